This is an optimization exercise on Yosys and OpenROAD, whose aim is small area, not a production implementation. Only simulation tests tie the RTL to the original design; equivalence was not proved. The runs stand in the order in which they began. Some may have run side by side, so a run need not build on the results above it, and the first need not be the original design. Not every run is shown, and edits may drop behaviour that the tests do not exercise.

===== run.sh =====
#!/bin/bash
# synth_recipe.tcl (not shown) runs the flow's synth.tcl, then flattens the netlist and writes it again
# the make line also repeats each setting of config.mk as NAME=value (left out here)
make -C /OpenROAD-flow-scripts/flow DESIGN_CONFIG=/design/flow/config.mk WORK_HOME=/design/flow/orfs CLKGATE_MAP_FILE= SYNTH_SCRIPT=/design/flow/synth_recipe.tcl finish

===== design.v =====
`timescale 1ns / 1ps
module clock_divider(
    clk, rst,
    clk_1ms, clk_1s
    );
    parameter MS_LAST = 3;    
    parameter S_LAST  = 199;  
    reg [27:0] i;
    reg [27:0] j;
    reg tgl_1ms;
    reg tgl_1s;
    input wire clk;
    input wire rst;
    output wire clk_1ms;
    output wire clk_1s;
    assign clk_1ms = (i == MS_LAST) && !tgl_1ms;
    assign clk_1s  = (j == S_LAST) && !tgl_1s;
    always @ (posedge clk)
    begin
        if (rst)
        begin
            i <= 0;
            tgl_1ms <= 1'b0;
        end
        else if (i == MS_LAST) 
        begin
            i <= 0;
            tgl_1ms <= ~tgl_1ms;
        end
        else i <= i+1;
    end
    always @ (posedge clk)
    begin
        if (rst)
        begin
            j <= 0;
            tgl_1s <= 1'b0;
        end
        else if (j == S_LAST) 
        begin
            j <= 0;
            tgl_1s <= ~tgl_1s;
        end
        else j <= j+1;
    end
endmodule
`timescale 1ns / 1ps
module Keypad(clk, rst, clk_1ms, row, col, LED, clk_1s);
    input wire clk;
    input wire rst;
    input wire clk_1ms;
    input wire clk_1s;
    input wire [3:0] row; 
    output reg [3:0] col;
    output reg [3:0] LED;
     always @ (posedge clk)
        if (rst)
            LED <= 4'd0;
        else if (clk_1s)
        begin
            case(col)
                4'b0111:
                begin
                    if(row == 4'b0111) 
                    LED <= 13;
                    else if(row == 4'b1011) 
                    LED <= 12;
                    else if(row == 4'b1101) 
                    LED <= 11;
                    else if(row == 4'b1110) 
                    LED <= 10;
                    else LED <= 0;
                end
                4'b1011:
                begin
                    if(row == 4'b0111) 
                    LED <= 14;
                    else if(row == 4'b1011) 
                    LED <= 9;
                    else if(row == 4'b1101) 
                    LED <= 6;
                    else if(row == 4'b1110) 
                    LED <= 3;
                    else LED <= 0;
                end
                4'b1101:
                begin
                    if(row == 4'b0111) 
                    LED <= 15;
                    else if(row == 4'b1011) 
                    LED <= 8;
                    else if(row == 4'b1101) 
                    LED <= 5;
                    else if(row == 4'b1110) 
                    LED <= 2;
                    else LED <= 0;
                end
                4'b1110:
                begin
                    if(row == 4'b0111) 
                    LED <= 0;
                    else if(row == 4'b1011) 
                    LED <= 7;
                    else if(row == 4'b1101) 
                    LED <= 4;
                    else if(row == 4'b1110) 
                    LED <= 1;
                    else LED <= 0;
                    end
                    default: LED <= 0; 
        endcase
       end
       always @ (posedge clk)
       if (rst)
           col <= 4'b0000;
       else if (clk_1s)
       begin
       case (col)
       4'b0111: col <= 4'b1011;
       4'b1011: col <= 4'b1101;
       4'b1101: col <= 4'b1110;
       4'b1110: col <= 4'b0111;
       default: col <= 4'b0111;   
       endcase
       end
endmodule
`timescale 1ns / 1ps
module NSL(
clk, rst, clk_1ms, LED, dispense, change, led_reset, ps, CurrProd, CurrPrice, money, btn, clk_1s, refnd, E_quantity
    );
 input wire clk;
 input wire rst;
 input wire clk_1ms;    
 input wire clk_1s;
 input wire [3:0] LED;
 output reg dispense;
 output reg [3:0] change;
 output reg led_reset;
 input wire btn;
 input wire refnd;
 reg flag;
 reg flag2;
 output reg [2:0] ps;
 reg [2:0] ns;
 parameter Reset   =  0;
 parameter ProdSel =  1;
 parameter AmtSel  =  2;
 parameter Disp    =  3;
 parameter Chng    =  4;
 parameter Refund  =  5;
 parameter Stock =  6;
 parameter A_price = 06;
 parameter B_price = 05;
 parameter C_price = 09;
 parameter D_price = 04;
 parameter E_price = 11;
 reg [3:0] A_quantity;
 reg [3:0] B_quantity;
 reg [3:0] C_quantity;
 reg [3:0] D_quantity;
 output reg [3:0] E_quantity;
 output reg [3:0] CurrProd;
 output reg [3:0] CurrPrice;
 output reg [3:0] money;  
 wire prod_key = (LED == 4'hA || LED == 4'hB || LED == 4'hC || LED == 4'hD || LED == 4'hE);
 wire [3:0] SelProd = prod_key ? LED : CurrProd;
 always @ (posedge clk)
 if (rst)
    ps <= Reset;
 else if (clk_1ms)
    ps <= ns;
 always @ (posedge clk)
    if (rst)
    begin
        ns <= Reset;
        flag <= 1'b0;
        flag2 <= 1'b0;
        money <= 0;
        change <= 0;
        dispense <= 1'b0;
        led_reset <= 1'b0;
        CurrProd <= 0;
        CurrPrice <= 0;
        A_quantity <= 10;
        B_quantity <= 4;
        C_quantity <= 1;
        D_quantity <= 3;
        E_quantity <= 2;
    end
    else if (clk_1ms)
    begin
    case(ps)
        Reset:  
        begin
            led_reset <= 1'b1;
            if (prod_key)  
            begin
                ns <= ProdSel;
                CurrProd <= LED;
            end
            else 
                begin
                    flag <= 1'b0;
                    flag2 <= 1'b0;
                    money <= 0;
                    change <= 0;
                    dispense <= 1'b0;
                    CurrPrice <= 4'd0; 
                end
        end 
        ProdSel:
        begin
            if (prod_key)  
            begin
                CurrProd <= LED;
                ns <= ProdSel;
            end
            else if (LED == 4'h1 || LED == 4'h2 || LED == 4'h5)  
            begin
                ns <= AmtSel;
                money <= money + LED;
            end
            case (SelProd)
                4'hA:CurrPrice <= A_price;
                4'hB:CurrPrice <= B_price;
                4'hC:CurrPrice <= C_price;
                4'hD:CurrPrice <= D_price;
                4'hE:CurrPrice <= E_price;
                default: CurrPrice <= 0;
            endcase
            case (SelProd)    
                4'hA: if (A_quantity == 4'h0) ns <= Stock;
                4'hB: if (B_quantity == 4'h0) ns <= Stock;
                4'hC: if (C_quantity == 4'h0) ns <= Stock;
                4'hD: if (D_quantity == 4'h0) ns <= Stock;
                4'hE: if (E_quantity == 4'h0) ns <= Stock;
                default : ns <= ProdSel;
            endcase 
        end
        AmtSel: 
        begin
            led_reset <= ~led_reset;
            if (refnd)
                ns <= Refund;
            case (LED)
            4'h1: 
            begin
                money <= money + 1;
            end
            4'h2: 
            begin
                money <= money + 2;
            end
            4'h5: 
            begin
                money <= money + 5;
            end
            default: money <= money;
            endcase
            if (money >= CurrPrice)
            begin
                ns <= Disp;
            end
        end 
        Disp:   
        begin 
            dispense <= 1'b1;  
            if (flag2 == 1'b0)
            begin 
                case(CurrProd)
                4'hA: A_quantity <= A_quantity -1;
                4'hB: B_quantity <= B_quantity -1;
                4'hC: C_quantity <= C_quantity -1;
                4'hD: D_quantity <= D_quantity -1;
                4'hE: E_quantity <= E_quantity -1;
                default: A_quantity <= A_quantity;
                endcase
            end
            flag2 <= 1'b1;
            if (btn)
                ns <= Reset;
            else if (money > CurrPrice)
                ns <= Chng;
            else if (money == CurrPrice)
            begin
                ns <= Disp;
            end
        end 
        Chng:   
        begin
            if (flag == 1'b0)
                change <= (money-CurrPrice); 
            if (btn)
                ns <= Reset;
            else 
            begin
                ns <= Chng;
                flag <= 1'b1;
            end
        end
        Refund: 
        begin
            change <= money;             
            if (btn)
                ns <= Reset;
            else ns <= Refund;
        end
        Stock:
        begin
            if (btn)
                ns <= Reset;
            else ns <= Stock;
        end
        default: 
        begin 
            ns <= Reset;
            led_reset <= 1'b0;
        end
    endcase
    end
endmodule
`timescale 1ns / 1ps
module sevenseg(clk, rst, clk_1ms, ps, anode, dout, LED, led_check, CurrPrice, CurrProd, money);
    input wire clk;
    input wire rst;
    input wire clk_1ms;    
    input wire [2:0] ps;
    input wire [3:0] LED;
    input wire [3:0] CurrProd;
    input wire [3:0] CurrPrice;
    input wire [3:0] money;
    output reg [3:0] anode;
    output reg [6:0] dout;
    output reg led_check;
    parameter Reset   =  0;
    parameter ProdSel =  1;
    parameter AmtSel  =  2;
    parameter Disp    =  3;
    parameter Chng    =  4;
    parameter Refund  =  5;
    parameter Stock =  6;
    function [6:0] prod_disp; 
    input [3:0] CurrProd;
    input [3:0] CurrPrice;
    input [3:0] anode;
    begin
    prod_disp = 7'b1111111;
    if (anode == 4'b1110)
    begin 
    case (CurrProd)
        4'hA : prod_disp = 7'b0001000;   
        4'hB : prod_disp = 7'b0000011;   
        4'hC : prod_disp = 7'b1000110;   
        4'hD : prod_disp = 7'b0100001;   
        4'hE : prod_disp = 7'b0000110;   
      default: prod_disp = 7'b1111111;
     endcase
     end  
   else if (anode == 4'b1101)
    case(CurrPrice)
        4'h0 : prod_disp = 7'b1000000;   
        4'h1 : prod_disp = 7'b1111001;   
        4'h2 : prod_disp = 7'b0100100;   
        4'h3 : prod_disp = 7'b0110000;   
        4'h4 : prod_disp = 7'b0011001;   
        4'h5 : prod_disp = 7'b0010010;   
        4'h6 : prod_disp = 7'b0000010;   
        4'h7 : prod_disp = 7'b1111000;   
        4'h8 : prod_disp = 7'b0000000;   
        4'h9 : prod_disp = 7'b0010000;   
        4'hA : prod_disp = 7'b1000000;   
        4'hB : prod_disp = 7'b1111001;   
        4'hC : prod_disp = 7'b0100100;   
        4'hD : prod_disp = 7'b0110000;   
        4'hE : prod_disp = 7'b0011001;   
        4'hF : prod_disp = 7'b0010010;   
     default : prod_disp = 7'b1111111;
    endcase
    end
    endfunction
    always @ (posedge clk)
    if (rst)
    begin
        led_check <= 1'b0;
        anode <= 4'b1111;
    end
    else if (clk_1ms)
    begin
        led_check <= ~led_check;
        case (anode)
        4'b0111: anode <= 4'b1011;
        4'b1011: anode <= 4'b1101;
        4'b1101: anode <= 4'b1110;
        4'b1110: anode <= 4'b0111;
        default: anode <= 4'b0111;
        endcase
    end
    always @ (posedge clk)
    if (rst)
        dout <= 7'b1111111;
    else if (clk_1ms)
    begin
    case (ps)
        Reset: 
            begin
                if (anode == 4'b1110) 
                    dout  <= 7'b0000011; 
                else if (anode == 4'b0111)
                    dout  <= 7'b1000001; 
                else if (anode == 4'b1011)
                    dout  <= 7'b0010001; 
                else dout <= 7'b1111111; 
            end
        ProdSel:
        begin
            if (anode == 4'b1110) 
            begin   
                 dout <= prod_disp(CurrProd, CurrPrice, anode);
            end
            if (anode ==4'b0111)
            begin
                dout <= 7'b1111111;
            end
            if (anode == 4'b1011)
            begin
                if (CurrPrice < 4'hA)
                    dout <= 7'b1000000;   
                else dout <= 7'b1111001;   
            end
            if (anode == 4'b1101)
            begin
                dout <= prod_disp(CurrProd, CurrPrice, anode);
            end
        end
        AmtSel:
        begin
            if (anode == 4'b1110) 
            begin   
                 dout <= prod_disp(CurrProd, CurrPrice, anode);
            end
            if (anode ==4'b0111)
            begin
                 dout <= 7'b0111111;
            end
            if (anode == 4'b1011)
            begin
                if ((CurrPrice-money) < 4'hA)  
                    dout <= 7'b1000000;   
                else dout <= 7'b1111001;   
            end
            if (anode == 4'b1101)
            begin
                dout <= prod_disp(CurrProd, (CurrPrice-money), anode);  
            end
        end
        Disp:
        begin 
            if (anode == 4'b1110) 
                dout  <= 7'b0100001; 
            else if (anode == 4'b0111)
                dout  <= 7'b1111001; 
            else if (anode == 4'b1011)
                dout  <= 7'b0010010; 
            else dout <= 7'b0001100; 
        end
        Chng:
        begin 
            if (anode == 4'b1110) 
                dout  <= 7'b1000110; 
            else if (anode == 4'b0111)
                dout  <= 7'b0001001; 
            else if (anode == 4'b1011) 
                if ((money-CurrPrice) < 4'hA)  
                    dout <= 7'b1000000;   
                else dout <= 7'b1111001;   
            else dout <= prod_disp(CurrProd, (money-CurrPrice), anode);  
        end
        Refund:
        begin
            if (anode == 4'b1110) 
                dout  <= 7'b0101111; 
            else if (anode == 4'b0111)
                dout  <= 7'b0001110; 
            else if (anode == 4'b1011) 
                if ((money) < 4'hA)  
                    dout <= 7'b1000000;   
                else dout <= 7'b1111001;   
            else dout <= prod_disp(CurrProd, (money), anode);  
        end
        Stock:
        begin
            if (anode == 4'b1110) 
                dout  <= 7'b0101011; 
            else if (anode == 4'b0111)
                dout  <= 7'b0100011; 
            else if (anode == 4'b1011)
                dout  <= 7'b1111111; 
            else  
                begin
                    case (CurrProd)
                        4'hA : dout <= 7'b0001000;   
                        4'hB : dout <= 7'b0000011;   
                        4'hC : dout <= 7'b1000110;   
                        4'hD : dout <= 7'b0100001;   
                        4'hE : dout <= 7'b0000110;   
                      default: dout <= 7'b1111111;
                    endcase
                end
        end
        default: 
        begin
            dout <= 7'b1111111;
        end
    endcase
    end
endmodule
`timescale 1ns / 1ps
module top(
    clk, rst, row, col,
    an, seg, led_reset, led_check, ps, dispense, money, btn, refnd, dp, E_quantity
    );
    input wire clk;
    input wire rst;
    input wire [3:0] row;
    input wire btn;
    input wire refnd;
    output [3:0] an;
    output wire dp;
    output [6:0] seg;
    output led_reset;
    output wire [3:0] col;
    output wire dispense; 
    output wire [2:0] ps;
    output wire led_check;
    output wire [3:0] money; 
    output wire [3:0] E_quantity;
    wire clk_1ms, clk_1s;
    wire [3:0] LED;
    wire [3:0] change;
    wire [2:0] ns;
    wire [6:0] dout;
    wire [3:0] CurrProd;
    wire [3:0] CurrPrice;
    assign dp = 1'b1;
    clock_divider c1 (.clk(clk), .rst(rst), .clk_1ms(clk_1ms), .clk_1s(clk_1s));   
    Keypad k1(.clk(clk), .rst(rst), .clk_1ms(clk_1ms), .row(row), .col(col), .LED(LED), .clk_1s(clk_1s));
    NSL n1(.clk(clk), .rst(rst), .clk_1ms(clk_1s), .LED(LED), .dispense(dispense), .change(change), .led_reset(led_reset), .ps(ps), .CurrProd(CurrProd), .CurrPrice(CurrPrice), .money(money), .btn(btn), .refnd(refnd), .E_quantity(E_quantity)); 
    sevenseg s1(.clk(clk), .rst(rst), .clk_1ms(clk_1ms), .ps(ps), .anode(an), .dout(seg), .LED(LED), .led_check(led_check), .CurrProd(CurrProd), .CurrPrice(CurrPrice), .money(money));
endmodule

===== constraint.sdc =====
create_clock -name core_clock -period 10.0 [get_ports {clk}]
set_input_delay 2.0000 -clock core_clock [delete_from_list [all_inputs] [get_ports {clk}]]
set_output_delay 2.0000 -clock core_clock [all_outputs]
set_load 0.01 [all_outputs]

===== config.mk =====
export PLATFORM = sky130hd
export DESIGN_NAME = top
export DESIGN_NICKNAME = top
export VERILOG_FILES = /design/flow/design.v
export SDC_FILE = /design/flow/constraint.sdc
export NUM_CORES = 4
export LEC_CHECK = 0
export CAP_MARGIN = 20
export CORE_MARGIN = 2
export CORE_UTILIZATION = 40
export SLEW_MARGIN = 20

==> flow_metrics.py, run 1 <==
metrics = {
    "status": {
        "outcome": "complete, no violations",
    },
    "clock_network": {
        "cts_buffers": 17,
        "cts_root_buffer": "clkbuf_16",
        "cts_hold_buffers": 0,
        "clock_path_buffers": 2,
        "cts_resized": 0,
        "cts_tree": "built",
        "cts.sinks": 132,
        "clock_latency_ns": 0.43,
        "postCtsSetupBuffers": 0,
        "cts.clk_slew.worst_paths_ns": 0.06,
        "cts.htree.levels": 4,
    },
    "synth": {
        "yosysSeqAreaShare_pct": 30.91,
        "syn_inst": 1101,
        "synthMuxAreaShare_pct": 2.766,
        "synth_warnings": 4,
        "ys_types": 78,
        "synthSimpleGateAreaFrac_pct": 27.02,
        "synth_ff_type": "dfxtp_1",
        "synth_top_family_by_area": "simple AND/OR/NAND/NOR gates",
        "synthAdderAreaFrac_pct": 7.142,
        "yosys.cell_count.top_type": "nor2_1",
        "synthArstFlopShare_pct": 0,
        "synth_compound_area_share_pct": 18.94,
        "synth_area_um2": 8549,
        "synth.avg_cell_area_um2": 7.765,
        "syn_nets": 1156,
        "synth-xor-area-share_pct": 8.400,
        "synthTopCellsByArea": "dfxtp_1 (31%), nor2_1 (6.8%), ha_1 (6.4%)",
        "yosysTopAreaCellShare_pct": 30.91,
        "yosys.area.top_type": "dfxtp_1",
        "synth_enable_flop_cells": 0,
        "synthTopCellsByCount": "nor2_1 (154), dfxtp_1 (132), nand2_1 (100), o21ai_0 (55), clkbuf_1 (50)",
        "synth_seq_cells": 132,
    },
    "cells_and_area": {
        "finalNonFillerCells": 1390,
        "layout-drive-gt1-share_pct": 5.291,
        "nets": 1157,
        "area_growth_pct": 12.92,
        "antennaDiodeCount": 0,
    },
    "sta": {
        "setup-violations-final": 0,
        "rsz0062_at_grt": "no",
        "post-route-period-util_pct": 39.69,
        "hold_viol_final": 0,
        "totalNegativeSetupSlack_ns": 0,
        "finalCriticalPeriod_ns": 3.969,
        "fin_skew_ns": 0.01067,
        "max_freq_mhz": 251.9,
        "tightest_slew_ns": 1.024,
        "relSlewSlack_pct": 31.73,
        "finalMaxSlewViolations": 0,
    },
    "drt": {
        "vias": 7908,
        "totalWireLength_um": 22910,
        "routed_via_density": 5.689,
        "drt-pass1-iter-count": 6,
        "ant_nets": 0,
        "routedWlPerCell_um": 16.48,
        "drt_iter0_markers": 464,
        "post-route-drc-count": 0,
    },
    "global_routing": {
        "grt_first_pass_wirelength_um": 37590,
        "grt_overflow_total": 0,
        "antenna_found_initial": 0,
        "grt_usage_pct": 20.86,
        "grt_max_degree": 54,
        "grt_pass1_vias": 7347,
    },
    "setup_path": {
        "worst-path-max-fanout": 21,
        "arrival_ns": 1.97,
        "cp-end-kind": "output port",
        "crit_path_cell_trace": "clkdlybuf4s50_1",
        "cp_num_buf_inv": 1,
        "cpLargestDelayFamily": "flip-flops",
        "rrSetupSlack_ns": 6.24,
        "crit_type": "reg2out",
        "cpPeakStageDelay_ns": 0.84,
        "startpoint_type": "flip-flop",
        "critPathSlowestCell": "dfxtp_1",
        "required_ns": 8.00,
    },
    "placement": {
        "gp_congestion": 0.9522,
        "placed_cells": 1358,
        "place_hpwl_um": 16350,
        "numPortBuffers": 36,
    },
    "floorplanning": {
        "fp-row-count": 53,
        "die_w_um": 150.2,
        "core_area_um2": 21020,
        "pin_count": 38,
        "initial_utilization_pct": 40.67,
        "die_h_um": 150.2,
        "die-area_um2": 22560,
    },
    "job": {
        "maxCapViolCount": 0,
    },
    "worst_hold_path": {
        "hold_path.class": "reg2reg",
    },
}
==> cells by family after synthesis <==
kind of cell | Yosys count
buffers and inverters | 107
adder cells (fa/ha/maj) | 47
AO/OA/AOI/OAI | 242
multiplexers | 22
XOR/XNOR | 82
other | 1
flip-flops | 132
AND/OR/NAND/NOR | 468
==> area by class of cell <==
type | count | area, µm²
Fill cell | 2091 | 11370
Multi-Input combinational cell | 862 | 5520
Sequential cell | 132 | 2643
Clock buffer | 18 | 439.2
Timing Repair Buffer | 42 | 400.4
Tap cell | 275 | 344.1
Inverter | 47 | 176.4
Clock inverter | 14 | 131.4
==> through the flow <==
| step | hold WS [ns] | util, % | setup WS, ns | instance area (µm²) |
|---|---|---|---|---|
| floorplan | 0.4179 | - | 6.269 | 8549 |
| detailed placement | 0.4380 | 43.14 | 5.799 | 9069 |
| global route | 0.4710 | 45.93 | 5.943 | 9654 |
| finish | 0.4498 | 45.93 | 6.031 | 9654 |
| global placement | 0.4291 | 43.14 | 5.855 | 9069 |
| CTS | 0.4523 | 45.85 | 6.039 | 9639 |
==> layer usage <==
metal	global-route usage [%]	share of wire, %	vias up
met5	0	0	-
met4	7.642	2.8	0
met3	4.303	6.8	52
met2	32.97	45	245
met1	28.12	46	3670
li1	-	-	3941
==> path summary, 6_finish.rpt <==
kind,startpoint,end,cells after the start
max,n1.ps[1],ps[1],1
min,c1.j[0],c1.j[0],1
max reg2reg,c1.j[8],flip-flop,12
min reg2reg,c1.j[0],c1.j[0],1
==> placed cells by master (no fill, tap or decap), types with 18 or more instances in the layout <==
master,n
nand3_1,44
xnor2_1,37
mux2i_1,18
nor2_1,154
a21oi_1,49
nand2_1,100
o21ai_0,55
dfxtp_1,132
ha_1,44
inv_1,47
nor3_1,37
clkdlybuf4s50_1,35
xor2_1,45
Power of run 1 is not shown: the default activity estimate is doubtful for this run.
==> inputs of run 2 (changes only) <==
==> design.v (replaced) <==
`timescale 1ns / 1ps
module top(
    clk, rst, row, col,
    an, seg, led_reset, led_check, ps, dispense, money, btn, refnd, dp, E_quantity
    );
    input wire clk;
    input wire rst;
    input wire [3:0] row;
    input wire btn;
    input wire refnd;
    output wire [3:0] an;
    output wire dp;
    output reg [6:0] seg;
    output reg led_reset;
    output wire [3:0] col;
    output reg dispense;
    output reg [2:0] ps;
    output wire led_check;
    output reg [3:0] money;
    output reg [3:0] E_quantity;
    assign dp = 1'b1;
    reg [2:0] c8;
    reg [5:0] c50;
    reg       w;     
    reg       vf;    
    reg [1:0] ci;    
    reg       vs;    
    wire fast = (c8 == 3'd7);
    wire slow = (c8 == 3'd3) && (c50 == 6'd25);
    wire wrap = (c50 == 6'd49);
    always @(posedge clk) begin
        if (rst) begin
            c8 <= 3'd4;
            c50 <= 6'd0;
            w <= 1'b0;
            vf <= 1'b0;
            ci <= 2'd3;
            vs <= 1'b0;
        end else begin
            c8 <= c8 + 3'd1;
            if (fast) begin
                c50 <= wrap ? 6'd0 : c50 + 6'd1;
                if (wrap) w <= ~w;
                vf <= 1'b1;
            end
            if (slow) begin
                ci <= ci + 2'd1;
                vs <= 1'b1;
            end
        end
    end
    wire [1:0] m  = {c50[1] ^ w, c50[0]};
    wire [1:0] ai = m - 2'd1;
    assign led_check = c50[0];
    assign an  = vf ? ~(4'b1000 >> ai) : 4'b1111;
    assign col = vs ? ~(4'b1000 >> ci) : 4'b0000;
    reg [3:0] LED;
    reg [3:0] key;
    always @* begin
        key = 4'd0;
        if (vs)
            case (ci)
                2'd0: case (row)
                        4'b0111: key = 4'hD;
                        4'b1011: key = 4'hC;
                        4'b1101: key = 4'hB;
                        4'b1110: key = 4'hA;
                        default: key = 4'd0;
                      endcase
                2'd1: key = (row == 4'b0111) ? 4'hE : 4'd0;
                2'd2: key = (row == 4'b1101) ? 4'd5 : (row == 4'b1110) ? 4'd2 : 4'd0;
                2'd3: key = (row == 4'b1110) ? 4'd1 : 4'd0;
            endcase
    end
    always @(posedge clk)
        if (rst) LED <= 4'd0;
        else if (slow) LED <= key;
    localparam R = 3'd0, PS = 3'd1, AS = 3'd2, DS = 3'd3, CH = 3'd4, RF = 3'd5, ST = 3'd6;
    reg [2:0] ns;
    reg       flag2;
    reg [2:0] cp;     
    reg [2:0] cpr;    
    reg [3:0] qA, qB, qC, qD;
    function [3:0] price(input [2:0] c);
        case (c)
            3'd2: price = 4'd6;
            3'd3: price = 4'd5;
            3'd4: price = 4'd9;
            3'd5: price = 4'd4;
            3'd6: price = 4'd11;
            default: price = 4'd0;
        endcase
    endfunction
    wire       pkey = LED[3];
    wire       coin = ~LED[3] & (LED[2:0] != 3'd0);
    wire [2:0] sel  = pkey ? LED[2:0] : cp;
    wire [3:0] CurrPrice = price(cpr);
    wire [4:0] diff = {1'b0, money} - {1'b0, CurrPrice};
    wire       ge = ~diff[4];
    wire       eq = (diff[3:0] == 4'd0);
    reg        empty;
    always @*
        case (sel)
            3'd2: empty = (qA == 4'd0);
            3'd3: empty = (qB == 4'd0);
            3'd4: empty = (qC == 4'd0);
            3'd5: empty = (qD == 4'd0);
            3'd6: empty = (E_quantity == 4'd0);
            default: empty = 1'b0;
        endcase
    always @(posedge clk)
        if (rst) begin
            ps <= R;
            ns <= R;
            flag2 <= 1'b0;
            money <= 4'd0;
            dispense <= 1'b0;
            led_reset <= 1'b0;
            cp <= 3'd0;
            cpr <= 3'd0;
            qA <= 4'd10;
            qB <= 4'd4;
            qC <= 4'd1;
            qD <= 4'd3;
            E_quantity <= 4'd2;
        end else if (slow) begin
            ps <= ns;
            case (ps)
                R: begin
                    led_reset <= 1'b1;
                    if (pkey) begin
                        ns <= PS;
                        cp <= LED[2:0];
                    end else begin
                        flag2 <= 1'b0;
                        money <= 4'd0;
                        dispense <= 1'b0;
                        cpr <= 3'd0;
                    end
                end
                PS: begin
                    if (pkey) begin
                        cp <= LED[2:0];
                        ns <= PS;
                    end else if (coin) begin
                        ns <= AS;
                        money <= money + {1'b0, LED[2:0]};
                    end
                    cpr <= sel;
                    if (sel == 3'd0) ns <= PS;
                    else if (empty) ns <= ST;
                end
                AS: begin
                    led_reset <= ~led_reset;
                    if (refnd) ns <= RF;
                    if (coin) money <= money + {1'b0, LED[2:0]};
                    if (ge) ns <= DS;
                end
                DS: begin
                    dispense <= 1'b1;
                    if (!flag2)
                        case (cp)
                            3'd2: qA <= qA - 4'd1;
                            3'd3: qB <= qB - 4'd1;
                            3'd4: qC <= qC - 4'd1;
                            3'd5: qD <= qD - 4'd1;
                            3'd6: E_quantity <= E_quantity - 4'd1;
                            default: ;
                        endcase
                    flag2 <= 1'b1;
                    if (btn) ns <= R;
                    else if (ge && !eq) ns <= CH;
                    else if (eq) ns <= DS;
                end
                CH, RF, ST: begin
                    if (btn) ns <= R;
                    else ns <= ps;
                end
                default: begin
                    ns <= R;
                    led_reset <= 1'b0;
                end
            endcase
        end
    function [6:0] letter(input [2:0] c);
        case (c)
            3'd2: letter = 7'b0001000;   
            3'd3: letter = 7'b0000011;   
            3'd4: letter = 7'b1000110;   
            3'd5: letter = 7'b0100001;   
            3'd6: letter = 7'b0000110;   
            default: letter = 7'b1111111;
        endcase
    endfunction
    function [6:0] digit(input [3:0] v);    
        case (v)
            4'h0, 4'hA: digit = 7'b1000000;
            4'h1, 4'hB: digit = 7'b1111001;
            4'h2, 4'hC: digit = 7'b0100100;
            4'h3, 4'hD: digit = 7'b0110000;
            4'h4, 4'hE: digit = 7'b0011001;
            4'h5, 4'hF: digit = 7'b0010010;
            4'h6: digit = 7'b0000010;
            4'h7: digit = 7'b1111000;
            4'h8: digit = 7'b0000000;
            default: digit = 7'b0010000;
        endcase
    endfunction
    reg [3:0] val;
    always @*
        case (ps)
            PS: val = CurrPrice;
            AS: val = -diff[3:0];
            CH: val = diff[3:0];
            default: val = money;
        endcase
    wire [6:0] tens = (val >= 4'd10) ? 7'b1111001 : 7'b1000000;
    reg [6:0] dnext;
    always @*
        case (ps)
            R:  case (ai)
                    2'd3: dnext = vf ? 7'b0000011 : 7'b1111111;
                    2'd0: dnext = 7'b1000001;
                    2'd1: dnext = 7'b0010001;
                    default: dnext = 7'b1111111;
                endcase
            PS: case (ai)
                    2'd3: dnext = letter(cp);
                    2'd0: dnext = 7'b1111111;
                    2'd1: dnext = tens;
                    default: dnext = digit(val);
                endcase
            AS: case (ai)
                    2'd3: dnext = letter(cp);
                    2'd0: dnext = 7'b0111111;
                    2'd1: dnext = tens;
                    default: dnext = digit(val);
                endcase
            DS: case (ai)
                    2'd3: dnext = 7'b0100001;
                    2'd0: dnext = 7'b1111001;
                    2'd1: dnext = 7'b0010010;
                    default: dnext = 7'b0001100;
                endcase
            CH: case (ai)
                    2'd3: dnext = 7'b1000110;
                    2'd0: dnext = 7'b0001001;
                    2'd1: dnext = tens;
                    default: dnext = digit(val);
                endcase
            RF: case (ai)
                    2'd3: dnext = 7'b0101111;
                    2'd0: dnext = 7'b0001110;
                    2'd1: dnext = tens;
                    default: dnext = digit(val);
                endcase
            ST: case (ai)
                    2'd3: dnext = 7'b0101011;
                    2'd0: dnext = 7'b0100011;
                    2'd1: dnext = 7'b1111111;
                    default: dnext = letter(cp);
                endcase
            default: dnext = 7'b1111111;
        endcase
    always @(posedge clk)
        if (rst) seg <= 7'b1111111;
        else if (fast) seg <= dnext;
endmodule
--- a/config.mk
+++ b/config.mk
@@ -5,6 +5,7 @@
 export SDC_FILE = /design/flow/constraint.sdc
 export NUM_CORES = 4
 export LEC_CHECK = 0
+export ABC_AREA = 1
 export CAP_MARGIN = 20
 export CORE_MARGIN = 2
 export CORE_UTILIZATION = 40
==> run 2 against run 1 <==
  * Routed wire length is 48% lower
  * Via count down 43%
  * Final area is 45% lower
  * Critical path depth is 3 higher
  * Non-clock buffer count down 5
  * Global-route usage is 0.56 points lower
  * Synthesized cell count down 38%
  * Highest routed layer unchanged
==> flow_metrics.py, run 2 <==
metrics = {
    "floorplanning": {
        "pin_count": 38,
        "initial_utilization_pct": 41.27,
        "die_h_um": 110.2,
        "fp-row-count": 38,
        "die-area_um2": 12150,
        "core_area_um2": 10940,
        "die_w_um": 110.2,
    },
    "sta": {
        "finalCriticalPeriod_ns": 3.978,
        "fin_skew_ns": 0.006009,
        "max_freq_mhz": 251.4,
        "totalNegativeSetupSlack_ns": 0,
        "hold_viol_final": 0,
        "tightest_slew_ns": 0.6942,
        "rsz0062_at_grt": "no",
        "relSlewSlack_pct": 53.37,
        "post-route-period-util_pct": 39.78,
        "setup-violations-final": 0,
        "finalMaxSlewViolations": 0,
    },
    "synth": {
        "synth_compound_area_share_pct": 19.74,
        "synthSimpleGateAreaFrac_pct": 30.25,
        "yosys.cell_count.top_type": "nand2_1",
        "synthArstFlopShare_pct": 0,
        "synth_warnings": 1,
        "synthTopCellsByCount": "nand2_1 (144), inv_1 (97), a21oi_1 (75), dfxtp_1 (63)",
        "synthMuxAreaShare_pct": 0,
        "ys_types": 47,
        "synthTopCellsByArea": "dfxtp_1 (28%), nand2_1 (12%), ha_1 (9.4%)",
        "synth_top_family_by_area": "simple AND/OR/NAND/NOR gates",
        "synth_enable_flop_cells": 0,
        "yosys.area.top_type": "dfxtp_1",
        "synth_ff_type": "dfxtp_1",
        "synth_seq_cells": 63,
        "synth-xor-area-share_pct": 1.164,
        "synth_area_um2": 4513,
        "synth.avg_cell_area_um2": 6.608,
        "synthAdderAreaFrac_pct": 10.31,
        "syn_nets": 727,
        "syn_inst": 683,
        "yosysTopAreaCellShare_pct": 27.95,
        "yosysSeqAreaShare_pct": 27.95,
    },
    "drt": {
        "ant_nets": 0,
        "totalWireLength_um": 11810,
        "vias": 4489,
        "post-route-drc-count": 0,
        "routedWlPerCell_um": 13.72,
        "routed_via_density": 5.214,
        "drt-pass1-iter-count": 4,
        "drt_iter0_markers": 258,
    },
    "worst_hold_path": {
        "hold_path.class": "reg2reg",
    },
    "global_routing": {
        "antenna_found_initial": 0,
        "grt_pass1_vias": 4116,
        "grt_max_degree": 41,
        "grt_usage_pct": 20.30,
        "grt_first_pass_wirelength_um": 19290,
        "grt_overflow_total": 0,
    },
    "clock_network": {
        "cts_root_buffer": "clkbuf_16",
        "clock_path_buffers": 2,
        "cts.htree.levels": 3,
        "cts_resized": 0,
        "cts_hold_buffers": 0,
        "cts.clk_slew.worst_paths_ns": 0.05,
        "clock_latency_ns": 0.33,
        "cts.sinks": 63,
        "postCtsSetupBuffers": 0,
        "cts_tree": "built",
        "cts_buffers": 9,
    },
    "cells_and_area": {
        "layout_commonest_cell": "nand2_1",
        "antennaDiodeCount": 0,
        "layout-drive-gt1-share_pct": 6.935,
        "nets": 760,
        "largest_register_ffs": 7,
        "area_growth_pct": 17.33,
        "fillCellCount": 1127,
        "top_register": "seg",
        "multi_input_area_um2": 2778,
        "layout_common_cells": "nand2_1 (144), inv_1 (97), a21oi_1 (75)",
        "biggestRegsByFlops": "seg (7), c50 (6)",
        "seqCellArea_um2": 1261,
        "fin_util_pct": 48.42,
    },
    "job": {
        "maxCapViolCount": 0,
    },
    "setup_path": {
        "worst-path-max-fanout": 11,
        "cp-end-kind": "output port",
        "crit_path_cell_trace": "inv_1, ha_1, nand2_1, clkdlybuf4s50_1",
        "required_ns": 8.00,
        "cpPeakStageDelay_ns": 0.56,
        "arrival_ns": 1.98,
        "startpoint_type": "flip-flop",
        "critPathSlowestCell": "dfxtp_1",
        "crit_type": "reg2out",
    },
    "placement": {
        "gp_congestion": 0.9621,
        "place_hpwl_um": 9044,
        "numPortBuffers": 36,
    },
    "status": {
        "outcome": "complete, no violations",
    },
}
run 2: cell count changes after synthesis, moves of 14 or more:
cell,previous run,this run
xor2_1,45,3
dfxtp_1,132,63
xnor2_1,37,3
or3_1,16,0
inv_1,47,97
nor2b_1,14,0
nand2_1,100,144
nor3_1,37,18
mux2i_1,18,0
o21ai_0,55,41
a21oi_1,49,75
clkbuf_1,50,8
nor2_1,154,51
run 2: cell families after synthesis:
family / count (synthesis)
other cells: 1
xor+xnor: 6
fa+ha+maj: 36
compound gates: 155
buf+inv: 119
flops: 63
simple gates: 303
run 2: final cells by class:
type	instances	area share [%]
clock buffers	10	4.513
clock inverters	6	1.583
inverters	104	7.372
multi-input cells	501	52.46
flip-flops and latches	63	23.82
well taps	140	3.308
repair buffers	37	6.947
run 2: path summary, 6_finish.rpt:
kind	startpoint	slack, ns	end	depth (start not counted)
hold reg to reg	c8[0]	0.42	c8[0]	1
setup / recovery	c50[0]	6.02	an[0]	4
setup reg to reg	cpr[1]	6.48	seg[3]	22
hold / removal	c8[0]	0.42	c8[0]	1
run 2: layer usage:
metal / track usage [%] / share of wire [%]
met3: 3.469 / 3.7
met1: 26.41 / 49
met5: 0 / 0
met4: 7.768 / 1.8
met2: 33.57 / 46
run 2: worst max-delay path: cells and delay by family (launching register included):
family | cells | cell delay, ns
and+or+nand+nor | 1 | 0.08
adders and majority gates | 1 | 0.28
buffers and inverters | 2 | 0.73
DFF | 1 | 0.56
run 2: metrics by stage:
stage / cells / hold WS [ns] / instance area [µm²] / setup slack, ns
global route: 861 / 0.4377 / 5295 / 5.885
finish: 861 / 0.4208 / 5295 / 6.022
floorplan: 683 / 0.3992 / 4513 / 6.943
global placement: 845 / 0.4078 / 4972 / 6.260
detailed placement: 845 / 0.4175 / 4972 / 6.211
CTS: 861 / 0.4252 / 5295 / 5.999
Power of run 2 is not shown: the default activity estimate is doubtful for this run.
==> inputs of run 3 (changes only) <==
--- a/config.mk
+++ b/config.mk
@@ -9,4 +9,7 @@
 export CAP_MARGIN = 20
 export CORE_MARGIN = 2
 export CORE_UTILIZATION = 40
+export CTS_BUF_LIST = sky130_fd_sc_hd__clkbuf_4
+export CTS_CLUSTER_DIAMETER = 100
+export CTS_CLUSTER_SIZE = 20
 export SLEW_MARGIN = 20
==> run 3 against run 2 <==
  * Non-clock buffer count unchanged
  * Flip-flop and latch count unchanged
  * Register-to-register slack barely moved
  * Cell count unchanged
  * Largest cell class unchanged
  * Fmax fell by 2.2%
  * Global-route usage shrank 0.23 points
  * Highest routed layer unchanged
==> flow_metrics.py, run 3 <==
metrics = {
    "status": {
        "outcome": "complete, no violations",
    },
    "clock_network": {
        "cts.htree.levels": 3,
        "cts_hold_buffers": 0,
        "clock_latency_ns": 0.40,
        "cts.clk_slew.worst_paths_ns": 0.11,
        "cts_resized": 0,
        "cts_root_buffer": "clkbuf_4",
        "postCtsSetupBuffers": 0,
        "cts_buffers": 9,
        "cts.sinks": 63,
        "clock_path_buffers": 2,
        "cts_tree": "built",
    },
    "drt": {
        "drt-pass1-iter-count": 5,
        "drt_iter0_markers": 283,
        "routed_via_density": 5.229,
        "totalWireLength_um": 11650,
        "vias": 4502,
        "ant_nets": 0,
        "routedWlPerCell_um": 13.53,
        "post-route-drc-count": 0,
    },
    "global_routing": {
        "grt_first_pass_wirelength_um": 19140,
        "grt_max_degree": 41,
        "grt_overflow_total": 0,
        "grt_usage_pct": 20.07,
        "antenna_found_initial": 0,
        "grt_pass1_vias": 4083,
    },
    "synth": {
        "yosys.area.top_type": "dfxtp_1",
        "synthTopCellsByCount": "nand2_1 (144), inv_1 (97), a21oi_1 (75), dfxtp_1 (63)",
        "synth_enable_flop_cells": 0,
        "synthArstFlopShare_pct": 0,
        "synth_seq_cells": 63,
        "syn_nets": 727,
        "synth_area_um2": 4513,
        "synth.avg_cell_area_um2": 6.608,
        "synthTopCellsByArea": "dfxtp_1 (28%), nand2_1 (12%), ha_1 (9.4%)",
        "yosys.cell_count.top_type": "nand2_1",
        "yosysTopAreaCellShare_pct": 27.95,
        "yosysSeqAreaShare_pct": 27.95,
        "synth_warnings": 1,
        "ys_types": 47,
        "synth_ff_type": "dfxtp_1",
        "syn_inst": 683,
    },
    "sta": {
        "relSlewSlack_pct": 52.83,
        "rsz0062_at_grt": "no",
        "fin_skew_ns": 0.01387,
        "tightest_slew_ns": 0.7023,
        "setup-violations-final": 0,
        "totalNegativeSetupSlack_ns": 0,
        "hold_viol_final": 0,
        "max_freq_mhz": 245.9,
        "finalCriticalPeriod_ns": 4.067,
        "post-route-period-util_pct": 40.67,
        "finalMaxSlewViolations": 0,
        "whs_ns": 0.4288,
    },
    "cells_and_area": {
        "nets": 760,
        "layout-drive-gt1-share_pct": 6.796,
        "layout_common_cells": "nand2_1 (144), inv_1 (97), a21oi_1 (75)",
        "largest_register_ffs": 7,
        "biggestRegsByFlops": "seg (7), c50 (6)",
        "top_register": "seg",
        "area_growth_pct": 13.61,
        "antennaDiodeCount": 0,
        "finalNonFillerCells": 861,
        "layout_commonest_cell": "nand2_1",
    },
    "worst_hold_path": {
        "hold_path.class": "reg2reg",
    },
    "floorplanning": {
        "pin_count": 38,
        "initial_utilization_pct": 41.27,
        "fp-row-count": 38,
        "core_area_um2": 10940,
        "die_h_um": 110.2,
        "die_w_um": 110.2,
        "die-area_um2": 12150,
    },
    "setup_path": {
        "worstReg2RegEnd": "seg[0]",
        "crit_type": "reg2out",
        "r2r_start": "cpr[1]",
        "arrival_ns": 2.07,
        "cp-startpoint": "c50[0]",
        "required_ns": 8.00,
        "reg2reg_depth": 22,
        "cp-end-kind": "output port",
        "worst-path-max-fanout": 11,
        "rrSetupSlack_ns": 6.48,
        "startpoint_type": "flip-flop",
        "crit_end": "an[0]",
    },
    "placement": {
        "place_hpwl_um": 9044,
        "gp_congestion": 0.9621,
        "placed_cells": 845,
        "numPortBuffers": 36,
    },
    "job": {
        "maxCapViolCount": 0,
    },
}
## run 3: cell types whose count changed in the layout (fill, tap and decap cells not counted)
cell       change
clkbuf_8       -1
clkinv_1       +1
clkbuf_4       +9
clkbuf_16      -9
## run 3: worst max-delay path, cell delays in order (launching register included)
cell	delay [ns]
dfxtp_1	0.58
inv_1	0.20
ha_1	0.29
nand2_1	0.08
clkdlybuf4s50_1	0.53
## run 3: how the worst min path moves through the flow
| stage | from | endpoint | slack [ns] | depth (start not counted) |
|---|---|---|---|---|
| floorplan | c8[0] | c8[0] | 0.40 | 1 |
| global placement | c8[0] | c8[0] | 0.41 | 1 |
| detailed placement | c8[0] | c8[0] | 0.42 | 1 |
| CTS | c8[0] | c8[0] | 0.43 | 1 |
| global route | c8[0] | c8[0] | 0.45 | 1 |
| finish | c8[0] | c8[0] | 0.43 | 1 |
## run 3: cell families after synthesis
| kind of cell | count (synthesis) | synth area share, % |
|---|---|---|
| AND/OR/NAND/NOR | 303 | 30.25 |
| AO/OA/AOI/OAI | 155 | 19.74 |
| buffers and inverters | 119 | 10.51 |
| flip-flops | 63 | 27.95 |
| adder cells (fa/ha/maj) | 36 | 10.31 |
| XOR/XNOR | 6 | 1.165 |
| other | 1 | 0.08309 |
## run 3: per-stage QoR
step | cell area, µm² | worst slack (ns) | util (%)
2_1_floorplan | 4513 | 6.943 | -
3_3_place_gp | 4972 | 6.260 | 45.47
3_5_place_dp | 4972 | 6.211 | 45.47
4_1_cts | 5127 | 5.894 | 46.89
5_1_grt | 5127 | 5.756 | 46.89
6_report | 5127 | 5.933 | 46.89
## run 3: area by class of cell
cell class | count | area (µm²)
clock buffer | 9 | 67.56
clock inverter | 7 | 87.58
fill | 1156 | 5808
inverter | 104 | 390.4
multi-input combinational | 501 | 2778
sequential | 63 | 1261
tap | 140 | 175.2
timing repair buffer | 37 | 367.9
## run 3: metal layers
metal  GRT usage (%)  routed length, µm
met1           26.63               5710
met2           32.87               5302
met3           3.645                450
met4           6.696                185
met5               0                  0
Power of run 3 is not shown: the default activity estimate is doubtful for this run.
==> inputs of run 4 (changes only) <==
==> flow/run.sh (new file) <==
#!/bin/bash
# Own layout flow: the standard ORFS flow (standard.sh) with
#  - synthesis through flow/synth.tcl (standard synthesis, area-oriented ABC
#    mapping, no half/full adder cell extraction),
#  - port buffers of the smallest buffer cell,
#  - a clock tree of small clock buffers without dummy loads.
# Each tool's full output goes to the ORFS logs under orfs/logs/; make's own
# output goes to flow_make.log in this folder.
set -euo pipefail
W=$(pwd)
bash standard.sh \
  SYNTH_SCRIPT="$W/flow/synth.tcl" \
  ADDER_MAP_FILE= \
  "BUFFER_PORTS_ARGS=-buffer_cell sky130_fd_sc_hd__buf_1" \
  "CTS_ARGS=-sink_clustering_enable -repair_clock_nets -dont_use_dummy_load -buf_list sky130_fd_sc_hd__clkbuf_4 -sink_clustering_size 20 -sink_clustering_max_diameter 100" \
  finish > "$W/flow_make.log" 2>&1
==> flow/abc_1.script (new file) <==
strash
&get -n
&deepsyn -T 30
&dch -f
&nf -R 1000
&put
==> flow/abc_2.script (new file) <==
strash
&get -n
&deepsyn -T 60
&put
dch -f
map -a
strash
&get -n
&deepsyn -T 30
&put
dch -f
map -a
==> flow/abc_3.script (new file) <==
strash
dc2
&get -n
&dch -f
&nf -R 1000
&put
strash
dc2
&get -n
&dch -f
&nf -R 1000
&put
==> flow/abc_4.script (new file) <==
strash
dch
map -B 0.9
topo
==> flow/synth.tcl (new file) <==
set own_dir [file dirname [file normalize [info script]]]
set own_scripts [lsort [glob -directory $own_dir abc_*.script]]

proc own_area {} {
  set libargs {}
  foreach lib $::env(LIB_FILES) { lappend libargs -liberty $lib }
  set s [tee -q -s result.string stat {*}$libargs]
  if {[regexp {Chip area for module [^:]*: ([0-9.eE+-]+)} $s -> a]} { return $a }
  return 1e18
}

proc abc {args} {
  set i [lsearch -exact $args -script]
  if {$i < 0} { return [yosys abc {*}$args] }
  yosys design -save own_pre_abc
  set best_area 1e18
  set best {}
  set n 0
  foreach s $::own_scripts {
    yosys design -load own_pre_abc
    set a [lreplace $args [expr {$i + 1}] [expr {$i + 1}] $s]
    if {[catch {yosys abc {*}$a} err]} { puts "own abc: $s failed: $err"; continue }
    yosys opt_clean
    set area [own_area]
    puts "own abc: $s area $area"
    if {$area < $best_area} {
      set best_area $area
      set best $s
      yosys design -save own_best
    }
    incr n
  }
  if {$best eq {}} {
    yosys design -load own_pre_abc
    return [yosys abc {*}$args]
  }
  puts "own abc: using $best (area $best_area)"
  yosys design -load own_best
}

source [file join $own_dir .. synth_recipe.tcl]
==> standard.sh (new file) <==
#!/bin/bash
# synth_recipe.tcl (not shown) runs the flow's synth.tcl, then flattens the netlist and writes it again
# the make line also repeats each setting of config.mk as NAME=value (left out here)
make -C /OpenROAD-flow-scripts/flow DESIGN_CONFIG=/design/flow/config.mk WORK_HOME=/design/flow/orfs CLKGATE_MAP_FILE= SYNTH_SCRIPT=/design/flow/synth_recipe.tcl "${@:-finish}"
==> config.mk (replaced) <==
export PLATFORM = sky130hd
export DESIGN_NAME = top
export DESIGN_NICKNAME = top
export VERILOG_FILES = /design/flow/design.v
export SDC_FILE = /design/flow/constraint.sdc
export NUM_CORES = 4
export LEC_CHECK = 0
export CAP_MARGIN = 20
export CORE_MARGIN = 2
export CORE_UTILIZATION = 40
export SLEW_MARGIN = 20
removed: run.sh
==> run 4 against run 3 <==
  * Synthesized cell count down 33%
  * Global-route usage down 0.27 points
  * Fmax about the same
  * Register-to-register slack about the same
  * Non-clock buffer count unchanged
  * Cell count down 30%
  * Final area down 26%
  * Core utilization down 1.2 points
  * Count of clock-buffer cells in the layout unchanged
==> flow_metrics.py, run 4 <==
metrics = {
    "global_routing": {
        "grt_max_degree": 42,
        "grt_usage_pct": 19.80,
        "antenna_found_initial": 0,
        "grt_overflow_total": 0,
        "grt_pass1_vias": 3172,
        "grt_first_pass_wirelength_um": 15440,
    },
    "sta": {
        "rsz0062_at_grt": "no",
        "max_freq_mhz": 245.7,
        "totalNegativeSetupSlack_ns": 0,
        "post-route-period-util_pct": 40.70,
        "finalCriticalPeriod_ns": 4.070,
        "setup-violations-final": 0,
        "fin_skew_ns": 0.03765,
        "tightest_slew_ns": 0.8623,
        "relSlewSlack_pct": 41.90,
        "whs_ns": 0.4766,
        "finalMaxSlewViolations": 0,
        "hold_viol_final": 0,
    },
    "floorplanning": {
        "core_area_um2": 8299,
        "die-area_um2": 9405,
        "pin_count": 38,
        "fp-row-count": 33,
        "die_h_um": 96.98,
        "die_w_um": 96.98,
        "initial_utilization_pct": 41.67,
    },
    "setup_path": {
        "cp-startpoint": "c50[0]",
        "cp.depth": 4,
        "startpoint_type": "flip-flop",
        "crit_end": "an[3]",
        "critPathSlowestCell": "dfxtp_1",
        "cpPeakStageDelay_ns": 0.72,
        "cpLargestDelayFamily": "flip-flops",
        "arrival_ns": 2.07,
        "worstReg2RegEnd": "seg[1]",
        "rrSetupSlack_ns": 6.49,
        "reg2reg_depth": 16,
        "cp-end-kind": "output port",
        "r2r_start": "cpr[1]",
        "crit_path_cell_trace": "clkinv_1, nor2_1, nand2_1, buf_1",
        "required_ns": 8.00,
        "worst-path-max-fanout": 20,
        "cp_num_buf_inv": 2,
        "crit_type": "reg2out",
    },
    "worst_hold_path": {
        "min_from": "qA[2]",
        "hold_path.class": "reg2reg",
        "holdPathStages": 2,
    },
    "drt": {
        "drt-pass1-iter-count": 5,
        "vias": 3504,
        "routedWlPerCell_um": 15.09,
        "totalWireLength_um": 9162,
        "drt_iter0_markers": 184,
        "routed_via_density": 5.773,
        "ant_nets": 0,
        "post-route-drc-count": 0,
    },
    "clock_network": {
        "postCtsSetupBuffers": 0,
        "cts_resized": 0,
        "clock_path_buffers": 2,
        "cts.clk_slew.worst_paths_ns": 0.10,
        "cts.htree.levels": 3,
        "cts_tree": "built",
        "cts_root_buffer": "clkbuf_4",
        "cts.sinks": 63,
        "clock_latency_ns": 0.41,
        "cts_buffers": 9,
        "cts_hold_buffers": 0,
    },
    "synth": {
        "synthAdderAreaFrac_pct": 0.5789,
        "syn_nets": 465,
        "yosys.area.top_type": "dfxtp_1",
        "synth_ff_type": "dfxtp_1",
        "synth_top_family_by_area": "compound AO/OA/AOI/OAI gates",
        "yosysTopAreaCellShare_pct": 36.47,
        "synthSimpleGateAreaFrac_pct": 27.39,
        "synth_area_um2": 3458,
        "synthArstFlopShare_pct": 0,
        "ys_types": 49,
        "synth_compound_area_share_pct": 27.57,
        "synth.avg_cell_area_um2": 7.567,
        "synth_enable_flop_cells": 0,
        "synthTopCellsByCount": "nor2_1 (64), dfxtp_1 (63), nand2_1 (55), a21oi_1 (49), o21ai_0 (38)",
        "synth_seq_cells": 63,
        "synth_warnings": 1,
        "yosysSeqAreaShare_pct": 36.47,
        "synthTopCellsByArea": "dfxtp_1 (36%), a21oi_1 (7.1%), nor2_1 (6.9%)",
        "yosys.cell_count.top_type": "nor2_1",
        "syn_inst": 457,
        "synthMuxAreaShare_pct": 1.773,
        "synth-xor-area-share_pct": 4.812,
    },
    "placement": {
        "numPortBuffers": 36,
        "place_area_um2": 3726,
        "gp_congestion": 0.9247,
        "place_hpwl_um": 6810,
    },
    "cells_and_area": {
        "largest_register_ffs": 7,
        "top_register": "seg",
        "fin_util_pct": 45.71,
        "antennaDiodeCount": 0,
        "layout_common_cells": "nor2_1 (64), dfxtp_1 (63), nand2_1 (55)",
        "layout-drive-gt1-share_pct": 2.191,
        "biggestRegsByFlops": "seg (7), c50 (6)",
        "area_growth_pct": 9.696,
        "layout_commonest_cell": "nor2_1",
        "design_area_um2": 3794,
        "nets": 512,
    },
    "status": {
        "outcome": "complete, no violations",
    },
    "job": {
        "maxCapViolCount": 0,
    },
}
==> run 4: cell count changes after synthesis, moves of 8 or more <==
cell      previous run  this run
nor2_1              51        64
nand2b_1             0         8
nor2b_1              0        13
inv_1               97         0
nand2_1            144        55
clkbuf_1             8         0
or3_1                0         9
clkinv_1             1        10
nand3_1             51        11
nor2_2              11         0
ha_1                34         0
a21oi_1             75        49
==> run 4: worst register-to-register path: stages, from the launching register on <==
cell	delay [ns]
dfxtp_1	0.39
nor2b_1	0.27
o21bai_1	0.20
nor2_1	0.10
nor3_1	0.23
a21oi_1	0.13
a21oi_1	0.21
nor2_1	0.10
xnor2_1	0.24
xor2_1	0.16
o21ai_0	0.19
nor2_1	0.27
o21ai_0	0.18
nand2_1	0.12
o21ai_0	0.09
and3_1	0.21
o32a_1	0.32
==> run 4: worst min path at each step <==
stage | endpoint
global placement | c8[0]
global route | led_reset
CTS | led_reset
detailed placement | c8[0]
floorplan | c8[0]
finish | qA[2]
==> run 4: stage by stage <==
stage | std cells | setup WS (ns)
finish | 607 | 5.930
global route | 607 | 5.655
CTS | 607 | 5.927
detailed placement | 598 | 6.335
global placement | 598 | 6.399
floorplan | 457 | 6.659
==> run 4: layout make-up <==
class	instances	area (µm²)
timing repair buffer	37	143.9
fill	869	4506
tap	105	131.4
sequential	63	1261
multi-input combinational	383	2152
inverter	10	37.54
clock buffer	9	67.56
==> run 4: routing by layer <==
metal  GRT usage, %  routed length [µm]
met2          31.94                4159
met5              0                   0
met1          26.33                4261
met4          6.284                 170
met3          4.408                 571
==> run 4: kinds of logic (layout without fill, tap and decap cells) <==
logic type | count (synthesis) | count (layout)
flip-flops | 63 | 63
XOR/XNOR | 19 | 19
AO/OA/AOI/OAI | 153 | 153
multiplexers | 6 | 6
AND/OR/NAND/NOR | 202 | 202
adder cells (fa/ha/maj) | 2 | 2
buffers and inverters | 11 | 56
other | 1 | 1
Power of run 4 is not shown: the default activity estimate is doubtful for this run.
==> inputs of run 5 (changes only) <==
--- a/design.v
+++ b/design.v
@@ -91,7 +91,7 @@
             default: price = 4'd0;
         endcase
     endfunction
-    wire       pkey = LED[3];
+    wire       pkey = LED[3] & vs;
     wire       coin = ~LED[3] & (LED[2:0] != 3'd0);
     wire [2:0] sel  = pkey ? LED[2:0] : cp;
     wire [3:0] CurrPrice = price(cpr);
@@ -105,83 +105,88 @@
             3'd3: empty = (qB == 4'd0);
             3'd4: empty = (qC == 4'd0);
             3'd5: empty = (qD == 4'd0);
-            3'd6: empty = (E_quantity == 4'd0);
-            default: empty = 1'b0;
+            default: empty = (E_quantity == 4'd0);
         endcase
     always @(posedge clk)
         if (rst) begin
             ps <= R;
             ns <= R;
-            flag2 <= 1'b0;
             money <= 4'd0;
             dispense <= 1'b0;
             led_reset <= 1'b0;
-            cp <= 3'd0;
-            cpr <= 3'd0;
+        end else if (slow) begin
+            ps <= ns;
+            case (ps)
+                R: begin
+                    led_reset <= 1'b1;
+                    if (pkey) ns <= PS;
+                    else begin
+                        money <= 4'd0;
+                        dispense <= 1'b0;
+                    end
+                end
+                PS: begin
+                    if (pkey) ns <= PS;
+                    else if (coin) begin
+                        ns <= AS;
+                        money <= money + {1'b0, LED[2:0]};
+                    end
+                    if (empty) ns <= ST;
+                end
+                AS: begin
+                    led_reset <= ~led_reset;
+                    if (refnd) ns <= RF;
+                    if (coin) money <= money + {1'b0, LED[2:0]};
+                    if (ge) ns <= DS;
+                end
+                DS: begin
+                    dispense <= 1'b1;
+                    if (btn) ns <= R;
+                    else if (ge && !eq) ns <= CH;
+                    else if (eq) ns <= DS;
+                end
+                default: begin  
+                    if (btn) ns <= R;
+                    else ns <= ps;
+                end
+            endcase
+        end
+    wire dec = slow & (ps == DS) & ~flag2;
+    always @(posedge clk)
+        if (rst) begin
             qA <= 4'd10;
             qB <= 4'd4;
             qC <= 4'd1;
             qD <= 4'd3;
             E_quantity <= 4'd2;
-        end else if (slow) begin
-            ps <= ns;
+        end else begin
+            qA <= qA - {3'd0, dec & (cp == 3'd2)};
+            qB <= qB - {3'd0, dec & (cp == 3'd3)};
+            qC <= qC - {3'd0, dec & (cp == 3'd4)};
+            qD <= qD - {3'd0, dec & (cp == 3'd5)};
+            E_quantity <= E_quantity - {3'd0, dec & (cp == 3'd6)};
+        end
+    always @(posedge clk)
+        if (rst) begin
+            cp <= 3'd0;
+            cpr <= 3'd0;
+            flag2 <= 1'b0;
+        end else if (slow)
             case (ps)
                 R: begin
-                    led_reset <= 1'b1;
-                    if (pkey) begin
-                        ns <= PS;
-                        cp <= LED[2:0];
-                    end else begin
+                    if (pkey) cp <= LED[2:0];
+                    else begin
                         flag2 <= 1'b0;
-                        money <= 4'd0;
-                        dispense <= 1'b0;
                         cpr <= 3'd0;
                     end
                 end
                 PS: begin
-                    if (pkey) begin
-                        cp <= LED[2:0];
-                        ns <= PS;
-                    end else if (coin) begin
-                        ns <= AS;
-                        money <= money + {1'b0, LED[2:0]};
-                    end
+                    if (pkey) cp <= LED[2:0];
                     cpr <= sel;
-                    if (sel == 3'd0) ns <= PS;
-                    else if (empty) ns <= ST;
-                end
-                AS: begin
-                    led_reset <= ~led_reset;
-                    if (refnd) ns <= RF;
-                    if (coin) money <= money + {1'b0, LED[2:0]};
-                    if (ge) ns <= DS;
-                end
-                DS: begin
-                    dispense <= 1'b1;
-                    if (!flag2)
-                        case (cp)
-                            3'd2: qA <= qA - 4'd1;
-                            3'd3: qB <= qB - 4'd1;
-                            3'd4: qC <= qC - 4'd1;
-                            3'd5: qD <= qD - 4'd1;
-                            3'd6: E_quantity <= E_quantity - 4'd1;
-                            default: ;
-                        endcase
-                    flag2 <= 1'b1;
-                    if (btn) ns <= R;
-                    else if (ge && !eq) ns <= CH;
-                    else if (eq) ns <= DS;
-                end
-                CH, RF, ST: begin
-                    if (btn) ns <= R;
-                    else ns <= ps;
-                end
-                default: begin
-                    ns <= R;
-                    led_reset <= 1'b0;
-                end
+                end
+                DS: flag2 <= 1'b1;
+                default: ;
             endcase
-        end
     function [6:0] letter(input [2:0] c);
         case (c)
             3'd2: letter = 7'b0001000;   
==> run 5 against run 4 <==
  * Still clean
  * Worst setup slack gained 0.22 ns
  * Non-clock buffer count grew 1
  * Cell count shrank 1.3%
  * Count of clock-buffer cells in the layout is the same
  * Global-route usage grew 1.4 points
  * Final area shrank 2.3%
  * Synthesized cell count shrank 2.0%
  * Fmax grew 5.6%
  * Critical path type unchanged
  * Highest routed layer unchanged
==> flow_metrics.py, run 5 <==
metrics = {
    "sta": {
        "layout_setup_ws_ns": 6.146,
        "tightest_slew_ns": 0.8719,
        "post-route-period-util_pct": 38.54,
        "finalCriticalPeriod_ns": 3.854,
        "rsz0062_at_grt": "no",
        "relSlewSlack_pct": 41.34,
        "hold_viol_final": 0,
        "setup-violations-final": 0,
        "finalMaxSlewViolations": 0,
        "fin_skew_ns": 0.03597,
        "totalNegativeSetupSlack_ns": 0,
        "max_freq_mhz": 259.5,
    },
    "global_routing": {
        "antenna_found_initial": 0,
        "grt_max_degree": 41,
        "grt_pass1_vias": 3182,
        "grt_first_pass_wirelength_um": 15080,
        "grt_usage_pct": 21.15,
        "grt_overflow_total": 0,
    },
    "synth": {
        "synthSimpleGateAreaFrac_pct": 28.60,
        "synth_top_family_by_area": "simple AND/OR/NAND/NOR gates",
        "synth_ff_type": "dfxtp_1",
        "synthTopCellsByArea": "dfxtp_1 (37%), a21oi_1 (6.8%), nor2_1 (6.7%)",
        "yosys.area.top_type": "dfxtp_1",
        "ys_types": 49,
        "yosysTopAreaCellShare_pct": 37.49,
        "syn_inst": 448,
        "yosys.cell_count.top_type": "dfxtp_1",
        "synth_compound_area_share_pct": 26.70,
        "synth-xor-area-share_pct": 3.384,
        "synth_enable_flop_cells": 0,
        "synthTopCellsByCount": "dfxtp_1 (63), nor2_1 (60), nand2_1 (55), a21oi_1 (46), o21ai_0 (40)",
        "synthArstFlopShare_pct": 0,
        "synth_warnings": 1,
        "yosysSeqAreaShare_pct": 37.49,
        "synth_area_um2": 3364,
        "synth.avg_cell_area_um2": 7.510,
        "synthAdderAreaFrac_pct": 0,
        "synth_seq_cells": 63,
        "synthMuxAreaShare_pct": 1.488,
        "syn_nets": 456,
    },
    "cells_and_area": {
        "area_growth_pct": 10.15,
        "layout_common_cells": "dfxtp_1 (63), nor2_1 (60), nand2_1 (55)",
        "antennaDiodeCount": 0,
        "nets": 504,
        "top_register": "seg",
        "largest_register_ffs": 7,
        "layout_commonest_cell": "dfxtp_1",
        "layout-drive-gt1-share_pct": 2.227,
        "biggestRegsByFlops": "seg (7), c50 (6)",
    },
    "placement": {
        "gp_congestion": 0.8936,
        "dpl_worst_slack_ns": 6.250,
        "numPortBuffers": 36,
        "place_hpwl_um": 6614,
    },
    "drt": {
        "vias": 3448,
        "routedWlPerCell_um": 15.17,
        "post-route-drc-count": 0,
        "drt_iter0_markers": 175,
        "routed_via_density": 5.756,
        "drt-pass1-iter-count": 5,
        "totalWireLength_um": 9087,
        "ant_nets": 0,
    },
    "setup_path": {
        "startpoint_type": "flip-flop",
        "required_ns": 8.00,
        "r2r_start": "money[0]",
        "arrival_ns": 1.85,
        "cp-startpoint": "c50[1]",
        "rrSetupSlack_ns": 6.18,
        "worst-path-max-fanout": 7,
        "crit_type": "reg2out",
        "cp-end-kind": "output port",
    },
    "clock_network": {
        "cts_root_buffer": "clkbuf_4",
        "cts_hold_buffers": 0,
        "cts.sinks": 63,
        "cts.htree.levels": 3,
        "clock_latency_ns": 0.42,
        "cts_buffers": 9,
        "cts_tree": "built",
        "clock_path_buffers": 2,
        "cts.clk_slew.worst_paths_ns": 0.12,
        "cts_resized": 0,
        "postCtsSetupBuffers": 0,
    },
    "floorplanning": {
        "fp-row-count": 33,
        "die_w_um": 95.71,
        "core_area_um2": 8175,
        "die-area_um2": 9160,
        "die_h_um": 95.71,
        "initial_utilization_pct": 41.15,
        "pin_count": 38,
    },
    "worst_hold_path": {
        "min_from": "c8[2]",
        "hold_path.class": "reg2reg",
    },
    "status": {
        "outcome": "complete, no violations",
    },
    "job": {
        "maxCapViolCount": 0,
    },
}
run 5: changes by cell type in the layout (fill, tap and decap cells not counted), sizes merged, moves of 4 or more:
cell / change
xnor2: -5
clkinv: +8
o31ai: +6
nor2: -4
a21boi: -6
run 5: stage by stage:
| step | cell area, µm² | instances | hold slack, ns | util, % |
|---|---|---|---|---|
| final | 3706 | 599 | 0.4699 | 45.33 |
| after floorplan | 3364 | 448 | 0.4302 | - |
| after global routing | 3706 | 599 | 0.4997 | 45.33 |
| after global placement | 3638 | 590 | 0.4477 | 44.51 |
| after CTS | 3706 | 599 | 0.4714 | 45.33 |
| after detailed placement | 3638 | 590 | 0.4555 | 44.51 |
run 5: kinds of logic after synthesis:
group / Yosys count
other: 1
DFF: 63
AOI/OAI and AO/OA: 144
buffers and inverters: 19
and+or+nand+nor: 203
muxes: 5
xor gates and xnor gates: 13
run 5: final timing paths:
path            end  cells past startpoint
max reg2reg  seg[3]                     16
max           an[0]                      4
min           c8[2]                      2
min reg2reg   c8[2]                      2
run 5: metal layers:
layer | part of all wire, % | GRT usage (%) | wire length (µm)
met1 | 49 | 28.20 | 4441
met2 | 44 | 33.22 | 4010
met3 | 4.7 | 4.150 | 425
met4 | 2.3 | 9.286 | 210
met5 | 0 | 0 | 0
run 5: cell type report:
type                    instances  area, µm²
well taps                     105      131.4
multi-input cells             366       2028
inverters                      18      67.56
fillers                       884       4469
clock buffers                   9      67.56
repair buffers                 38      150.1
flip-flops and latches         63       1261
run 5: critical path, stage by stage, from the launching register on:
cell and delay, ns:
dfxtp_1 0.45, xor2_1 0.53, nor2_1 0.18, nand2_1 0.12, buf_1 0.15
Power of run 5 is not shown: the default activity estimate is doubtful for this run.
==> inputs of run 6 (changes only) <==
==> design.v (replaced) <==
`timescale 1ns / 1ps
module top(
    clk, rst, row, col,
    an, seg, led_reset, led_check, ps, dispense, money, btn, refnd, dp, E_quantity
    );
    input wire clk;
    input wire rst;
    input wire [3:0] row;
    input wire btn;
    input wire refnd;
    output wire [3:0] an;
    output wire dp;
    output reg [6:0] seg;
    output reg led_reset;
    output wire [3:0] col;
    output reg dispense;
    output reg [2:0] ps;
    output wire led_check;
    output reg [3:0] money;
    output reg [3:0] E_quantity;
    assign dp = 1'b1;
    reg [2:0] c8;
    reg [5:0] c50;
    reg       w;     
    reg [1:0] cs;    
    reg       vs;    
    wire fast = (c8 == 3'd7);
    wire slow = (c8 == 3'd3) && (c50 == 6'd24);
    wire wrap = c50[5] & c50[4] & ~c50[3] & c50[0];    
    wire vf   = ~(c50[5] & c50[4] & c50[3]);           
    always @(posedge clk) begin
        if (rst) begin
            c8 <= 3'd4;
            c50 <= 6'd63;
            w <= 1'b0;
            cs <= 2'd2;
            vs <= 1'b0;
        end else begin
            c8 <= c8 + 3'd1;
            if (fast) begin
                c50 <= wrap ? 6'd0 : c50 + 6'd1;
                if (wrap) w <= ~w;
            end
            if (slow) begin
                cs <= cs + 2'd1;
                vs <= 1'b1;
            end
        end
    end
    wire [1:0] ai = {c50[1] ^ w, c50[0]};
    wire [1:0] cc = cs + 2'd1;   
    assign led_check = ~c50[0];
    assign an  = vf ? ~(4'b1000 >> ai) : 4'b1111;
    assign col = vs ? ~(4'b1000 >> cc) : 4'b0000;
    reg        kv;
    reg  [1:0] kr;
    reg        nv;
    reg  [1:0] nr;
    always @* begin
        nr = 2'd0;
        nv = 1'b0;
        case (row)
            4'b0111: begin nr = 2'd0; nv = (cc == 2'd0) | (cc == 2'd1); end
            4'b1011: begin nr = 2'd1; nv = (cc == 2'd0); end
            4'b1101: begin nr = 2'd2; nv = (cc == 2'd0) | (cc == 2'd2); end
            4'b1110: begin nr = 2'd3; nv = (cc != 2'd1); end
            default: begin nr = 2'bxx; nv = 1'b0; end
        endcase
        nv = nv & vs;
    end
    always @(posedge clk)
        if (rst) begin
            kv <= 1'b0;
            kr <= 2'd0;
        end else if (slow) begin
            kv <= nv;
            kr <= nr;
        end
    localparam R = 3'd0, PS = 3'd1, AS = 3'd2, DS = 3'd3, CH = 3'd4, RF = 3'd5, ST = 3'd6;
    reg [2:0] ns;
    reg       flag2;
    reg [2:0] cp;     
    reg [2:0] cpr;    
    reg [3:0] qA, qB, qC, qD;
    function [3:0] price(input [2:0] c);
        case (c)
            3'b000: price = 4'd4;
            3'b001: price = 4'd9;
            3'b010: price = 4'd5;
            3'b011: price = 4'd6;
            3'b100: price = 4'd11;
            3'b111: price = 4'd0;
            default: price = 4'bxxxx;
        endcase
    endfunction
    wire       pkey = kv & ~cs[1];
    wire       coin = kv & cs[1];
    wire [2:0] kprod = {cs[0], kr};                        
    wire [2:0] kcoin = cs[0] ? 3'b001 : {~kr[0], kr[0], ~kr[0]};   
    wire [2:0] sel  = pkey ? kprod : cp;
    wire [3:0] CurrPrice = price(cpr);
    wire       p_is_money = (ps == CH) | (ps == RF);
    wire [3:0] sub_p = p_is_money ? money : CurrPrice;
    wire [3:0] sub_q = (ps == AS || ps == DS) ? money : (ps == CH) ? CurrPrice : 4'd0;
    wire [4:0] diff = {1'b0, sub_p} - {1'b0, sub_q};
    wire       eq = (diff[3:0] == 4'd0);      
    wire       gt = diff[4];                  
    wire       ge = gt | eq;
    function [4:0] pdec(input [2:0] c);    
        pdec = {c[2], c[1] & c[0], c[1] & ~c[0], ~c[1] & c[0], ~c[2] & ~c[1] & ~c[0]};
    endfunction
    wire [4:0] sd = pdec(sel);
    wire empty = (sd[4] & (E_quantity == 4'd0)) | (sd[3] & (qA == 4'd0)) |
                 (sd[2] & (qB == 4'd0)) | (sd[1] & (qC == 4'd0)) | (sd[0] & (qD == 4'd0));
    always @(posedge clk)
        if (rst) begin
            ps <= R;
            ns <= R;
            money <= 4'd0;
            dispense <= 1'b0;
            led_reset <= 1'b0;
        end else if (slow) begin
            ps <= ns;
            case (ps)
                R: begin
                    led_reset <= 1'b1;
                    if (pkey) ns <= PS;
                    else begin
                        money <= 4'd0;
                        dispense <= 1'b0;
                    end
                end
                PS: begin
                    if (pkey) ns <= PS;
                    else if (coin) begin
                        ns <= AS;
                        money <= money + {1'b0, kcoin};
                    end
                    if (empty) ns <= ST;
                end
                AS: begin
                    led_reset <= ~led_reset;
                    if (refnd) ns <= RF;
                    if (coin) money <= money + {1'b0, kcoin};
                    if (ge) ns <= DS;
                end
                DS: begin
                    dispense <= 1'b1;
                    if (btn) ns <= R;
                    else if (gt) ns <= CH;
                    else if (eq) ns <= DS;
                end
                default: begin  
                    if (btn) ns <= R;
                    else ns <= ps;
                end
            endcase
        end
    wire       dec = slow & (ps == DS) & ~flag2;
    wire [4:0] cd  = pdec(cp);
    always @(posedge clk)
        if (rst) begin
            qA <= 4'd10;
            qB <= 4'd4;
            qC <= 4'd1;
            qD <= 4'd3;
            E_quantity <= 4'd2;
        end else begin
            qA <= qA - {3'd0, dec & cd[3]};
            qB <= qB - {3'd0, dec & cd[2]};
            qC <= qC - {3'd0, dec & cd[1]};
            qD <= qD - {3'd0, dec & cd[0]};
            E_quantity <= E_quantity - {3'd0, dec & cd[4]};
        end
    always @(posedge clk)
        if (rst) begin
            cp <= 3'd0;
            cpr <= 3'b111;
            flag2 <= 1'b0;
        end else if (slow)
            case (ps)
                R: begin
                    if (pkey) cp <= kprod;
                    else begin
                        flag2 <= 1'b0;
                        cpr <= 3'b111;
                    end
                end
                PS: begin
                    if (pkey) cp <= kprod;
                    cpr <= sel;
                end
                DS: flag2 <= 1'b1;
                default: ;
            endcase
    function [6:0] glyph(input [4:0] y);
        case (y)
            5'd0:  glyph = 7'b1000000;   
            5'd1:  glyph = 7'b1111001;   
            5'd2:  glyph = 7'b0100100;   
            5'd3:  glyph = 7'b0110000;   
            5'd4:  glyph = 7'b0011001;   
            5'd5:  glyph = 7'b0010010;   
            5'd6:  glyph = 7'b0000010;   
            5'd7:  glyph = 7'b1111000;   
            5'd8:  glyph = 7'b0000000;   
            5'd9:  glyph = 7'b0010000;   
            5'd10: glyph = 7'b1111111;   
            5'd11: glyph = 7'b1000001;   
            5'd12: glyph = 7'b0010001;   
            5'd13: glyph = 7'b0001100;   
            5'd14: glyph = 7'b0001001;   
            5'd15: glyph = 7'b0101111;   
            5'd16: glyph = 7'b0100001;   
            5'd17: glyph = 7'b1000110;   
            5'd18: glyph = 7'b0000011;   
            5'd19: glyph = 7'b0001000;   
            5'd20: glyph = 7'b0000110;   
            5'd21: glyph = 7'b0001110;   
            5'd22: glyph = 7'b0101011;   
            5'd23: glyph = 7'b0100011;   
            5'd24: glyph = 7'b0111111;   
            default: glyph = 7'bxxxxxxx;
        endcase
    endfunction
    wire [3:0] val = diff[3:0];
    wire       ten = val[3] & (val[2] | val[1]);
    wire [3:0] lo  = ten ? val - 4'd10 : val;
    wire [4:0] num = ai[0] ? {4'd0, ten} : {1'b0, lo};
    wire [4:0] ltr = {2'b10, cp};       
    reg [4:0] sym;
    always @*
        case (ps)
            R:  case (ai)
                    2'd3: sym = vf ? 5'd18 : 5'd10;
                    2'd0: sym = 5'd11;
                    2'd1: sym = 5'd12;
                    default: sym = 5'd10;
                endcase
            PS: case (ai)
                    2'd3: sym = ltr;
                    2'd0: sym = 5'd10;
                    default: sym = num;
                endcase
            AS: case (ai)
                    2'd3: sym = ltr;
                    2'd0: sym = 5'd24;
                    default: sym = num;
                endcase
            DS: case (ai)
                    2'd3: sym = 5'd16;
                    2'd0: sym = 5'd1;
                    2'd1: sym = 5'd5;
                    default: sym = 5'd13;
                endcase
            CH: case (ai)
                    2'd3: sym = 5'd17;
                    2'd0: sym = 5'd14;
                    default: sym = num;
                endcase
            RF: case (ai)
                    2'd3: sym = 5'd15;
                    2'd0: sym = 5'd21;
                    default: sym = num;
                endcase
            ST: case (ai)
                    2'd3: sym = 5'd22;
                    2'd0: sym = 5'd23;
                    2'd1: sym = 5'd10;
                    default: sym = ltr;
                endcase
            default: sym = 5'bxxxxx;
        endcase
    always @(posedge clk)
        if (rst) seg <= 7'b1111111;
        else if (fast) seg <= glyph(sym);
endmodule
==> run 6 against run 5 <==
  * First-iteration DRC count fell by 8.0%
  * Worst hold slack got worse by 0.038 ns
  * Routed wire length fell by 11%
  * Largest cell class unchanged
  * Via count fell by 6.8%
  * Die area fell by 3.2%
  * Clock skew rose by 0.0044 ns
  * Flip-flop and latch count fell by 2
  * Global-route usage fell by 1.4 points
  * Synthesized cell count fell by 3.6%
==> flow_metrics.py, run 6 <==
metrics = {
    "status": {
        "outcome": "complete, no violations",
    },
    "placement": {
        "gp_congestion": 0.8440,
        "place_hpwl_um": 5922,
        "numPortBuffers": 36,
    },
    "setup_path": {
        "startpoint_type": "flip-flop",
        "critPathSlowestCell": "nor3_1",
        "reg2reg_depth": 21,
        "cp-end-kind": "flip-flop",
        "crit_path_cell_trace": "o21ai_0, a21boi_0, nand2_1, nand2_1, nand2_1, a31oi_1, nor2_1, a21oi_1, nor2_1, o21ai_0, xor2_1, a31oi_1, nor3_1, clkinv_1, nor2_1, nor2_1, nor2_1, nor3_1, a21oi_1, o211ai_1, o21a_1",
        "rrSetupSlack_ns": 4.90,
        "crit_type": "reg2reg",
        "required_ns": 10.29,
        "cpPeakStageDelay_ns": 0.82,
        "r2r_start": "cpr[2]",
        "arrival_ns": 5.39,
        "worst-path-max-fanout": 8,
        "worstReg2RegEnd": "seg[6]",
        "path_common_cell": "nor2_1",
    },
    "clock_network": {
        "clock_latency_ns": 0.41,
        "cts.sinks": 61,
        "cts_resized": 0,
        "cts_buffers": 9,
        "cts.clk_slew.worst_paths_ns": 0.10,
        "clock_path_buffers": 2,
        "cts.htree.levels": 3,
        "postCtsSetupBuffers": 0,
        "cts_tree": "built",
        "cts_root_buffer": "clkbuf_4",
        "cts_hold_buffers": 0,
    },
    "global_routing": {
        "grt_first_pass_wirelength_um": 13900,
        "antenna_found_initial": 0,
        "grt_usage_pct": 19.78,
        "grt_overflow_total": 0,
        "grt_pass1_vias": 2978,
        "grt_max_degree": 42,
    },
    "synth": {
        "ys_types": 46,
        "yosys.area.top_type": "dfxtp_1",
        "yosys.cell_count.top_type": "nor2_1",
        "synth_enable_flop_cells": 0,
        "synth_ff_type": "dfxtp_1",
        "synth_seq_cells": 61,
        "synth_warnings": 1,
        "syn_inst": 432,
        "synth_area_um2": 3252,
        "yosysSeqAreaShare_pct": 37.55,
        "synth.avg_cell_area_um2": 7.527,
        "syn_nets": 440,
        "yosysTopAreaCellShare_pct": 37.55,
        "synthTopCellsByArea": "dfxtp_1 (38%), nor2_1 (7.7%), nand2_1 (6.6%)",
        "synthTopCellsByCount": "nor2_1 (67), dfxtp_1 (61), nand2_1 (57), a21oi_1 (37), o21ai_0 (29)",
        "synthArstFlopShare_pct": 0,
    },
    "floorplanning": {
        "core_area_um2": 7807,
        "fp-row-count": 32,
        "die_h_um": 94.17,
        "die-area_um2": 8867,
        "initial_utilization_pct": 41.65,
        "die_w_um": 94.17,
        "pin_count": 38,
    },
    "sta": {
        "fin_skew_ns": 0.04034,
        "hold_viol_final": 0,
        "finalMaxSlewViolations": 0,
        "relSlewSlack_pct": 34.27,
        "rsz0062_at_grt": "no",
        "totalNegativeSetupSlack_ns": 0,
        "post-route-period-util_pct": 51.03,
        "tightest_slew_ns": 0.9784,
        "max_freq_mhz": 196.0,
        "setup-violations-final": 0,
        "finalCriticalPeriod_ns": 5.103,
    },
    "worst_hold_path": {
        "hold_path.class": "reg2reg",
        "min_from": "c8[0]",
        "hold_end": "c8[0]",
        "holdPathStages": 1,
    },
    "cells_and_area": {
        "biggestRegsByFlops": "seg (7), c50 (6)",
        "layout-drive-gt1-share_pct": 2.096,
        "largest_register_ffs": 7,
        "nets": 487,
        "antennaDiodeCount": 0,
        "top_register": "seg",
        "layout_common_cells": "nor2_1 (67), dfxtp_1 (61), nand2_1 (57)",
        "layout_commonest_cell": "nor2_1",
        "area_growth_pct": 10.16,
    },
    "drt": {
        "drt_iter0_markers": 161,
        "routedWlPerCell_um": 13.96,
        "ant_nets": 0,
        "totalWireLength_um": 8084,
        "drt-pass1-iter-count": 4,
        "post-route-drc-count": 0,
        "vias": 3213,
        "routed_via_density": 5.549,
    },
    "job": {
        "maxCapViolCount": 0,
    },
}
## run 6: cell count changes in the layout (fill, tap and decap cells not counted), moves of 4 or more
cell,previous run,this run
a22o_1,4,9
nand2b_1,10,3
o211ai_1,2,6
o21bai_1,0,6
a21oi_1,46,37
clkinv_1,18,14
xnor2_1,4,10
o21ai_0,40,29
a31oi_1,7,13
nor2b_1,12,3
xor2_1,9,13
nor2_1,60,67
## run 6: area by class of cell
cell class	instances	area, µm²
Clock buffer	9	67.56
Fill cell	837	4225
Inverter	14	52.55
Multi-Input combinational cell	356	1971
Sequential cell	61	1221
Tap cell	102	127.6
Timing Repair Buffer	37	142.6
## run 6: metrics by stage
step | util (%) | setup WS [ns] | std cells | hold slack, ns | instance area (µm²)
after global routing | 45.88 | 4.356 | 579 | 0.4672 | 3582
after floorplan | - | 5.864 | 432 | 0.4033 | 3252
after CTS | 45.88 | 5.000 | 579 | 0.4350 | 3582
after global placement | 45.02 | 5.377 | 570 | 0.4183 | 3515
after detailed placement | 45.02 | 5.058 | 570 | 0.4235 | 3515
final | 45.88 | 4.897 | 579 | 0.4314 | 3582
## run 6: worst max path at each step
stage,endpoint,startpoint
after floorplan,seg[6],cpr[2]
after CTS,seg[6],cpr[2]
after global placement,seg[6],cpr[2]
after detailed placement,seg[6],cpr[2]
after global routing,seg[6],cpr[2]
final,seg[6],cpr[2]
## run 6: cell families after synthesis
| logic type | count (synthesis) | share of synthesized area, % |
|---|---|---|
| AOI/OAI and AO/OA | 125 | 24.09 |
| xor gates and xnor gates | 23 | 6.195 |
| buffers and inverters | 15 | 1.847 |
| DFF | 61 | 37.55 |
| muxes | 5 | 1.578 |
| other | 1 | 0.1153 |
| and+or+nand+nor | 202 | 28.63 |
## run 6: layer usage
metal,GRT usage (%),routed length [µm]
met1,25.40,3797
met2,32.92,3817
met3,5.217,387
met5,0,0
met4,5.072,82
## run 6: critical path: cells and delay by family (launching register included)
family | cells | cell delay (ns)
AO/OA/AOI/OAI | 9 | 2.17
AND/OR/NAND/NOR | 10 | 1.81
flip-flops | 1 | 0.37
XOR/XNOR | 1 | 0.37
buffers and inverters | 1 | 0.23
Power of run 6 is not shown: the default activity estimate is doubtful for this run.
==> inputs of run 7 (changes only) <==
--- a/flow/run.sh
+++ b/flow/run.sh
@@ -12,5 +12,5 @@
   SYNTH_SCRIPT="$W/flow/synth.tcl" \
   ADDER_MAP_FILE= \
   "BUFFER_PORTS_ARGS=-buffer_cell sky130_fd_sc_hd__buf_1" \
-  "CTS_ARGS=-sink_clustering_enable -repair_clock_nets -dont_use_dummy_load -buf_list sky130_fd_sc_hd__clkbuf_4 -sink_clustering_size 20 -sink_clustering_max_diameter 100" \
+  "CTS_ARGS=-sink_clustering_enable -repair_clock_nets -dont_use_dummy_load -buf_list sky130_fd_sc_hd__clkbuf_16 -sink_clustering_size 64 -sink_clustering_max_diameter 500" \
   finish > "$W/flow_make.log" 2>&1
==> flow/abc_a1.script (new file) <==
strash
&get -n
&deepsyn -T 30
&dch -f
&nf -R 1000
&put
==> flow/abc_a2.script (new file) <==
strash
&get -n
&deepsyn -T 60
&put
dch -f
map -a
strash
&get -n
&deepsyn -T 30
&put
dch -f
map -a
==> flow/abc_u1.script (new file) <==
strash
&get -n
&deepsyn -T 30 -S 1
&put
dch -f
amap
==> flow/abc_u2.script (new file) <==
strash
&get -n
&deepsyn -T 30 -S 2
&put
dch -f
amap
==> flow/abc_u3.script (new file) <==
strash
&get -n
&deepsyn -T 30 -S 3
&put
dch -f
amap
==> flow/abc_u4.script (new file) <==
strash
&get -n
&deepsyn -T 30 -S 4
&put
dch -f
amap
==> flow/abc_u5.script (new file) <==
strash
&get -n
&deepsyn -T 30 -S 5
&put
dch -f
amap
==> flow/abc_u6.script (new file) <==
strash
&get -n
&deepsyn -T 30 -S 6
&put
dch -f
amap
removed: flow/abc_1.script
removed: flow/abc_2.script
removed: flow/abc_3.script
removed: flow/abc_4.script
==> run 7 against run 6 <==
  * First-iteration DRC count up 0.62%
  * Count of clock-buffer cells in the layout stayed put
  * Fmax is 1.9% lower
  * Non-clock buffer count increased by 1
  * Global-route usage up 0.77 points
  * Critical path depth grew 5
  * Cell count increased by 5.2%
  * Synthesized cell count rose by 6.7%
  * Worst setup slack worse by 0.10 ns
==> flow_metrics.py, run 7 <==
metrics = {
    "drt": {
        "ant_nets": 0,
        "routed_via_density": 5.443,
        "routedWlPerCell_um": 14.02,
        "totalWireLength_um": 8536,
        "post-route-drc-count": 0,
        "vias": 3315,
        "drt-pass1-iter-count": 4,
        "drt_iter0_markers": 162,
    },
    "sta": {
        "rsz0062_at_grt": "no",
        "totalNegativeSetupSlack_ns": 0,
        "setup-violations-final": 0,
        "fin_skew_ns": 0.01538,
        "relSlewSlack_pct": 43.24,
        "finalCriticalPeriod_ns": 5.203,
        "max_freq_mhz": 192.2,
        "post-route-period-util_pct": 52.03,
        "hold_viol_final": 0,
        "tightest_slew_ns": 0.8404,
        "finalMaxSlewViolations": 0,
    },
    "clock_network": {
        "cts.htree.levels": 3,
        "cts_resized": 0,
        "postCtsSetupBuffers": 0,
        "clock_latency_ns": 0.33,
        "cts_tree": "built",
        "cts_hold_buffers": 0,
        "clock_path_buffers": 2,
        "cts_buffers": 9,
        "cts_root_buffer": "clkbuf_16",
        "cts.sinks": 61,
        "cts.clk_slew.worst_paths_ns": 0.05,
    },
    "synth": {
        "yosys.cell_count.top_type": "nor2_1",
        "synth_ff_type": "dfxtp_1",
        "ys_types": 41,
        "syn_nets": 469,
        "synthTopCellsByArea": "dfxtp_1 (38%), nor2_1 (11%), clkinv_1 (8.8%)",
        "yosys.area.top_type": "dfxtp_1",
        "synth.avg_cell_area_um2": 6.935,
        "yosysTopAreaCellShare_pct": 38.20,
        "synthArstFlopShare_pct": 0,
        "syn_inst": 461,
        "synth_seq_cells": 61,
        "yosysSeqAreaShare_pct": 38.20,
        "synth_area_um2": 3197,
        "synth_enable_flop_cells": 0,
        "synth_warnings": 1,
        "synthTopCellsByCount": "nor2_1 (91), clkinv_1 (75), dfxtp_1 (61), nand2_1 (40), o21ai_0 (40)",
    },
    "job": {
        "maxCapViolCount": 0,
    },
    "global_routing": {
        "grt_pass1_vias": 3072,
        "grt_max_degree": 24,
        "grt_first_pass_wirelength_um": 14250,
        "grt_usage_pct": 20.55,
        "antenna_found_initial": 0,
        "grt_overflow_total": 0,
    },
    "floorplanning": {
        "core_area_um2": 7727,
        "fp-row-count": 32,
        "die-area_um2": 8724,
        "pin_count": 38,
        "die_w_um": 93.40,
        "die_h_um": 93.40,
        "initial_utilization_pct": 41.37,
    },
    "cells_and_area": {
        "layout_commonest_cell": "nor2_1",
        "layout_common_cells": "nor2_1 (91), clkinv_1 (75), dfxtp_1 (61)",
        "biggestRegsByFlops": "seg (7), c50 (6)",
        "largest_register_ffs": 7,
        "area_growth_pct": 15.50,
        "nets": 517,
        "layout-drive-gt1-share_pct": 2.170,
        "antennaDiodeCount": 0,
        "fillCellCount": 776,
        "top_register": "seg",
    },
    "setup_path": {
        "arrival_ns": 5.41,
        "startpoint_type": "flip-flop",
        "worst-path-max-fanout": 6,
        "cp-end-kind": "flip-flop",
        "crit_type": "reg2reg",
        "required_ns": 10.21,
    },
    "placement": {
        "place_hpwl_um": 6438,
        "numPortBuffers": 36,
        "gp_congestion": 0.9173,
    },
    "worst_hold_path": {
        "hold_path.class": "reg2reg",
    },
    "status": {
        "outcome": "complete, no violations",
    },
}
[run 7: cell types whose count changed after synthesis, moves of 5 or more]
cell	change
o21ai_0	+11
nor2_1	+24
xnor2_1	-10
clkinv_1	+61
a22o_1	-8
xor2_1	-13
and2_0	-5
o21bai_1	-6
a31oi_1	-7
nor3_1	-8
nand2_1	-17
o22ai_1	+18
[run 7: area by class of cell]
class                           instances  area [µm²]  share of cell area (%)
Tap cell                              102       127.6                   3.456
Timing Repair Buffer                   38       150.1                   4.066
Clock buffer                            9       225.2                   6.100
Sequential cell                        61        1221                   33.07
Multi-Input combinational cell        324        1687                   45.68
Inverter                               75       281.5                   7.625
[run 7: critical path, cell delays in order (launching register included)]
cell and delay (ns):
dfxtp_1 0.31, clkinv_1 0.09, o21ai_0 0.12, a21oi_1 0.22, clkinv_1 0.11, o21ai_0 0.13, clkinv_1 0.13, nor2_1 0.15
o22a_1 0.17, o32ai_1 0.12, o32ai_1 0.30, nor2_1 0.10, nor2_1 0.10, nand2_1 0.07, o21ai_0 0.43, nand2_1 0.14
o221ai_1 0.19, o21ai_0 0.12, a222oi_1 0.36, o41ai_1 0.26, nor2_1 0.30, clkinv_1 0.17, nor2_1 0.17, nor3_1 0.07
a21oi_1 0.30, nor3_1 0.09, o32a_1 0.35
[run 7: final timing paths]
kind         startpoint      to  slack (ns)  depth (start not counted)
max              cpr[2]  seg[1]        4.80                         26
min               c8[0]   c8[0]        0.44                          1
max reg2reg      cpr[2]  seg[1]        4.80                         26
min reg2reg       c8[0]   c8[0]        0.44                          1
[run 7: metal layers]
metal,GRT usage (%),part of all wire (%),vias up
li1,-,-,1731
met1,27.38,50,1504
met2,32.49,45,71
met3,5.802,3.9,9
met4,5.760,1.1,0
met5,0,0,-
[run 7: cells by family (layout without fill, tap and decap cells)]
kind of cell	after synthesis	in the layout	share of synthesized area, %
AO/OA/AOI/OAI	155	155	30.72
other	1	1	0.1173
AND/OR/NAND/NOR	168	168	21.92
buffers and inverters	76	122	9.041
flip-flops	61	61	38.20
[run 7: through the flow]
step	worst slack, ns	area [µm²]	instances	utilization [%]	hold slack (ns)
final	4.797	3692	609	47.78	0.4424
after global routing	4.210	3692	609	47.78	0.4604
after detailed placement	4.928	3467	600	44.87	0.4374
after global placement	5.196	3467	600	44.87	0.4240
after CTS	4.928	3692	609	47.78	0.4452
after floorplan	5.592	3197	461	-	0.4097
Power of run 7 is not shown: the default activity estimate is doubtful for this run.
==> inputs of run 8 (changes only) <==
--- a/design.v
+++ b/design.v
@@ -78,7 +78,6 @@
         end
     localparam R = 3'd0, PS = 3'd1, AS = 3'd2, DS = 3'd3, CH = 3'd4, RF = 3'd5, ST = 3'd6;
     reg [2:0] ns;
-    reg       flag2;
     reg [2:0] cp;     
     reg [2:0] cpr;    
     reg [3:0] qA, qB, qC, qD;
@@ -156,7 +155,7 @@
                 end
             endcase
         end
-    wire       dec = slow & (ps == DS) & ~flag2;
+    wire       dec = slow & (ps == DS) & ~dispense;
     wire [4:0] cd  = pdec(cp);
     always @(posedge clk)
         if (rst) begin
@@ -176,21 +175,16 @@
         if (rst) begin
             cp <= 3'd0;
             cpr <= 3'b111;
-            flag2 <= 1'b0;
         end else if (slow)
             case (ps)
                 R: begin
                     if (pkey) cp <= kprod;
-                    else begin
-                        flag2 <= 1'b0;
-                        cpr <= 3'b111;
-                    end
+                    else cpr <= 3'b111;
                 end
                 PS: begin
                     if (pkey) cp <= kprod;
                     cpr <= sel;
                 end
-                DS: flag2 <= 1'b1;
                 default: ;
             endcase
     function [6:0] glyph(input [4:0] y);
--- a/flow/run.sh
+++ b/flow/run.sh
@@ -12,5 +12,5 @@
   SYNTH_SCRIPT="$W/flow/synth.tcl" \
   ADDER_MAP_FILE= \
   "BUFFER_PORTS_ARGS=-buffer_cell sky130_fd_sc_hd__buf_1" \
-  "CTS_ARGS=-sink_clustering_enable -repair_clock_nets -dont_use_dummy_load -buf_list sky130_fd_sc_hd__clkbuf_16 -sink_clustering_size 64 -sink_clustering_max_diameter 500" \
+  "CTS_ARGS=-sink_clustering_enable -repair_clock_nets -dont_use_dummy_load -buf_list sky130_fd_sc_hd__clkbuf_4 -sink_clustering_size 20 -sink_clustering_max_diameter 100" \
   finish > "$W/flow_make.log" 2>&1
==> flow/abc_u7.script (new file) <==
strash
&get -n
&deepsyn -T 30 -S 7
&put
dch -f
amap
==> flow/abc_u8.script (new file) <==
strash
&get -n
&deepsyn -T 30 -S 8
&put
dch -f
amap
removed: flow/abc_a2.script
==> run 8 against run 7 <==
  * Area after synthesis up 1.3%
  * Via count up 3.5%
  * Fmax up 14%
  * Non-clock buffer count up 1
  * Core utilization down 1.6 points
  * Worst setup slack better by 0.65 ns
  * Flip-flop and latch count unchanged
  * Clock skew up 0.013 ns
  * Register-to-register slack better by 0.65 ns
  * Critical endpoint is now seg[0]
==> flow_metrics.py, run 8 <==
metrics = {
    "synth": {
        "synth_warnings": 1,
        "synthTopCellsByArea": "dfxtp_1 (38%), nor2_1 (13%), clkinv_1 (7.9%)",
        "synth_area_um2": 3239,
        "syn_nets": 477,
        "synthTopCellsByCount": "nor2_1 (108), clkinv_1 (68), dfxtp_1 (61), nand2_1 (39), a21oi_1 (38)",
        "synth_ff_type": "dfxtp_1",
        "yosys.cell_count.top_type": "nor2_1",
        "syn_inst": 469,
        "yosysSeqAreaShare_pct": 37.70,
        "synth_seq_cells": 61,
        "ys_types": 39,
        "yosysTopAreaCellShare_pct": 37.70,
        "yosys.area.top_type": "dfxtp_1",
        "synth_enable_flop_cells": 0,
        "synth.avg_cell_area_um2": 6.907,
        "synthArstFlopShare_pct": 0,
    },
    "sta": {
        "setup-violations-final": 0,
        "relSlewSlack_pct": 54.22,
        "hold_viol_final": 0,
        "rsz0062_at_grt": "no",
        "finalMaxSlewViolations": 0,
        "fin_skew_ns": 0.02830,
        "max_freq_mhz": 219.5,
        "tightest_slew_ns": 0.6841,
        "finalCriticalPeriod_ns": 4.555,
        "totalNegativeSetupSlack_ns": 0,
        "post-route-period-util_pct": 45.55,
        "whs_ns": 0.4357,
    },
    "clock_network": {
        "cts.sinks": 61,
        "clock_path_buffers": 2,
        "clock_latency_ns": 0.42,
        "cts_buffers": 9,
        "cts_hold_buffers": 0,
        "cts_resized": 0,
        "cts.htree.levels": 3,
        "cts_tree": "built",
        "postCtsSetupBuffers": 0,
        "cts_root_buffer": "clkbuf_4",
        "cts.clk_slew.worst_paths_ns": 0.10,
    },
    "drt": {
        "ant_nets": 0,
        "post-route-drc-count": 0,
        "routed_via_density": 5.552,
        "drt-pass1-iter-count": 5,
        "vias": 3431,
        "routedWlPerCell_um": 14.05,
        "drt_iter0_markers": 191,
        "totalWireLength_um": 8681,
    },
    "placement": {
        "placed_cells": 609,
        "place_hpwl_um": 6615,
        "numPortBuffers": 36,
        "gp_congestion": 0.8983,
    },
    "cells_and_area": {
        "area_growth_pct": 10.66,
        "layout_commonest_cell": "nor2_1",
        "antennaDiodeCount": 0,
        "top_register": "seg",
        "layout-drive-gt1-share_pct": 2.326,
        "nets": 526,
        "fin_util_pct": 46.15,
        "layout_common_cells": "nor2_1 (108), clkinv_1 (68), dfxtp_1 (61)",
        "finalNonFillerCells": 618,
        "biggestRegsByFlops": "seg (7), c50 (6)",
        "largest_register_ffs": 7,
    },
    "setup_path": {
        "cp-end-kind": "flip-flop",
        "cpLargestDelayFamily": "compound AO/OA/AOI/OAI gates",
        "startpoint_type": "flip-flop",
        "cp-startpoint": "ps[0]",
        "required_ns": 10.28,
        "path_common_cell": "nor2_1",
        "cpPeakStageDelay_ns": 0.42,
        "cp_num_buf_inv": 4,
        "crit_path_cell_trace": "nor2_1, a21oi_1, a21oi_1, clkinv_1, o32ai_1, nor2_1, o21ai_0, a21oi_1, o211ai_1, o211ai_1, o2111a_1, a2111oi_0, buf_4, clkinv_1, nor4_1, nor2_1, clkinv_1, nor2_1, nor2_1, nor2_1, a21oi_1, nor2_1, o22a_1",
        "worst-path-max-fanout": 9,
        "critPathSlowestCell": "dfxtp_1",
        "rrSetupSlack_ns": 5.44,
        "r2r_start": "ps[0]",
        "crit_type": "reg2reg",
        "arrival_ns": 4.84,
    },
    "floorplanning": {
        "die-area_um2": 8834,
        "initial_utilization_pct": 41.70,
        "die_w_um": 93.99,
        "core_area_um2": 7767,
        "die_h_um": 93.99,
        "pin_count": 38,
        "fp-row-count": 32,
    },
    "global_routing": {
        "grt_pass1_vias": 3097,
        "met3_usage_pct": 5.136,
        "grt_first_pass_wirelength_um": 14840,
        "grtUsageMet1_pct": 28.34,
        "grt_max_degree": 25,
        "gr-max-usage-layer": "met2",
        "antenna_found_initial": 0,
        "grt_usage_pct": 21.28,
        "grt_overflow_total": 0,
        "met2_usage_pct": 32.98,
    },
    "status": {
        "outcome": "complete, no violations",
    },
    "worst_hold_path": {
        "min_from": "c8[0]",
        "hold_path.class": "reg2reg",
    },
    "job": {
        "maxCapViolCount": 0,
    },
}
## run 8: path summary, 6_finish.rpt
path | endpoint | depth (start not counted)
min | c8[0] | 1
min reg2reg | c8[0] | 1
max reg2reg | seg[0] | 23
max | seg[0] | 23
## run 8: through the flow
stage | worst slack [ns] | cell area (µm²)
after global routing | 4.865 | 3585
after CTS | 5.522 | 3585
final | 5.445 | 3585
after global placement | 5.621 | 3517
after detailed placement | 5.621 | 3517
after floorplan | 5.500 | 3239
## run 8: kinds of logic (layout without fill, tap and decap cells)
kind of cell           count (synthesis)  in the layout  synth area share (%)
AO/OA/AOI/OAI                        141            141                 28.16
other                                  1              1                0.1158
flip-flops                            61             61                 37.70
buffers and inverters                 69            116                 8.111
AND/OR/NAND/NOR                      197            197                 25.92
## run 8: layer usage
metal	up-vias	wire [µm]
met5	-	0
met1	1546	4157
met3	21	468
met4	0	194
li1	1759	-
met2	105	3861
## run 8: final cells by class
cell class,count,area (µm²)
Fill cell,840,4183
Sequential cell,61,1221
Multi-Input combinational cell,339,1755
Inverter,68,255.2
Timing Repair Buffer,39,157.7
Clock buffer,9,67.56
Tap cell,102,127.6
Power of run 8 is not shown: the default activity estimate is doubtful for this run.
==> inputs of run 9 (changes only) <==
--- a/design.v
+++ b/design.v
@@ -20,26 +20,26 @@
     output reg [3:0] E_quantity;
     assign dp = 1'b1;
     reg [2:0] c8;
-    reg [5:0] c50;
-    reg       w;     
+    reg [1:0] fl;
+    reg [4:0] hi;
     reg [1:0] cs;    
     reg       vs;    
     wire fast = (c8 == 3'd7);
-    wire slow = (c8 == 3'd3) && (c50 == 6'd24);
-    wire wrap = c50[5] & c50[4] & ~c50[3] & c50[0];    
-    wire vf   = ~(c50[5] & c50[4] & c50[3]);           
+    wire slow = (c8 == 3'd3) & ~fl[0] & hi[1] & ~hi[0] & ~hi[3] & (hi[4] ^ hi[2]) & (hi[4] == fl[1]);
+    wire hwrap = hi[4] & hi[3] & ~hi[0];                 
+    wire vf    = ~(hi[4] & hi[3] & hi[0]);               
     always @(posedge clk) begin
         if (rst) begin
             c8 <= 3'd4;
-            c50 <= 6'd63;
-            w <= 1'b0;
+            fl <= 2'd3;
+            hi <= 5'd31;
             cs <= 2'd2;
             vs <= 1'b0;
         end else begin
             c8 <= c8 + 3'd1;
             if (fast) begin
-                c50 <= wrap ? 6'd0 : c50 + 6'd1;
-                if (wrap) w <= ~w;
+                fl <= fl + 2'd1;
+                if (fl == 2'd3) hi <= hwrap ? 5'd0 : hi + 5'd1;
             end
             if (slow) begin
                 cs <= cs + 2'd1;
@@ -47,9 +47,9 @@
             end
         end
     end
-    wire [1:0] ai = {c50[1] ^ w, c50[0]};
+    wire [1:0] ai = fl;
     wire [1:0] cc = cs + 2'd1;   
-    assign led_check = ~c50[0];
+    assign led_check = ~fl[0];
     assign an  = vf ? ~(4'b1000 >> ai) : 4'b1111;
     assign col = vs ? ~(4'b1000 >> cc) : 4'b0000;
     reg        kv;
@@ -187,85 +187,55 @@
                 end
                 default: ;
             endcase
-    function [6:0] glyph(input [4:0] y);
-        case (y)
-            5'd0:  glyph = 7'b1000000;   
-            5'd1:  glyph = 7'b1111001;   
-            5'd2:  glyph = 7'b0100100;   
-            5'd3:  glyph = 7'b0110000;   
-            5'd4:  glyph = 7'b0011001;   
-            5'd5:  glyph = 7'b0010010;   
-            5'd6:  glyph = 7'b0000010;   
-            5'd7:  glyph = 7'b1111000;   
-            5'd8:  glyph = 7'b0000000;   
-            5'd9:  glyph = 7'b0010000;   
-            5'd10: glyph = 7'b1111111;   
-            5'd11: glyph = 7'b1000001;   
-            5'd12: glyph = 7'b0010001;   
-            5'd13: glyph = 7'b0001100;   
-            5'd14: glyph = 7'b0001001;   
-            5'd15: glyph = 7'b0101111;   
-            5'd16: glyph = 7'b0100001;   
-            5'd17: glyph = 7'b1000110;   
-            5'd18: glyph = 7'b0000011;   
-            5'd19: glyph = 7'b0001000;   
-            5'd20: glyph = 7'b0000110;   
-            5'd21: glyph = 7'b0001110;   
-            5'd22: glyph = 7'b0101011;   
-            5'd23: glyph = 7'b0100011;   
-            5'd24: glyph = 7'b0111111;   
-            default: glyph = 7'bxxxxxxx;
-        endcase
-    endfunction
     wire [3:0] val = diff[3:0];
-    wire       ten = val[3] & (val[2] | val[1]);
+    wire       ten = val[3] & (val[2] | val[1]);    
     wire [3:0] lo  = ten ? val - 4'd10 : val;
-    wire [4:0] num = ai[0] ? {4'd0, ten} : {1'b0, lo};
-    wire [4:0] ltr = {2'b10, cp};       
-    reg [4:0] sym;
+    wire       isD = (ps == DS);
+    wire [3:0] num = isD ? (ai[0] ? 4'd5 : 4'd1) : ai[0] ? {3'd0, ten} : lo;
+    reg  [6:0] dg;
     always @*
-        case (ps)
-            R:  case (ai)
-                    2'd3: sym = vf ? 5'd18 : 5'd10;
-                    2'd0: sym = 5'd11;
-                    2'd1: sym = 5'd12;
-                    default: sym = 5'd10;
-                endcase
-            PS: case (ai)
-                    2'd3: sym = ltr;
-                    2'd0: sym = 5'd10;
-                    default: sym = num;
-                endcase
-            AS: case (ai)
-                    2'd3: sym = ltr;
-                    2'd0: sym = 5'd24;
-                    default: sym = num;
-                endcase
-            DS: case (ai)
-                    2'd3: sym = 5'd16;
-                    2'd0: sym = 5'd1;
-                    2'd1: sym = 5'd5;
-                    default: sym = 5'd13;
-                endcase
-            CH: case (ai)
-                    2'd3: sym = 5'd17;
-                    2'd0: sym = 5'd14;
-                    default: sym = num;
-                endcase
-            RF: case (ai)
-                    2'd3: sym = 5'd15;
-                    2'd0: sym = 5'd21;
-                    default: sym = num;
-                endcase
-            ST: case (ai)
-                    2'd3: sym = 5'd22;
-                    2'd0: sym = 5'd23;
-                    2'd1: sym = 5'd10;
-                    default: sym = ltr;
-                endcase
-            default: sym = 5'bxxxxx;
-        endcase
+        case (num)
+            4'd0: dg = 7'b1000000;
+            4'd1: dg = 7'b1111001;
+            4'd2: dg = 7'b0100100;
+            4'd3: dg = 7'b0110000;
+            4'd4: dg = 7'b0011001;
+            4'd5: dg = 7'b0010010;
+            4'd6: dg = 7'b0000010;
+            4'd7: dg = 7'b1111000;
+            4'd8: dg = 7'b0000000;
+            default: dg = 7'b0010000;
+        endcase
+    wire [2:0] lc = isD ? 3'b000 : (ps == CH) ? 3'b001 : (ps == R) ? 3'b010 : cp;
+    reg  [6:0] lt;
+    always @*
+        case (lc)
+            3'b000: lt = 7'b0100001;   
+            3'b001: lt = 7'b1000110;   
+            3'b010: lt = 7'b0000011;   
+            3'b011: lt = 7'b0001000;   
+            default: lt = 7'b0000110;  
+        endcase
+    reg  [6:0] fx;
+    always @*
+        case ({ps, ai})
+            {R, 2'd0}:  fx = 7'b1000001;   
+            {R, 2'd1}:  fx = 7'b0010001;   
+            {AS, 2'd0}: fx = 7'b0111111;   
+            {DS, 2'd2}: fx = 7'b0001100;   
+            {CH, 2'd0}: fx = 7'b0001001;   
+            {RF, 2'd3}: fx = 7'b0101111;   
+            {RF, 2'd0}: fx = 7'b0001110;   
+            {ST, 2'd3}: fx = 7'b0101011;   
+            {ST, 2'd0}: fx = 7'b0100011;   
+            default:    fx = 7'b1111111;   
+        endcase
+    wire numeric = ((ai[1] ^ ai[0]) & ((ps == PS) | (ps == AS) | (ps == CH) | (ps == RF))) |
+                   (isD & ~ai[1]);
+    wire letter  = ((ai == 2'd3) & ((ps == PS) | (ps == AS) | isD | (ps == CH) | ((ps == R) & vf))) |
+                   ((ai == 2'd2) & (ps == ST));
+    wire [6:0] dnext = numeric ? dg : letter ? lt : fx;
     always @(posedge clk)
         if (rst) seg <= 7'b1111111;
-        else if (fast) seg <= glyph(sym);
+        else if (fast) seg <= dnext;
 endmodule
==> run 9 against run 8 <==
  * Global-route usage is 1.8 points lower
  * Largest cell class unchanged
  * Highest routed layer unchanged
  * Clock skew is 0.0089 ns higher
  * Synthesized cell count fell by 3.6%
  * Flip-flop and latch count unchanged
  * Routed wire length is 8.3% lower
  * Register-to-register slack improved by 0.76 ns
  * Still clean on timing, DRC and antenna
==> flow_metrics.py, run 9 <==
metrics = {
    "status": {
        "outcome": "complete, no violations",
    },
    "global_routing": {
        "grt_overflow_total": 0,
        "grt_first_pass_wirelength_um": 13300,
        "grt_pass1_vias": 2888,
        "grt_usage_pct": 19.49,
        "antenna_found_initial": 0,
        "grt_max_degree": 25,
    },
    "cells_and_area": {
        "top_register": "seg",
        "layout-drive-gt1-share_pct": 2.012,
        "area_growth_pct": 10.57,
        "largest_register_ffs": 7,
        "nets": 507,
        "fin_util_pct": 45.19,
        "seqCellArea_um2": 1221,
        "fillCellCount": 822,
        "multi_input_area_um2": 1649,
        "antennaDiodeCount": 0,
        "biggestRegsByFlops": "seg (7), hi (5)",
        "layout_common_cells": "nor2_1 (107), clkinv_1 (66), dfxtp_1 (61)",
        "layout_commonest_cell": "nor2_1",
    },
    "clock_network": {
        "clock_path_buffers": 2,
        "cts_root_buffer": "clkbuf_4",
        "cts_resized": 0,
        "cts_buffers": 9,
        "cts.htree.levels": 3,
        "postCtsSetupBuffers": 0,
        "clock_latency_ns": 0.42,
        "cts.sinks": 61,
        "cts_tree": "built",
        "cts_hold_buffers": 0,
        "cts.clk_slew.worst_paths_ns": 0.09,
    },
    "sta": {
        "hold_viol_final": 0,
        "tightest_slew_ns": 0.8759,
        "max_freq_mhz": 251.8,
        "setup-violations-final": 0,
        "rsz0062_at_grt": "no",
        "relSlewSlack_pct": 40.10,
        "post-route-period-util_pct": 39.72,
        "totalNegativeSetupSlack_ns": 0,
        "fin_skew_ns": 0.03719,
        "finalMaxSlewViolations": 0,
        "finalCriticalPeriod_ns": 3.972,
    },
    "synth": {
        "synth.avg_cell_area_um2": 6.915,
        "synthTopCellsByCount": "nor2_1 (107), clkinv_1 (66), dfxtp_1 (61), o21ai_0 (34)",
        "yosys.cell_count.top_type": "nor2_1",
        "yosysSeqAreaShare_pct": 39.07,
        "synth_area_um2": 3125,
        "synth_enable_flop_cells": 0,
        "syn_inst": 452,
        "yosys.area.top_type": "dfxtp_1",
        "synthArstFlopShare_pct": 0,
        "synth_warnings": 1,
        "yosysTopAreaCellShare_pct": 39.07,
        "ys_types": 33,
        "synth_ff_type": "dfxtp_1",
        "synthTopCellsByArea": "dfxtp_1 (39%), nor2_1 (13%), clkinv_1 (7.9%)",
        "synth_seq_cells": 61,
        "syn_nets": 460,
    },
    "placement": {
        "place_hpwl_um": 6137,
        "numPortBuffers": 36,
        "gp_congestion": 0.9069,
    },
    "setup_path": {
        "cp-end-kind": "output port",
        "startpoint_type": "flip-flop",
        "worst-path-max-fanout": 14,
        "worstReg2RegEnd": "seg[0]",
        "required_ns": 8.00,
        "reg2reg_depth": 18,
        "rrSetupSlack_ns": 6.20,
        "crit_type": "reg2out",
        "r2r_start": "money[0]",
        "arrival_ns": 1.97,
    },
    "worst_hold_path": {
        "hold_end": "c8[0]",
        "holdPathStages": 1,
        "min_from": "c8[0]",
        "hold_path.class": "reg2reg",
    },
    "floorplanning": {
        "fp-row-count": 32,
        "die_h_um": 92.40,
        "die_w_um": 92.40,
        "core_area_um2": 7647,
        "die-area_um2": 8537,
        "pin_count": 38,
        "initial_utilization_pct": 40.87,
    },
    "drt": {
        "drt_iter0_markers": 194,
        "drt-pass1-iter-count": 5,
        "post-route-drc-count": 0,
        "ant_nets": 0,
        "vias": 3206,
        "routedWlPerCell_um": 13.29,
        "routed_via_density": 5.352,
        "totalWireLength_um": 7960,
    },
    "job": {
        "maxCapViolCount": 0,
    },
}
==> run 9: changes by cell type after synthesis, moves of 4 or more <==
cell | previous run | this run
nand2_1 | 39 | 32
o21a_1 | 3 | 10
a21oi_1 | 38 | 32
o21ai_0 | 28 | 34
nor3_1 | 13 | 17
o22a_1 | 6 | 2
==> run 9: cell families after synthesis <==
logic type                Yosys count  synth area share [%]
AOI/OAI and AO/OA                 135                 27.14
other                               1                0.1200
xor gates and xnor gates            1                0.2803
buffers and inverters              67                 8.167
and+or+nand+nor                   187                 25.22
DFF                                61                 39.07
==> run 9: how the worst max path moves through the flow <==
stage              from      to  slack (ns)
6_report          fl[0]   an[2]        6.03
5_1_grt        money[0]  seg[2]        5.57
4_1_cts           fl[0]   an[2]        6.03
3_5_place_dp        rst  seg[0]        5.97
3_3_place_gp        rst      kv        5.99
2_1_floorplan       rst  seg[5]        6.61
==> run 9: metrics by stage <==
step | setup slack [ns] | instances | hold WS, ns | area [µm²]
floorplan | 6.608 | 452 | 0.4033 | 3126
global placement | 5.995 | 590 | 0.4248 | 3388
detailed placement | 5.975 | 590 | 0.4312 | 3388
CTS | 6.031 | 599 | 0.4459 | 3456
global route | 5.571 | 599 | 0.4676 | 3456
finish | 6.028 | 599 | 0.4375 | 3456
==> run 9: per-layer routing <==
| layer | GRT usage, % | part of all wire, % | vias up |
|---|---|---|---|
| li1 | - | - | 1675 |
| met1 | 24.67 | 48 | 1410 |
| met2 | 32.12 | 44 | 108 |
| met3 | 5.858 | 6.8 | 13 |
| met4 | 5.597 | 1.5 | 0 |
| met5 | 0 | 0 | - |
==> run 9: layout make-up <==
cell class,instances,share of cell area [%]
multi-input cells,324,47.72
flip-flops and latches,61,35.34
inverters,66,7.169
repair buffers,37,4.127
well taps,102,3.693
clock buffers,9,1.955
==> run 9: worst max-delay path: stages (launching register included) <==
cell and delay [ns]:
dfxtp_1 0.61, clkinv_1 0.39, or3_1 0.45, buf_1 0.13
Power of run 9 is not shown: the default activity estimate is doubtful for this run.
==> inputs of run 10 (changes only) <==
--- a/design.v
+++ b/design.v
@@ -54,17 +54,15 @@
     assign col = vs ? ~(4'b1000 >> cc) : 4'b0000;
     reg        kv;
     reg  [1:0] kr;
+    wire [1:0] nr = {~(row[1] & row[0]), ~(row[2] & row[0])};
     reg        nv;
-    reg  [1:0] nr;
     always @* begin
-        nr = 2'd0;
-        nv = 1'b0;
         case (row)
-            4'b0111: begin nr = 2'd0; nv = (cc == 2'd0) | (cc == 2'd1); end
-            4'b1011: begin nr = 2'd1; nv = (cc == 2'd0); end
-            4'b1101: begin nr = 2'd2; nv = (cc == 2'd0) | (cc == 2'd2); end
-            4'b1110: begin nr = 2'd3; nv = (cc != 2'd1); end
-            default: begin nr = 2'bxx; nv = 1'b0; end
+            4'b0111: nv = (cc == 2'd0) | (cc == 2'd1);
+            4'b1011: nv = (cc == 2'd0);
+            4'b1101: nv = (cc == 2'd0) | (cc == 2'd2);
+            4'b1110: nv = (cc != 2'd1);
+            default: nv = 1'b0;
         endcase
         nv = nv & vs;
     end
==> flow/abc_v1.script (new file) <==
strash
&get -n
&deepsyn -T 30 -S 2
&put
dch -f
amap
strash
dch -f
amap
==> flow/abc_v2.script (new file) <==
strash
&get -n
&deepsyn -T 30 -S 2
&put
dc2
dch -f
amap
==> flow/abc_v3.script (new file) <==
strash
&get -n
&deepsyn -T 30 -S 2
&put
dch -f
amap -m
==> run 10 against run 9 <==
  * Fmax grew 3.1%
  * Core utilization grew 0.11 points
  * Flip-flop and latch count is the same
  * Register-to-register slack lost 0.05 ns
  * Worst hold slack gained 0.016 ns
  * Via count grew 0.44%
  * Cell count shrank 0.67%
  * Critical path depth grew 16
  * Area after synthesis is essentially flat
  * Count of clock-buffer cells in the layout is the same
  * Die area is essentially flat
==> flow_metrics.py, run 10 <==
metrics = {
    "status": {
        "outcome": "complete, no violations",
    },
    "cells_and_area": {
        "layout-drive-gt1-share_pct": 2.231,
        "layout_commonest_cell": "nor2_1",
        "biggestRegsByFlops": "seg (7), hi (5)",
        "area_growth_pct": 10.80,
        "layout_common_cells": "nor2_1 (100), clkinv_1 (66), dfxtp_1 (61)",
        "top_register": "seg",
        "nets": 503,
        "largest_register_ffs": 7,
        "fin_util_pct": 45.30,
        "design_area_um2": 3465,
        "antennaDiodeCount": 0,
    },
    "sta": {
        "finalMaxSlewViolations": 0,
        "whs_ns": 0.4534,
        "max_freq_mhz": 259.7,
        "setup-violations-final": 0,
        "fin_skew_ns": 0.03954,
        "post-route-period-util_pct": 38.51,
        "totalNegativeSetupSlack_ns": 0,
        "rsz0062_at_grt": "no",
        "relSlewSlack_pct": 54.95,
        "tightest_slew_ns": 0.6587,
        "finalCriticalPeriod_ns": 3.851,
        "hold_viol_final": 0,
    },
    "drt": {
        "drt-pass1-iter-count": 4,
        "routedWlPerCell_um": 13.85,
        "post-route-drc-count": 0,
        "totalWireLength_um": 8238,
        "ant_nets": 0,
        "drt_iter0_markers": 133,
        "routed_via_density": 5.412,
        "vias": 3220,
    },
    "clock_network": {
        "postCtsSetupBuffers": 0,
        "clock_path_buffers": 2,
        "cts.sinks": 61,
        "cts.htree.levels": 3,
        "cts_hold_buffers": 0,
        "clock_latency_ns": 0.42,
        "cts_tree": "built",
        "cts_resized": 0,
        "cts_buffers": 9,
        "cts.clk_slew.worst_paths_ns": 0.10,
        "cts_root_buffer": "clkbuf_4",
    },
    "synth": {
        "yosys.area.top_type": "dfxtp_1",
        "synthTopCellsByCount": "nor2_1 (100), clkinv_1 (66), dfxtp_1 (61), nand2_1 (35), o21ai_0 (30)",
        "synthSimpleGateAreaFrac_pct": 26.05,
        "synth_top_family_by_area": "compound AO/OA/AOI/OAI gates",
        "synth_enable_flop_cells": 0,
        "synthArstFlopShare_pct": 0,
        "syn_nets": 455,
        "synthAdderAreaFrac_pct": 0,
        "yosysTopAreaCellShare_pct": 39.06,
        "synthTopCellsByArea": "dfxtp_1 (39%), nor2_1 (12%), clkinv_1 (7.9%)",
        "synth-xor-area-share_pct": 0,
        "yosys.cell_count.top_type": "nor2_1",
        "synth_ff_type": "dfxtp_1",
        "syn_inst": 447,
        "yosysSeqAreaShare_pct": 39.06,
        "synth_area_um2": 3127,
        "synthMuxAreaShare_pct": 0,
        "synth_seq_cells": 61,
        "synth.avg_cell_area_um2": 6.995,
        "synth_compound_area_share_pct": 26.61,
        "synth_warnings": 1,
        "ys_types": 40,
    },
    "placement": {
        "numPortBuffers": 36,
        "place_hpwl_um": 6155,
        "place_area_um2": 3397,
        "gp_congestion": 0.9074,
    },
    "global_routing": {
        "grt_overflow_total": 0,
        "grt_usage_pct": 20.03,
        "grt_max_degree": 24,
        "grt_pass1_vias": 2940,
        "grt_first_pass_wirelength_um": 13720,
        "antenna_found_initial": 0,
    },
    "floorplanning": {
        "initial_utilization_pct": 40.89,
        "die_w_um": 92.42,
        "die-area_um2": 8541,
        "pin_count": 38,
        "core_area_um2": 7647,
        "fp-row-count": 32,
        "die_h_um": 92.42,
    },
    "job": {
        "maxCapViolCount": 0,
    },
    "setup_path": {
        "reg2reg_depth": 19,
        "worst-path-max-fanout": 8,
        "r2r_start": "ps[1]",
        "required_ns": 10.28,
        "cp-end-kind": "flip-flop",
        "crit_type": "reg2reg",
        "arrival_ns": 4.13,
        "startpoint_type": "flip-flop",
        "worstReg2RegEnd": "seg[2]",
        "rrSetupSlack_ns": 6.15,
    },
    "worst_hold_path": {
        "holdPathStages": 1,
        "min_from": "c8[0]",
        "hold_path.class": "reg2reg",
        "hold_end": "c8[0]",
    },
}
run 10: worst max path at each step:
stage | from | to | slack, ns | cells after the start
floorplan | ps[1] | seg[2] | 6.74 | 19
CTS | ps[1] | seg[2] | 6.18 | 19
detailed placement | rst | cpr[0] | 6.20 | 9
finish | ps[1] | seg[2] | 6.15 | 19
global route | ps[1] | seg[2] | 5.67 | 19
global placement | rst | cpr[2] | 6.25 | 8
run 10: cell families (layout without fill, tap and decap cells):
family | after synthesis | count (layout)
flops | 61 | 61
compound gates | 129 | 129
other cells | 1 | 1
simple gates | 189 | 189
buf+inv | 67 | 113
run 10: routing by layer:
metal  part of all wire (%)  GRT usage, %  routed length, µm
met5                      0             0                  0
met4                    1.4         9.204                113
met3                    4.6         3.417                380
met2                     45         31.57               3719
met1                     49         26.75               4024
run 10: final cells by class:
class                      count  area (µm²)
fill                         822        4183
multi-input combinational    319        1650
sequential                    61        1221
inverter                      66       247.7
timing repair buffer          38       150.1
tap                          102       127.6
clock buffer                   9       67.56
run 10: metrics by stage:
step           setup WS [ns]  std cells
5_1_grt                5.673        595
6_report               6.149        595
4_1_cts                6.185        595
3_3_place_gp           6.251        586
2_1_floorplan          6.735        447
3_5_place_dp           6.200        586
run 10: critical path: stages (launching register included):
cell,delay [ns]
dfxtp_1,0.41
nor2_1,0.28
clkinv_1,0.27
o31ai_1,0.35
o31a_1,0.21
o21ai_0,0.12
nand2_1,0.10
clkinv_1,0.05
o21ai_0,0.19
nand2_1,0.07
o21ai_0,0.12
clkinv_1,0.17
nor2_1,0.18
a21oi_1,0.07
nor2_1,0.10
nand3_1,0.14
or3_1,0.35
nor2_1,0.19
nor3_1,0.09
o32a_1,0.28
Power of run 10 is not shown: the default activity estimate is doubtful for this run.
==> inputs of run 11 (changes only) <==
==> flow/abc_h11.script (new file) <==
strash
&get -n
&deepsyn -T 120 -S 11
&put
dch -f
amap
==> flow/abc_h12.script (new file) <==
strash
&get -n
&deepsyn -T 120 -S 12
&put
dch -f
amap
==> flow/abc_h13.script (new file) <==
strash
&get -n
&deepsyn -T 120 -S 13
&put
dch -f
amap
==> flow/abc_h14.script (new file) <==
strash
&get -n
&deepsyn -T 120 -S 14
&put
dch -f
amap
==> flow/abc_k11.script (new file) <==
strash
&get -n
&deepsyn -T 30 -S 11
&put
strash
&get -n
&deepsyn -T 30 -S 21
&put
dch -f
amap
==> flow/abc_k12.script (new file) <==
strash
&get -n
&deepsyn -T 30 -S 12
&put
strash
&get -n
&deepsyn -T 30 -S 22
&put
dch -f
amap
==> flow/abc_k13.script (new file) <==
strash
&get -n
&deepsyn -T 30 -S 13
&put
strash
&get -n
&deepsyn -T 30 -S 23
&put
dch -f
amap
removed: flow/abc_u1.script
removed: flow/abc_u3.script
removed: flow/abc_u5.script
removed: flow/abc_u6.script
removed: flow/abc_u7.script
removed: flow/abc_v1.script
removed: flow/abc_v2.script
removed: flow/abc_v3.script
==> run 11 against run 10 <==
  * Still clean on timing, DRC and antenna
  * Routed wire length down 1.6%
  * Count of clock-buffer cells in the layout is the same
  * Critical path depth increased by 7
  * First-iteration DRC count rose by 9.0%
  * Die area fell by 0.31%
  * Core utilization fell by 0.23 points
==> flow_metrics.py, run 11 <==
metrics = {
    "status": {
        "outcome": "complete, no violations",
    },
    "floorplanning": {
        "core_area_um2": 7647,
        "initial_utilization_pct": 40.76,
        "die_w_um": 92.27,
        "die-area_um2": 8514,
        "pin_count": 38,
        "die_h_um": 92.27,
        "fp-row-count": 32,
    },
    "drt": {
        "routed_via_density": 5.349,
        "met3_length_um": 492,
        "post-route-drc-count": 0,
        "met2WireLength_um": 3592,
        "drt-pass1-iter-count": 5,
        "drt_iter0_markers": 145,
        "dr.max_layer_used": "met4",
        "routedWlPerCell_um": 13.54,
        "wl_met1_um": 3919,
        "vias": 3204,
        "ant_nets": 0,
        "totalWireLength_um": 8110,
    },
    "global_routing": {
        "grt_max_degree": 26,
        "grt_overflow_total": 0,
        "grt_first_pass_wirelength_um": 13540,
        "antenna_found_initial": 0,
        "grt_pass1_vias": 2836,
        "grt_usage_pct": 20.15,
    },
    "placement": {
        "placed_cells": 590,
        "dpl_worst_slack_ns": 5.328,
        "gp_congestion": 0.9395,
        "place_hpwl_um": 6043,
        "numPortBuffers": 36,
    },
    "synth": {
        "synthSimpleGateAreaFrac_pct": 27.42,
        "synthTopCellsByCount": "nor2_1 (103), dfxtp_1 (61), clkinv_1 (55), o21ai_0 (45), nand2_1 (38)",
        "yosysSeqAreaShare_pct": 39.18,
        "synth_area_um2": 3117,
        "ys_types": 36,
        "yosys.cell_count.top_type": "nor2_1",
        "syn_nets": 460,
        "synthArstFlopShare_pct": 0,
        "synthMuxAreaShare_pct": 0,
        "synth_warnings": 1,
        "synth_ff_type": "dfxtp_1",
        "synth-xor-area-share_pct": 0,
        "synthTopCellsByArea": "dfxtp_1 (39%), nor2_1 (12%), o21ai_0 (7.2%)",
        "synthAdderAreaFrac_pct": 0,
        "synth_enable_flop_cells": 0,
        "yosysTopAreaCellShare_pct": 39.18,
        "syn_inst": 452,
        "synth.avg_cell_area_um2": 6.895,
        "synth_compound_area_share_pct": 26.42,
        "synth_seq_cells": 61,
        "yosys.area.top_type": "dfxtp_1",
        "synth_top_family_by_area": "simple AND/OR/NAND/NOR gates",
    },
    "setup_path": {
        "startpoint_type": "flip-flop",
        "reg2reg_depth": 26,
        "required_ns": 10.28,
        "crit_type": "reg2reg",
        "cp-end-kind": "flip-flop",
        "cpPeakStageDelay_ns": 0.44,
        "worst-path-max-fanout": 5,
        "path_common_cell": "o21ai_0",
        "arrival_ns": 5.07,
        "critPathSlowestCell": "o21ai_0",
    },
    "cells_and_area": {
        "largest_register_ffs": 7,
        "layout_common_cells": "nor2_1 (103), dfxtp_1 (61), clkinv_1 (55)",
        "finalNonFillerCells": 599,
        "biggestRegsByFlops": "seg (7), hi (5)",
        "antennaDiodeCount": 0,
        "layout-drive-gt1-share_pct": 2.012,
        "top_register": "seg",
        "layout_commonest_cell": "nor2_1",
        "multi_input_area_um2": 1682,
        "nets": 507,
        "seqCellArea_um2": 1221,
        "fillCellCount": 828,
        "area_growth_pct": 10.60,
    },
    "clock_network": {
        "cts.sinks": 61,
        "cts_buffers": 9,
        "cts_hold_buffers": 0,
        "cts_root_buffer": "clkbuf_4",
        "clock_path_buffers": 2,
        "postCtsSetupBuffers": 0,
        "cts.clk_slew.worst_paths_ns": 0.10,
        "cts_resized": 0,
        "cts_tree": "built",
        "cts.htree.levels": 3,
        "clock_latency_ns": 0.41,
    },
    "worst_hold_path": {
        "hold_path.class": "reg2reg",
        "holdPathStages": 1,
    },
    "sta": {
        "layout_setup_ws_ns": 5.213,
        "tightest_slew_ns": 0.8642,
        "totalNegativeSetupSlack_ns": 0,
        "finalCriticalPeriod_ns": 4.787,
        "finalMaxSlewViolations": 0,
        "relSlewSlack_pct": 41.78,
        "fin_skew_ns": 0.02017,
        "rsz0062_at_grt": "no",
        "whs_ns": 0.4398,
        "setup-violations-final": 0,
        "hold_viol_final": 0,
        "max_freq_mhz": 208.9,
        "post-route-period-util_pct": 47.87,
    },
    "job": {
        "maxCapViolCount": 0,
    },
}
-- run 11: area by class of cell --
type / count / share of cell area, %
multi-input combinational: 335 / 48.78
sequential: 61 / 35.43
inverter: 55 / 5.989
timing repair buffer: 37 / 4.138
tap: 102 / 3.702
clock buffer: 9 / 1.960
-- run 11: metrics by stage --
step	instance area, µm²	utilization (%)
2_1_floorplan	3117	-
4_1_cts	3447	45.08
5_1_grt	3447	45.08
6_report	3447	45.08
3_3_place_gp	3379	44.19
3_5_place_dp	3379	44.19
-- run 11: routing by layer --
metal	global-route usage (%)	vias up
li1	-	1675
met1	27.47	1415
met2	30.82	104
met3	5.094	10
met4	7.338	0
met5	0	-
-- run 11: critical path: cells and delay by family, from the launching register on --
| kind | cells | cell delay (ns) |
|---|---|---|
| AO/OA/AOI/OAI | 13 | 2.62 |
| AND/OR/NAND/NOR | 12 | 1.58 |
| buffers and inverters | 1 | 0.12 |
| flip-flops | 1 | 0.34 |
-- run 11: worst paths after layout --
kind	from	to	slack, ns
setup / recovery	cpr[1]	seg[1]	5.21
hold reg to reg	c8[0]	c8[0]	0.44
setup reg to reg	cpr[1]	seg[1]	5.21
hold / removal	c8[0]	c8[0]	0.44
-- run 11: cells by family after synthesis --
family / after synthesis
AOI/OAI and AO/OA: 136
buffers and inverters: 56
DFF: 61
other: 1
and+or+nand+nor: 198
Power of run 11 is not shown: the default activity estimate is doubtful for this run.
==> inputs of run 12 (changes only) <==
==> flow/run.sh (replaced) <==
#!/bin/bash
# Own layout flow: the standard ORFS flow (standard.sh) with
#  - synthesis through flow/synth.tcl: the standard synthesis script,
#    except that the final ABC mapping tries the area-oriented scripts
#    flow/abc_*.script and keeps the smallest result; no half/full adder
#    cell extraction (ADDER_MAP_FILE empty) and Yosys's default carry
#    lookahead mapping instead of the Kogge-Stone one (SYNTH_OPERATIONS_ARGS
#    set, which drops ORFS's -extra-map; -nofsm is already on every synth
#    call),
#  - port buffers of the smallest buffer cell,
#  - a clock tree of small clock buffers without dummy loads.
# Each tool's full output goes to the ORFS logs under orfs/logs/; make's own
# output goes to flow_make.log in this folder.
set -euo pipefail
W=$(pwd)
bash standard.sh \
  SYNTH_SCRIPT="$W/flow/synth.tcl" \
  ADDER_MAP_FILE= \
  SYNTH_OPERATIONS_ARGS=-nofsm \
  "BUFFER_PORTS_ARGS=-buffer_cell sky130_fd_sc_hd__buf_1" \
  "CTS_ARGS=-sink_clustering_enable -repair_clock_nets -dont_use_dummy_load -buf_list sky130_fd_sc_hd__clkbuf_4 -sink_clustering_size 20 -sink_clustering_max_diameter 100" \
  finish > "$W/flow_make.log" 2>&1
removed: flow/abc_h12.script
removed: flow/abc_h13.script
removed: flow/abc_k13.script
==> run 12 against run 11 <==
  * Critical path depth fell by 7
  * Critical path type unchanged
  * Flip-flop and latch count unchanged
  * Fmax rose by 6.7%
  * Still clean on timing, DRC and antenna
  * Core utilization increased by 1.1 points
  * Non-clock buffer count unchanged
  * First-iteration DRC count is 29% higher
  * Synthesized cell count is 7.1% lower
  * Global-route usage fell by 0.18 points
==> flow_metrics.py, run 12 <==
metrics = {
    "floorplanning": {
        "core_area_um2": 7331,
        "fp-row-count": 31,
        "die_w_um": 91.44,
        "pin_count": 38,
        "die_h_um": 91.44,
        "initial_utilization_pct": 41.71,
        "die-area_um2": 8360,
    },
    "synth": {
        "synth_area_um2": 3058,
        "yosys.area.top_type": "dfxtp_1",
        "synthTopCellsByCount": "nor2_1 (82), dfxtp_1 (61), clkinv_1 (58), a21oi_1 (33), o21ai_0 (30)",
        "synth-xor-area-share_pct": 0.2864,
        "synthSimpleGateAreaFrac_pct": 23.77,
        "yosys.cell_count.top_type": "nor2_1",
        "yosysSeqAreaShare_pct": 39.93,
        "ys_types": 40,
        "syn_nets": 428,
        "syn_inst": 420,
        "synthAdderAreaFrac_pct": 0,
        "synth_ff_type": "dfxtp_1",
        "synth.avg_cell_area_um2": 7.281,
        "synthMuxAreaShare_pct": 0,
        "synthArstFlopShare_pct": 0,
        "synth_top_family_by_area": "compound AO/OA/AOI/OAI gates",
        "synthTopCellsByArea": "dfxtp_1 (40%), nor2_1 (10%), clkinv_1 (7.1%)",
        "synth_seq_cells": 61,
        "synth_warnings": 1,
        "synth_compound_area_share_pct": 28.52,
        "yosysTopAreaCellShare_pct": 39.93,
        "synth_enable_flop_cells": 0,
    },
    "status": {
        "outcome": "complete, no violations",
    },
    "sta": {
        "finalMaxSlewViolations": 0,
        "fin_skew_ns": 0.01669,
        "rsz0062_at_grt": "no",
        "tightest_slew_ns": 0.7534,
        "max_freq_mhz": 223.0,
        "hold_viol_final": 0,
        "finalCriticalPeriod_ns": 4.485,
        "post-route-period-util_pct": 44.85,
        "totalNegativeSetupSlack_ns": 0,
        "relSlewSlack_pct": 49.24,
        "setup-violations-final": 0,
    },
    "drt": {
        "routed_via_density": 5.528,
        "routedWlPerCell_um": 14.03,
        "drt_iter0_markers": 187,
        "post-route-drc-count": 0,
        "ant_nets": 0,
        "vias": 3118,
        "drt-pass1-iter-count": 5,
        "totalWireLength_um": 7915,
    },
    "clock_network": {
        "clock_latency_ns": 0.41,
        "cts.clk_slew.worst_paths_ns": 0.08,
        "cts_hold_buffers": 0,
        "cts_root_buffer": "clkbuf_4",
        "cts.sinks": 61,
        "clock_path_buffers": 2,
        "cts_tree": "built",
        "cts.htree.levels": 3,
        "postCtsSetupBuffers": 0,
        "cts_resized": 0,
        "cts_buffers": 9,
    },
    "cells_and_area": {
        "layout_common_cells": "nor2_1 (82), dfxtp_1 (61), clkinv_1 (58)",
        "area_growth_pct": 10.68,
        "nets": 475,
        "layout_commonest_cell": "nor2_1",
        "biggestRegsByFlops": "seg (7), hi (5)",
        "antennaDiodeCount": 0,
        "layout-drive-gt1-share_pct": 2.151,
        "largest_register_ffs": 7,
        "top_register": "seg",
    },
    "setup_path": {
        "worst-path-max-fanout": 6,
        "crit_type": "reg2reg",
        "cp-end-kind": "flip-flop",
        "startpoint_type": "flip-flop",
        "arrival_ns": 4.78,
        "reg2reg_depth": 19,
        "required_ns": 10.29,
    },
    "placement": {
        "numPortBuffers": 36,
        "place_hpwl_um": 6038,
        "gp_congestion": 0.8919,
    },
    "global_routing": {
        "grt_overflow_total": 0,
        "grt_pass1_vias": 2825,
        "antenna_found_initial": 0,
        "grt_first_pass_wirelength_um": 13420,
        "grt_max_degree": 25,
        "grt_usage_pct": 19.97,
    },
    "worst_hold_path": {
        "holdPathStages": 1,
        "hold_path.class": "reg2reg",
    },
    "job": {
        "maxCapViolCount": 0,
    },
}
## run 12: cell types whose count changed in the layout (fill, tap and decap cells not counted), sizes merged, moves of 3 or more
cell and change:
nor2 -21, nand3 -7, o21ai -15, nor3 +3
a31oi +4, nor2b -3, or3 -3, clkinv +3
nor4 +5, o22a +3, nand2 -13
## run 12: worst max-delay path: stages, from the launching register on
cell and delay (ns):
dfxtp_1 0.44, nor3_1 0.11, a31oi_1 0.28, a21oi_1 0.17, a31oi_1 0.37, clkinv_1 0.15
nor2_1 0.15, nor3_1 0.06, a221oi_1 0.26, nor2_1 0.09, o21ai_0 0.27, a221oi_1 0.09
a31oi_1 0.42, o21ai_0 0.27, a222oi_1 0.37, nor2_1 0.11, clkinv_1 0.09, o21ai_0 0.11
a41o_1 0.28, o32a_1 0.29
## run 12: layout make-up
class / instances / area, µm²
multi-input combinational: 300 / 1612
tap: 99 / 123.9
fill: 778 / 3946
timing repair buffer: 37 / 142.6
clock buffer: 9 / 67.56
inverter: 58 / 217.7
sequential: 61 / 1221
## run 12: path summary, 6_finish.rpt
path	endpoint	from	slack (ns)
worst max-delay path	seg[0]	cpr[0]	5.51
worst min-delay path	c8[0]	c8[0]	0.43
worst max register to register	seg[0]	cpr[0]	5.51
worst min register to register	c8[0]	c8[0]	0.43
## run 12: cell families (layout without fill, tap and decap cells)
logic type,after synthesis,count (layout)
compound gates,135,135
xor+xnor,1,1
buf+inv,59,104
flops,61,61
other cells,1,1
simple gates,163,163
## run 12: routing by layer
layer | up-vias | GRT usage (%) | routed length (µm)
met1 | 1394 | 25.94 | 3749
met5 | - | 0 | 0
met2 | 95 | 31.31 | 3479
li1 | 1606 | - | -
met3 | 23 | 4.730 | 429
met4 | 0 | 9.091 | 256
## run 12: stage by stage
stage | setup slack (ns) | utilization, % | hold slack, ns | cell area [µm²] | cells
4_1_cts | 5.635 | 46.17 | 0.4348 | 3385 | 564
2_1_floorplan | 6.400 | - | 0.4033 | 3058 | 420
3_3_place_gp | 5.857 | 45.25 | 0.4176 | 3317 | 555
3_5_place_dp | 5.689 | 45.25 | 0.4233 | 3317 | 555
6_report | 5.515 | 46.17 | 0.4300 | 3385 | 564
5_1_grt | 5.018 | 46.17 | 0.4643 | 3385 | 564
Power of run 12 is not shown: the default activity estimate is doubtful for this run.
==> inputs of run 13 (changes only) <==
==> flow/abc_h15.script (new file) <==
strash
&get -n
&deepsyn -T 120 -S 15
&put
dch -f
amap
==> flow/abc_h16.script (new file) <==
strash
&get -n
&deepsyn -T 120 -S 16
&put
dch -f
amap
==> flow/abc_h17.script (new file) <==
strash
&get -n
&deepsyn -T 120 -S 17
&put
dch -f
amap
==> flow/abc_h18.script (new file) <==
strash
&get -n
&deepsyn -T 120 -S 18
&put
dch -f
amap
removed: flow/abc_k12.script
removed: flow/abc_u2.script
removed: flow/abc_u8.script
==> run 13 against run 12 <==
  * Clock skew stayed put
  * Fmax unchanged
  * First-iteration DRC count stayed put
  * Die area stayed put
  * Global-route usage is the same
  * Cell count unchanged
  * Synthesized cell count unchanged
  * Worst setup slack is the same
  * Count of clock-buffer cells in the layout is the same
  * Critical path type unchanged
  * Largest cell class unchanged
==> flow_metrics.py, run 13 <==
metrics = {
    "status": {
        "outcome": "complete, no violations",
    },
    "sta": {
        "totalNegativeSetupSlack_ns": 0,
        "rsz0062_at_grt": "no",
        "tightest_slew_ns": 0.7534,
        "fin_skew_ns": 0.01669,
        "relSlewSlack_pct": 49.24,
        "setup-violations-final": 0,
        "finalMaxSlewViolations": 0,
        "finalCriticalPeriod_ns": 4.485,
        "hold_viol_final": 0,
        "max_freq_mhz": 223.0,
        "post-route-period-util_pct": 44.85,
        "layout_setup_ws_ns": 5.515,
    },
    "setup_path": {
        "arrival_ns": 4.78,
        "r2r_start": "cpr[0]",
        "reg2reg_depth": 19,
        "worstReg2RegEnd": "seg[0]",
        "cp-end-kind": "flip-flop",
        "required_ns": 10.29,
        "startpoint_type": "flip-flop",
        "crit_type": "reg2reg",
        "rrSetupSlack_ns": 5.51,
        "worst-path-max-fanout": 6,
    },
    "floorplanning": {
        "pin_count": 38,
        "fp-row-count": 31,
        "initial_utilization_pct": 41.71,
        "core_area_um2": 7331,
        "die_h_um": 91.44,
        "die_w_um": 91.44,
        "die-area_um2": 8360,
    },
    "synth": {
        "synth-xor-area-share_pct": 0.2864,
        "synthMuxAreaShare_pct": 0,
        "ys_types": 40,
        "synth_area_um2": 3058,
        "synth_seq_cells": 61,
        "yosys.area.top_type": "dfxtp_1",
        "synthAdderAreaFrac_pct": 0,
        "synth_top_family_by_area": "compound AO/OA/AOI/OAI gates",
        "synth_enable_flop_cells": 0,
        "yosysTopAreaCellShare_pct": 39.93,
        "syn_nets": 428,
        "synth_compound_area_share_pct": 28.52,
        "yosysSeqAreaShare_pct": 39.93,
        "synth_ff_type": "dfxtp_1",
        "synthTopCellsByArea": "dfxtp_1 (40%), nor2_1 (10%), clkinv_1 (7.1%)",
        "synth.avg_cell_area_um2": 7.281,
        "synthArstFlopShare_pct": 0,
        "yosys.cell_count.top_type": "nor2_1",
        "synth_warnings": 1,
        "synthTopCellsByCount": "nor2_1 (82), dfxtp_1 (61), clkinv_1 (58), a21oi_1 (33), o21ai_0 (30)",
        "synthSimpleGateAreaFrac_pct": 23.77,
        "syn_inst": 420,
    },
    "cells_and_area": {
        "layout_common_cells": "nor2_1 (82), dfxtp_1 (61), clkinv_1 (58)",
        "design_area_um2": 3385,
        "antennaDiodeCount": 0,
        "fillCellCount": 778,
        "area_growth_pct": 10.68,
        "multi_input_area_um2": 1612,
        "layout_commonest_cell": "nor2_1",
        "layout-drive-gt1-share_pct": 2.151,
        "top_register": "seg",
        "finalNonFillerCells": 564,
        "largest_register_ffs": 7,
        "nets": 475,
        "seqCellArea_um2": 1221,
        "biggestRegsByFlops": "seg (7), hi (5)",
    },
    "placement": {
        "place_area_um2": 3317,
        "place_hpwl_um": 6038,
        "numPortBuffers": 36,
        "gp_congestion": 0.8919,
        "placed_cells": 555,
        "dpl_worst_slack_ns": 5.689,
    },
    "clock_network": {
        "cts_buffers": 9,
        "postCtsSetupBuffers": 0,
        "clock_latency_ns": 0.41,
        "cts_resized": 0,
        "cts_tree": "built",
        "clock_path_buffers": 2,
        "cts.clk_slew.worst_paths_ns": 0.08,
        "cts.sinks": 61,
        "cts.htree.levels": 3,
        "cts_root_buffer": "clkbuf_4",
        "cts_hold_buffers": 0,
    },
    "drt": {
        "drt_iter0_markers": 187,
        "totalWireLength_um": 7915,
        "routedWlPerCell_um": 14.03,
        "routed_via_density": 5.528,
        "vias": 3118,
        "ant_nets": 0,
        "drt-pass1-iter-count": 5,
        "post-route-drc-count": 0,
    },
    "worst_hold_path": {
        "hold_end": "c8[0]",
        "min_from": "c8[0]",
        "holdPathStages": 1,
        "hold_path.class": "reg2reg",
    },
    "global_routing": {
        "grt_usage_pct": 19.97,
        "grt_overflow_total": 0,
        "grt_pass1_vias": 2825,
        "antenna_found_initial": 0,
        "grt_max_degree": 25,
        "grt_first_pass_wirelength_um": 13420,
    },
    "job": {
        "maxCapViolCount": 0,
    },
}
==> run 13: cell counts after synthesis <==
No cell type changed its count.
==> run 13: layout make-up <==
| cell class | instances | share of cell area (%) |
|---|---|---|
| repair buffers | 37 | 4.214 |
| flip-flops and latches | 61 | 36.08 |
| well taps | 99 | 3.660 |
| inverters | 58 | 6.433 |
| clock buffers | 9 | 1.996 |
| multi-input cells | 300 | 47.62 |
==> run 13: cells by family after synthesis <==
| logic type | count (synthesis) |
|---|---|
| and+or+nand+nor | 163 |
| buffers and inverters | 59 |
| DFF | 61 |
| AOI/OAI and AO/OA | 135 |
| other | 1 |
| xor gates and xnor gates | 1 |
==> run 13: worst max-delay path by stage <==
stage | start | to | slack (ns)
2_1_floorplan | cpr[1] | seg[0] | 6.40
3_3_place_gp | cpr[0] | seg[0] | 5.86
3_5_place_dp | cpr[0] | seg[0] | 5.69
4_1_cts | cpr[0] | seg[0] | 5.63
5_1_grt | cpr[0] | seg[0] | 5.02
6_report | cpr[0] | seg[0] | 5.51
==> run 13: per-layer routing <==
| layer | global-route usage, % | share of wire, % | routed length [µm] |
|---|---|---|---|
| met1 | 25.94 | 47 | 3749 |
| met2 | 31.31 | 44 | 3479 |
| met3 | 4.730 | 5.4 | 429 |
| met4 | 9.091 | 3.2 | 256 |
| met5 | 0 | 0 | 0 |
==> run 13: critical path: stages (launching register included) <==
cell and delay (ns):
dfxtp_1 0.44, nor3_1 0.11, a31oi_1 0.28, a21oi_1 0.17, a31oi_1 0.37, clkinv_1 0.15, nor2_1 0.15, nor3_1 0.06
a221oi_1 0.26, nor2_1 0.09, o21ai_0 0.27, a221oi_1 0.09, a31oi_1 0.42, o21ai_0 0.27, a222oi_1 0.37, nor2_1 0.11
clkinv_1 0.09, o21ai_0 0.11, a41o_1 0.28, o32a_1 0.29
==> run 13: stage by stage <==
stage | util (%) | hold slack (ns)
5_1_grt | 46.17 | 0.4643
3_5_place_dp | 45.25 | 0.4233
3_3_place_gp | 45.25 | 0.4176
2_1_floorplan | - | 0.4033
4_1_cts | 46.17 | 0.4348
6_report | 46.17 | 0.4300
Power of run 13 is not shown: the default activity estimate is doubtful for this run.

## separate check: timing with driven ports
In the flow no input, the clock included, has a driving cell. The finished layouts below were timed again as built, in two steps.
Step 1: set_driving_cell puts a clkbuf_16 on clk and a buf_2 on each other input, an assumption about the parent block.
Step 2 adds t to the input delays and takes it off the output delays; t is the mean of the earliest and latest rising clock arrival at the registers after step 1. Input paths then give back, and output paths get back, about the clock's delay inside the block.
Three values: ideal ports, drivers, drivers and shift; two values: the first two.
run	t (ns)	setup slack, ns	worst setup path after step 2
run 1	0.474	6.031 / 5.984 / 5.776	input to register
run 2	0.360	6.022 / 5.984 / 6.212	input to register
run 3	0.422	5.933 / 5.901 / 6.269	input to register
run 4	0.418	5.930 / 5.902 / 6.319	input to register
run 5	0.433	6.146 / 6.116 / 6.180	register to register
run 6	0.420	4.897 / 4.897 / 4.897	register to register
run 7	0.356	4.797 / 4.797 / 4.797	register to register
run 8	0.432	5.445 / 5.445 / 5.445	register to register
run 9	0.433	6.028 / 5.999 / 5.818	input to register
run 10	0.430	6.149 / 6.149 / 6.149	register to register
run 11	0.430	5.213 / 5.213 / 5.213	register to register
run 12	0.428	5.515 / 5.515 / 5.515	register to register
run 13	0.428	5.515 / 5.515 / 5.515	register to register
After both steps setup and hold are still met in every run listed. The setup slack of run 1, which loses most, moves by -0.047 ns with the drivers and by -0.255 ns with both steps.
